Source: an optimization exercise on an open RTL-to-GDS flow (aim: small area). Production flows keep margins and buffers that such runs may drop. At most, simulation tests tie the RTL to the original design; equivalence was not proved. Order is by start time. A run may have started before the one above it ended, and the first run may already hold edits. Not every run is shown, and edits may drop behaviour that the tests do not exercise. Function not checked in runs 4 and 10: the RTL went through the layout flow alone. Power is estimated from default activity; no workload was simulated.

## flow/design.v

```verilog
module cntwithen #(
    parameter BITWIDTH = 4  
) (
    input wire iClk,  
    input wire iRstN,  
    input wire iEn, 
    input wire iClr, 
    output reg [BITWIDTH - 1:0] oCnt
);
    always@(posedge iClk or negedge iRstN) begin
        if(~iRstN) begin
            oCnt <= 0;
        end else begin
            if(iClr) begin
                oCnt <= 0;
            end else begin
                oCnt <= oCnt + iEn;
            end
        end
    end
endmodule
module lsz # (
    parameter BITWIDTH = 4,
    parameter LOGBITWIDTH = $clog2(BITWIDTH)  
) (
    input wire [BITWIDTH - 1: 0] iGrey,  
    output wire [BITWIDTH - 1: 0] oOneHot,  
    output reg [LOGBITWIDTH - 1: 0] lszIdx  
);
    wire [BITWIDTH - 1: 0] tc;  
    genvar i;
    assign tc[0] = ~iGrey[0]; 
    generate 
        for (i = 1; i < BITWIDTH; i = i + 1) begin
            assign tc[i] = tc[i - 1] | ~iGrey[i];
        end
    endgenerate
    genvar j;
    assign oOneHot[0] = tc[0];
    generate 
        for(j = 1; j < BITWIDTH; j = j + 1) begin
            assign oOneHot[j] = tc[j - 1] ^ tc[j];
        end
    endgenerate
    always@(*) begin
        case(oOneHot)
            'd1 : lszIdx = 'd0;
            'd2 : lszIdx = 'd1;
            'd4 : lszIdx = 'd2;
            'd8 : lszIdx = 'd3;
            'd16 : lszIdx = 'd4;
            'd32 : lszIdx = 'd5;
            'd64 : lszIdx = 'd6;
            'd128 : lszIdx = 'd7;
            'd256 : lszIdx = 'd8;
            'd512 : lszIdx = 'd9;
            default : lszIdx = 'd0;
        endcase
    end
endmodule
module sobolrng_core #(
    parameter BITWIDTH = 8
) (
    input wire iClk,  
    input wire iRstN,  
    input wire iEn,
    input wire iClr,
    input wire [BITWIDTH - 1: 0] iOneHot,  
    input wire [BITWIDTH*BITWIDTH - 1: 0] dirVec,
    output reg [BITWIDTH - 1: 0] oRand  
);
    wire [BITWIDTH * BITWIDTH - 1: 0] orVec;
    wire [BITWIDTH - 1: 0] vec;
    assign orVec[BITWIDTH - 1: 0] = iOneHot[0] ? dirVec[BITWIDTH - 1: 0] : 0;
    genvar i;
    generate 
        for(i = 1; i < BITWIDTH; i = i + 1) begin
            assign orVec[(i+1)*BITWIDTH-1:i*BITWIDTH] = orVec[i*BITWIDTH-1:(i-1)*BITWIDTH] | (iOneHot[i] ? dirVec[(i+1)*BITWIDTH-1 : i*BITWIDTH] : 0);
        end
    endgenerate
    assign vec = orVec[BITWIDTH*BITWIDTH - 1: (BITWIDTH-1)*BITWIDTH];
    always@(posedge iClk or negedge iRstN) begin
        if(~iRstN) begin
            oRand <= 0;
        end else begin
            if(iClr) begin
                oRand <= 0;
            end else begin
                if(iEn) begin
                    oRand <= oRand ^ vec;
                end else begin 
                    oRand <= oRand;
                end 
            end 
        end
    end
endmodule
module sobolrng #(
    parameter BITWIDTH = 8
) (
    input wire iClk,  
    input wire iRstN,  
    input wire iEn, 
    input wire iClr, 
    output wire [BITWIDTH - 1: 0] sobolseq
);
    wire [BITWIDTH - 1: 0] cntNum;
    wire [BITWIDTH - 1: 0] oneHot;
    wire [BITWIDTH*BITWIDTH - 1: 0] dirVec;
    cntwithen #(
        .BITWIDTH(BITWIDTH)
    ) u_cntwithen (
        .iClk(iClk),
        .iRstN(iRstN),
        .iEn(iEn),
        .iClr(iClr),
        .oCnt(cntNum)
    );
    lsz #(
        .BITWIDTH(BITWIDTH)
    ) u_lsz (
        .iGrey(cntNum),
        .oOneHot(oneHot),
        .lszIdx()
    );
        assign dirVec[1*BITWIDTH-1 : 0*BITWIDTH] = 'd128;
        assign dirVec[2*BITWIDTH-1 : 1*BITWIDTH] = 'd64;
        assign dirVec[3*BITWIDTH-1 : 2*BITWIDTH] = 'd32;
        assign dirVec[4*BITWIDTH-1 : 3*BITWIDTH] = 'd16;
        assign dirVec[5*BITWIDTH-1 : 4*BITWIDTH] = 'd8;
        assign dirVec[6*BITWIDTH-1 : 5*BITWIDTH] = 'd4;
        assign dirVec[7*BITWIDTH-1 : 6*BITWIDTH] = 'd2;
        assign dirVec[8*BITWIDTH-1 : 7*BITWIDTH] = 'd1;
    sobolrng_core #(
        .BITWIDTH(BITWIDTH)
    ) u_sobolrng_core (
        .iClk(iClk),
        .iRstN(iRstN),
        .iEn(iEn),
        .iClr(iClr),
        .iOneHot(oneHot),
        .dirVec(dirVec),
        .oRand(sobolseq)
    );
endmodule
module parallelcnt (
    input wire iClk,
    input wire iRstN,
    input wire iA,
    input wire iB,
    output wire [1:0] oC
);
    assign oC = iA + iB;
endmodule
module uSADD #(
    parameter BINPUT = 2
) (
    input wire iClk,
    input wire iRstN, 
    input wire iA,
    input wire iB,
    output wire oC
);
    wire [BINPUT-1:0] PCout;
    reg [1:0] acc;
    parallelcnt u_parallelcnt (
        .iClk(iClk),
        .iRstN(iRstN),
        .iA(iA),
        .iB(iB),
        .oC(PCout)
    );
    always@(posedge iClk or negedge iRstN) begin
        if(~iRstN) begin
            acc <= 0;
        end else begin
            acc <= acc[0] + PCout;
        end
    end
    assign oC = acc[1];
endmodule
module uSSUB #(
    parameter BINPUT = 2
) (
    input wire iClk,
    input wire iRstN, 
    input wire iA,
    input wire iB,
    output wire oC
);
    wire [BINPUT-1:0] PCout;
    reg [1:0] acc;
    parallelcnt u_parallelcnt (
        .iClk(iClk),
        .iRstN(iRstN),
        .iA(iA),
        .iB(~iB),
        .oC(PCout)
    );
    always@(posedge iClk or negedge iRstN) begin
        if(~iRstN) begin
            acc <= 0;
        end else begin
            acc <= acc[0] + PCout;
        end
    end
    assign oC = acc[1];
endmodule
module uMUL_bi #(
    parameter BITWIDTH = 8
) (
    input wire iClk,
    input wire iRstN,
    input wire iA,
    input wire [BITWIDTH - 1: 0] iB,
    input wire loadB,
    input wire iClr,
    output reg oMult
);
    reg [BITWIDTH-1:0] iB_buff;  
    wire [BITWIDTH-1:0] sobolseqIn;
    wire [BITWIDTH-1:0] sobolseq;
    wire andTop;
    wire andBot;
    wire iA_inv = ~iA;
    always@(posedge iClk or negedge iRstN) begin
        if(~iRstN) begin
            iB_buff <= 0;
        end else begin
            if(loadB) begin
                iB_buff <= iB;
            end else begin
                iB_buff <= iB_buff;
            end
        end
    end
    sobolrng #(
        .BITWIDTH(BITWIDTH)
    ) u_sobolrngTop (
        .iClk(iClk),
        .iRstN(iRstN),
        .iEn(iA_inv), 
        .iClr(iClr),
        .sobolseq(sobolseqIn)
    );
    sobolrng #(
        .BITWIDTH(BITWIDTH)
    ) u_sobolrngBot (
        .iClk(iClk),
        .iRstN(iRstN),
        .iEn(iA), 
        .iClr(iClr),
        .sobolseq(sobolseq)
    );
    assign andTop = iA_inv & ~(iB_buff > sobolseqIn);
    assign andBot = iA & (iB_buff > sobolseq);
    always@(*) begin
        oMult <= andTop | andBot;
    end
endmodule
module uButterfly #(
    parameter BITWIDTH = 8,
              BINPUT = 2
) (
    input wire iClk,
    input wire iRstN,
    input wire loadW,
    input wire iClr,
    input wire iReal0,
    input wire iImg0,
    input wire iReal1,
    input wire iImg1,
    input wire [BITWIDTH-1:0] iwReal,
    input wire [BITWIDTH-1:0] iwImg,
    output wire oReal0,
    output wire oImg0,
    output wire oReal1,
    output wire oImg1
);
    wire eq_Real1_x_wReal;
    wire eq_Real1_x_wImg;
    wire eq_Img1_x_wReal;
    wire eq_Img1_x_wImg;
    wire scalerReal0;
    wire scalerImg0;
    wire real_eq;
    wire img_eq;
    reg biZero;
    always@(posedge iClk or negedge iRstN) begin
        if(~iRstN) begin 
            biZero <= 0;
        end else begin
            biZero <= ~biZero;
        end
    end
    uMUL_bi #(
        .BITWIDTH(BITWIDTH)
    )u_uMUL_bi_Real1_x_wReal (
        .iClk(iClk),
        .iRstN(iRstN),
        .iA(iReal1),
        .iB(iwReal),
        .loadB(loadW),
        .iClr(iClr),
        .oMult(eq_Real1_x_wReal)
    );
    uMUL_bi #(
        .BITWIDTH(BITWIDTH)
    ) u_uMUL_bi_Real1_x_wImg (
        .iClk(iClk),
        .iRstN(iRstN),
        .iA(iReal1),
        .iB(iwImg),
        .loadB(loadW),
        .iClr(iClr),
        .oMult(eq_Real1_x_wImg)
    );
    uMUL_bi #(
        .BITWIDTH(BITWIDTH)
    ) u_uMUL_bi_Img1_x_wReal (
        .iClk(iClk),
        .iRstN(iRstN),
        .iA(iImg1),
        .iB(iwReal),
        .loadB(loadW),
        .iClr(iClr),
        .oMult(eq_Img1_x_wReal)
    );
    uMUL_bi #(
        .BITWIDTH(BITWIDTH)
    ) u_uMUL_bi_Img1_x_wImg (
        .iClk(iClk),
        .iRstN(iRstN),
        .iA(iImg1),
        .iB(iwImg),
        .loadB(loadW),
        .iClr(iClr),
        .oMult(eq_Img1_x_wImg)
    );
    uSSUB #(
        .BINPUT(BINPUT)
    ) u_uSSUB_realeq (
        .iClk(iClk),
        .iRstN(iRstN),
        .iA(eq_Real1_x_wReal),
        .iB(eq_Img1_x_wImg),
        .oC(real_eq)
    );
    uSADD #(
        .BINPUT(BINPUT)
    ) u_uSADD_imgeq (
        .iClk(iClk),
        .iRstN(iRstN),
        .iA(eq_Real1_x_wImg),
        .iB(eq_Img1_x_wReal),
        .oC(img_eq) 
    );
    uSADD #(
        .BINPUT(BINPUT)
    ) u_uSADD_scalerReal (
        .iClk(iClk),
        .iRstN(iRstN),
        .iA(iReal0),
        .iB(biZero),
        .oC(scalerReal0)
    );
    uSADD #(
        .BINPUT(BINPUT)
    ) uSADD_scalerImg (
        .iClk(iClk),
        .iRstN(iRstN),
        .iA(iImg0),
        .iB(biZero),
        .oC(scalerImg0)
    );
    uSADD #(
        .BINPUT(BINPUT)
    ) u_uSADD_oReal0 (
        .iClk(iClk),
        .iRstN(iRstN),
        .iA(scalerReal0),
        .iB(real_eq),
        .oC(oReal0) 
    );
    uSADD #(
        .BINPUT(BINPUT)
    ) u_uSADD_oImg0 (
        .iClk(iClk),
        .iRstN(iRstN),
        .iA(scalerImg0),
        .iB(img_eq),
        .oC(oImg0) 
    );
    uSSUB #(
        .BINPUT(BINPUT)
    ) u_uSSUB_oReal1 (
        .iClk(iClk),
        .iRstN(iRstN),
        .iA(scalerReal0),
        .iB(real_eq),
        .oC(oReal1) 
    );
    uSSUB #(
        .BINPUT(BINPUT)
    ) u_uSSUB_oImg1 (
        .iClk(iClk),
        .iRstN(iRstN),
        .iA(scalerImg0),
        .iB(img_eq),
        .oC(oImg1) 
    );
endmodule
module uSFFT #(
    parameter BITWIDTH = 8,
    parameter BINPUT = 2
) (
    input wire iClk,
    input wire iRstN,
    input wire loadW,
    input wire iClr,
    input wire iAReal0,
    input wire iAImg0,
    input wire iAReal1,
    input wire iAImg1,
    input wire iBReal0,
    input wire iBImg0,
    input wire iBReal1,
    input wire iBImg1,
    input wire [BITWIDTH-1:0] iwReal,
    input wire [BITWIDTH-1:0] iwImg,
    output wire oCReal0,
    output wire oCImg0,
    output wire oCReal1,
    output wire oCImg1,
    output wire oDReal0,
    output wire oDImg0,
    output wire oDReal1,
    output wire oDImg1
);
    wire mid1_Real0;
    wire mid1_Img0;
    wire mid1_Real1;
    wire mid1_Img1;
    wire mid2_Real0;
    wire mid2_Img0;
    wire mid2_Real1;
    wire mid2_Img1;
    uButterfly #(
        .BITWIDTH(BITWIDTH),
        .BINPUT(BINPUT)
    ) u_uButterfly_in1 (
        .iClk(iClk),
        .iRstN(iRstN),
        .loadW(loadW),
        .iClr(iClr),
        .iReal0(iAReal0),
        .iImg0(iAImg0),
        .iReal1(iAReal1),
        .iImg1(iAImg1),
        .iwReal(iwReal),
        .iwImg(iwImg),
        .oReal0(mid1_Real0),
        .oImg0(mid1_Img0),
        .oReal1(mid1_Real1),
        .oImg1(mid1_Img1)
    );
    uButterfly #(
        .BITWIDTH(BITWIDTH),
        .BINPUT(BINPUT)
    ) u_uButterfly_in2 (
        .iClk(iClk),
        .iRstN(iRstN),
        .loadW(loadW),
        .iClr(iClr),
        .iReal0(iBReal0),
        .iImg0(iBImg0),
        .iReal1(iBReal1),
        .iImg1(iBImg1),
        .iwReal(iwReal),
        .iwImg(iwImg),
        .oReal0(mid2_Real0),
        .oImg0(mid2_Img0),
        .oReal1(mid2_Real1),
        .oImg1(mid2_Img1)
    );
    uButterfly #(
        .BITWIDTH(BITWIDTH),
        .BINPUT(BINPUT)
    ) u_uButterfly_out13 (
        .iClk(iClk),
        .iRstN(iRstN),
        .loadW(loadW),
        .iClr(iClr),
        .iReal0(mid1_Real0),
        .iImg0(mid1_Img0),
        .iReal1(mid2_Real0),
        .iImg1(mid2_Img0),
        .iwReal(iwReal),
        .iwImg(iwImg),
        .oReal0(oCReal0),
        .oImg0(oCImg0),
        .oReal1(oCReal1),
        .oImg1(oCImg1)
    );
    uButterfly #(
        .BITWIDTH(BITWIDTH),
        .BINPUT(BINPUT)
    ) u_uButterfly_out24 (
        .iClk(iClk),
        .iRstN(iRstN),
        .loadW(loadW),
        .iClr(iClr),
        .iReal0(mid1_Real1),
        .iImg0(mid1_Img1),
        .iReal1(mid2_Real1),
        .iImg1(mid2_Img1),
        .iwReal(iwReal),
        .iwImg(iwImg),
        .oReal0(oDReal0),
        .oImg0(oDImg0),
        .oReal1(oDReal1),
        .oImg1(oDImg1)
    );
endmodule
```

## flow/run.sh

```bash
#!/bin/bash
# synth_recipe.tcl (not shown) runs the flow's synth.tcl, then flattens the netlist and writes it again
# the make line also repeats each setting of config.mk as NAME=value (left out here)
make -C /OpenROAD-flow-scripts/flow DESIGN_CONFIG=/design/flow/config.mk WORK_HOME=/design/flow/orfs CLKGATE_MAP_FILE= SYNTH_SCRIPT=/design/flow/synth_recipe.tcl finish
```

## flow/config.mk

```make
export PLATFORM = sky130hd
export DESIGN_NAME = uSFFT
export DESIGN_NICKNAME = uSFFT
export VERILOG_FILES = /design/flow/design.v
export SDC_FILE = /design/flow/constraint.sdc
export NUM_CORES = 4
export LEC_CHECK = 0
export CAP_MARGIN = 20
export CORE_MARGIN = 2
export CORE_UTILIZATION = 40
export SLEW_MARGIN = 20
```

## flow/constraint.sdc

```tcl
create_clock -name core_clock -period 4.0 [get_ports {iClk}]
set_input_delay 0.8000 -clock core_clock [delete_from_list [all_inputs] [get_ports {iClk}]]
set_output_delay 0.8000 -clock core_clock [all_outputs]
set_load 0.01 [all_outputs]
```

==> results of run 1 <==
critical path: cells and delay by family (launching register included):
family / cells / cell delay, ns
buf+inv: 1 / 0.04
flops: 1 / 0.90
fa+ha+maj: 2 / 0.87
simple gates: 2 / 0.61
compound gates: 2 / 0.43
layout make-up:
type | instances | area, um2
fillers | 7623 | 43700
multi-input cells | 2259 | 16200
flip-flops and latches | 596 | 14900
clock buffers | 98 | 2060
well taps | 1060 | 1330
inverters | 288 | 1080
repair buffers | 81 | 868
clock inverters | 22 | 238
diodes | 1 | 2.50
cells in the mapped netlist, drive strengths merged:
cell type / number
xor2: 95
o211ai: 31
nor3b: 77
a21oi: 197
xnor2: 212
o221a: 7
nor3: 68
o31ai: 1
and4: 2
a211o: 3
dfrtp: 596
nand2: 101
fa: 32
mux2: 14
clkbuf: 61
and4bb: 3
or3: 148
ha: 320
and4b: 1
o21a: 8
nor4: 2
nand4b: 20
buf: 15
o41ai: 1
o311ai: 2
nor4b: 1
nand3: 102
clkinv: 1
nor2b: 102
a2111oi: 9
and3: 30
nor2: 336
o221ai: 8
inv: 287
or4: 6
o21ai: 169
o21bai: 2
nor4bb: 13
a21o: 23
nand4: 89
a211oi: 24
metrics by stage:
step / worst slack, ns / hold WS, ns / power (uW) / instance area [um2]
3_5_place_dp: 0.895 / 0.474 / 10800 / 34400
5_1_grt: 0.896 / 0.211 / 18200 / 36700
3_3_place_gp: 0.964 / 0.468 / 10700 / 34400
4_1_cts: 0.988 / 0.197 / 17400 / 36700
6_report: 1.02 / 0.188 / 17100 / 36700
2_1_floorplan: 1.41 / 0.453 / 9560 / 32500
metal layers:
metal	routed length, um	share of wire (%)	track usage, %	vias to the layer above
met1	33900	50	24.1	11000
met5	0	0	0	-
li1	-	-	-	11300
met3	1900	2.8	2.54	98
met2	30500	45	27.3	229
met4	1480	2.2	4.28	0
path summary, 6_finish.rpt:
path                                                                 endpoint  cells after the start                           startpoint
max                        u_uButterfly_out13.u_uSSUB_realeq.acc[0]$_DFF_PN0_                      7                                 flop
min                                                asynchronous set/reset pin                      1                                iRstN
max reg2reg                u_uButterfly_out13.u_uSSUB_realeq.acc[0]$_DFF_PN0_                      7                                 flop
min reg2reg                               u_uButterfly_out13.biZero$_DFF_PN0_                      1  u_uButterfly_out13.biZero$_DFF_PN0_
max in group asynchronous     u_uButterfly_in1.u_uSSUB_oImg1.acc[1]$_DFF_PN0_                      2                                iRstN
min in group core_clock                   u_uButterfly_out13.biZero$_DFF_PN0_                      1  u_uButterfly_out13.biZero$_DFF_PN0_
kinds of logic after synthesis:
kind of cell	after synthesis	share of synthesized area [%]
AO/OA/AOI/OAI	485	8.56
XOR/XNOR	307	8.28
adder cells (fa/ha/maj)	352	14.3
buffers and inverters	364	4.25
flip-flops	596	45.9
multiplexers	14	0.486
AND/OR/NAND/NOR	1101	18.2
report_power, final:
part           leakage, uW  switching, uW  internal [uW]
Combinational      0.00637           1650           1470
Clock              0.00115           2530           3890
Sequential         0.00804            784           6740
Total               0.0156           4960          12100
==> results.sh, run 1 <==
export IMPL_outcome="timing/DRC/antenna clean"
export IMPL_syn_avg_cell_area_um2=10.1
export IMPL_first_pass_iters=5
export IMPL_synth_cell_types=49
export IMPL_fin_crit_ns=2.98
export IMPL_setup_viol_count_final=0
export IMPL_synthCells=3219
export IMPL_critical_path_class="reg -> reg"
export IMPL_fin_crit_sh_pct=74.4
export IMPL_cp_end_kind="flop"
export IMPL_worst_slew_pin_slew_ns=1.00
export IMPL_cts_tree="yes"
export IMPL_max_slew_margin_pct=32.9
export IMPL_antenna_found_initial=0
export IMPL_vias=22600
export IMPL_post_cts_buffers=0
export IMPL_ios=36
export IMPL_arrival_ns=3.46
export IMPL_cp_max_fo=12
export IMPL_cts_sinks=596
export IMPL_dp_cells=4284
export IMPL_synth_top_cell_area_share_pct=45.9
export IMPL_coreArea_um2=80400
export IMPL_ctsHoldBuffers=0
export IMPL_nets=3674
export IMPL_grt_pass1_wl_um=116000
export IMPL_rows=104
export IMPL_clock_latency_ns=0.60
export IMPL_die_area_um2=83500
export IMPL_clkTransAtPathRegs_ns=0.06
export IMPL_synth_fp_nets=3599
export IMPL_synth_seq_area_share_pct=45.9
export IMPL_leakage_uw=0.0156
export IMPL_slowest_delay_ns=0.90
export IMPL_portBuffers=35
export IMPL_yosys_area_top_type="dfrtp_1"
export IMPL_die_w_um=289
export IMPL_area_delta_synth_final_pct=12.9
export IMPL_yosysWarningCount=7
export IMPL_hold_path_class="in -> async"
export IMPL_wl_per_cell_um=15.4
export IMPL_cp_slowest_cell="dfrtp_1"
export IMPL_layout_drive_gt1_share_pct=5.92
export IMPL_routed_wl_um=67800
export IMPL_cp_start_kind="flop"
export IMPL_gp_congestion=0.777
export IMPL_crit_chain="ha_1 > o21ai_0 > nor2_1 > o221a_2 > or4_1 > fa_1 > inv_1"
export IMPL_synthTopCellsByArea="dfrtp_1 (46%), ha_1 (12%), xnor2_1 (5.7%)"
export IMPL_root_buffer="clkbuf_16"
export IMPL_cts_buffers=68
export IMPL_cts_resized=0
export IMPL_r2r_slack_ns=1.02
export IMPL_final_common_cell="dfrtp_1"
export IMPL_fin_cells=4405
export IMPL_grt_pass1_vias=22500
export IMPL_hpwl_um=45500
export IMPL_cp_required_ns=4.48
export IMPL_ir_drop_uv=325
export IMPL_htreeDepth=3
export IMPL_finalMaxSlewViolations=0
export IMPL_setup_tns_ns=0
export IMPL_powerDensity_nw_per_um2=465
export IMPL_avgViaCountPerCell=5.13
export IMPL_final_setup_skew_ns=0.0149
export IMPL_final_hold_violation_count=0
export IMPL_fin_util_pct=45.6
export IMPL_drt_iter0_drc=1104
export IMPL_layout_common_cells="dfrtp_1 (596), nor2_1 (336), ha_1 (320)"
export IMPL_rsz0062_at_grt="false"
export IMPL_fmax_mhz=336
export IMPL_post_route_drc_count=0
export IMPL_initial_core_util_pct=40.4
export IMPL_overflow=0
export IMPL_die_h_um=289
export IMPL_drtAntennaViolNets=0
export IMPL_synth_area_um2=32500
export IMPL_grt_total_usage_pct=17.0
export IMPL_ys_ff_latch=596
export IMPL_clockBufferDepth=3
export IMPL_grt_max_degree=114
export IMPL_drv_cap=0
==> run 2: changes to the inputs <==
==> flow/design.v (replaced) <==
module uSADD (
    input wire iClk,
    input wire iRstN,
    input wire iA,
    input wire iB,
    output reg oC
);
    reg acc0;
    always@(posedge iClk or negedge iRstN) begin
        if(~iRstN) begin
            acc0 <= 1'b0;
            oC <= 1'b0;
        end else begin
            acc0 <= acc0 ^ iA ^ iB;
            oC <= (acc0 & iA) | (acc0 & iB) | (iA & iB);
        end
    end
endmodule
module uSSUB (
    input wire iClk,
    input wire iRstN,
    input wire iBiZero,
    input wire iA,
    input wire iB,
    output reg oAdd,
    output reg oSub
);
    reg acc0;
    wire sub0 = acc0 ^ iBiZero;
    wire iBn = ~iB;
    always@(posedge iClk or negedge iRstN) begin
        if(~iRstN) begin
            acc0 <= 1'b0;
            oAdd <= 1'b0;
            oSub <= 1'b0;
        end else begin
            acc0 <= acc0 ^ iA ^ iB;
            oAdd <= (acc0 & iA) | (acc0 & iB) | (iA & iB);
            oSub <= (sub0 & iA) | (sub0 & iBn) | (iA & iBn);
        end
    end
endmodule
module uMUL_bi (
    input wire iClk,
    input wire iRstN,
    input wire iClr,
    input wire iA,
    input wire [8:0] iT,
    input wire [7:0] iwReal,
    input wire [7:0] iwImg,
    output wire oMultReal,
    output wire oMultImg
);
    reg [8:0] nBot;
    wire [8:0] n = iA ? nBot : (iT - nBot);
    wire [7:0] g = n[7:0] ^ n[8:1];
    wire [7:0] seq = {g[0], g[1], g[2], g[3], g[4], g[5], g[6], g[7]};
    always@(posedge iClk or negedge iRstN) begin
        if(~iRstN) begin
            nBot <= 9'd0;
        end else begin
            if(iClr) begin
                nBot <= 9'd0;
            end else begin
                nBot <= nBot + {8'd0, iA};
            end
        end
    end
    assign oMultReal = ~(iA ^ (iwReal > seq));
    assign oMultImg = ~(iA ^ (iwImg > seq));
endmodule
module uButterfly (
    input wire iClk,
    input wire iRstN,
    input wire iClr,
    input wire iBiZero,
    input wire [8:0] iT,
    input wire iReal0,
    input wire iImg0,
    input wire iReal1,
    input wire iImg1,
    input wire [7:0] iwReal,
    input wire [7:0] iwImg,
    output wire oReal0,
    output wire oImg0,
    output wire oReal1,
    output wire oImg1
);
    wire eq_Real1_x_wReal;
    wire eq_Real1_x_wImg;
    wire eq_Img1_x_wReal;
    wire eq_Img1_x_wImg;
    wire scalerReal0;
    wire scalerImg0;
    wire real_eq;
    wire img_eq;
    uMUL_bi u_uMUL_bi_Real1 (
        .iClk(iClk),
        .iRstN(iRstN),
        .iClr(iClr),
        .iA(iReal1),
        .iT(iT),
        .iwReal(iwReal),
        .iwImg(iwImg),
        .oMultReal(eq_Real1_x_wReal),
        .oMultImg(eq_Real1_x_wImg)
    );
    uMUL_bi u_uMUL_bi_Img1 (
        .iClk(iClk),
        .iRstN(iRstN),
        .iClr(iClr),
        .iA(iImg1),
        .iT(iT),
        .iwReal(iwReal),
        .iwImg(iwImg),
        .oMultReal(eq_Img1_x_wReal),
        .oMultImg(eq_Img1_x_wImg)
    );
    uSSUB u_uSSUB_realeq (
        .iClk(iClk),
        .iRstN(iRstN),
        .iBiZero(iBiZero),
        .iA(eq_Real1_x_wReal),
        .iB(eq_Img1_x_wImg),
        .oAdd(),
        .oSub(real_eq)
    );
    uSADD u_uSADD_imgeq (
        .iClk(iClk),
        .iRstN(iRstN),
        .iA(eq_Real1_x_wImg),
        .iB(eq_Img1_x_wReal),
        .oC(img_eq)
    );
    uSADD u_uSADD_scalerReal (
        .iClk(iClk),
        .iRstN(iRstN),
        .iA(iReal0),
        .iB(iBiZero),
        .oC(scalerReal0)
    );
    uSADD u_uSADD_scalerImg (
        .iClk(iClk),
        .iRstN(iRstN),
        .iA(iImg0),
        .iB(iBiZero),
        .oC(scalerImg0)
    );
    uSSUB u_uSSUB_oReal (
        .iClk(iClk),
        .iRstN(iRstN),
        .iBiZero(iBiZero),
        .iA(scalerReal0),
        .iB(real_eq),
        .oAdd(oReal0),
        .oSub(oReal1)
    );
    uSSUB u_uSSUB_oImg (
        .iClk(iClk),
        .iRstN(iRstN),
        .iBiZero(iBiZero),
        .iA(scalerImg0),
        .iB(img_eq),
        .oAdd(oImg0),
        .oSub(oImg1)
    );
endmodule
module uSFFT #(
    parameter BITWIDTH = 8,
    parameter BINPUT = 2
) (
    input wire iClk,
    input wire iRstN,
    input wire loadW,
    input wire iClr,
    input wire iAReal0,
    input wire iAImg0,
    input wire iAReal1,
    input wire iAImg1,
    input wire iBReal0,
    input wire iBImg0,
    input wire iBReal1,
    input wire iBImg1,
    input wire [BITWIDTH-1:0] iwReal,
    input wire [BITWIDTH-1:0] iwImg,
    output wire oCReal0,
    output wire oCImg0,
    output wire oCReal1,
    output wire oCImg1,
    output wire oDReal0,
    output wire oDImg0,
    output wire oDReal1,
    output wire oDImg1
);
    reg [7:0] wReal;
    reg [7:0] wImg;
    reg biZero;
    reg [8:0] cycT;  
    always@(posedge iClk or negedge iRstN) begin
        if(~iRstN) begin
            wReal <= 8'd0;
            wImg <= 8'd0;
        end else begin
            if(loadW) begin
                wReal <= iwReal;
                wImg <= iwImg;
            end
        end
    end
    always@(posedge iClk or negedge iRstN) begin
        if(~iRstN) begin
            biZero <= 1'b0;
        end else begin
            biZero <= ~biZero;
        end
    end
    always@(posedge iClk or negedge iRstN) begin
        if(~iRstN) begin
            cycT <= 9'd0;
        end else begin
            if(iClr) begin
                cycT <= 9'd0;
            end else begin
                cycT <= cycT + 9'd1;
            end
        end
    end
    wire mid1_Real0;
    wire mid1_Img0;
    wire mid1_Real1;
    wire mid1_Img1;
    wire mid2_Real0;
    wire mid2_Img0;
    wire mid2_Real1;
    wire mid2_Img1;
    uButterfly u_uButterfly_in1 (
        .iClk(iClk), .iRstN(iRstN), .iClr(iClr), .iBiZero(biZero), .iT(cycT),
        .iReal0(iAReal0), .iImg0(iAImg0), .iReal1(iAReal1), .iImg1(iAImg1),
        .iwReal(wReal), .iwImg(wImg),
        .oReal0(mid1_Real0), .oImg0(mid1_Img0), .oReal1(mid1_Real1), .oImg1(mid1_Img1)
    );
    uButterfly u_uButterfly_in2 (
        .iClk(iClk), .iRstN(iRstN), .iClr(iClr), .iBiZero(biZero), .iT(cycT),
        .iReal0(iBReal0), .iImg0(iBImg0), .iReal1(iBReal1), .iImg1(iBImg1),
        .iwReal(wReal), .iwImg(wImg),
        .oReal0(mid2_Real0), .oImg0(mid2_Img0), .oReal1(mid2_Real1), .oImg1(mid2_Img1)
    );
    uButterfly u_uButterfly_out13 (
        .iClk(iClk), .iRstN(iRstN), .iClr(iClr), .iBiZero(biZero), .iT(cycT),
        .iReal0(mid1_Real0), .iImg0(mid1_Img0), .iReal1(mid2_Real0), .iImg1(mid2_Img0),
        .iwReal(wReal), .iwImg(wImg),
        .oReal0(oCReal0), .oImg0(oCImg0), .oReal1(oCReal1), .oImg1(oCImg1)
    );
    uButterfly u_uButterfly_out24 (
        .iClk(iClk), .iRstN(iRstN), .iClr(iClr), .iBiZero(biZero), .iT(cycT),
        .iReal0(mid1_Real1), .iImg0(mid1_Img1), .iReal1(mid2_Real1), .iImg1(mid2_Img1),
        .iwReal(wReal), .iwImg(wImg),
        .oReal0(oDReal0), .oImg0(oDImg0), .oReal1(oDReal1), .oImg1(oDImg1)
    );
endmodule
==> run 2 against run 1 <==
Against the previous run: routed wire length decreased by 45%; critical path depth increased by 14; largest power group is now combinational cells; sequential cell count decreased by 442; the layout now fails its checks (setup timing); combinational power up about 80%; synthesized cell count shrank 52%; core utilization rose by 4.2 points; area after synthesis fell by 57%.
==> results.sh, run 2 <==
export IMPL_outcome="complete, but fails checks"
export IMPL_failed_checks="setup timing"
export IMPL_drtAntennaViolNets=0
export IMPL_fin_ws_ns=-0.131
export IMPL_leakage_uw=0.00748
export IMPL_layout_common_cells="ha_1 (197), dfrtp_1 (151), buf_4 (132)"
export IMPL_avgViaCountPerCell=5.39
export IMPL_setup_viol_count_final=3
export IMPL_fmax_mhz=242
export IMPL_arrival_ns=4.48
export IMPL_cts_tree="yes"
export IMPL_cp_max_fo=4
export IMPL_grt_pass1_vias=11600
export IMPL_synth_top_cell_area_share_pct=27.4
export IMPL_grt_pass1_wl_um=59700
export IMPL_vias=11700
export IMPL_initial_core_util_pct=40.7
export IMPL_routed_wl_um=37500
export IMPL_rsz0062_at_grt="true"
export IMPL_synth_area_um2=14100
export IMPL_yosysWarningCount=4
export IMPL_ctsHoldBuffers=0
export IMPL_r2r_slack_ns=-0.13
export IMPL_dp_worst_setup_slack_ns=-0.256
export IMPL_cp_end_kind="flop"
export IMPL_synth_commonest_cells="ha_1 (209), dfrtp_1 (154), o21ai_0 (125), xnor2_1 (123), nor2_1 (105)"
export IMPL_critical_path_class="reg -> reg"
export IMPL_die_w_um=192
export IMPL_use_met3_pct=3.67
export IMPL_finalMaxSlewViolations=0
export IMPL_timing_rr_end="u_uButterfly_in2.u_uSADD_imgeq.acc0$_DFF_PN0_"
export IMPL_syn_avg_cell_area_um2=9.13
export IMPL_nets=1958
export IMPL_synth_edf_count=0
export IMPL_async_reset_ff_share_pct=100
export IMPL_p_int_uw=5850
export IMPL_setup_tns_ns=-0.187
export IMPL_synth_seq_area_share_pct=27.4
export IMPL_synthCells=1543
export IMPL_hpwl_um=27000
export IMPL_p_comb_share_pct=57.9
export IMPL_power_switching_uw=3850
export IMPL_fin_crit_sh_pct=103
export IMPL_drv_cap=0
export IMPL_synth_cell_types=53
export IMPL_overflow=0
export IMPL_final_setup_skew_ns=0.0118
export IMPL_clkTransAtPathRegs_ns=0.07
export IMPL_first_pass_iters=6
export IMPL_cts_buffers=17
export IMPL_layout_drive_gt1_share_pct=17.9
export IMPL_crit_chain="inv_2 > buf_6 > ha_4 > fa_2 > nor2b_4 > o2111ai_4 > a31oi_4 > or3_4 > o211a_1 > o31ai_2 > xor2_1 > ha_2 > nor2b_1 > o21a_1 > o21a_1 > o21a_1 > o21ai_1 > a21oi_1 > xor2_1 > fa_2 > inv_1"
export IMPL_cts_sinks=154
export IMPL_dp_cells=2110
export IMPL_die_h_um=192
export IMPL_cp_start_kind="flop"
export IMPL_worst_slew_pin_slew_ns=0.998
export IMPL_powerDensity_nw_per_um2=563
export IMPL_yosys_area_top_type="dfrtp_1"
export IMPL_antenna_found_initial=0
export IMPL_r2r_start="cycT[0]$_DFF_PN0_"
export IMPL_coreArea_um2=34600
export IMPL_ir_drop_uv=411
export IMPL_power_total_uw=9700
export IMPL_rows=68
export IMPL_met2_usage_pct=35.1
export IMPL_fin_hold_ws_ns=0.370
export IMPL_grt_max_degree=87
export IMPL_clockBufferDepth=2
export IMPL_num_antenna_cells=0
export IMPL_gp_congestion=0.869
export IMPL_reg2reg_depth=21
export IMPL_ios=36
export IMPL_final_common_cell="ha_1"
export IMPL_drt_iter0_drc=587
export IMPL_clock_latency_ns=0.45
export IMPL_grt_busiest_layer="met2"
export IMPL_cp_required_ns=4.35
export IMPL_portBuffers=35
export IMPL_synth_fp_nets=1808
export IMPL_root_buffer="clkbuf_16"
export IMPL_post_route_drc_count=0
export IMPL_p_clk_share_pct=18.5
export IMPL_max_slew_margin_pct=33.3
export IMPL_met1_usage_pct=26.9
export IMPL_wl_per_cell_um=17.4
export IMPL_htreeDepth=4
export IMPL_fin_crit_ns=4.13
export IMPL_final_hold_violation_count=0
export IMPL_crit_top_cell="o21a_1"
export IMPL_synth_most_common_cell="ha_1"
export IMPL_hold_path_class="in -> async"
export IMPL_seq_power_share_pct=23.7
export IMPL_switching_share_pct=39.7
export IMPL_fin_cells=2161
export IMPL_cp_slowest_cell="fa_2"
export IMPL_synthTopCellsByArea="dfrtp_1 (27%), ha_1 (19%), xnor2_1 (7.6%)"
export IMPL_die_area_um2=36700
export IMPL_area_delta_synth_final_pct=22.4
export IMPL_grt_total_usage_pct=21.1
export IMPL_slowest_delay_ns=0.53
export IMPL_synth_ff_type="dfrtp_1"
export IMPL_ys_ff_latch=154
[run 2: layer usage]
layer	vias to the layer above	routed length [um]
li1	5748	-
met1	5598	17000
met2	229	17400
met3	76	1610
met4	0	1460
met5	-	0
[run 2: worst max-delay path by stage]
| stage | start | cells past startpoint | to | slack, ns |
|---|---|---|---|---|
| floorplan | cycT[1]$_DFF_PN0_ | 19 | u_uButterfly_in2.u_uSADD_imgeq.acc0$_DFF_PN0_ | 0.006 |
| global placement | cycT[0]$_DFF_PN0_ | 21 | u_uButterfly_out24.u_uSADD_imgeq.acc0$_DFF_PN0_ | -0.18 |
| detailed placement | cycT[0]$_DFF_PN0_ | 21 | u_uButterfly_out24.u_uSADD_imgeq.acc0$_DFF_PN0_ | -0.26 |
| CTS | cycT[1]$_DFF_PN0_ | 20 | u_uButterfly_in2.u_uSADD_imgeq.acc0$_DFF_PN0_ | -0.12 |
| global route | cycT[0]$_DFF_PN0_ | 21 | u_uButterfly_in2.u_uSADD_imgeq.acc0$_DFF_PN0_ | -0.32 |
| finish | cycT[0]$_DFF_PN0_ | 21 | u_uButterfly_in2.u_uSADD_imgeq.acc0$_DFF_PN0_ | -0.13 |
[run 2: logic make-up (layout without fill, tap and decap cells)]
logic type | Yosys count | after routing | synth area share [%]
buffers and inverters | 138 | 301 | 3.68
AND/OR/NAND/NOR | 422 | 422 | 15.2
multiplexers | 20 | 20 | 1.55
adder cells (fa/ha/maj) | 249 | 249 | 23.4
AO/OA/AOI/OAI | 349 | 349 | 15.3
XOR/XNOR | 211 | 211 | 13.5
flip-flops | 154 | 154 | 27.4
[run 2: through the flow]
stage / utilization [%] / area, um2
3_3_place_gp: 45.7 / 15800
5_1_grt: 49.8 / 17200
2_1_floorplan: - / 14100
6_report: 49.8 / 17200
4_1_cts: 48.5 / 16800
3_5_place_dp: 45.7 / 15800
[run 2: cell type report]
class                           instances  area, um2
Clock buffer                           19        443
Clock inverter                         13        191
Fill cell                            3157      17400
Inverter                               92        349
Multi-Input combinational cell       1251      10300
Sequential cell                       154       3860
Tap cell                              455        569
Timing Repair Buffer                  177       1500
[run 2: power groups by stage]
| stage | clock network [uW] | logic (uW) | registers (uW) |
|---|---|---|---|
| 2_1_floorplan | 0 | 3730 | 2230 |
| 3_5_place_dp | 0 | 5070 | 2310 |
| 6_report | 1790 | 5610 | 2300 |
| 5_1_grt | 1900 | 6350 | 2340 |
| 4_1_cts | 1830 | 5300 | 2290 |
| 3_3_place_gp | 0 | 4880 | 2310 |
[run 2: what timing repair did]
item | in CTS | in global routing
setup buffers | 10 | 10
resized for setup | 69 | 83
pin swaps | 41 | 54
cloned | 0 | 0
endpoints found under the setup margin | 16 | 16
hold endpoints to repair | 0 | 0
[run 2: critical path, delay by kind of cell (launching register included)]
family                     cells  cell delay (ns)
AOI/OAI and AO/OA              9             1.37
xor gates and xnor gates       2             0.42
adders and majority gates      4             1.10
buffers and inverters          3             0.27
DFF                            1             0.39
and+or+nand+nor                3             0.46
==> run 3: changes to the inputs <==
--- a/flow/design.v
+++ b/flow/design.v
@@ -54,5 +54,17 @@
     reg [8:0] nBot;
-    wire [8:0] n = iA ? nBot : (iT - nBot);
+    reg [8:0] nTop;
+    wire [8:0] n = iA ? nBot : nTop;
+    wire [8:0] nInc = n + 9'd1;
     wire [7:0] g = n[7:0] ^ n[8:1];
-    wire [7:0] seq = {g[0], g[1], g[2], g[3], g[4], g[5], g[6], g[7]};
+    wire [8:0] cR;
+    wire [8:0] cI;
+    assign cR[8] = 1'b0;
+    assign cI[8] = 1'b0;
+    genvar i;
+    generate
+        for (i = 0; i < 8; i = i + 1) begin : g_cmp
+            assign cR[i] = (iwReal[7-i] & ~g[i]) | (cR[i+1] & (iwReal[7-i] | ~g[i]));
+            assign cI[i] = (iwImg[7-i] & ~g[i]) | (cI[i+1] & (iwImg[7-i] | ~g[i]));
+        end
+    endgenerate
     always@(posedge iClk or negedge iRstN) begin
@@ -60,2 +72,3 @@
             nBot <= 9'd0;
+            nTop <= 9'd0;
         end else begin
@@ -63,4 +76,9 @@
                 nBot <= 9'd0;
+                nTop <= 9'd0;
             end else begin
-                nBot <= nBot + {8'd0, iA};
+                if(iA) begin
+                    nBot <= nInc;
+                end else begin
+                    nTop <= nInc;
+                end
             end
@@ -68,4 +86,4 @@
     end
-    assign oMultReal = ~(iA ^ (iwReal > seq));
-    assign oMultImg = ~(iA ^ (iwImg > seq));
+    assign oMultReal = ~(iA ^ cR[0]);
+    assign oMultImg = ~(iA ^ cI[0]);
 endmodule
==> run 3 against run 2 <==
Against the previous run: highest routed layer unchanged; synthesized cell count is 18% lower; now clean on timing, DRC and antenna; register-to-register slack better by 0.60 ns; cell area is 17% lower; first-iteration DRC count is 5.5% lower; critical path type unchanged; critical path depth is 11 lower.
==> results.sh, run 3 <==
export IMPL_crit_top_cell="maj3_1"
export IMPL_yosys_area_top_type="dfrtp_1"
export IMPL_timing_rr_end="u_uButterfly_out13.u_uSADD_imgeq.acc0$_DFF_PN0_"
export IMPL_worst_slew_pin_slew_ns=1.03
export IMPL_cts_tree="yes"
export IMPL_dp_worst_setup_slack_ns=0.0221
export IMPL_powerDensity_nw_per_um2=513
export IMPL_drt_iter0_drc=555
export IMPL_fmax_mhz=284
export IMPL_critical_path_class="reg -> reg"
export IMPL_async_reset_ff_share_pct=100
export IMPL_layout_common_cells="dfrtp_1 (217), nor2_1 (171), xor2_1 (103)"
export IMPL_path_delay_family="adder cells"
export IMPL_r2r_start="u_uButterfly_in2.u_uSSUB_oReal.oAdd$_DFF_PN0_"
export IMPL_overflow=0
export IMPL_fin_ws_ns=0.473
export IMPL_synth_edf_count=0
export IMPL_coreArea_um2=31500
export IMPL_arrival_ns=3.95
export IMPL_drtAntennaViolNets=0
export IMPL_htreeDepth=1
export IMPL_syn_avg_cell_area_um2=10.1
export IMPL_rows=65
export IMPL_cts_resized=0
export IMPL_final_setup_skew_ns=0.00902
export IMPL_cp_start_kind="flop"
export IMPL_synth_ff_type="dfrtp_1"
export IMPL_setup_viol_count_final=0
export IMPL_final_hold_violation_count=0
export IMPL_cp_required_ns=4.42
export IMPL_yosysWarningCount=4
export IMPL_slowest_delay_ns=0.57
export IMPL_first_pass_iters=5
export IMPL_routed_wl_um=29200
export IMPL_cp_slowest_cell="dfrtp_1"
export IMPL_hold_path_class="in -> async"
export IMPL_cp_end_kind="flop"
export IMPL_fin_crit_sh_pct=88.2
export IMPL_avgViaCountPerCell=5.28
export IMPL_die_h_um=183
export IMPL_crit_chain="mux2_2 > ha_1 > nor2b_1 > maj3_1 > o311a_1 > o31ai_1 > maj3_1 > xnor2_1 > fa_1 > inv_1"
export IMPL_outcome="timing/DRC/antenna clean"
export IMPL_layout_drive_gt1_share_pct=10.6
export IMPL_ir_drop_uv=377
export IMPL_grt_total_usage_pct=18.1
export IMPL_synth_commonest_cells="dfrtp_1 (217), nor2_1 (171), xor2_1 (103), nand2_1 (76), inv_1 (68)"
export IMPL_reg2reg_depth=10
export IMPL_synth_cell_types=59
export IMPL_post_cts_buffers=0
export IMPL_finalMaxSlewViolations=0
export IMPL_synth_most_common_cell="dfrtp_1"
export IMPL_r2r_slack_ns=0.47
export IMPL_gp_congestion=0.906
export IMPL_grt_max_degree=97
export IMPL_ctsHoldBuffers=0
export IMPL_synth_fp_nets=1368
export IMPL_synthCells=1264
export IMPL_initial_core_util_pct=40.5
export IMPL_root_buffer="clkbuf_16"
export IMPL_area_delta_synth_final_pct=12.5
export IMPL_grt_pass1_vias=9364
export IMPL_cts_sinks=217
export IMPL_final_common_cell="dfrtp_1"
export IMPL_hpwl_um=20100
export IMPL_setup_tns_ns=0
export IMPL_ys_ff_latch=217
export IMPL_synth_seq_area_share_pct=42.6
export IMPL_worst_path_buf_inv=1
export IMPL_rsz0062_at_grt="false"
export IMPL_synthTopCellsByArea="dfrtp_1 (43%), xor2_1 (7.1%), mux2_2 (5.7%)"
export IMPL_die_w_um=183
export IMPL_synth_area_um2=12800
export IMPL_drv_cap=0
export IMPL_clkTransAtPathRegs_ns=0.06
export IMPL_clockBufferDepth=3
export IMPL_nets=1399
export IMPL_die_area_um2=33300
export IMPL_synth_top_cell_area_share_pct=42.6
export IMPL_max_slew_margin_pct=31.4
export IMPL_vias=9052
export IMPL_fin_crit_ns=3.53
export IMPL_num_antenna_cells=0
export IMPL_grt_pass1_wl_um=48800
export IMPL_clock_latency_ns=0.53
export IMPL_post_route_drc_count=0
export IMPL_wl_per_cell_um=17.0
export IMPL_cts_buffers=25
export IMPL_portBuffers=35
export IMPL_cp_max_fo=10
export IMPL_antenna_found_initial=0
export IMPL_leakage_uw=0.00650
export IMPL_ios=36
run 3: area by class of cell:
type	count	area [um2]
clock buffer	37	731
clock inverter	6	38.8
fill	2910	17100
inverter	75	282
multi-input combinational	913	6760
sequential	217	5430
tap	402	503
timing repair buffer	63	613
run 3: layer usage:
layer	routed length, um	track usage (%)
met5	0	0
met4	913	5.94
met1	13800	25.5
met2	13100	28.8
met3	1420	2.55
run 3: how the worst max path moves through the flow:
stage / startpoint / to / slack (ns) / cells after the start
after CTS: u_uButterfly_in2.u_uSSUB_oReal.oAdd$_DFF_PN0_ / u_uButterfly_out13.u_uSADD_imgeq.acc0$_DFF_PN0_ / 0.47 / 10
after global placement: iBImg1 / u_uButterfly_in2.u_uSSUB_realeq.oSub$_DFF_PN0_ / 0.06 / 10
after floorplan: iBImg1 / u_uButterfly_in2.u_uSADD_imgeq.acc0$_DFF_PN0_ / 0.28 / 11
after global routing: u_uButterfly_in2.u_uSSUB_oReal.oAdd$_DFF_PN0_ / u_uButterfly_out13.u_uSADD_imgeq.acc0$_DFF_PN0_ / 0.30 / 10
final: u_uButterfly_in2.u_uSSUB_oReal.oAdd$_DFF_PN0_ / u_uButterfly_out13.u_uSADD_imgeq.acc0$_DFF_PN0_ / 0.47 / 10
after detailed placement: iAImg1 / u_uButterfly_in1.u_uSADD_imgeq.acc0$_DFF_PN0_ / 0.02 / 12
run 3: power breakdown:
group	internal [uW]	switching (uW)	leakage [uW]
Combinational	1040	1160	0.00328
Clock	1260	914	0.000375
Sequential	2610	378	0.00285
Total	4910	2450	0.00650
run 3: cell families (layout without fill, tap and decap cells):
kind of cell | Yosys count | in the layout | synth area share (%)
compound gates | 160 | 160 | 8.23
xor+xnor | 170 | 170 | 11.8
fa+ha+maj | 116 | 116 | 11.8
buf+inv | 134 | 181 | 4.44
flops | 217 | 217 | 42.6
mux | 92 | 92 | 7.85
simple gates | 375 | 375 | 13.4
run 3: metrics by stage:
step / utilization (%) / cell area, um2 / total power (uW) / cells / hold slack (ns)
after detailed placement: 43.2 / 13600 / 5250 / 1670 / 0.505
after global routing: 45.6 / 14400 / 7860 / 1713 / 0.367
after CTS: 45.6 / 14400 / 7450 / 1713 / 0.336
after floorplan: - / 12800 / 4540 / 1264 / 0.480
final: 45.6 / 14400 / 7360 / 1713 / 0.307
after global placement: 43.2 / 13600 / 5180 / 1670 / 0.498
==> run 4: changes to the inputs <==
--- a/flow/design.v
+++ b/flow/design.v
@@ -54,6 +54,20 @@
     reg [8:0] nBot;
-    reg [8:0] nTop;
+    wire [8:0] nTop;
+    wire [9:0] cSub;  
+    wire [9:0] cBot;  
+    assign cSub[0] = 1'b1;
+    assign cBot[0] = iA;
     wire [8:0] n = iA ? nBot : nTop;
-    wire [8:0] nInc = n + 9'd1;
     wire [7:0] g = n[7:0] ^ n[8:1];
+    always@(posedge iClk or negedge iRstN) begin
+        if(~iRstN) begin
+            nBot <= 9'd0;
+        end else begin
+            if(iClr) begin
+                nBot <= 9'd0;
+            end else begin
+                nBot <= nBot ^ cBot[8:0];
+            end
+        end
+    end
     wire [8:0] cR;
@@ -67,21 +81,9 @@
             assign cI[i] = (iwImg[7-i] & ~g[i]) | (cI[i+1] & (iwImg[7-i] | ~g[i]));
+            assign cBot[i+1] = cBot[i] & nBot[i];
+        end
+        for (i = 0; i < 9; i = i + 1) begin : g_sub
+            assign nTop[i] = iT[i] ^ ~nBot[i] ^ cSub[i];
+            assign cSub[i+1] = (iT[i] & ~nBot[i]) | (cSub[i] & (iT[i] | ~nBot[i]));
         end
     endgenerate
-    always@(posedge iClk or negedge iRstN) begin
-        if(~iRstN) begin
-            nBot <= 9'd0;
-            nTop <= 9'd0;
-        end else begin
-            if(iClr) begin
-                nBot <= 9'd0;
-                nTop <= 9'd0;
-            end else begin
-                if(iA) begin
-                    nBot <= nInc;
-                end else begin
-                    nTop <= nInc;
-                end
-            end
-        end
-    end
     assign oMultReal = ~(iA ^ cR[0]);
==> run 4 against run 3 <==
Against the previous run: now fails the layout checks on setup timing; power is 21% higher; die area is 8.2% lower; register-to-register slack worse by 2.4 ns; synthesized cell count is 11% lower; clock power is 23% lower; sequential power is 23% lower; cell area is 4.1% higher; global-route usage is 2.0 points higher; routed wire length is 0.28% higher; highest routed layer unchanged; critical path depth is 14 higher; sequential cell count is 63 lower.
==> results.sh, run 4 <==
export IMPL_wl_per_cell_um=17.1
export IMPL_synth_compound_area_share_pct=10.7
export IMPL_synthCells=1131
export IMPL_synth_top_family_by_area="adder cells"
export IMPL_cp_required_ns=4.35
export IMPL_synth_xor_area_share_pct=14.4
export IMPL_post_route_drc_count=0
export IMPL_final_setup_skew_ns=0.0101
export IMPL_final_hold_violation_count=0
export IMPL_clkTransAtPathRegs_ns=0.07
export IMPL_synth_commonest_cells="dfrtp_1 (154), inv_1 (93), xnor2_1 (85), nor2_1 (79)"
export IMPL_routed_wl_um=29200
export IMPL_hold_path_class="in -> async"
export IMPL_avgViaCountPerCell=5.07
export IMPL_finalMaxSlewViolations=0
export IMPL_yosys_area_share_adder_pct=23.8
export IMPL_fin_crit_ns=5.94
export IMPL_vias=8657
export IMPL_initial_core_util_pct=40.6
export IMPL_leakage_uw=0.00686
export IMPL_failed_checks="setup timing"
export IMPL_grt_pass1_vias=8938
export IMPL_hpwl_um=21200
export IMPL_slowest_delay_ns=0.55
export IMPL_rsz0062_at_grt="true"
export IMPL_fmax_mhz=168
export IMPL_drv_cap=0
export IMPL_max_slew_margin_pct=28.8
export IMPL_arrival_ns=6.29
export IMPL_reg2reg_depth=24
export IMPL_coreArea_um2=28800
export IMPL_nets=1488
export IMPL_yosysWarningCount=4
export IMPL_gp_congestion=0.840
export IMPL_overflow=0
export IMPL_synth_most_common_cell="dfrtp_1"
export IMPL_seq_power_share_pct=26.0
export IMPL_p_comb_share_pct=55.0
export IMPL_area_delta_synth_final_pct=27.9
export IMPL_syn_avg_cell_area_um2=10.3
export IMPL_powerDensity_nw_per_um2=594
export IMPL_yosys_area_top_type="dfrtp_1"
export IMPL_worst_slew_pin_slew_ns=1.07
export IMPL_fin_cells=1708
export IMPL_cp_end_kind="flop"
export IMPL_power_switching_uw=3460
export IMPL_root_buffer="clkbuf_16"
export IMPL_fin_crit_sh_pct=148
export IMPL_fin_ws_ns=-1.94
export IMPL_synth_ff_type="dfrtp_1"
export IMPL_synth_edf_count=0
export IMPL_path_delay_family="adder cells"
export IMPL_synth_area_um2=11700
export IMPL_layout_common_cells="buf_4 (165), dfrtp_1 (154), nor2_1 (79)"
export IMPL_crit_chain="inv_4 > buf_6 > ha_4 > fa_2 > inv_2 > fa_2 > fa_2 > fa_2 > fa_2 > fa_2 > inv_2 > fa_2 > xnor3_2 > o211ai_2 > and3_4 > o211ai_1 > a31oi_1 > maj3_2 > maj3_2 > maj3_2 > a2bb2oi_4 > xnor2_2 > fa_2 > inv_2"
export IMPL_cts_tree="yes"
export IMPL_first_pass_iters=9
export IMPL_synth_seq_area_share_pct=32.9
export IMPL_die_w_um=175
export IMPL_clock_latency_ns=0.44
export IMPL_cp_max_fo=5
export IMPL_ios=36
export IMPL_synth_mux_area_share_pct=2.44
export IMPL_async_reset_ff_share_pct=100
export IMPL_drtAntennaViolNets=0
export IMPL_grt_max_degree=71
export IMPL_outcome="complete, but fails checks"
export IMPL_crit_top_cell="fa_2"
export IMPL_dp_worst_setup_slack_ns=-2.12
export IMPL_portBuffers=35
export IMPL_clockBufferDepth=2
export IMPL_drt_iter0_drc=543
export IMPL_p_clk_share_pct=19.0
export IMPL_antenna_found_initial=0
export IMPL_ys_ff_latch=154
export IMPL_switching_share_pct=38.9
export IMPL_cts_sinks=154
export IMPL_synthTopCellsByArea="dfrtp_1 (33%), fa_1 (13%), ha_1 (7.8%)"
export IMPL_die_area_um2=30600
export IMPL_grt_pass1_wl_um=47300
export IMPL_dp_cells=1653
export IMPL_layout_drive_gt1_share_pct=28.9
export IMPL_cp_start_kind="flop"
export IMPL_final_common_cell="buf_4"
export IMPL_htreeDepth=4
export IMPL_die_h_um=175
export IMPL_synth_fp_nets=1308
export IMPL_p_int_uw=5420
export IMPL_setup_tns_ns=-27.47
export IMPL_grt_total_usage_pct=20.1
export IMPL_cp_slowest_cell="fa_2"
export IMPL_cts_buffers=17
export IMPL_num_antenna_cells=0
export IMPL_critical_path_class="reg -> reg"
export IMPL_setup_viol_count_final=16
export IMPL_rows=62
export IMPL_synthSimpleGateAreaFrac_pct=11.1
export IMPL_synth_top_cell_area_share_pct=32.9
export IMPL_worst_path_buf_inv=5
export IMPL_ir_drop_uv=378
export IMPL_synth_cell_types=65
export IMPL_cp_depth=24
==> run 4: cell count changes after synthesis, moves of 17 or more <==
cell / previous run / this run
a21oi_1: 32 / 50
dfrtp_1: 217 / 154
fa_1: 20 / 76
ha_1: 56 / 73
inv_1: 68 / 93
mux2_2: 65 / 9
nand2_1: 76 / 53
nand3_1: 35 / 8
nor2_1: 171 / 79
nor2b_1: 26 / 65
xnor2_1: 66 / 85
xor2_1: 103 / 76
==> run 4: final cells by class <==
class                      instances  area, um2
clock inverter                    15        175
fill                            2578      13800
clock buffer                      17        425
timing repair buffer             215       1830
multi-input combinational        830       7830
tap                              384        480
inverter                          93        355
sequential                       154       3850
==> run 4: path summary, 6_finish.rpt <==
path / from / to / slack [ns]
setup / recovery: cycT[0]$_DFF_PN0_ / u_uButterfly_out24.u_uSADD_imgeq.acc0$_DFF_PN0_ / -1.94
hold / removal: iRstN / u_uButterfly_out24.u_uMUL_bi_Real1.nBot[5]$_DFF_PN0_ / 0.36
setup reg to reg: cycT[0]$_DFF_PN0_ / u_uButterfly_out24.u_uSADD_imgeq.acc0$_DFF_PN0_ / -1.94
hold reg to reg: u_uButterfly_in1.u_uSADD_scalerReal.acc0$_DFF_PN0_ / u_uButterfly_in1.u_uSADD_scalerReal.oC$_DFF_PN0_ / 0.52
max in group asynchronous: iRstN / u_uButterfly_out13.u_uMUL_bi_Img1.nBot[0]$_DFF_PN0_ / 2.72
min in group core_clock: u_uButterfly_in1.u_uSADD_scalerReal.acc0$_DFF_PN0_ / u_uButterfly_in1.u_uSADD_scalerReal.oC$_DFF_PN0_ / 0.52
==> run 4: worst register-to-register path, cell delays in order, from the launching register on <==
cell and delay [ns]:
dfrtp_1 0.41, inv_4 0.12, buf_6 0.11, ha_4 0.12, fa_2 0.20, inv_2 0.04, fa_2 0.33, fa_2 0.35
fa_2 0.35, fa_2 0.34, fa_2 0.34, inv_2 0.06, fa_2 0.47, xnor3_2 0.29, o211ai_2 0.10, and3_4 0.17
o211ai_1 0.10, a31oi_1 0.14, maj3_2 0.31, maj3_2 0.32, maj3_2 0.34, a2bb2oi_4 0.16, xnor2_2 0.12, fa_2 0.55
inv_2 0.03
==> run 4: cell families (layout without fill, tap and decap cells) <==
| kind of cell | count (synthesis) | count (layout) |
|---|---|---|
| AO/OA/AOI/OAI | 184 | 184 |
| XOR/XNOR | 173 | 173 |
| adder cells (fa/ha/maj) | 183 | 183 |
| buffers and inverters | 147 | 340 |
| flip-flops | 154 | 154 |
| multiplexers | 27 | 27 |
| AND/OR/NAND/NOR | 263 | 263 |
==> run 4: per-layer routing <==
metal / routed length [um] / GRT usage (%) / share of wire [%]
met5: 0 / 0 / 0
met4: 831 / 6.88 / 2.8
met3: 1250 / 3.33 / 4.3
met2: 14300 / 33.5 / 49
met1: 12800 / 26.6 / 44
==> run 4: power groups by stage <==
stage / registers (uW) / clock network, uW / logic, uW
final: 2310 / 1680 / 4890
after global routing: 2360 / 1790 / 5440
after CTS: 2310 / 1720 / 4730
after detailed placement: 2330 / 0 / 4400
after global placement: 2320 / 0 / 4270
after floorplan: 2190 / 0 / 3160
==> run 4: repair_timing <==
item,4_1_cts,5_1_grt
hold endpoints to repair,0,0
pin swaps,79,47
endpoints found under the setup margin,16,16
hold buffers,0,0
setup buffers,19,8
resized for setup,91,31
==> run 4: metrics by stage <==
| stage | instance area [um2] | hold slack, ns | power, uW | utilization [%] |
|---|---|---|---|---|
| floorplan | 11800 | 0.496 | 5350 | - |
| global placement | 13700 | 0.505 | 6590 | 47.7 |
| detailed placement | 13700 | 0.508 | 6730 | 47.7 |
| CTS | 14800 | 0.380 | 8760 | 51.4 |
| global route | 15000 | 0.415 | 9590 | 52.0 |
| finish | 15000 | 0.359 | 8880 | 52.0 |
==> run 5: changes to the inputs <==
--- a/flow/design.v
+++ b/flow/design.v
@@ -54,20 +54,6 @@
     reg [8:0] nBot;
-    wire [8:0] nTop;
-    wire [9:0] cSub;  
-    wire [9:0] cBot;  
-    assign cSub[0] = 1'b1;
-    assign cBot[0] = iA;
+    reg [8:0] nTop;
     wire [8:0] n = iA ? nBot : nTop;
+    wire [8:0] nInc = n + 9'd1;
     wire [7:0] g = n[7:0] ^ n[8:1];
-    always@(posedge iClk or negedge iRstN) begin
-        if(~iRstN) begin
-            nBot <= 9'd0;
-        end else begin
-            if(iClr) begin
-                nBot <= 9'd0;
-            end else begin
-                nBot <= nBot ^ cBot[8:0];
-            end
-        end
-    end
     wire [8:0] cR;
@@ -81,9 +67,21 @@
             assign cI[i] = (iwImg[7-i] & ~g[i]) | (cI[i+1] & (iwImg[7-i] | ~g[i]));
-            assign cBot[i+1] = cBot[i] & nBot[i];
-        end
-        for (i = 0; i < 9; i = i + 1) begin : g_sub
-            assign nTop[i] = iT[i] ^ ~nBot[i] ^ cSub[i];
-            assign cSub[i+1] = (iT[i] & ~nBot[i]) | (cSub[i] & (iT[i] | ~nBot[i]));
         end
     endgenerate
+    always@(posedge iClk or negedge iRstN) begin
+        if(~iRstN) begin
+            nBot <= 9'd0;
+            nTop <= 9'd0;
+        end else begin
+            if(iClr) begin
+                nBot <= 9'd0;
+                nTop <= 9'd0;
+            end else begin
+                if(iA) begin
+                    nBot <= nInc;
+                end else begin
+                    nTop <= nInc;
+                end
+            end
+        end
+    end
     assign oMultReal = ~(iA ^ cR[0]);
--- a/flow/config.mk
+++ b/flow/config.mk
@@ -10,2 +10,5 @@
 export CORE_UTILIZATION = 40
+export CTS_BUF_LIST = sky130_fd_sc_hd__clkbuf_8
+export CTS_CLUSTER_DIAMETER = 60
+export CTS_CLUSTER_SIZE = 20
 export SLEW_MARGIN = 20
==> run 5 against run 4 <==
Against the previous run: the run now finishes clean; sequential power grew 29%; critical path depth is 14 lower; core utilization decreased by 7.0 points; area after synthesis up 9.1%; sequential cell count increased by 63; register-to-register slack better by 2.4 ns; non-clock buffer count fell by 152; cell area down 5.3%; first-iteration DRC count grew 3.5%; largest cell class unchanged.
==> results.sh, run 5 <==
export IMPL_rsz0062_at_grt="false"
export IMPL_die_w_um=183
export IMPL_hold_path_class="in -> async"
export IMPL_hpwl_um=20100
export IMPL_die_area_um2=33300
export IMPL_worst_path_buf_inv=1
export IMPL_cts_resized=0
export IMPL_final_hold_violation_count=0
export IMPL_yosys_area_top_type="dfrtp_1"
export IMPL_yosysWarningCount=4
export IMPL_gp_congestion=0.906
export IMPL_stdcell_area_um2=14200
export IMPL_synth_commonest_cells="dfrtp_1 (217), nor2_1 (171), xor2_1 (103), nand2_1 (76), inv_1 (68)"
export IMPL_coreArea_um2=31500
export IMPL_clock_latency_ns=0.57
export IMPL_fin_crit_sh_pct=87.4
export IMPL_critical_path_class="reg -> reg"
export IMPL_crit_top_cell="maj3_1"
export IMPL_synth_xor_area_share_pct=11.8
export IMPL_layout_common_cells="dfrtp_1 (217), nor2_1 (171), xor2_1 (103)"
export IMPL_slowest_delay_ns=0.58
export IMPL_cts_buffers=24
export IMPL_outcome="timing/DRC/antenna clean"
export IMPL_htreeDepth=1
export IMPL_layout_drive_gt1_share_pct=11.1
export IMPL_clkTransAtPathRegs_ns=0.11
export IMPL_antenna_found_initial=0
export IMPL_grt_total_usage_pct=18.1
export IMPL_vias=9042
export IMPL_post_cts_buffers=0
export IMPL_syn_avg_cell_area_um2=10.1
export IMPL_routed_wl_um=29100
export IMPL_drv_cap=0
export IMPL_setup_viol_count_final=0
export IMPL_nets=1398
export IMPL_ys_ff_latch=217
export IMPL_synth_top_cell_area_share_pct=42.6
export IMPL_first_pass_iters=5
export IMPL_final_setup_skew_ns=0.0230
export IMPL_avgViaCountPerCell=5.28
export IMPL_synth_fp_nets=1368
export IMPL_cp_max_fo=10
export IMPL_power_total_uw=6890
export IMPL_grt_max_degree=97
export IMPL_grt_pass1_wl_um=48900
export IMPL_cp_end_kind="flop"
export IMPL_async_reset_ff_share_pct=100
export IMPL_worst_slew_pin_slew_ns=1.07
export IMPL_synthSimpleGateAreaFrac_pct=13.4
export IMPL_drt_iter0_drc=562
export IMPL_setup_tns_ns=0
export IMPL_fin_util_pct=45.0
export IMPL_synth_area_um2=12800
export IMPL_rows=65
export IMPL_root_buffer="clkbuf_8"
export IMPL_ios=36
export IMPL_synthCells=1264
export IMPL_drtAntennaViolNets=0
export IMPL_final_common_cell="dfrtp_1"
export IMPL_clockBufferDepth=3
export IMPL_die_h_um=183
export IMPL_wl_per_cell_um=17.0
export IMPL_synth_mux_area_share_pct=7.85
export IMPL_max_slew_margin_pct=28.7
export IMPL_crit_chain="mux2_2 > ha_1 > nor2b_1 > maj3_1 > o311a_1 > o31ai_1 > maj3_1 > xnor2_1 > fa_1 > inv_1"
export IMPL_grt_pass1_vias=9381
export IMPL_cts_sinks=217
export IMPL_synthTopCellsByArea="dfrtp_1 (43%), xor2_1 (7.1%), mux2_2 (5.7%)"
export IMPL_path_delay_family="adder cells"
export IMPL_area_delta_synth_final_pct=11.0
export IMPL_initial_core_util_pct=40.5
export IMPL_leakage_uw=0.00640
export IMPL_cp_start_kind="flop"
export IMPL_fin_crit_ns=3.49
export IMPL_post_dp_cell_area_um2=13600
export IMPL_num_antenna_cells=0
export IMPL_overflow=0
export IMPL_powerDensity_nw_per_um2=486
export IMPL_synth_seq_area_share_pct=42.6
export IMPL_finalMaxSlewViolations=0
export IMPL_cp_required_ns=4.47
export IMPL_fin_hold_ws_ns=0.256
export IMPL_synth_cell_types=59
export IMPL_portBuffers=35
export IMPL_ir_drop_uv=278
export IMPL_synth_edf_count=0
export IMPL_yosys_area_share_adder_pct=11.8
export IMPL_fmax_mhz=286
export IMPL_synth_ff_type="dfrtp_1"
export IMPL_synth_top_family_by_area="simple AND/OR/NAND/NOR gates"
export IMPL_post_route_drc_count=0
export IMPL_synth_compound_area_share_pct=8.23
export IMPL_cts_tree="yes"
export IMPL_synth_most_common_cell="dfrtp_1"
export IMPL_ctsHoldBuffers=0
export IMPL_cp_slowest_cell="dfrtp_1"
export IMPL_arrival_ns=3.97
run 5: cell families (layout without fill, tap and decap cells):
kind of cell / Yosys count / after routing
and+or+nand+nor: 375 / 375
DFF: 217 / 217
xor gates and xnor gates: 170 / 170
AOI/OAI and AO/OA: 160 / 160
buffers and inverters: 134 / 181
adders and majority gates: 116 / 116
muxes: 92 / 92
run 5: cell type report:
class                      count  area [um2]
clock buffer                  27         372
clock inverter                16         198
fill                        2948       17300
inverter                      75         282
multi-input combinational    913        6760
sequential                   217        5430
tap                          402         503
timing repair buffer          63         613
run 5: routing by layer:
| metal | share of wire [%] | track usage [%] |
|---|---|---|
| met1 | 47 | 25.6 |
| met2 | 45 | 28.9 |
| met3 | 5.5 | 2.65 |
| met4 | 3.1 | 5.61 |
| met5 | 0 | 0 |
run 5: power breakdown:
group	leakage [uW]	switching (uW)	internal, uW	total, uW
clock network	0.000277	946	750	1700
registers	0.00285	380	2600	2980
logic	0.00328	1160	1040	2210
total	0.00640	2490	4400	6890
run 5: stage by stage:
stage / instances / worst slack (ns)
floorplan: 1264 / 0.285
global placement: 1670 / 0.0594
detailed placement: 1670 / 0.0221
CTS: 1713 / 0.488
global route: 1713 / 0.324
finish: 1713 / 0.505
run 5: path summary, 6_finish.rpt:
path | startpoint | end | slack [ns] | cells past startpoint
max | u_uButterfly_in2.u_uSSUB_oReal.oAdd$_DFF_PN0_ | u_uButterfly_out13.u_uSADD_imgeq.acc0$_DFF_PN0_ | 0.51 | 10
min | iRstN | u_uButterfly_in2.u_uSSUB_oReal.acc0$_DFF_PN0_ | 0.26 | 1
max reg2reg | u_uButterfly_in2.u_uSSUB_oReal.oAdd$_DFF_PN0_ | u_uButterfly_out13.u_uSADD_imgeq.acc0$_DFF_PN0_ | 0.51 | 10
min reg2reg | u_uButterfly_in2.u_uMUL_bi_Img1.nBot[1]$_DFFE_PN0P_ | u_uButterfly_in2.u_uMUL_bi_Img1.nBot[1]$_DFFE_PN0P_ | 0.52 | 2
max in group asynchronous | iRstN | u_uButterfly_in2.u_uMUL_bi_Img1.nTop[3]$_DFFE_PN0P_ | 2.95 | 2
min in group core_clock | u_uButterfly_in2.u_uMUL_bi_Img1.nBot[1]$_DFFE_PN0P_ | u_uButterfly_in2.u_uMUL_bi_Img1.nBot[1]$_DFFE_PN0P_ | 0.52 | 2
run 5: worst reg2reg max path: cells and delay by family, from the launching register on:
kind	cells	cell delay (ns)
flops	1	0.58
xor+xnor	1	0.11
simple gates	1	0.15
mux	1	0.41
compound gates	2	0.64
fa+ha+maj	4	1.50
buf+inv	1	0.04
==> run 6: changes to the inputs <==
--- a/flow/config.mk
+++ b/flow/config.mk
@@ -10,5 +10,5 @@
 export CORE_UTILIZATION = 40
-export CTS_BUF_LIST = sky130_fd_sc_hd__clkbuf_8
-export CTS_CLUSTER_DIAMETER = 60
-export CTS_CLUSTER_SIZE = 20
+export CTS_BUF_LIST = sky130_fd_sc_hd__clkbuf_16
+export CTS_CLUSTER_DIAMETER = 100
+export CTS_CLUSTER_SIZE = 30
 export SLEW_MARGIN = 20
==> run 6 against run 5 <==
Against the previous run: still clean on timing, DRC and antenna; non-clock buffer count unchanged; largest cell class unchanged; largest power group unchanged; routed wire length shrank 1.0%; setup slack got worse by 0.065 ns; global-route usage decreased by 0.20 points.
==> results.sh, run 6 <==
export IMPL_outcome="timing/DRC/antenna clean"
export IMPL_rsz0062_at_grt="false"
export IMPL_yosys_area_top_type="dfrtp_1"
export IMPL_powerDensity_nw_per_um2=473
export IMPL_drv_cap=0
export IMPL_synth_cell_types=59
export IMPL_synthTopCellsByArea="dfrtp_1 (43%), xor2_1 (7.1%), mux2_2 (5.7%)"
export IMPL_synth_area_um2=12800
export IMPL_cts_sinks=217
export IMPL_yosysWarningCount=4
export IMPL_grt_max_degree=97
export IMPL_synth_commonest_cells="dfrtp_1 (217), nor2_1 (171), xor2_1 (103), nand2_1 (76), inv_1 (68)"
export IMPL_hpwl_um=20100
export IMPL_fin_crit_ns=3.56
export IMPL_vias=8919
export IMPL_syn_avg_cell_area_um2=10.1
export IMPL_fin_ws_ns=0.441
export IMPL_ctsHoldBuffers=0
export IMPL_htreeDepth=1
export IMPL_leakage_uw=0.00632
export IMPL_clkTransAtPathRegs_ns=0.11
export IMPL_ys_ff_latch=217
export IMPL_num_antenna_cells=0
export IMPL_setup_tns_ns=0
export IMPL_final_hold_violation_count=0
export IMPL_drtAntennaViolNets=0
export IMPL_area_delta_synth_final_pct=9.54
export IMPL_timing_rr_end="u_uButterfly_out13.u_uSADD_imgeq.acc0$_DFF_PN0_"
export IMPL_dp_worst_setup_slack_ns=0.0221
export IMPL_final_setup_skew_ns=0.0282
export IMPL_r2r_start="u_uButterfly_in2.u_uSSUB_oReal.oAdd$_DFF_PN0_"
export IMPL_ios=36
export IMPL_grt_pass1_vias=9270
export IMPL_final_common_cell="dfrtp_1"
export IMPL_overflow=0
export IMPL_cts_buffers=12
export IMPL_layout_common_cells="dfrtp_1 (217), nor2_1 (171), xor2_1 (103)"
export IMPL_grt_total_usage_pct=17.9
export IMPL_die_h_um=183
export IMPL_hold_path_class="in -> async"
export IMPL_cp_required_ns=4.38
export IMPL_ir_drop_uv=260
export IMPL_r2r_slack_ns=0.47
export IMPL_gp_congestion=0.906
export IMPL_finalMaxSlewViolations=0
export IMPL_reg2reg_depth=10
export IMPL_synthCells=1264
export IMPL_synth_most_common_cell="dfrtp_1"
export IMPL_async_reset_ff_share_pct=100
export IMPL_synth_edf_count=0
export IMPL_nets=1386
export IMPL_fin_cells=1688
export IMPL_max_slew_margin_pct=31.4
export IMPL_crit_chain="clkdlybuf4s50_1 > buf_12 > mux2_2 > ha_1 > nor2b_1 > o21ai_0 > a21oi_1 > a2111oi_0 > nand3b_1 > maj3_1"
export IMPL_rows=65
export IMPL_post_cts_buffers=0
export IMPL_wl_per_cell_um=17.0
export IMPL_post_route_drc_count=0
export IMPL_slowest_delay_ns=0.50
export IMPL_cp_max_fo=28
export IMPL_cp_end_kind="flop"
export IMPL_layout_drive_gt1_share_pct=9.25
export IMPL_cts_resized=0
export IMPL_synth_top_cell_area_share_pct=42.6
export IMPL_synth_ff_type="dfrtp_1"
export IMPL_critical_path_class="in -> reg"
export IMPL_fin_crit_sh_pct=89.0
export IMPL_clockBufferDepth=3
export IMPL_setup_viol_count_final=0
export IMPL_avgViaCountPerCell=5.28
export IMPL_cts_tree="yes"
export IMPL_initial_core_util_pct=40.5
export IMPL_cp_slowest_cell="clkdlybuf4s50_1"
export IMPL_coreArea_um2=31500
export IMPL_root_buffer="clkbuf_16"
export IMPL_portBuffers=35
export IMPL_fmax_mhz=281
export IMPL_antenna_found_initial=0
export IMPL_clock_latency_ns=0.50
export IMPL_die_area_um2=33300
export IMPL_die_w_um=183
export IMPL_dp_cells=1670
export IMPL_grt_pass1_wl_um=48400
export IMPL_synth_fp_nets=1368
export IMPL_drt_iter0_drc=535
export IMPL_first_pass_iters=5
export IMPL_arrival_ns=3.94
export IMPL_worst_slew_pin_slew_ns=1.03
export IMPL_power_total_uw=6610
export IMPL_cp_start_kind="input pin"
export IMPL_fill_cells=2948
export IMPL_synth_seq_area_share_pct=42.6
export IMPL_routed_wl_um=28800
[run 6: changes by cell type in the layout (fill, tap and decap cells not counted)]
cell,delta
clkbuf_8,-27
clkbuf_16,+13
clkinv_8,-4
clkinv_4,-3
clkinvlp_4,-3
clkinv_2,-2
bufinv_16,-1
clkinv_1,+1
inv_12,+1
inv_6,+1
inv_8,-1
[run 6: final cells by class]
type	count	area [um2]	area share (%)
inverters	75	282	2.01
repair buffers	63	613	4.39
flip-flops and latches	217	5430	38.8
clock buffers	13	325	2.33
multi-input cells	913	6760	48.4
well taps	402	503	3.60
clock inverters	5	61.3	0.439
[run 6: cells by family (layout without fill, tap and decap cells)]
family          after synthesis  after routing  share of synthesized area, %
flops                       217            217                          42.6
compound gates              160            160                          8.23
simple gates                375            375                          13.4
xor+xnor                    170            170                          11.8
fa+ha+maj                   116            116                          11.8
buf+inv                     134            156                          4.44
mux                          92             92                          7.85
[run 6: worst max-delay path by stage]
stage / start / endpoint
after floorplan: iBImg1 / u_uButterfly_in2.u_uSADD_imgeq.acc0$_DFF_PN0_
after global placement: iBImg1 / u_uButterfly_in2.u_uSSUB_realeq.oSub$_DFF_PN0_
after detailed placement: iAImg1 / u_uButterfly_in1.u_uSADD_imgeq.acc0$_DFF_PN0_
after CTS: u_uButterfly_in2.u_uSSUB_oReal.oAdd$_DFF_PN0_ / u_uButterfly_out13.u_uSADD_imgeq.acc0$_DFF_PN0_
after global routing: iBImg1 / u_uButterfly_in2.u_uSSUB_realeq.oSub$_DFF_PN0_
final: iBImg1 / u_uButterfly_in2.u_uSSUB_realeq.oSub$_DFF_PN0_
[run 6: where the power goes]
group	total (uW)	switching (uW)	leakage (uW)	internal, uW
clock network	1430	802	0.000188	624
logic	2200	1160	0.00328	1040
registers	2980	376	0.00285	2600
[run 6: per-layer routing]
metal,routed length (um),GRT usage (%),share of wire [%],vias to the layer above
met3,1390,2.18,4.8,61
met5,0,0,0,-
met4,797,5.39,2.8,0
met1,13600,25.5,47,4353
li1,-,-,-,4292
met2,13000,28.7,45,213
[run 6: metrics by stage]
| step | util, % | hold slack (ns) | cell area, um2 |
|---|---|---|---|
| 6_report | 44.4 | 0.336 | 14000 |
| 5_1_grt | 44.4 | 0.383 | 14000 |
| 4_1_cts | 44.4 | 0.367 | 14000 |
| 3_5_place_dp | 43.2 | 0.505 | 13600 |
| 3_3_place_gp | 43.2 | 0.498 | 13600 |
| 2_1_floorplan | - | 0.480 | 12800 |
[run 6: critical path, delay by kind of cell]
family / cells / cell delay (ns)
simple gates: 2 / 0.39
compound gates: 3 / 0.87
buf+inv: 2 / 0.69
mux: 1 / 0.37
fa+ha+maj: 2 / 0.83
==> run 7: changes to the inputs <==
==> flow/flow/run.sh (new file) <==
#!/bin/bash
# Own layout flow: the standard flow (standard.sh) with two changes.
#  - Synthesis maps the logic with an area-oriented ABC script (area.abc)
#    instead of ORFS's delay-oriented one, and without ORFS's pre-mapping
#    of full/half adders, so ABC sees all of the logic.
#  - The ports are buffered with the smallest buffer, buf_1.
# Everything else (the synthesis passes, register names, floorplan, power
# grid, placement, CTS, routing) is the standard flow.
set -euo pipefail
W=$(pwd)
F=$W/flow

# The standard flow's synthesis script, with its abc call given our script
{
  head -n 1 synth_recipe.tcl
  cat <<TCL
proc abc {args} {
  set i [lsearch \$args -script]
  if {\$i >= 0} {
    set args [lreplace \$args \$i [expr {\$i + 1}] -script $F/area.abc]
  }
  yosys abc {*}\$args
}
TCL
  tail -n +2 synth_recipe.tcl
} > own_synth.tcl

sed -e "s#SYNTH_SCRIPT=[^ ]*#SYNTH_SCRIPT=$W/own_synth.tcl ADDER_MAP_FILE= 'BUFFER_PORTS_ARGS=-buffer_cell sky130_fd_sc_hd__buf_1'#" \
  standard.sh > own_standard.sh

bash own_standard.sh > own_flow.log 2>&1
==> flow/flow/area.abc (new file) <==
&get -n
&st
&dch
&nf -a
&put
==> flow/standard.sh (new file) <==
#!/bin/bash
# synth_recipe.tcl (not shown) runs the flow's synth.tcl, then flattens the netlist and writes it again
# the make line also repeats each setting of config.mk as NAME=value (left out here)
make -C /OpenROAD-flow-scripts/flow DESIGN_CONFIG=/design/flow/config.mk WORK_HOME=/design/flow/orfs CLKGATE_MAP_FILE= SYNTH_SCRIPT=/design/flow/synth_recipe.tcl "${@:-finish}"
--- a/flow/config.mk
+++ b/flow/config.mk
@@ -10,5 +10,5 @@
 export CORE_UTILIZATION = 40
-export CTS_BUF_LIST = sky130_fd_sc_hd__clkbuf_16
-export CTS_CLUSTER_DIAMETER = 100
-export CTS_CLUSTER_SIZE = 30
+export CTS_BUF_LIST = sky130_fd_sc_hd__clkbuf_8
+export CTS_CLUSTER_DIAMETER = 60
+export CTS_CLUSTER_SIZE = 20
 export SLEW_MARGIN = 20
removed: flow/run.sh
==> run 7 against run 6 <==
Against the previous run: clock-buffer cell count up 11; combinational power fell by 6%; sequential cell count is the same; cell area down 6.8%; synthesized cell count down 5.4%; non-clock buffer count is 4 lower; setup slack better by 0.18 ns; first-iteration DRC count rose by 20%; via count grew 0.22%; core utilization rose by 0.99 points; critical path type is now reg -> reg.
==> results.sh, run 7 <==
export IMPL_outcome="timing/DRC/antenna clean"
export IMPL_slowest_delay_ns=0.76
export IMPL_clock_latency_ns=0.57
export IMPL_yosysWarningCount=4
export IMPL_synth_top_cell_area_share_pct=46.5
export IMPL_leakage_uw=0.00549
export IMPL_cts_resized=0
export IMPL_final_common_cell="dfrtp_1"
export IMPL_dp_cells=1639
export IMPL_powerDensity_nw_per_um2=516
export IMPL_wl_per_cell_um=15.7
export IMPL_cp_required_ns=4.44
export IMPL_post_route_drc_count=0
export IMPL_cp_start_kind="flop"
export IMPL_vias=8939
export IMPL_fin_crit_ns=3.38
export IMPL_synth_fp_nets=1224
export IMPL_drtAntennaViolNets=0
export IMPL_drt_met1_wl_um=12800
export IMPL_startpoint="u_uButterfly_in2.u_uSSUB_oImg.oAdd$_DFF_PN0_"
export IMPL_die_h_um=175
export IMPL_setup_viol_count_final=0
export IMPL_overflow=0
export IMPL_syn_avg_cell_area_um2=9.75
export IMPL_synth_seq_area_share_pct=46.5
export IMPL_cts_buffers=23
export IMPL_r2r_start="u_uButterfly_in2.u_uSSUB_oImg.oAdd$_DFF_PN0_"
export IMPL_timing_rr_end="u_uButterfly_out13.u_uSSUB_realeq.acc0$_DFF_PN0_"
export IMPL_first_pass_iters=5
export IMPL_critical_path_class="reg -> reg"
export IMPL_synth_commonest_cells="dfrtp_1 (217), nand2_1 (208), o21ai_0 (160), xnor2_1 (98), nor2_1 (88)"
export IMPL_final_hold_violation_count=0
export IMPL_synth_ff_type="dfrtp_1"
export IMPL_fin_hold_ws_ns=0.361
export IMPL_cts_tree="yes"
export IMPL_synth_edf_count=0
export IMPL_rows=62
export IMPL_r2r_slack_ns=0.62
export IMPL_grt_pass1_wl_um=44300
export IMPL_clkTransAtPathRegs_ns=0.10
export IMPL_final_setup_skew_ns=0.0294
export IMPL_coreArea_um2=28700
export IMPL_cp_max_fo=15
export IMPL_worst_slew_pin_slew_ns=1.05
export IMPL_ys_ff_latch=217
export IMPL_post_cts_buffers=0
export IMPL_htreeDepth=1
export IMPL_fin_crit_sh_pct=84.5
export IMPL_fmax_mhz=296
export IMPL_die_w_um=175
export IMPL_wl_met2_um=11700
export IMPL_ios=36
export IMPL_synth_cell_types=40
export IMPL_fin_cells=1681
export IMPL_fill_cells=2773
export IMPL_rsz0062_at_grt="false"
export IMPL_grt_max_degree=63
export IMPL_initial_core_util_pct=40.6
export IMPL_crit_chain="mux2i_1 > xnor2_1 > a22oi_1 > o21ai_0 > o221ai_1 > a311o_1 > a31oi_1 > xor2_1 > xnor3_1"
export IMPL_drv_cap=0
export IMPL_grt_total_usage_pct=17.6
export IMPL_max_slew_margin_pct=30.0
export IMPL_hold_path_class="in -> async"
export IMPL_async_reset_ff_share_pct=100
export IMPL_root_buffer="clkbuf_8"
export IMPL_ir_drop_uv=333
export IMPL_dr_wl_met3_um=1300
export IMPL_drt_iter0_drc=643
export IMPL_arrival_ns=3.82
export IMPL_reg2reg_depth=9
export IMPL_grt_pass1_vias=8602
export IMPL_clockBufferDepth=3
export IMPL_highest_layer="met5"
export IMPL_gp_congestion=0.794
export IMPL_die_area_um2=30500
export IMPL_cp_slowest_cell="dfrtp_1"
export IMPL_portBuffers=35
export IMPL_ctsHoldBuffers=0
export IMPL_layout_common_cells="dfrtp_1 (217), nand2_1 (208), o21ai_0 (160)"
export IMPL_layout_drive_gt1_share_pct=5.17
export IMPL_num_antenna_cells=0
export IMPL_antenna_found_initial=1
export IMPL_synthCells=1196
export IMPL_fin_util_pct=45.4
export IMPL_setup_tns_ns=0
export IMPL_synth_most_common_cell="dfrtp_1"
export IMPL_synthTopCellsByArea="dfrtp_1 (47%), xnor2_1 (7.4%), o21ai_0 (6.9%)"
export IMPL_cp_end_kind="flop"
export IMPL_synth_area_um2=11700
export IMPL_cts_sinks=217
export IMPL_routed_wl_um=26400
export IMPL_hpwl_um=17300
export IMPL_yosys_area_top_type="dfrtp_1"
export IMPL_area_delta_synth_final_pct=11.7
export IMPL_avgViaCountPerCell=5.32
export IMPL_finalMaxSlewViolations=0
export IMPL_nets=1308
==> run 7: cell count changes after synthesis, moves of 20 or more <==
cell	previous run	this run
inv_1	68	0
clkbuf_1	31	0
xor2_1	103	30
nand3_1	35	9
nand2_1	76	208
mux2i_1	27	70
mux2_2	65	0
o21ai_0	44	160
xnor2_1	66	98
fa_1	20	0
nor2_1	171	88
ha_1	56	0
a22oi_1	9	34
==> run 7: stage by stage <==
stage                     area, um2  setup WS [ns]  power [uW]
after floorplan               11700          0.906        4570
after global placement        12500          0.424        5110
after detailed placement      12500          0.349        5170
after CTS                     13000          0.620        6810
after global routing          13000          0.311        7140
final                         13000          0.621        6730
==> run 7: cell type report <==
| type | count | area [um2] | share of cell area (%) |
|---|---|---|---|
| well taps | 384 | 480 | 3.69 |
| clock buffers | 24 | 330 | 2.53 |
| inverters | 9 | 33.8 | 0.259 |
| repair buffers | 59 | 367 | 2.81 |
| multi-input cells | 970 | 6200 | 47.6 |
| flip-flops and latches | 217 | 5430 | 41.7 |
| clock inverters | 18 | 188 | 1.44 |
==> run 7: how the worst max path moves through the flow <==
stage / slack, ns / to
global placement: 0.42 / u_uButterfly_in1.u_uSADD_imgeq.acc0$_DFF_PN0_
CTS: 0.62 / u_uButterfly_out13.u_uSSUB_realeq.acc0$_DFF_PN0_
detailed placement: 0.35 / u_uButterfly_in2.u_uSSUB_realeq.acc0$_DFF_PN0_
floorplan: 0.91 / u_uButterfly_out24.u_uSADD_imgeq.oC$_DFF_PN0_
finish: 0.62 / u_uButterfly_out13.u_uSSUB_realeq.acc0$_DFF_PN0_
global route: 0.31 / u_uButterfly_out13.u_uSSUB_realeq.acc0$_DFF_PN0_
==> run 7: cells by family after synthesis <==
logic type / after synthesis / synth area share, %
adders and majority gates: 33 / 2.83
buffers and inverters: 9 / 0.290
AOI/OAI and AO/OA: 282 / 14.8
and+or+nand+nor: 430 / 16.5
muxes: 89 / 7.84
xor gates and xnor gates: 136 / 11.2
DFF: 217 / 46.5
==> run 7: power by group <==
group	total (uW)	internal [uW]	switching, uW	leakage (uW)
logic	2070	1050	1020	0.00239
registers	3040	2590	451	0.00283
clock network	1610	689	925	0.000262
==> run 7: per-layer routing <==
metal  global-route usage, %  up-vias
met5                       0        -
met4                    4.79        2
met3                    2.42       45
met2                    27.8      188
met1                    25.5     4281
li1                        -     4423
==> run 7: worst max-delay path: cells and delay by family (launching register included) <==
| family | cells | cell delay, ns |
|---|---|---|
| compound gates | 5 | 1.07 |
| xor+xnor | 3 | 0.89 |
| flops | 1 | 0.76 |
| mux | 1 | 0.52 |
==> run 8: changes to the inputs <==
--- a/flow/flow/run.sh
+++ b/flow/flow/run.sh
@@ -6,2 +6,3 @@
 #  - The ports are buffered with the smallest buffer, buf_1.
+#  - CTS builds the clock tree from clkbuf_8 without dummy loads.
 # Everything else (the synthesis passes, register names, floorplan, power
@@ -27,3 +28,7 @@
 
-sed -e "s#SYNTH_SCRIPT=[^ ]*#SYNTH_SCRIPT=$W/own_synth.tcl ADDER_MAP_FILE= 'BUFFER_PORTS_ARGS=-buffer_cell sky130_fd_sc_hd__buf_1'#" \
+CTS="-sink_clustering_enable -repair_clock_nets -dont_use_dummy_load"
+CTS="$CTS -sink_clustering_size 20 -sink_clustering_max_diameter 60"
+CTS="$CTS -buf_list sky130_fd_sc_hd__clkbuf_8"
+
+sed -e "s#SYNTH_SCRIPT=[^ ]*#SYNTH_SCRIPT=$W/own_synth.tcl ADDER_MAP_FILE= 'BUFFER_PORTS_ARGS=-buffer_cell sky130_fd_sc_hd__buf_1' 'CTS_ARGS=$CTS'#" \
   standard.sh > own_standard.sh
==> run 8 against run 7 <==
Against the previous run: largest power group unchanged; clock power fell by 23%; core utilization is 0.70 points lower; first-iteration DRC count shrank 0.78%; clock-buffer cell count shrank 1; routed wire length fell by 0.39%; power decreased by 5.6%; synthesized cell count unchanged; global-route usage about the same; cell area down 1.5%.
==> results.sh, run 8 <==
export IMPL_cts_tree="yes"
export IMPL_cts_resized=0
export IMPL_grt_total_usage_pct=17.6
export IMPL_cp_depth=9
export IMPL_rsz0062_at_grt="false"
export IMPL_die_area_um2=30500
export IMPL_first_pass_iters=5
export IMPL_dp_worst_setup_slack_ns=0.349
export IMPL_r2r_start="u_uButterfly_in2.u_uSSUB_oImg.oAdd$_DFF_PN0_"
export IMPL_die_w_um=175
export IMPL_fin_crit_sh_pct=84.4
export IMPL_area_delta_synth_final_pct=9.97
export IMPL_switching_share_pct=34.6
export IMPL_drt_iter0_drc=638
export IMPL_nets=1308
export IMPL_p_comb_share_pct=32.6
export IMPL_worst_slew_pin_slew_ns=1.03
export IMPL_portBuffers=35
export IMPL_max_slew_margin_pct=31.5
export IMPL_startpoint="u_uButterfly_in2.u_uSSUB_oImg.oAdd$_DFF_PN0_"
export IMPL_ios=36
export IMPL_clockBufferDepth=3
export IMPL_synth_cell_types=40
export IMPL_fin_ws_ns=0.626
export IMPL_final_setup_skew_ns=0.0770
export IMPL_cp_start_kind="flop"
export IMPL_die_h_um=175
export IMPL_synth_edf_count=0
export IMPL_timing_rr_end="u_uButterfly_out13.u_uSSUB_realeq.acc0$_DFF_PN0_"
export IMPL_clkTransAtPathRegs_ns=0.10
export IMPL_fin_crit_ns=3.37
export IMPL_reg2reg_depth=9
export IMPL_setup_tns_ns=0
export IMPL_crit_chain="mux2i_1 > xnor2_1 > a22oi_1 > o21ai_0 > o221ai_1 > a311o_1 > a31oi_1 > xor2_1 > xnor3_1"
export IMPL_num_antenna_cells=0
export IMPL_critical_path_class="reg -> reg"
export IMPL_p_int_uw=4150
export IMPL_cts_sinks=217
export IMPL_synth_ff_type="dfrtp_1"
export IMPL_leakage_uw=0.00539
export IMPL_cp_max_fo=15
export IMPL_synthTopCellsByArea="dfrtp_1 (47%), xnor2_1 (7.4%), o21ai_0 (6.9%)"
export IMPL_post_dp_cell_area_um2=12500
export IMPL_synth_top_cell_area_share_pct=46.5
export IMPL_overflow=0
export IMPL_cts_buffers=23
export IMPL_synth_fp_nets=1224
export IMPL_stdcell_area_um2=12800
export IMPL_coreArea_um2=28700
export IMPL_synth_area_um2=11700
export IMPL_rows=62
export IMPL_async_reset_ff_share_pct=100
export IMPL_ir_drop_uv=304
export IMPL_ctsHoldBuffers=0
export IMPL_post_cts_buffers=0
export IMPL_power_total_uw=6350
export IMPL_wl_per_cell_um=15.8
export IMPL_syn_avg_cell_area_um2=9.75
export IMPL_arrival_ns=3.78
export IMPL_yosysWarningCount=4
export IMPL_hold_path_class="in -> async"
export IMPL_slowest_delay_ns=0.75
export IMPL_synthCells=1196
export IMPL_powerDensity_nw_per_um2=495
export IMPL_finalMaxSlewViolations=0
export IMPL_clock_latency_ns=0.58
export IMPL_fmax_mhz=296
export IMPL_crit_path_end="u_uButterfly_out13.u_uSSUB_realeq.acc0$_DFF_PN0_"
export IMPL_seq_power_share_pct=47.9
export IMPL_r2r_slack_ns=0.63
export IMPL_yosys_area_top_type="dfrtp_1"
export IMPL_initial_core_util_pct=40.6
export IMPL_root_buffer="clkbuf_8"
export IMPL_power_switching_uw=2200
export IMPL_worst_path_buf_inv=0
export IMPL_final_hold_violation_count=0
export IMPL_post_route_drc_count=0
export IMPL_cp_slowest_cell="dfrtp_1"
export IMPL_final_common_cell="dfrtp_1"
export IMPL_cp_end_kind="flop"
export IMPL_synth_commonest_cells="dfrtp_1 (217), nand2_1 (208), o21ai_0 (160), xnor2_1 (98), nor2_1 (88)"
export IMPL_gp_congestion=0.794
export IMPL_dp_cells=1639
export IMPL_vias=8889
export IMPL_setup_viol_count_final=0
export IMPL_path_delay_family="compound AO/OA/AOI/OAI gates"
export IMPL_layout_common_cells="dfrtp_1 (217), nand2_1 (208), o21ai_0 (160)"
export IMPL_antenna_found_initial=1
export IMPL_avgViaCountPerCell=5.35
export IMPL_grt_pass1_wl_um=44200
export IMPL_hpwl_um=17300
export IMPL_htreeDepth=1
export IMPL_synth_most_common_cell="dfrtp_1"
export IMPL_routed_wl_um=26300
export IMPL_fin_cells=1662
export IMPL_cp_required_ns=4.40
export IMPL_grt_pass1_vias=8573
export IMPL_grt_max_degree=63
export IMPL_p_clk_share_pct=19.5
export IMPL_synth_seq_area_share_pct=46.5
export IMPL_outcome="timing/DRC/antenna clean"
export IMPL_layout_drive_gt1_share_pct=3.83
export IMPL_drv_cap=0
export IMPL_drtAntennaViolNets=0
export IMPL_ys_ff_latch=217
-- run 8: worst reg2reg max path, cell delays in order, from the launching register on --
cell and delay (ns):
dfrtp_1 0.75, mux2i_1 0.52, xnor2_1 0.25, a22oi_1 0.14, o21ai_0 0.21, o221ai_1 0.13, a311o_1 0.40, a31oi_1 0.20
xor2_1 0.35, xnor3_1 0.27
-- run 8: power by group through the flow --
stage / combinational (uW) / clock (uW) / sequential [uW]
finish: 2070 / 1240 / 3040
floorplan: 1550 / 0 / 3020
detailed placement: 2090 / 0 / 3080
global route: 2300 / 1360 / 3090
CTS: 2100 / 1310 / 3030
global placement: 2050 / 0 / 3060
-- run 8: how the worst min path moves through the flow --
stage / end / slack (ns) / depth (start not counted)
2_1_floorplan: u_uButterfly_out24.u_uMUL_bi_Img1.nBot[8]$_DFFE_PN0P_ / 0.44 / 2
3_5_place_dp: u_uButterfly_in2.u_uMUL_bi_Real1.nTop[0]$_DFFE_PN0P_ / 0.46 / 2
3_3_place_gp: u_uButterfly_out24.u_uMUL_bi_Img1.nBot[8]$_DFFE_PN0P_ / 0.45 / 2
6_report: u_uButterfly_in2.u_uMUL_bi_Real1.nBot[8]$_DFFE_PN0P_ / 0.36 / 1
4_1_cts: u_uButterfly_in2.u_uMUL_bi_Real1.nBot[8]$_DFFE_PN0P_ / 0.37 / 1
5_1_grt: u_uButterfly_in2.u_uMUL_bi_Real1.nBot[8]$_DFFE_PN0P_ / 0.42 / 1
-- run 8: cell type report --
| class | count | area, um2 |
|---|---|---|
| Clock buffer | 23 | 317 |
| Fill cell | 2791 | 15900 |
| Inverter | 9 | 33.8 |
| Multi-Input combinational cell | 970 | 6200 |
| Sequential cell | 217 | 5430 |
| Tap cell | 384 | 480 |
| Timing Repair Buffer | 59 | 367 |
-- run 8: logic make-up after synthesis --
logic type | count (synthesis) | share of synthesized area, %
flip-flops | 217 | 46.5
XOR/XNOR | 136 | 11.2
adder cells (fa/ha/maj) | 33 | 2.83
AO/OA/AOI/OAI | 282 | 14.8
buffers and inverters | 9 | 0.290
multiplexers | 89 | 7.84
AND/OR/NAND/NOR | 430 | 16.5
-- run 8: through the flow --
stage	util, %	hold WS (ns)
final	44.7	0.364
after global routing	44.7	0.419
after CTS	44.7	0.366
after detailed placement	43.6	0.460
after global placement	43.6	0.454
after floorplan	-	0.438
-- run 8: routing by layer --
layer / GRT usage [%] / vias to the layer above / share of wire [%]
met2: 27.8 / 185 / 45
li1: - / 4394 / -
met5: 0 / - / 0.050
met1: 25.5 / 4264 / 48
met4: 4.79 / 2 / 2.3
met3: 2.39 / 44 / 4.9
==> run 9: changes to the inputs <==
--- a/flow/design.v
+++ b/flow/design.v
@@ -47,3 +47,3 @@
     input wire iA,
-    input wire [8:0] iT,
+    input wire [2:0] iT,
     input wire [7:0] iwReal,
@@ -54,3 +54,5 @@
     reg [8:0] nBot;
-    reg [8:0] nTop;
+    reg [8:3] nTopHi;
+    wire [2:0] nTopLo = iT[2:0] - nBot[2:0];
+    wire [8:0] nTop = {nTopHi, nTopLo};
     wire [8:0] n = iA ? nBot : nTop;
@@ -58,2 +60,19 @@
     wire [7:0] g = n[7:0] ^ n[8:1];
+    always@(posedge iClk or negedge iRstN) begin
+        if(~iRstN) begin
+            nBot <= 9'd0;
+            nTopHi <= 6'd0;
+        end else begin
+            if(iClr) begin
+                nBot <= 9'd0;
+                nTopHi <= 6'd0;
+            end else begin
+                if(iA) begin
+                    nBot <= nInc;
+                end else begin
+                    nTopHi <= nInc[8:3];
+                end
+            end
+        end
+    end
     wire [8:0] cR;
@@ -69,19 +88,2 @@
     endgenerate
-    always@(posedge iClk or negedge iRstN) begin
-        if(~iRstN) begin
-            nBot <= 9'd0;
-            nTop <= 9'd0;
-        end else begin
-            if(iClr) begin
-                nBot <= 9'd0;
-                nTop <= 9'd0;
-            end else begin
-                if(iA) begin
-                    nBot <= nInc;
-                end else begin
-                    nTop <= nInc;
-                end
-            end
-        end
-    end
     assign oMultReal = ~(iA ^ cR[0]);
@@ -94,3 +96,3 @@
     input wire iBiZero,
-    input wire [8:0] iT,
+    input wire [2:0] iT,
     input wire iReal0,
@@ -215,3 +217,3 @@
     reg biZero;
-    reg [8:0] cycT;  
+    reg [2:0] cycT;  
     always@(posedge iClk or negedge iRstN) begin
@@ -236,8 +238,8 @@
         if(~iRstN) begin
-            cycT <= 9'd0;
+            cycT <= 3'd0;
         end else begin
             if(iClr) begin
-                cycT <= 9'd0;
+                cycT <= 3'd0;
             end else begin
-                cycT <= cycT + 9'd1;
+                cycT <= cycT + 3'd1;
             end
==> run 9 against run 8 <==
Against the previous run: worst hold slack improved by 0.076 ns; first-iteration DRC count down 14%; sequential cell count down 21; core utilization is 0.69 points higher; synthesized cell count fell by 4.8%; critical path type unchanged; largest power group is now combinational cells.
==> results.sh, run 9 <==
export IMPL_die_w_um=171
export IMPL_yosys_area_top_type="dfrtp_1"
export IMPL_max_slew_margin_pct=37.4
export IMPL_clockBufferDepth=2
export IMPL_layout_common_cells="dfrtp_1 (195), nand2_1 (175), o21ai_0 (122)"
export IMPL_path_delay_family="adder cells"
export IMPL_drv_cap=0
export IMPL_first_pass_iters=5
export IMPL_ys_ff_latch=196
export IMPL_synth_edf_count=0
export IMPL_cp_slowest_cell="dfrtp_1"
export IMPL_outcome="timing/DRC/antenna clean"
export IMPL_die_h_um=171
export IMPL_synth_commonest_cells="dfrtp_1 (196), nand2_1 (175), o21ai_0 (122), xnor2_1 (118), maj3_1 (76)"
export IMPL_fin_crit_sh_pct=94.1
export IMPL_htreeDepth=4
export IMPL_setup_viol_count_final=0
export IMPL_grt_pass1_vias=8492
export IMPL_gp_congestion=0.809
export IMPL_cp_max_fo=10
export IMPL_area_delta_synth_final_pct=12.2
export IMPL_crit_top_cell="maj3_1"
export IMPL_cp_required_ns=4.33
export IMPL_arrival_ns=4.10
export IMPL_synthTopCellsByArea="dfrtp_1 (44%), xnor2_1 (9.2%), maj3_1 (6.8%)"
export IMPL_portBuffers=35
export IMPL_clkTransAtPathRegs_ns=0.10
export IMPL_powerDensity_nw_per_um2=528
export IMPL_hpwl_um=18300
export IMPL_fmax_mhz=266
export IMPL_critical_path_class="reg -> reg"
export IMPL_routed_wl_um=26600
export IMPL_cts_tree="yes"
export IMPL_wl_per_cell_um=16.3
export IMPL_synth_mux_area_share_pct=6.41
export IMPL_fill_cells=2638
export IMPL_r2r_slack_ns=0.23
export IMPL_drtAntennaViolNets=0
export IMPL_grt_pass1_wl_um=44300
export IMPL_r2r_start="u_uButterfly_in2.u_uSSUB_oImg.oSub$_DFF_PN0_"
export IMPL_rsz0062_at_grt="false"
export IMPL_clock_latency_ns=0.48
export IMPL_synth_top_cell_area_share_pct=43.7
export IMPL_initial_core_util_pct=40.5
export IMPL_final_hold_violation_count=0
export IMPL_overflow=0
export IMPL_cts_buffers=17
export IMPL_fin_crit_ns=3.77
export IMPL_cp_start_kind="flop"
export IMPL_post_route_drc_count=0
export IMPL_vias=8593
export IMPL_root_buffer="clkbuf_8"
export IMPL_ir_drop_uv=263
export IMPL_grt_total_usage_pct=19.2
export IMPL_synth_area_um2=11200
export IMPL_coreArea_um2=27700
export IMPL_drt_iter0_drc=546
export IMPL_final_common_cell="dfrtp_1"
export IMPL_antenna_found_initial=1
export IMPL_async_reset_ff_share_pct=100
export IMPL_cp_end_kind="flop"
export IMPL_synth_compound_area_share_pct=14.5
export IMPL_synthSimpleGateAreaFrac_pct=13.8
export IMPL_worst_slew_pin_slew_ns=0.936
export IMPL_timing_rr_end="u_uButterfly_out24.u_uSSUB_realeq.oSub$_DFF_PN0_"
export IMPL_ios=36
export IMPL_synthCells=1139
export IMPL_worst_path_buf_inv=0
export IMPL_post_dp_cell_area_um2=12300
export IMPL_die_area_um2=29400
export IMPL_syn_avg_cell_area_um2=9.84
export IMPL_nets=1285
export IMPL_leakage_uw=0.00501
export IMPL_synth_top_family_by_area="compound AO/OA/AOI/OAI gates"
export IMPL_synth_fp_nets=1167
export IMPL_fin_util_pct=45.4
export IMPL_cts_sinks=196
export IMPL_rows=61
export IMPL_synth_most_common_cell="dfrtp_1"
export IMPL_avgViaCountPerCell=5.26
export IMPL_synth_cell_types=38
export IMPL_synth_seq_area_share_pct=43.7
export IMPL_synth_xor_area_share_pct=14.2
export IMPL_finalMaxSlewViolations=0
export IMPL_yosys_area_share_adder_pct=6.78
export IMPL_layout_drive_gt1_share_pct=6.77
export IMPL_grt_max_degree=70
export IMPL_slowest_delay_ns=0.67
export IMPL_crit_chain="mux2i_1 > xor2_1 > a22oi_1 > a21oi_1 > o21ai_0 > maj3_1 > maj3_1 > maj3_1 > xor2_1 > maj3_1"
export IMPL_reg2reg_depth=10
export IMPL_hold_path_class="in -> async"
export IMPL_num_antenna_cells=0
export IMPL_final_setup_skew_ns=0.0443
export IMPL_yosysWarningCount=4
export IMPL_stdcell_area_um2=12600
export IMPL_synth_ff_type="dfrtp_1"
-- run 9: changes by cell type in the layout (fill, tap and decap cells not counted), sizes merged, moves of 23 or more --
cell / previous run / this run
a21oi: 13 / 36
nand2: 208 / 175
nor2: 88 / 52
o31ai: 3 / 31
maj3: 33 / 76
o21ai: 160 / 122
buf: 58 / 97
-- run 9: logic make-up after synthesis --
kind of cell             Yosys count
AO/OA/AOI/OAI                    269
XOR/XNOR                         168
AND/OR/NAND/NOR                  341
adder cells (fa/ha/maj)           76
buffers and inverters             19
multiplexers                      70
flip-flops                       196
-- run 9: metrics by stage --
stage	power, uW	hold slack (ns)	setup TNS, ns	cells	setup WS [ns]
after CTS	6710	0.440	0	1633	0.175
after global placement	5610	0.454	0	1616	0.0773
after floorplan	4930	0.438	0	1139	0.294
after global routing	7140	0.481	0	1633	0.0508
final	6640	0.440	0	1633	0.235
after detailed placement	5680	0.465	-0.0124	1616	-0.0124
-- run 9: per-layer routing --
layer	wire, um	vias up	GRT usage, %
li1	-	4263	-
met2	12100	191	30.8
met4	528	2	5.56
met5	13	-	0
met1	12500	4099	26.3
met3	1370	38	3.82
-- run 9: how the worst max path moves through the flow --
stage	from	endpoint	cells past startpoint
finish	u_uButterfly_in2.u_uSSUB_oImg.oSub$_DFF_PN0_	u_uButterfly_out24.u_uSSUB_realeq.oSub$_DFF_PN0_	10
global route	u_uButterfly_in2.u_uSSUB_oImg.oSub$_DFF_PN0_	u_uButterfly_out24.u_uSADD_imgeq.oC$_DFF_PN0_	10
CTS	u_uButterfly_in2.u_uSSUB_oReal.oSub$_DFF_PN0_	u_uButterfly_out24.u_uSSUB_realeq.acc0$_DFF_PN0_	10
detailed placement	iBReal1	u_uButterfly_in2.u_uSSUB_realeq.acc0$_DFF_PN0_	12
global placement	iBReal1	u_uButterfly_in2.u_uSSUB_realeq.acc0$_DFF_PN0_	12
floorplan	cycT[1]$_DFF_PN0_	u_uButterfly_out24.u_uSADD_imgeq.acc0$_DFF_PN0_	10
-- run 9: final cells by class --
| class | count | area, um2 | share of cell area, % |
|---|---|---|---|
| clock buffers | 17 | 234 | 1.86 |
| inverters | 19 | 71.3 | 0.567 |
| well taps | 378 | 473 | 3.76 |
| multi-input cells | 924 | 6240 | 49.6 |
| repair buffers | 99 | 656 | 5.21 |
| flip-flops and latches | 196 | 4910 | 39.0 |
-- run 9: repair_timing --
action | 4_1_cts | 5_1_grt
setup buffers | 0 | 0
hold buffers | 0 | 0
resized for setup | 0 | 1
endpoints found under the setup margin | 0 | 2
-- run 9: power breakdown --
group	internal (uW)	switching [uW]	total [uW]
Combinational	1490	1370	2860
Sequential	2360	421	2780
Clock	377	618	995
==> run 10: changes to the inputs <==
--- a/flow/design.v
+++ b/flow/design.v
@@ -47,3 +47,3 @@
     input wire iA,
-    input wire [2:0] iT,
+    input wire [3:0] iT,
     input wire [7:0] iwReal,
@@ -54,4 +54,4 @@
     reg [8:0] nBot;
-    reg [8:3] nTopHi;
-    wire [2:0] nTopLo = iT[2:0] - nBot[2:0];
+    reg [8:4] nTopHi;
+    wire [3:0] nTopLo = iT[3:0] - nBot[3:0];
     wire [8:0] nTop = {nTopHi, nTopLo};
@@ -63,3 +63,3 @@
             nBot <= 9'd0;
-            nTopHi <= 6'd0;
+            nTopHi <= 5'd0;
         end else begin
@@ -67,3 +67,3 @@
                 nBot <= 9'd0;
-                nTopHi <= 6'd0;
+                nTopHi <= 5'd0;
             end else begin
@@ -72,3 +72,3 @@
                 end else begin
-                    nTopHi <= nInc[8:3];
+                    nTopHi <= nInc[8:4];
                 end
@@ -96,3 +96,3 @@
     input wire iBiZero,
-    input wire [2:0] iT,
+    input wire [3:0] iT,
     input wire iReal0,
@@ -217,3 +217,3 @@
     reg biZero;
-    reg [2:0] cycT;  
+    reg [3:0] cycT;  
     always@(posedge iClk or negedge iRstN) begin
@@ -238,8 +238,8 @@
         if(~iRstN) begin
-            cycT <= 3'd0;
+            cycT <= 4'd0;
         end else begin
             if(iClr) begin
-                cycT <= 3'd0;
+                cycT <= 4'd0;
             end else begin
-                cycT <= cycT + 3'd1;
+                cycT <= cycT + 4'd1;
             end
==> flow/flow/area.abc (replaced) <==
strash
dch -f
amap
topo
==> run 10 against run 9 <==
Against the previous run: clock-buffer cell count unchanged; register-to-register slack better by 0.05 ns; cell count up 15%; core utilization up 0.43 points; critical path depth up 12; combinational power up 56%; fmax up 1.5%; synthesized cell count up 27%.
==> results.sh, run 10 <==
export IMPL_avgViaCountPerCell=5.77
export IMPL_async_reset_ff_share_pct=100
export IMPL_synth_most_common_cell="nor2_1"
export IMPL_synthSimpleGateAreaFrac_pct=16.1
export IMPL_cts_buffers=17
export IMPL_leakage_uw=0.00478
export IMPL_cts_sinks=189
export IMPL_yosys_area_share_adder_pct=0
export IMPL_drv_cap=0
export IMPL_clock_latency_ns=0.49
export IMPL_htreeDepth=4
export IMPL_final_setup_skew_ns=0.0460
export IMPL_arrival_ns=4.13
export IMPL_cp_required_ns=4.42
export IMPL_hpwl_um=22000
export IMPL_cp_end_kind="flop"
export IMPL_fmax_mhz=269
export IMPL_reg2reg_depth=22
export IMPL_grt_pass1_vias=10000
export IMPL_slowest_delay_ns=0.42
export IMPL_synth_area_um2=11000
export IMPL_ir_drop_uv=234
export IMPL_synth_xor_area_share_pct=0
export IMPL_ios=36
export IMPL_nets=1575
export IMPL_drt_iter0_drc=892
export IMPL_timing_rr_end="u_uButterfly_out24.u_uSADD_imgeq.acc0$_DFF_PN0_"
export IMPL_initial_core_util_pct=40.6
export IMPL_die_h_um=169
export IMPL_grt_total_usage_pct=23.1
export IMPL_portBuffers=35
export IMPL_first_pass_iters=8
export IMPL_yosysWarningCount=4
export IMPL_setup_viol_count_final=0
export IMPL_gp_congestion=0.858
export IMPL_syn_avg_cell_area_um2=7.59
export IMPL_post_route_drc_count=0
export IMPL_hold_path_class="in -> async"
export IMPL_die_area_um2=28700
export IMPL_ys_ff_latch=189
export IMPL_crit_top_cell="a21oi_1"
export IMPL_grt_pass1_wl_um=52300
export IMPL_synthCells=1442
export IMPL_dp_worst_setup_slack_ns=-0.0709
export IMPL_synth_compound_area_share_pct=32.0
export IMPL_ctsHoldBuffers=0
export IMPL_num_antenna_cells=0
export IMPL_rsz0062_at_grt="true"
export IMPL_wl_per_cell_um=17.1
export IMPL_synthTopCellsByArea="dfrtp_1 (43%), o22ai_1 (12%), nor2_1 (9.4%)"
export IMPL_r2r_slack_ns=0.29
export IMPL_overflow=0
export IMPL_synth_cell_types=25
export IMPL_setup_tns_ns=0
export IMPL_routed_wl_um=32200
export IMPL_clockBufferDepth=2
export IMPL_synth_top_family_by_area="compound AO/OA/AOI/OAI gates"
export IMPL_synth_fp_nets=1470
export IMPL_critical_path_class="reg -> reg"
export IMPL_final_common_cell="nor2_1"
export IMPL_antenna_found_initial=0
export IMPL_die_w_um=169
export IMPL_fin_crit_sh_pct=92.8
export IMPL_worst_slew_pin_slew_ns=0.930
export IMPL_grt_max_degree=69
export IMPL_synth_seq_area_share_pct=43.2
export IMPL_finalMaxSlewViolations=0
export IMPL_cp_slowest_cell="dfrtp_1"
export IMPL_worst_path_buf_inv=3
export IMPL_max_slew_margin_pct=38.0
export IMPL_powerDensity_nw_per_um2=671
export IMPL_layout_drive_gt1_share_pct=6.93
export IMPL_cp_start_kind="flop"
export IMPL_outcome="timing/DRC/antenna clean"
export IMPL_vias=10900
export IMPL_cts_tree="yes"
export IMPL_drtAntennaViolNets=0
export IMPL_coreArea_um2=27000
export IMPL_area_delta_synth_final_pct=12.7
export IMPL_fin_util_pct=45.8
export IMPL_final_hold_violation_count=0
export IMPL_fin_crit_ns=3.71
export IMPL_rows=60
export IMPL_r2r_start="cycT[1]$_DFF_PN0_"
export IMPL_crit_chain="clkinv_1 > buf_4 > nor2_1 > a21oi_1 > nor2b_1 > o32ai_1 > a21oi_1 > o22ai_2 > clkinv_1 > o22ai_1 > o21ai_0 > nand3_1 > o221a_1 > a21oi_1 > a21oi_1 > a21oi_1 > nor2b_1 > nor2_1 > nand2_1 > o21ai_0 > nor2_1 > a21oi_1"
export IMPL_synth_commonest_cells="nor2_1 (274), clkinv_1 (254), o22ai_1 (215), dfrtp_1 (189), a21oi_1 (177)"
export IMPL_path_delay_family="compound AO/OA/AOI/OAI gates"
export IMPL_fin_ws_ns=0.289
export IMPL_synth_ff_type="dfrtp_1"
export IMPL_synth_mux_area_share_pct=0
export IMPL_clkTransAtPathRegs_ns=0.11
export IMPL_layout_common_cells="nor2_1 (269), clkinv_1 (249), o22ai_1 (197)"
export IMPL_synth_edf_count=0
export IMPL_synth_top_cell_area_share_pct=43.2
export IMPL_root_buffer="clkbuf_8"
export IMPL_yosys_area_top_type="dfrtp_1"
export IMPL_cp_max_fo=7
## run 10: how the worst max path moves through the flow
| stage | end | depth (start not counted) | start | slack (ns) |
|---|---|---|---|---|
| after CTS | u_uButterfly_out13.u_uSSUB_realeq.acc0$_DFF_PN0_ | 22 | cycT[1]$_DFF_PN0_ | 0.16 |
| after detailed placement | u_uButterfly_in1.u_uSADD_imgeq.acc0$_DFF_PN0_ | 21 | iAReal1 | -0.07 |
| after floorplan | u_uButterfly_in2.u_uSSUB_realeq.acc0$_DFF_PN0_ | 19 | iBReal1 | 0.43 |
| final | u_uButterfly_out24.u_uSADD_imgeq.acc0$_DFF_PN0_ | 22 | cycT[1]$_DFF_PN0_ | 0.29 |
| after global placement | u_uButterfly_in1.u_uSADD_imgeq.acc0$_DFF_PN0_ | 21 | iAReal1 | -0.004 |
| after global routing | u_uButterfly_out24.u_uSADD_imgeq.acc0$_DFF_PN0_ | 22 | cycT[1]$_DFF_PN0_ | -0.05 |
## run 10: cell type report
type	instances	area, um2
well taps	341	427
clock buffers	17	234
inverters	254	957
fillers	2692	14600
multi-input cells	999	5440
repair buffers	86	556
flip-flops and latches	189	4730
## run 10: cell families (layout without fill, tap and decap cells)
family          count (synthesis)  after routing
compound gates                557            557
buf+inv                       254            357
flops                         189            189
simple gates                  442            442
## run 10: metal layers
metal | share of wire [%] | GRT usage [%] | vias up
met4 | 1.8 | 6.13 | 0
li1 | - | - | 5418
met2 | 45 | 36.5 | 303
met3 | 5.9 | 3.36 | 40
met5 | 0 | 0 | -
met1 | 47 | 33.2 | 5127
## run 10: repair_timing
| item | 4_1_cts | 5_1_grt |
|---|---|---|
| gates resized for setup | 0 | 42 |
| hold endpoints to repair | 0 | 0 |
| endpoints found under the setup margin | 0 | 15 |
| buffers inserted | 0 | 0 |
## run 10: through the flow
step | cell area (um2) | hold WS [ns] | power (uW) | cells
after floorplan | 11000 | 0.468 | 6000 | 1442
after global placement | 11900 | 0.499 | 6990 | 1869
after detailed placement | 11900 | 0.495 | 7100 | 1869
after CTS | 12200 | 0.488 | 8110 | 1886
after global routing | 12300 | 0.518 | 9070 | 1886
final | 12300 | 0.432 | 8290 | 1886
## run 10: power by group
group,switching [uW],internal (uW)
Sequential,407,2420
Clock,631,377
Combinational,2790,1670
Total,3830,4460
==> run 11: changes to the inputs <==
--- a/flow/design.v
+++ b/flow/design.v
@@ -47,3 +47,3 @@
     input wire iA,
-    input wire [3:0] iT,
+    input wire [2:0] iT,
     input wire [7:0] iwReal,
@@ -54,4 +54,4 @@
     reg [8:0] nBot;
-    reg [8:4] nTopHi;
-    wire [3:0] nTopLo = iT[3:0] - nBot[3:0];
+    reg [8:3] nTopHi;
+    wire [2:0] nTopLo = iT[2:0] - nBot[2:0];
     wire [8:0] nTop = {nTopHi, nTopLo};
@@ -63,3 +63,3 @@
             nBot <= 9'd0;
-            nTopHi <= 5'd0;
+            nTopHi <= 6'd0;
         end else begin
@@ -67,3 +67,3 @@
                 nBot <= 9'd0;
-                nTopHi <= 5'd0;
+                nTopHi <= 6'd0;
             end else begin
@@ -72,3 +72,3 @@
                 end else begin
-                    nTopHi <= nInc[8:4];
+                    nTopHi <= nInc[8:3];
                 end
@@ -96,3 +96,3 @@
     input wire iBiZero,
-    input wire [3:0] iT,
+    input wire [2:0] iT,
     input wire iReal0,
@@ -217,3 +217,3 @@
     reg biZero;
-    reg [3:0] cycT;  
+    reg [2:0] cycT;  
     always@(posedge iClk or negedge iRstN) begin
@@ -238,8 +238,8 @@
         if(~iRstN) begin
-            cycT <= 4'd0;
+            cycT <= 3'd0;
         end else begin
             if(iClr) begin
-                cycT <= 4'd0;
+                cycT <= 3'd0;
             end else begin
-                cycT <= cycT + 4'd1;
+                cycT <= cycT + 3'd1;
             end
==> run 11 against run 10 <==
Against the previous run: worst hold slack lost 0.0032 ns; still clean on timing, DRC and antenna; cell count shrank 3.4%; sequential power grew 3%; largest power group unchanged.
==> results.sh, run 11 <==
export IMPL_setup_viol_count_final=0
export IMPL_synthCells=1391
export IMPL_yosysWarningCount=4
export IMPL_vias=10200
export IMPL_synth_ff_type="dfrtp_1"
export IMPL_coreArea_um2=27000
export IMPL_num_antenna_cells=0
export IMPL_portBuffers=35
export IMPL_clock_latency_ns=0.48
export IMPL_final_hold_violation_count=0
export IMPL_drt_iter0_drc=771
export IMPL_drtAntennaViolNets=0
export IMPL_gp_congestion=0.827
export IMPL_finalMaxSlewViolations=0
export IMPL_synth_fp_nets=1419
export IMPL_cp_required_ns=4.42
export IMPL_cp_max_fo=9
export IMPL_fmax_mhz=276
export IMPL_final_setup_skew_ns=0.0404
export IMPL_syn_avg_cell_area_um2=7.94
export IMPL_ys_ff_latch=196
export IMPL_cts_resized=0
export IMPL_seq_power_share_pct=36.1
export IMPL_powerDensity_nw_per_um2=660
export IMPL_arrival_ns=4.04
export IMPL_worst_slew_pin_slew_ns=0.827
export IMPL_avgViaCountPerCell=5.59
export IMPL_first_pass_iters=6
export IMPL_initial_core_util_pct=40.8
export IMPL_yosys_area_top_type="dfrtp_1"
export IMPL_dp_worst_setup_slack_ns=0.0323
export IMPL_max_slew_margin_pct=44.9
export IMPL_async_reset_ff_share_pct=100
export IMPL_ir_drop_uv=285
export IMPL_synth_top_cell_area_share_pct=44.4
export IMPL_nets=1510
export IMPL_final_common_cell="clkinv_1"
export IMPL_rsz0062_at_grt="true"
export IMPL_grt_pass1_vias=9418
export IMPL_grt_max_degree=77
export IMPL_ctsHoldBuffers=0
export IMPL_layout_drive_gt1_share_pct=4.93
export IMPL_synth_edf_count=0
export IMPL_power_switching_uw=3570
export IMPL_synth_cell_types=20
export IMPL_cp_start_kind="flop"
export IMPL_fin_hold_ws_ns=0.428
export IMPL_routed_wl_um=29100
export IMPL_post_route_drc_count=0
export IMPL_critical_path_class="reg -> reg"
export IMPL_leakage_uw=0.00470
export IMPL_synth_seq_area_share_pct=44.4
export IMPL_synthTopCellsByArea="dfrtp_1 (44%), o22ai_1 (15%), clkinv_1 (9.0%)"
export IMPL_switching_share_pct=44.2
export IMPL_p_comb_share_pct=51.4
export IMPL_clockBufferDepth=2
export IMPL_cts_tree="yes"
export IMPL_ios=36
export IMPL_die_area_um2=28900
export IMPL_drv_cap=0
export IMPL_fin_crit_sh_pct=90.5
export IMPL_r2r_start="u_uButterfly_in2.u_uSSUB_oReal.oAdd$_DFF_PN0_"
export IMPL_outcome="timing/DRC/antenna clean"
export IMPL_power_total_uw=8070
export IMPL_antenna_found_initial=0
export IMPL_die_h_um=170
export IMPL_layout_common_cells="clkinv_1 (263), o22ai_1 (258), nor2_1 (226)"
export IMPL_grt_pass1_wl_um=47900
export IMPL_overflow=0
export IMPL_startpoint="u_uButterfly_in2.u_uSSUB_oReal.oAdd$_DFF_PN0_"
export IMPL_post_cts_buffers=0
export IMPL_wl_per_cell_um=16.0
export IMPL_grt_total_usage_pct=20.7
export IMPL_reg2reg_depth=20
export IMPL_area_delta_synth_final_pct=10.8
export IMPL_root_buffer="clkbuf_8"
export IMPL_p_int_uw=4500
export IMPL_p_clk_share_pct=12.5
export IMPL_synth_area_um2=11000
export IMPL_cts_buffers=17
export IMPL_rows=60
export IMPL_crit_path_end="u_uButterfly_out13.u_uSADD_imgeq.acc0$_DFF_PN0_"
export IMPL_timing_rr_end="u_uButterfly_out13.u_uSADD_imgeq.acc0$_DFF_PN0_"
export IMPL_htreeDepth=4
export IMPL_fin_util_pct=45.3
export IMPL_die_w_um=170
export IMPL_synth_commonest_cells="clkinv_1 (264), o22ai_1 (264), nor2_1 (227), dfrtp_1 (196), a21oi_1 (125)"
export IMPL_r2r_slack_ns=0.38
export IMPL_fin_ws_ns=0.379
export IMPL_hold_path_class="in -> async"
export IMPL_clkTransAtPathRegs_ns=0.11
export IMPL_fin_crit_ns=3.62
export IMPL_cts_sinks=196
export IMPL_hpwl_um=19700
export IMPL_setup_tns_ns=0
export IMPL_cp_end_kind="flop"
==> run 11: cell count changes in the layout (fill, tap and decap cells not counted), sizes merged, moves of 12 or more <==
| cell | before | now |
|---|---|---|
| nand2 | 118 | 88 |
| o221a | 6 | 32 |
| nor3 | 12 | 0 |
| buf | 85 | 70 |
| o32ai | 43 | 6 |
| a222oi | 16 | 0 |
| a21oi | 177 | 125 |
| o22ai | 215 | 264 |
| nor2 | 274 | 227 |
| clkinv | 249 | 263 |
| a221o | 0 | 22 |
| o211ai | 16 | 0 |
| o21ai | 45 | 78 |
| or2 | 2 | 19 |
==> run 11: how the worst min path moves through the flow <==
| stage | from | endpoint | depth (start not counted) |
|---|---|---|---|
| global route | iRstN | u_uButterfly_out13.u_uSSUB_oImg.oSub$_DFF_PN0_ | 1 |
| finish | iRstN | u_uButterfly_out24.u_uMUL_bi_Real1.nTopHi[5]$_DFFE_PN0P_ | 1 |
| global placement | u_uButterfly_out24.u_uSADD_imgeq.oC$_DFF_PN0_ | u_uButterfly_out24.u_uSSUB_oImg.oSub$_DFF_PN0_ | 1 |
| floorplan | u_uButterfly_in1.u_uSADD_imgeq.oC$_DFF_PN0_ | u_uButterfly_in1.u_uSSUB_oImg.oSub$_DFF_PN0_ | 1 |
| CTS | iRstN | u_uButterfly_in1.u_uSADD_scalerImg.acc0$_DFF_PN0_ | 1 |
| detailed placement | u_uButterfly_out24.u_uSADD_imgeq.oC$_DFF_PN0_ | u_uButterfly_out24.u_uSSUB_oImg.oSub$_DFF_PN0_ | 1 |
==> run 11: kinds of logic after synthesis <==
group,count (synthesis),share of synthesized area [%]
compound gates,579,33.8
simple gates,352,12.8
buf+inv,264,8.98
flops,196,44.4
==> run 11: area by class of cell <==
cell class              instances  area [um2]
multi-input cells             931        5220
repair buffers                 72         452
fillers                      2688       14800
flip-flops and latches        196        4900
clock buffers                  17         234
well taps                     341         427
inverters                     264         991
==> run 11: power groups by stage <==
stage	combinational (uW)	clock [uW]	sequential, uW
after floorplan	3090	0	2890
after global placement	3990	0	2930
after detailed placement	4070	0	2940
after CTS	4080	1040	2910
after global routing	4720	1120	2980
final	4150	1010	2920
==> run 11: worst max-delay path, stage by stage, from the launching register on <==
cell and delay, ns:
dfrtp_1 0.37, clkinv_1 0.24, o22ai_1 0.37, clkinv_1 0.21, o22ai_2 0.26, clkinv_1 0.12
o21ai_0 0.16, nand2_1 0.07, o221a_1 0.11, a221o_1 0.26, o221a_1 0.12, a221o_1 0.26
o21ai_0 0.08, nor2_1 0.06, a21oi_1 0.17, nor2_1 0.06, a21oi_1 0.22, nand2_1 0.12
o21ai_0 0.13, nor2_1 0.07, a21oi_1 0.12
==> run 11: routing by layer <==
metal / GRT usage (%) / vias to the layer above / routed length [um]
li1: - / 5259 / -
met1: 27.1 / 4722 / 13600
met2: 35.5 / 169 / 13900
met3: 3.16 / 30 / 1060
met4: 6.35 / 0 / 612
met5: 0 / - / 0
==> run 11: stage by stage <==
step / instance area, um2 / std cells
after floorplan: 11000 / 1391
after global placement: 11900 / 1804
after CTS: 12200 / 1821
after global routing: 12200 / 1821
final: 12200 / 1821
after detailed placement: 11900 / 1804
==> run 12: changes to the inputs <==
==> flow/flow/area.abc (replaced) <==
&get -n
&st
&dch -f
&nf -a -R 100
&put
==> run 12 against run 11 <==
Against the previous run: largest power group is now sequential cells; clock skew rose by 0.00054 ns; sequential cell count did not move; critical path type unchanged; critical path depth fell by 9.
==> results.sh, run 12 <==
export IMPL_leakage_uw=0.00495
export IMPL_layout_drive_gt1_share_pct=5.88
export IMPL_initial_core_util_pct=40.8
export IMPL_grt_max_degree=81
export IMPL_yosys_area_top_type="dfrtp_1"
export IMPL_grt_total_usage_pct=18.5
export IMPL_synth_most_common_cell="dfrtp_1"
export IMPL_setup_tns_ns=0
export IMPL_synthCells=1154
export IMPL_max_slew_margin_pct=41.6
export IMPL_async_reset_ff_share_pct=100
export IMPL_htreeDepth=4
export IMPL_synth_mux_area_share_pct=6.00
export IMPL_finalMaxSlewViolations=0
export IMPL_fill_cells=2597
export IMPL_final_setup_skew_ns=0.0409
export IMPL_synth_xor_area_share_pct=13.4
export IMPL_r2r_start="cycT[1]$_DFF_PN0_"
export IMPL_synth_compound_area_share_pct=14.2
export IMPL_hold_path_class="in -> async"
export IMPL_met2_usage_pct=29.8
export IMPL_fin_crit_ns=3.79
export IMPL_root_buffer="clkbuf_8"
export IMPL_met1_usage_pct=26.2
export IMPL_first_pass_iters=5
export IMPL_fin_crit_sh_pct=94.8
export IMPL_nets=1289
export IMPL_final_common_cell="dfrtp_1"
export IMPL_use_met3_pct=3.09
export IMPL_wl_per_cell_um=15.6
export IMPL_grt_pass1_vias=8268
export IMPL_die_area_um2=28900
export IMPL_ys_ff_latch=196
export IMPL_vias=8406
export IMPL_area_delta_synth_final_pct=11.2
export IMPL_grt_pass1_wl_um=42500
export IMPL_syn_avg_cell_area_um2=9.55
export IMPL_cp_max_fo=8
export IMPL_synthSimpleGateAreaFrac_pct=13.7
export IMPL_final_hold_violation_count=0
export IMPL_critical_path_class="reg -> reg"
export IMPL_clock_latency_ns=0.47
export IMPL_synth_cell_types=25
export IMPL_antenna_found_initial=1
export IMPL_synth_edf_count=0
export IMPL_overflow=0
export IMPL_synth_ff_type="dfrtp_1"
export IMPL_synth_area_um2=11000
export IMPL_gp_congestion=0.808
export IMPL_cts_buffers=17
export IMPL_cp_end_kind="flop"
export IMPL_yosysWarningCount=4
export IMPL_die_h_um=170
export IMPL_ctsHoldBuffers=0
export IMPL_grt_busiest_layer="met2"
export IMPL_portBuffers=35
export IMPL_powerDensity_nw_per_um2=519
export IMPL_setup_viol_count_final=0
export IMPL_avgViaCountPerCell=5.25
export IMPL_reg2reg_depth=11
export IMPL_coreArea_um2=27000
export IMPL_synth_commonest_cells="dfrtp_1 (196), nand2_1 (182), o21ai_0 (167), xnor2_1 (126), maj3_1 (84)"
export IMPL_synth_seq_area_share_pct=44.5
export IMPL_outcome="timing/DRC/antenna clean"
export IMPL_ir_drop_uv=241
export IMPL_num_antenna_cells=0
export IMPL_clkTransAtPathRegs_ns=0.09
export IMPL_cp_required_ns=4.32
export IMPL_cts_tree="yes"
export IMPL_fmax_mhz=264
export IMPL_routed_wl_um=25000
export IMPL_cp_start_kind="flop"
export IMPL_startpoint="cycT[1]$_DFF_PN0_"
export IMPL_fin_hold_ws_ns=0.468
export IMPL_worst_slew_pin_slew_ns=0.872
export IMPL_drt_iter0_drc=445
export IMPL_rsz0062_at_grt="false"
export IMPL_synth_fp_nets=1182
export IMPL_arrival_ns=4.12
export IMPL_hpwl_um=16900
export IMPL_drv_cap=0
export IMPL_synth_top_cell_area_share_pct=44.5
export IMPL_yosys_area_share_adder_pct=7.63
export IMPL_synthTopCellsByArea="dfrtp_1 (45%), xnor2_1 (10%), maj3_1 (7.6%)"
export IMPL_synth_top_family_by_area="compound AO/OA/AOI/OAI gates"
export IMPL_layout_common_cells="dfrtp_1 (196), nand2_1 (182), o21ai_0 (167)"
export IMPL_cts_sinks=196
export IMPL_ios=36
export IMPL_die_w_um=170
export IMPL_rows=60
export IMPL_drtAntennaViolNets=0
export IMPL_clockBufferDepth=2
export IMPL_post_route_drc_count=0
## run 12: worst max-delay path, stage by stage, from the launching register on
cell and delay [ns]:
dfrtp_1 0.34, clkinv_1 0.34, maj3_1 0.49, a21oi_1 0.14, o21ai_0 0.12, xor2_1 0.40, xnor2_1 0.17, maj3_1 0.36
maj3_1 0.36, maj3_1 0.38, xor2_1 0.18, maj3_1 0.39
## run 12: timing repair
action	4_1_cts	5_1_grt
gates resized for setup	0	1
endpoints found under the hold margin	0	0
setup endpoints to repair	0	1
setup buffers	0	0
## run 12: final cells by class
cell class,count,area (um2),share of cell area [%]
Tap cell,341,427,3.48
Clock buffer,17,234,1.91
Timing Repair Buffer,88,573,4.68
Sequential cell,196,4900,40.0
Inverter,13,48.8,0.398
Multi-Input combinational cell,945,6070,49.5
## run 12: logic make-up after synthesis
| group | count (synthesis) |
|---|---|
| muxes | 64 |
| and+or+nand+nor | 345 |
| xor gates and xnor gates | 169 |
| buffers and inverters | 13 |
| AOI/OAI and AO/OA | 283 |
| adders and majority gates | 84 |
| DFF | 196 |
## run 12: power breakdown
| part | switching (uW) | total [uW] | internal [uW] | leakage, uW |
|---|---|---|---|---|
| Sequential | 425 | 2790 | 2370 | 0.00255 |
| Combinational | 1310 | 2570 | 1260 | 0.00228 |
| Clock | 618 | 996 | 378 | 0.000122 |
| Total | 2350 | 6360 | 4010 | 0.00495 |
## run 12: per-layer routing
layer  vias up  wire (um)
met2       138      11300
met1      3996      12300
met4         2        281
li1       4249          -
met5         -         13
met3        21        987
## run 12: stage by stage
step / utilization (%) / instances / instance area (um2) / power (uW) / setup slack, ns
floorplan: - / 1154 / 11000 / 4740 / 0.327
global placement: 44.5 / 1583 / 12000 / 5340 / 0.0824
detailed placement: 44.5 / 1583 / 12000 / 5410 / -0.0295
CTS: 45.3 / 1600 / 12200 / 6430 / 0.219
global route: 45.3 / 1600 / 12300 / 6860 / 0.0159
finish: 45.3 / 1600 / 12300 / 6360 / 0.210
## run 12: path summary, 6_finish.rpt
path                                                                      endpoint  slack [ns]
setup / recovery                  u_uButterfly_out13.u_uSSUB_realeq.oSub$_DFF_PN0_        0.21
hold / removal                     u_uButterfly_out13.u_uSSUB_oReal.oAdd$_DFF_PN0_        0.47
setup reg to reg                  u_uButterfly_out13.u_uSSUB_realeq.oSub$_DFF_PN0_        0.21
hold reg to reg            u_uButterfly_out13.u_uMUL_bi_Img1.nTopHi[4]$_DFFE_PN0P_        0.49
max in group asynchronous      u_uButterfly_in1.u_uMUL_bi_Img1.nBot[0]$_DFFE_PN0P_        2.60
min in group core_clock    u_uButterfly_out13.u_uMUL_bi_Img1.nTopHi[4]$_DFFE_PN0P_        0.49
==> run 13: changes to the inputs <==
==> flow/flow/area.abc (replaced) <==
strash
dch -f
amap
topo
--- a/flow/config.mk
+++ b/flow/config.mk
@@ -10,5 +10,3 @@
 export CORE_UTILIZATION = 40
-export CTS_BUF_LIST = sky130_fd_sc_hd__clkbuf_8
-export CTS_CLUSTER_DIAMETER = 60
-export CTS_CLUSTER_SIZE = 20
+export GPL_TIMING_DRIVEN = 0
 export SLEW_MARGIN = 20
==> run 13 against run 12 <==
Against the previous run: core utilization shrank 0.12 points; non-clock buffer count shrank 42; clock power is essentially flat; via count grew 21%; register-to-register slack gained 0.08 ns; sequential cell count is the same; combinational power grew 57%; clock skew shrank 0.0048 ns; sequential share of layout area grew 0.25 points; worst hold slack lost 0.21 ns; largest cell class unchanged.
==> results.sh, run 13 <==
export IMPL_yosysWarningCount=4
export IMPL_ios=36
export IMPL_synth_seq_area_share_pct=44.4
export IMPL_finalMaxSlewViolations=0
export IMPL_wl_per_cell_um=15.7
export IMPL_hpwl_um=18800
export IMPL_synthCells=1391
export IMPL_synth_edf_count=0
export IMPL_met1_usage_pct=25.8
export IMPL_grt_busiest_layer="met2"
export IMPL_drtAntennaViolNets=0
export IMPL_final_hold_violation_count=0
export IMPL_critical_path_class="reg -> reg"
export IMPL_synth_xor_area_share_pct=0
export IMPL_yosys_area_share_adder_pct=0
export IMPL_final_common_cell="clkinv_1"
export IMPL_die_area_um2=28900
export IMPL_post_route_drc_count=0
export IMPL_async_reset_ff_share_pct=100
export IMPL_max_slew_margin_pct=37.0
export IMPL_seq_power_share_pct=37.4
export IMPL_root_buffer="clkbuf_8"
export IMPL_synth_cell_types=20
export IMPL_synth_commonest_cells="clkinv_1 (264), o22ai_1 (264), nor2_1 (227), dfrtp_1 (196), a21oi_1 (125)"
export IMPL_clock_latency_ns=0.49
export IMPL_cts_buffers=17
export IMPL_power_total_uw=8070
export IMPL_portBuffers=35
export IMPL_synth_mux_area_share_pct=0
export IMPL_grt_pass1_vias=9402
export IMPL_power_switching_uw=3590
export IMPL_yosys_area_top_type="dfrtp_1"
export IMPL_fin_crit_sh_pct=92.7
export IMPL_powerDensity_nw_per_um2=660
export IMPL_setup_viol_count_final=0
export IMPL_ctsHoldBuffers=0
export IMPL_synthSimpleGateAreaFrac_pct=12.8
export IMPL_clkTransAtPathRegs_ns=0.11
export IMPL_syn_avg_cell_area_um2=7.94
export IMPL_grt_pass1_wl_um=46400
export IMPL_area_delta_synth_final_pct=10.7
export IMPL_fin_util_pct=45.2
export IMPL_first_pass_iters=7
export IMPL_drv_cap=0
export IMPL_p_clk_share_pct=12.6
export IMPL_p_comb_share_pct=50.0
export IMPL_cp_end_kind="flop"
export IMPL_routed_wl_um=28200
export IMPL_synth_ff_type="dfrtp_1"
export IMPL_p_int_uw=4480
export IMPL_die_h_um=170
export IMPL_fmax_mhz=270
export IMPL_switching_share_pct=44.4
export IMPL_grt_total_usage_pct=20.0
export IMPL_cp_start_kind="flop"
export IMPL_htreeDepth=4
export IMPL_ys_ff_latch=196
export IMPL_cp_required_ns=4.34
export IMPL_overflow=0
export IMPL_synth_area_um2=11000
export IMPL_gp_congestion=0.798
export IMPL_cts_tree="yes"
export IMPL_synth_top_family_by_area="compound AO/OA/AOI/OAI gates"
export IMPL_synth_compound_area_share_pct=33.8
export IMPL_nets=1484
export IMPL_clockBufferDepth=2
export IMPL_cp_max_fo=8
export IMPL_avgViaCountPerCell=5.65
export IMPL_met2_usage_pct=34.8
export IMPL_num_antenna_cells=0
export IMPL_worst_slew_pin_slew_ns=0.945
export IMPL_fin_crit_ns=3.71
export IMPL_cts_sinks=196
export IMPL_layout_common_cells="clkinv_1 (254), o22ai_1 (247), nor2_1 (227)"
export IMPL_hold_path_class="in -> async"
export IMPL_synth_top_cell_area_share_pct=44.4
export IMPL_fin_hold_ws_ns=0.257
export IMPL_leakage_uw=0.00467
export IMPL_coreArea_um2=27000
export IMPL_initial_core_util_pct=40.8
export IMPL_synthTopCellsByArea="dfrtp_1 (44%), o22ai_1 (15%), clkinv_1 (9.0%)"
export IMPL_arrival_ns=4.04
export IMPL_vias=10100
export IMPL_use_met3_pct=3.42
export IMPL_grt_max_degree=41
export IMPL_drt_iter0_drc=622
export IMPL_outcome="timing/DRC/antenna clean"
export IMPL_dp_worst_setup_slack_ns=-1.38
export IMPL_fin_ws_ns=0.293
export IMPL_antenna_found_initial=0
export IMPL_final_setup_skew_ns=0.0361
export IMPL_synth_fp_nets=1419
export IMPL_layout_drive_gt1_share_pct=5.50
export IMPL_die_w_um=170
export IMPL_rows=60
export IMPL_ir_drop_uv=207
==> run 13: final cells by class <==
cell class                 count  area (um2)
fill                        2729       14800
clock buffer                  17         234
timing repair buffer          46         314
inverter                     264        1020
tap                          341         427
multi-input combinational    931        5310
sequential                   196        4920
==> run 13: metal layers <==
metal  part of all wire [%]  vias up
met5                      0        -
met2                     48      183
met4                    1.6        0
met3                    4.0       34
met1                     46     4747
li1                       -     5174
==> run 13: final timing paths <==
check | from | cells after the start | slack [ns] | end
max in group asynchronous | iRstN | 3 | 2.91 | u_uButterfly_in1.u_uMUL_bi_Img1.nBot[0]$_DFFE_PN0P_
min in group core_clock | u_uButterfly_in1.u_uSSUB_realeq.oSub$_DFF_PN0_ | 1 | 0.48 | u_uButterfly_in1.u_uSSUB_oReal.oSub$_DFF_PN0_
setup / recovery | cycT[1]$_DFF_PN0_ | 18 | 0.29 | u_uButterfly_in1.u_uSSUB_realeq.oSub$_DFF_PN0_
hold / removal | iRstN | 1 | 0.26 | u_uButterfly_out24.u_uMUL_bi_Img1.nTopHi[8]$_DFFE_PN0P_
hold reg to reg | u_uButterfly_in1.u_uSSUB_realeq.oSub$_DFF_PN0_ | 1 | 0.48 | u_uButterfly_in1.u_uSSUB_oReal.oSub$_DFF_PN0_
setup reg to reg | cycT[1]$_DFF_PN0_ | 18 | 0.29 | u_uButterfly_in1.u_uSSUB_realeq.oSub$_DFF_PN0_
==> run 13: per-stage QoR <==
step,instances,TNS [ns],instance area [um2]
5_1_grt,1795,-0.0401,12200
2_1_floorplan,1391,0,11000
3_3_place_gp,1767,-1533.37,11600
4_1_cts,1791,0,12000
6_report,1795,0,12200
3_5_place_dp,1774,-16.26,11700
==> run 13: what timing repair did <==
| action | 4_1_cts | 5_1_grt |
|---|---|---|
| gates resized for setup | 27 | 46 |
| pin swaps | 0 | 2 |
| endpoints found under the setup margin | 44 | 16 |
| setup buffers | 0 | 4 |
==> run 13: cells by family (layout without fill, tap and decap cells) <==
group,count (synthesis),count (layout)
buffers and inverters,264,327
DFF,196,196
AOI/OAI and AO/OA,579,579
and+or+nand+nor,352,352
==> run 13: power groups by stage <==
stage	Combinational, uW	Sequential [uW]	Clock, uW
after floorplan	3090	2890	0
after global placement	3780	3010	0
after detailed placement	3870	3020	0
after CTS	3900	2990	1050
after global routing	4600	3100	1110
final	4040	3020	1020
==> run 13: worst max-delay path, stage by stage, from the launching register on <==
cell	delay (ns)
dfrtp_4	0.52
buf_4	0.20
o22ai_1	0.18
nor2_1	0.08
a21oi_1	0.16
nor2_1	0.06
a211oi_1	0.33
nor2_1	0.09
a21oi_2	0.22
clkinv_1	0.14
o22ai_2	0.21
o221a_1	0.21
a21oi_1	0.05
a221oi_1	0.34
a21oi_1	0.09
nand2_1	0.09
nor2b_1	0.24
nor2_1	0.07
o21ai_1	0.30
==> run 14: changes to the inputs <==
--- a/flow/design.v
+++ b/flow/design.v
@@ -58,3 +58,2 @@
     wire [8:0] n = iA ? nBot : nTop;
-    wire [8:0] nInc = n + 9'd1;
     wire [7:0] g = n[7:0] ^ n[8:1];
@@ -69,7 +68,4 @@
             end else begin
-                if(iA) begin
-                    nBot <= nInc;
-                end else begin
-                    nTopHi <= nInc[8:3];
-                end
+                nBot <= nBot + {8'd0, iA};
+                nTopHi <= nTopHi + {5'd0, ~iA & (&nTopLo)};
             end
--- a/flow/flow/run.sh
+++ b/flow/flow/run.sh
@@ -6,3 +6,3 @@
 #  - The ports are buffered with the smallest buffer, buf_1.
-#  - CTS builds the clock tree from clkbuf_8 without dummy loads.
+#  - CTS builds the clock tree from clkbuf_16 without dummy loads.
 # Everything else (the synthesis passes, register names, floorplan, power
@@ -30,3 +30,3 @@
 CTS="$CTS -sink_clustering_size 20 -sink_clustering_max_diameter 60"
-CTS="$CTS -buf_list sky130_fd_sc_hd__clkbuf_8"
+CTS="$CTS -buf_list sky130_fd_sc_hd__clkbuf_16"
 
--- a/flow/config.mk
+++ b/flow/config.mk
@@ -10,3 +10,2 @@
 export CORE_UTILIZATION = 40
-export GPL_TIMING_DRIVEN = 0
 export SLEW_MARGIN = 20
==> run 14 against run 13 <==
Against the previous run: sequential power is 15% lower; cell area is 2.2% lower; core utilization grew 0.54 points; largest cell class unchanged; power fell by 16%; clock power rose by about 40%; clock skew is 0.0053 ns lower; first-iteration DRC count grew 6.8%; register-to-register slack improved by 0.15 ns; area after synthesis down 3.1%; sequential cell count did not move.
==> results.sh, run 14 <==
export IMPL_outcome="timing/DRC/antenna clean"
export IMPL_arrival_ns=3.92
export IMPL_setup_viol_count_final=0
export IMPL_layout_common_cells="nor2_1 (275), dfrtp_1 (196), a21oi_1 (134), o22ai_1 (134), clkinv_1 (110)"
export IMPL_gp_congestion=0.843
export IMPL_initial_core_util_pct=40.9
export IMPL_htreeDepth=4
export IMPL_die_w_um=168
export IMPL_yosys_area_top_type="dfrtp_1"
export IMPL_synth_top_cell_area_share_pct=45.8
export IMPL_area_delta_synth_final_pct=11.8
export IMPL_path_delay_family="compound AO/OA/AOI/OAI gates"
export IMPL_synth_seq_area_share_pct=45.8
export IMPL_grt_pass1_vias=8771
export IMPL_wl_per_cell_um=15.7
export IMPL_clockBufferDepth=2
export IMPL_grt_max_degree=74
export IMPL_root_buffer="clkbuf_16"
export IMPL_die_area_um2=28100
export IMPL_worst_path_buf_inv=2
export IMPL_routed_wl_um=27200
export IMPL_yosysWarningCount=4
export IMPL_rsz0062_at_grt="false"
export IMPL_synthCells=1311
export IMPL_hold_path_class="in -> async"
export IMPL_final_common_cell="nor2_1"
export IMPL_powerDensity_nw_per_um2=565
export IMPL_synth_fp_nets=1339
export IMPL_clock_latency_ns=0.45
export IMPL_cts_buffers=17
export IMPL_cp_end_kind="flop"
export IMPL_slowest_delay_ns=0.51
export IMPL_synth_commonest_cells="nor2_1 (275), dfrtp_1 (196), a21oi_1 (134), o22ai_1 (134), clkinv_1 (111)"
export IMPL_crit_top_cell="o21ai_0"
export IMPL_async_reset_ff_share_pct=100
export IMPL_leakage_uw=0.00482
export IMPL_avgViaCountPerCell=5.61
export IMPL_rows=59
export IMPL_post_dp_cell_area_um2=11500
export IMPL_cp_max_fo=9
export IMPL_hpwl_um=18900
export IMPL_fin_crit_ns=3.56
export IMPL_drtAntennaViolNets=0
export IMPL_fin_crit_sh_pct=88.9
export IMPL_cts_tree="yes"
export IMPL_drt_iter0_drc=664
export IMPL_post_route_drc_count=0
export IMPL_ir_drop_uv=316
export IMPL_cp_slowest_cell="dfrtp_1"
export IMPL_coreArea_um2=26100
export IMPL_grt_pass1_wl_um=45000
export IMPL_drv_cap=0
export IMPL_cp_start_kind="flop"
export IMPL_final_setup_skew_ns=0.0307
export IMPL_first_pass_iters=5
export IMPL_stdcell_area_um2=12000
export IMPL_layout_drive_gt1_share_pct=3.66
export IMPL_nets=1424
export IMPL_r2r_slack_ns=0.44
export IMPL_ios=36
export IMPL_synth_cell_types=16
export IMPL_die_h_um=168
export IMPL_portBuffers=35
export IMPL_post_cts_buffers=0
export IMPL_critical_path_class="reg -> reg"
export IMPL_syn_avg_cell_area_um2=8.16
export IMPL_setup_tns_ns=0
export IMPL_num_antenna_cells=0
export IMPL_worst_slew_pin_slew_ns=0.781
export IMPL_synth_ff_type="dfrtp_1"
export IMPL_overflow=0
export IMPL_cts_sinks=196
export IMPL_cp_required_ns=4.37
export IMPL_final_hold_violation_count=0
export IMPL_ys_ff_latch=196
export IMPL_antenna_found_initial=0
export IMPL_fmax_mhz=281
export IMPL_clkTransAtPathRegs_ns=0.07
export IMPL_max_slew_margin_pct=48.0
export IMPL_grt_total_usage_pct=20.1
export IMPL_synth_most_common_cell="nor2_1"
export IMPL_finalMaxSlewViolations=0
export IMPL_synth_edf_count=0
export IMPL_crit_chain="clkinv_1 > o22ai_1 > nand2_1 > o21ai_0 > clkinv_1 > o22ai_1 > o21ai_0 > nand2_1 > o221a_1 > a221o_1 > o221a_1 > a221o_1 > o21ai_0 > nor2_1 > a21oi_1 > o21ai_0 > nor2_1 > a21oi_1 > nor2_1 > a21oi_1"
export IMPL_synthTopCellsByArea="dfrtp_1 (46%), nor2_1 (9.6%), o22ai_1 (7.8%)"
export IMPL_synth_area_um2=10700
export IMPL_vias=9695
## run 14: changes by cell type after synthesis, moves of 10 or more
cell,change
a211oi_1,+22
a21o_1,-11
a221o_1,+10
and2_0,+31
and3_1,+49
clkinv_1,-153
nor2_1,+48
nor3_1,+91
o22ai_1,-130
or2_0,-19
## run 14: area by class of cell
| type | instances | area, um2 |
|---|---|---|
| fillers | 2602 | 14200 |
| multi-input cells | 1004 | 5380 |
| flip-flops and latches | 196 | 4900 |
| clock buffers | 17 | 425 |
| inverters | 111 | 420 |
| well taps | 335 | 419 |
| repair buffers | 66 | 409 |
## run 14: layer usage
metal  routed length, um  GRT usage, %
met2               12900          34.0
met4                 550          6.39
met3                 946          2.88
met1               12800          26.7
met5                   0             0
## run 14: what timing repair did
item,4_1_cts,5_1_grt
hold buffers,0,0
resized for setup,0,1
setup endpoints to repair,0,4
## run 14: power by group
group          switching, uW  leakage (uW)  internal, uW  total [uW]
Sequential               274       0.00253          2300        2570
Clock                    689      0.000209           740        1430
Combinational           1690       0.00208          1070        2760
Total                   2650       0.00482          4110        6760
## run 14: worst reg2reg max path, stage by stage, from the launching register on
cell      delay (ns)
dfrtp_1         0.51
clkinv_1        0.26
o22ai_1         0.30
nand2_1         0.09
o21ai_0         0.21
clkinv_1        0.17
o22ai_1         0.16
o21ai_0         0.11
nand2_1         0.09
o221a_1         0.16
a221o_1         0.10
o221a_1         0.16
a221o_1         0.10
o21ai_0         0.07
nor2_1          0.12
a21oi_1         0.07
o21ai_0         0.41
nor2_1          0.07
a21oi_1         0.16
nor2_1          0.06
a21oi_1         0.12
## run 14: worst paths after layout
check,startpoint,cells past startpoint,endpoint
worst max-delay path,u_uButterfly_in2.u_uSSUB_oReal.oAdd$_DFF_PN0_,20,u_uButterfly_out13.u_uSSUB_realeq.acc0$_DFF_PN0_
worst min-delay path,iRstN,1,u_uButterfly_out24.u_uMUL_bi_Real1.nBot[8]$_DFF_PN0_
worst max register to register,u_uButterfly_in2.u_uSSUB_oReal.oAdd$_DFF_PN0_,20,u_uButterfly_out13.u_uSSUB_realeq.acc0$_DFF_PN0_
worst min register to register,u_uButterfly_in2.u_uMUL_bi_Real1.nBot[8]$_DFF_PN0_,1,u_uButterfly_in2.u_uMUL_bi_Real1.nBot[8]$_DFF_PN0_
max in group asynchronous,iRstN,2,u_uButterfly_in1.u_uMUL_bi_Real1.nBot[7]$_DFF_PN0_
min in group core_clock,u_uButterfly_in2.u_uMUL_bi_Real1.nBot[8]$_DFF_PN0_,1,u_uButterfly_in2.u_uMUL_bi_Real1.nBot[8]$_DFF_PN0_
## run 14: kinds of logic after synthesis
family,share of synthesized area [%]
AO/OA/AOI/OAI,28.4
buffers and inverters,3.89
AND/OR/NAND/NOR,21.9
flip-flops,45.8
## run 14: through the flow
| stage | util, % | power [uW] | instances | hold WS (ns) | setup slack (ns) |
|---|---|---|---|---|---|
| 3_5_place_dp | 44.1 | 5340 | 1712 | 0.469 | 0.312 |
| 2_1_floorplan | - | 4630 | 1311 | 0.446 | 0.648 |
| 4_1_cts | 45.7 | 6790 | 1729 | 0.480 | 0.450 |
| 3_3_place_gp | 44.1 | 5280 | 1712 | 0.465 | 0.375 |
| 5_1_grt | 45.8 | 7340 | 1729 | 0.502 | 0.0181 |
| 6_report | 45.8 | 6760 | 1729 | 0.461 | 0.443 |
==> run 15: changes to the inputs <==
--- a/flow/flow/run.sh
+++ b/flow/flow/run.sh
@@ -6,3 +6,3 @@
 #  - The ports are buffered with the smallest buffer, buf_1.
-#  - CTS builds the clock tree from clkbuf_16 without dummy loads.
+#  - CTS builds the clock tree from clkbuf_8 without dummy loads.
 # Everything else (the synthesis passes, register names, floorplan, power
@@ -30,3 +30,3 @@
 CTS="$CTS -sink_clustering_size 20 -sink_clustering_max_diameter 60"
-CTS="$CTS -buf_list sky130_fd_sc_hd__clkbuf_16"
+CTS="$CTS -buf_list \"sky130_fd_sc_hd__clkbuf_8 sky130_fd_sc_hd__clkbuf_16\""
 
==> run 15 against run 14 <==
Against the previous run: the flow now stops in 4_1_cts; area after synthesis did not move; synthesized cell count stayed put.
==> results.sh, run 15 <==
export IMPL_outcome="aborted with a tool error"
export IMPL_stop_stage="4_1_cts"
export IMPL_error_line="[ERROR STA-0564] clock_tree_synthesis positional arguments not supported."
export IMPL_synthTopCellsByArea="dfrtp_1 (46%), nor2_1 (9.6%), o22ai_1 (7.8%)"
export IMPL_yosys_area_top_type="dfrtp_1"
export IMPL_yosys_area_share_adder_pct=0
export IMPL_synth_cell_types=16
export IMPL_syn_avg_cell_area_um2=8.16
export IMPL_synth_xor_area_share_pct=0
export IMPL_synth_area_um2=10700
export IMPL_portBuffers=35
export IMPL_initial_core_util_pct=40.9
export IMPL_synth_compound_area_share_pct=28.4
export IMPL_synth_fp_nets=1339
export IMPL_die_w_um=168
export IMPL_gp_congestion=0.843
export IMPL_hpwl_um=18900
export IMPL_synthCells=1311
export IMPL_ios=36
export IMPL_synth_most_common_cell="nor2_1"
export IMPL_rows=59
export IMPL_synthSimpleGateAreaFrac_pct=21.9
export IMPL_synth_seq_area_share_pct=45.8
export IMPL_synth_edf_count=0
export IMPL_synth_top_cell_area_share_pct=45.8
export IMPL_post_dp_cell_area_um2=11500
export IMPL_synth_top_family_by_area="compound AO/OA/AOI/OAI gates"
export IMPL_yosysWarningCount=4
export IMPL_synth_commonest_cells="nor2_1 (275), dfrtp_1 (196), a21oi_1 (134), o22ai_1 (134), clkinv_1 (111)"
export IMPL_async_reset_ff_share_pct=100
export IMPL_ys_ff_latch=196
export IMPL_die_h_um=168
export IMPL_synth_mux_area_share_pct=0
export IMPL_synth_ff_type="dfrtp_1"
[run 15: kinds of logic after synthesis]
logic type | after synthesis
and+or+nand+nor | 535
AOI/OAI and AO/OA | 469
buffers and inverters | 111
DFF | 196
[run 15: through the flow]
| stage | worst slack, ns | hold WS (ns) | util, % | total power (uW) | cells |
|---|---|---|---|---|---|
| 3_5_place_dp | 0.312 | 0.469 | 44.1 | 5340 | 1712 |
| 3_3_place_gp | 0.375 | 0.465 | 44.1 | 5280 | 1712 |
| 2_1_floorplan | 0.648 | 0.446 | - | 4630 | 1311 |
[run 15: power by group through the flow]
| stage | clock network, uW | registers, uW | logic (uW) |
|---|---|---|---|
| after floorplan | 0 | 2560 | 2070 |
| after global placement | 0 | 2600 | 2680 |
| after detailed placement | 0 | 2600 | 2740 |
[run 15: worst max path at each step]
stage,to,slack (ns),cells after the start
after floorplan,u_uButterfly_in1.u_uSSUB_realeq.acc0$_DFF_PN0_,0.65,20
after detailed placement,u_uButterfly_in2.u_uSSUB_realeq.acc0$_DFF_PN0_,0.31,21
after global placement,u_uButterfly_in2.u_uSSUB_realeq.acc0$_DFF_PN0_,0.38,21
==> run 16: changes to the inputs <==
--- a/flow/flow/run.sh
+++ b/flow/flow/run.sh
@@ -1,3 +1,3 @@
 #!/bin/bash
-# Own layout flow: the standard flow (standard.sh) with two changes.
+# Own layout flow: the standard flow (standard.sh) with these changes.
 #  - Synthesis maps the logic with an area-oriented ABC script (area.abc)
@@ -6,3 +6,3 @@
 #  - The ports are buffered with the smallest buffer, buf_1.
-#  - CTS builds the clock tree from clkbuf_8 without dummy loads.
+#  - CTS builds the clock tree from clkbuf_16 without dummy loads.
 # Everything else (the synthesis passes, register names, floorplan, power
@@ -30,3 +30,3 @@
 CTS="$CTS -sink_clustering_size 20 -sink_clustering_max_diameter 60"
-CTS="$CTS -buf_list \"sky130_fd_sc_hd__clkbuf_8 sky130_fd_sc_hd__clkbuf_16\""
+CTS="$CTS -buf_list sky130_fd_sc_hd__clkbuf_16"
 
==> run 16 against run 15 <==
Against the previous run: now clean on timing, DRC and antenna; synthesized cell count stayed put; area after synthesis stayed put.
==> results.sh, run 16 <==
export IMPL_area_delta_synth_final_pct=11.8
export IMPL_powerDensity_nw_per_um2=565
export IMPL_clock_latency_ns=0.45
export IMPL_hold_path_class="in -> async"
export IMPL_ios=36
export IMPL_synth_cell_types=16
export IMPL_final_common_cell="nor2_1"
export IMPL_portBuffers=35
export IMPL_synth_edf_count=0
export IMPL_root_buffer="clkbuf_16"
export IMPL_ir_drop_uv=316
export IMPL_critical_path_class="reg -> reg"
export IMPL_synth_seq_area_share_pct=45.8
export IMPL_p_comb_share_pct=40.8
export IMPL_cts_resized=0
export IMPL_synth_top_cell_area_share_pct=45.8
export IMPL_die_h_um=168
export IMPL_antenna_found_initial=0
export IMPL_cp_required_ns=4.37
export IMPL_htreeDepth=4
export IMPL_first_pass_iters=5
export IMPL_routed_wl_um=27200
export IMPL_max_slew_margin_pct=48.0
export IMPL_outcome="timing/DRC/antenna clean"
export IMPL_yosys_area_top_type="dfrtp_1"
export IMPL_cts_buffers=17
export IMPL_grt_max_degree=74
export IMPL_fin_hold_ws_ns=0.461
export IMPL_post_cts_buffers=0
export IMPL_ys_ff_latch=196
export IMPL_synthTopCellsByArea="dfrtp_1 (46%), nor2_1 (9.6%), o22ai_1 (7.8%)"
export IMPL_die_area_um2=28100
export IMPL_met1_usage_pct=26.7
export IMPL_use_met3_pct=2.88
export IMPL_cp_start_kind="flop"
export IMPL_gp_congestion=0.843
export IMPL_grt_busiest_layer="met2"
export IMPL_clkTransAtPathRegs_ns=0.07
export IMPL_drt_iter0_drc=664
export IMPL_post_route_drc_count=0
export IMPL_final_hold_violation_count=0
export IMPL_seq_power_share_pct=38.1
export IMPL_grt_pass1_vias=8771
export IMPL_synth_ff_type="dfrtp_1"
export IMPL_setup_tns_ns=0
export IMPL_coreArea_um2=26100
export IMPL_nets=1424
export IMPL_hpwl_um=18900
export IMPL_power_total_uw=6760
export IMPL_power_switching_uw=2650
export IMPL_num_antenna_cells=0
export IMPL_rows=59
export IMPL_drv_cap=0
export IMPL_vias=9695
export IMPL_rsz0062_at_grt="false"
export IMPL_fin_util_pct=45.8
export IMPL_arrival_ns=3.92
export IMPL_cp_end_kind="flop"
export IMPL_grt_total_usage_pct=20.1
export IMPL_yosysWarningCount=4
export IMPL_overflow=0
export IMPL_layout_drive_gt1_share_pct=3.66
export IMPL_met2_usage_pct=34.0
export IMPL_cp_max_fo=9
export IMPL_p_clk_share_pct=21.2
export IMPL_synth_area_um2=10700
export IMPL_fin_crit_sh_pct=88.9
export IMPL_clockBufferDepth=2
export IMPL_worst_slew_pin_slew_ns=0.781
export IMPL_layout_common_cells="nor2_1 (275), dfrtp_1 (196), a21oi_1 (134), o22ai_1 (134), clkinv_1 (110)"
export IMPL_final_setup_skew_ns=0.0307
export IMPL_syn_avg_cell_area_um2=8.16
export IMPL_p_int_uw=4110
export IMPL_grt_pass1_wl_um=45000
export IMPL_synthCells=1311
export IMPL_ctsHoldBuffers=0
export IMPL_drtAntennaViolNets=0
export IMPL_wl_per_cell_um=15.7
export IMPL_synth_most_common_cell="nor2_1"
export IMPL_avgViaCountPerCell=5.61
export IMPL_fmax_mhz=281
export IMPL_finalMaxSlewViolations=0
export IMPL_synth_commonest_cells="nor2_1 (275), dfrtp_1 (196), a21oi_1 (134), o22ai_1 (134), clkinv_1 (111)"
export IMPL_synth_fp_nets=1339
export IMPL_die_w_um=168
export IMPL_cts_tree="yes"
export IMPL_async_reset_ff_share_pct=100
export IMPL_initial_core_util_pct=40.9
export IMPL_fin_crit_ns=3.56
export IMPL_leakage_uw=0.00482
export IMPL_cts_sinks=196
export IMPL_setup_viol_count_final=0
export IMPL_switching_share_pct=39.2
==> run 16: cell counts after synthesis <==
Identical to the previous run, type by type.
==> run 16: power by group through the flow <==
stage / Clock (uW) / Sequential (uW) / Combinational (uW)
after floorplan: 0 / 2560 / 2070
after global placement: 0 / 2600 / 2680
after detailed placement: 0 / 2600 / 2740
after CTS: 1470 / 2570 / 2750
after global routing: 1550 / 2600 / 3180
final: 1430 / 2570 / 2760
==> run 16: cell families after synthesis <==
family / Yosys count / synth area share, %
buffers and inverters: 111 / 3.89
DFF: 196 / 45.8
AOI/OAI and AO/OA: 469 / 28.4
and+or+nand+nor: 535 / 21.9
==> run 16: worst paths after layout <==
check	start	endpoint	slack, ns	depth (start not counted)
max	u_uButterfly_in2.u_uSSUB_oReal.oAdd$_DFF_PN0_	u_uButterfly_out13.u_uSSUB_realeq.acc0$_DFF_PN0_	0.44	20
min in group core_clock	u_uButterfly_in2.u_uMUL_bi_Real1.nBot[8]$_DFF_PN0_	u_uButterfly_in2.u_uMUL_bi_Real1.nBot[8]$_DFF_PN0_	0.48	1
max in group asynchronous	iRstN	u_uButterfly_in1.u_uMUL_bi_Real1.nBot[7]$_DFF_PN0_	2.66	2
min	iRstN	u_uButterfly_out24.u_uMUL_bi_Real1.nBot[8]$_DFF_PN0_	0.46	1
max reg2reg	u_uButterfly_in2.u_uSSUB_oReal.oAdd$_DFF_PN0_	u_uButterfly_out13.u_uSSUB_realeq.acc0$_DFF_PN0_	0.44	20
min reg2reg	u_uButterfly_in2.u_uMUL_bi_Real1.nBot[8]$_DFF_PN0_	u_uButterfly_in2.u_uMUL_bi_Real1.nBot[8]$_DFF_PN0_	0.48	1
==> run 16: metal layers <==
metal / routed length, um / part of all wire (%)
met2: 12900 / 47
met3: 946 / 3.5
met4: 550 / 2.0
met5: 0 / 0
met1: 12800 / 47
==> run 16: area by class of cell <==
class | instances | area, um2
Sequential cell | 196 | 4900
Inverter | 111 | 420
Timing Repair Buffer | 66 | 409
Multi-Input combinational cell | 1004 | 5380
Fill cell | 2602 | 14200
Tap cell | 335 | 419
Clock buffer | 17 | 425
==> run 16: worst max-delay path: stages (launching register included) <==
cell	delay, ns
dfrtp_1	0.51
clkinv_1	0.26
o22ai_1	0.30
nand2_1	0.09
o21ai_0	0.21
clkinv_1	0.17
o22ai_1	0.16
o21ai_0	0.11
nand2_1	0.09
o221a_1	0.16
a221o_1	0.10
o221a_1	0.16
a221o_1	0.10
o21ai_0	0.07
nor2_1	0.12
a21oi_1	0.07
o21ai_0	0.41
nor2_1	0.07
a21oi_1	0.16
nor2_1	0.06
a21oi_1	0.12
==> run 16: metrics by stage <==
stage          setup slack, ns  area (um2)  instances
3_5_place_dp             0.312       11500       1712
2_1_floorplan            0.648       10700       1311
5_1_grt                 0.0181       12000       1729
6_report                 0.443       12000       1729
4_1_cts                  0.450       12000       1729
3_3_place_gp             0.375       11500       1712
==> run 17: changes to the inputs <==
--- a/flow/flow/run.sh
+++ b/flow/flow/run.sh
@@ -29,3 +29,3 @@
 CTS="-sink_clustering_enable -repair_clock_nets -dont_use_dummy_load"
-CTS="$CTS -sink_clustering_size 20 -sink_clustering_max_diameter 60"
+CTS="$CTS -sink_clustering_size 30 -sink_clustering_max_diameter 80"
 CTS="$CTS -buf_list sky130_fd_sc_hd__clkbuf_16"
==> run 17 against run 16 <==
Against the previous run: sequential share of layout area did not move; setup slack did not move; largest cell class unchanged; clock skew did not move; cell area did not move; worst hold slack did not move; global-route usage did not move; register-to-register slack barely moved; non-clock buffer count did not move; combinational power barely moved; via count did not move; die area did not move; power did not move.
==> results.sh, run 17 <==
export IMPL_power_switching_uw=2650
export IMPL_coreArea_um2=26100
export IMPL_grt_pass1_wl_um=45000
export IMPL_drv_cap=0
export IMPL_first_pass_iters=5
export IMPL_cp_max_fo=9
export IMPL_ios=36
export IMPL_synth_fp_nets=1339
export IMPL_arrival_ns=3.92
export IMPL_worst_path_buf_inv=2
export IMPL_synth_commonest_cells="nor2_1 (275), dfrtp_1 (196), a21oi_1 (134), o22ai_1 (134), clkinv_1 (111)"
export IMPL_die_h_um=168
export IMPL_antenna_found_initial=0
export IMPL_fin_crit_ns=3.56
export IMPL_die_w_um=168
export IMPL_worst_slew_pin_slew_ns=0.781
export IMPL_path_delay_family="compound AO/OA/AOI/OAI gates"
export IMPL_p_clk_share_pct=21.2
export IMPL_synth_cell_types=16
export IMPL_hpwl_um=18900
export IMPL_rsz0062_at_grt="false"
export IMPL_synth_top_cell_area_share_pct=45.8
export IMPL_post_dp_cell_area_um2=11500
export IMPL_portBuffers=35
export IMPL_fmax_mhz=281
export IMPL_layout_common_cells="nor2_1 (275), dfrtp_1 (196), a21oi_1 (134), o22ai_1 (134), clkinv_1 (110)"
export IMPL_syn_avg_cell_area_um2=8.16
export IMPL_synth_edf_count=0
export IMPL_routed_wl_um=27200
export IMPL_fill_cells=2602
export IMPL_seq_power_share_pct=38.1
export IMPL_max_slew_margin_pct=48.0
export IMPL_hold_path_class="in -> async"
export IMPL_powerDensity_nw_per_um2=565
export IMPL_cp_slowest_cell="dfrtp_1"
export IMPL_htreeDepth=4
export IMPL_final_setup_skew_ns=0.0307
export IMPL_initial_core_util_pct=40.9
export IMPL_cts_tree="yes"
export IMPL_stdcell_area_um2=12000
export IMPL_drtAntennaViolNets=0
export IMPL_grt_max_degree=74
export IMPL_root_buffer="clkbuf_16"
export IMPL_wl_per_cell_um=15.7
export IMPL_finalMaxSlewViolations=0
export IMPL_rows=59
export IMPL_post_cts_buffers=0
export IMPL_synth_most_common_cell="nor2_1"
export IMPL_outcome="timing/DRC/antenna clean"
export IMPL_layout_drive_gt1_share_pct=3.66
export IMPL_leakage_uw=0.00482
export IMPL_die_area_um2=28100
export IMPL_p_int_uw=4110
export IMPL_p_comb_share_pct=40.8
export IMPL_synthTopCellsByArea="dfrtp_1 (46%), nor2_1 (9.6%), o22ai_1 (7.8%)"
export IMPL_yosysWarningCount=4
export IMPL_ys_ff_latch=196
export IMPL_synth_area_um2=10700
export IMPL_ir_drop_uv=316
export IMPL_grt_pass1_vias=8771
export IMPL_synth_ff_type="dfrtp_1"
export IMPL_post_route_drc_count=0
export IMPL_slowest_delay_ns=0.51
export IMPL_switching_share_pct=39.2
export IMPL_fin_crit_sh_pct=88.9
export IMPL_drt_iter0_drc=664
export IMPL_overflow=0
export IMPL_yosys_area_top_type="dfrtp_1"
export IMPL_vias=9695
export IMPL_final_hold_violation_count=0
export IMPL_nets=1424
export IMPL_final_common_cell="nor2_1"
export IMPL_clkTransAtPathRegs_ns=0.07
export IMPL_setup_tns_ns=0
export IMPL_async_reset_ff_share_pct=100
export IMPL_clockBufferDepth=2
export IMPL_cp_start_kind="flop"
export IMPL_gp_congestion=0.843
export IMPL_setup_viol_count_final=0
export IMPL_synthCells=1311
export IMPL_clock_latency_ns=0.45
export IMPL_crit_chain="clkinv_1 > o22ai_1 > nand2_1 > o21ai_0 > clkinv_1 > o22ai_1 > o21ai_0 > nand2_1 > o221a_1 > a221o_1 > o221a_1 > a221o_1 > o21ai_0 > nor2_1 > a21oi_1 > o21ai_0 > nor2_1 > a21oi_1 > nor2_1 > a21oi_1"
export IMPL_synth_seq_area_share_pct=45.8
export IMPL_crit_top_cell="o21ai_0"
export IMPL_avgViaCountPerCell=5.61
export IMPL_cp_end_kind="flop"
export IMPL_cts_buffers=17
export IMPL_cp_required_ns=4.37
export IMPL_critical_path_class="reg -> reg"
export IMPL_area_delta_synth_final_pct=11.8
export IMPL_grt_total_usage_pct=20.1
export IMPL_num_antenna_cells=0
export IMPL_r2r_slack_ns=0.44
export IMPL_cts_sinks=196
## run 17: cell counts after synthesis
Identical to the previous run, type by type.
## run 17: routing by layer
metal  track usage, %  up-vias  share of wire [%]
li1                 -     5020                  -
met1             26.7     4467                 47
met2             34.0      179                 47
met3             2.88       29                3.5
met4             6.39        0                2.0
met5                0        -                  0
## run 17: kinds of logic after synthesis
logic type	synth area share, %
AND/OR/NAND/NOR	21.9
AO/OA/AOI/OAI	28.4
flip-flops	45.8
buffers and inverters	3.89
## run 17: worst reg2reg max path: stages, from the launching register on
cell	delay, ns
dfrtp_1	0.51
clkinv_1	0.26
o22ai_1	0.30
nand2_1	0.09
o21ai_0	0.21
clkinv_1	0.17
o22ai_1	0.16
o21ai_0	0.11
nand2_1	0.09
o221a_1	0.16
a221o_1	0.10
o221a_1	0.16
a221o_1	0.10
o21ai_0	0.07
nor2_1	0.12
a21oi_1	0.07
o21ai_0	0.41
nor2_1	0.07
a21oi_1	0.16
nor2_1	0.06
a21oi_1	0.12
## run 17: final timing paths
kind,start,to,cells past startpoint
setup / recovery,u_uButterfly_in2.u_uSSUB_oReal.oAdd$_DFF_PN0_,u_uButterfly_out13.u_uSSUB_realeq.acc0$_DFF_PN0_,20
hold / removal,iRstN,u_uButterfly_out24.u_uMUL_bi_Real1.nBot[8]$_DFF_PN0_,1
setup reg to reg,u_uButterfly_in2.u_uSSUB_oReal.oAdd$_DFF_PN0_,u_uButterfly_out13.u_uSSUB_realeq.acc0$_DFF_PN0_,20
hold reg to reg,u_uButterfly_in2.u_uMUL_bi_Real1.nBot[8]$_DFF_PN0_,u_uButterfly_in2.u_uMUL_bi_Real1.nBot[8]$_DFF_PN0_,1
max in group asynchronous,iRstN,u_uButterfly_in1.u_uMUL_bi_Real1.nBot[7]$_DFF_PN0_,2
min in group core_clock,u_uButterfly_in2.u_uMUL_bi_Real1.nBot[8]$_DFF_PN0_,u_uButterfly_in2.u_uMUL_bi_Real1.nBot[8]$_DFF_PN0_,1
## run 17: final cells by class
| class | count | area [um2] | share of cell area, % |
|---|---|---|---|
| multi-input cells | 1004 | 5380 | 45.0 |
| flip-flops and latches | 196 | 4900 | 41.0 |
| clock buffers | 17 | 425 | 3.56 |
| inverters | 111 | 420 | 3.52 |
| well taps | 335 | 419 | 3.51 |
| repair buffers | 66 | 409 | 3.42 |
## run 17: metrics by stage
| step | util [%] | worst slack (ns) | instances | hold WS (ns) | total power (uW) |
|---|---|---|---|---|---|
| 5_1_grt | 45.8 | 0.0181 | 1729 | 0.502 | 7340 |
| 2_1_floorplan | - | 0.648 | 1311 | 0.446 | 4630 |
| 4_1_cts | 45.7 | 0.450 | 1729 | 0.480 | 6790 |
| 6_report | 45.8 | 0.443 | 1729 | 0.461 | 6760 |
| 3_3_place_gp | 44.1 | 0.375 | 1712 | 0.465 | 5280 |
| 3_5_place_dp | 44.1 | 0.312 | 1712 | 0.469 | 5340 |
## run 17: power by group through the flow
stage               clock network [uW]  logic [uW]  registers (uW)
floorplan                            0        2070            2560
global placement                     0        2680            2600
detailed placement                   0        2740            2600
CTS                               1470        2750            2570
global route                      1550        3180            2600
finish                            1430        2760            2570
## run 17: repair_timing
action | CTS | global route
setup endpoints to repair | 0 | 4
hold buffers | 0 | 0
resized for setup | 0 | 1
==> run 18: changes to the inputs <==
--- a/flow/flow/run.sh
+++ b/flow/flow/run.sh
@@ -6,3 +6,3 @@
 #  - The ports are buffered with the smallest buffer, buf_1.
-#  - CTS builds the clock tree from clkbuf_16 without dummy loads.
+#  - CTS builds the clock tree from clkbuf_8 without dummy loads.
 # Everything else (the synthesis passes, register names, floorplan, power
@@ -29,4 +29,4 @@
 CTS="-sink_clustering_enable -repair_clock_nets -dont_use_dummy_load"
-CTS="$CTS -sink_clustering_size 30 -sink_clustering_max_diameter 80"
-CTS="$CTS -buf_list sky130_fd_sc_hd__clkbuf_16"
+CTS="$CTS -sink_clustering_size 10 -sink_clustering_max_diameter 40"
+CTS="$CTS -buf_list sky130_fd_sc_hd__clkbuf_8"
 
==> run 18 against run 17 <==
Against the previous run: cell count did not move; fmax grew 0.14%; setup slack improved by 0.0051 ns; largest power group unchanged; cell area down 1.6%; combinational power is essentially flat; register-to-register slack hardly changed; power is 6.3% lower.
==> results.sh, run 18 <==
export IMPL_rsz0062_at_grt="false"
export IMPL_drv_cap=0
export IMPL_cp_slowest_cell="dfrtp_1"
export IMPL_max_slew_margin_pct=46.9
export IMPL_htreeDepth=4
export IMPL_yosys_area_top_type="dfrtp_1"
export IMPL_portBuffers=35
export IMPL_multi_input_area_um2=5380
export IMPL_finalMaxSlewViolations=0
export IMPL_die_h_um=168
export IMPL_rows=59
export IMPL_cts_tree="yes"
export IMPL_routed_wl_um=27100
export IMPL_synth_seq_area_share_pct=45.8
export IMPL_layout_common_cells="nor2_1 (275), dfrtp_1 (196), a21oi_1 (134), o22ai_1 (134), clkinv_1 (110)"
export IMPL_hold_path_class="in -> async"
export IMPL_synth_ff_type="dfrtp_1"
export IMPL_ctsHoldBuffers=0
export IMPL_die_area_um2=28100
export IMPL_coreArea_um2=26100
export IMPL_crit_top_cell="o21ai_0"
export IMPL_worst_path_buf_inv=2
export IMPL_final_common_cell="nor2_1"
export IMPL_vias=9653
export IMPL_arrival_ns=3.95
export IMPL_cp_max_fo=9
export IMPL_synthTopCellsByArea="dfrtp_1 (46%), nor2_1 (9.6%), o22ai_1 (7.8%)"
export IMPL_synth_edf_count=0
export IMPL_layout_drive_gt1_share_pct=3.66
export IMPL_post_dp_cell_area_um2=11500
export IMPL_fin_crit_ns=3.55
export IMPL_clock_latency_ns=0.48
export IMPL_grt_pass1_vias=8757
export IMPL_hpwl_um=18900
export IMPL_synth_area_um2=10700
export IMPL_setup_viol_count_final=0
export IMPL_num_antenna_cells=0
export IMPL_drt_iter0_drc=654
export IMPL_fmax_mhz=282
export IMPL_cts_buffers=17
export IMPL_outcome="timing/DRC/antenna clean"
export IMPL_clockBufferDepth=2
export IMPL_die_w_um=168
export IMPL_yosysWarningCount=4
export IMPL_ir_drop_uv=194
export IMPL_synth_commonest_cells="nor2_1 (275), dfrtp_1 (196), a21oi_1 (134), o22ai_1 (134), clkinv_1 (111)"
export IMPL_ys_ff_latch=196
export IMPL_first_pass_iters=5
export IMPL_drtAntennaViolNets=0
export IMPL_nets=1424
export IMPL_syn_avg_cell_area_um2=8.16
export IMPL_leakage_uw=0.00474
export IMPL_cts_sinks=196
export IMPL_avgViaCountPerCell=5.58
export IMPL_overflow=0
export IMPL_slowest_delay_ns=0.52
export IMPL_setup_tns_ns=0
export IMPL_fin_crit_sh_pct=88.8
export IMPL_powerDensity_nw_per_um2=538
export IMPL_grt_pass1_wl_um=44800
export IMPL_root_buffer="clkbuf_8"
export IMPL_area_delta_synth_final_pct=9.96
export IMPL_synth_most_common_cell="nor2_1"
export IMPL_path_delay_family="compound AO/OA/AOI/OAI gates"
export IMPL_cp_required_ns=4.39
export IMPL_grt_max_degree=74
export IMPL_final_hold_violation_count=0
export IMPL_gp_congestion=0.843
export IMPL_initial_core_util_pct=40.9
export IMPL_ios=36
export IMPL_crit_chain="clkinv_1 > o22ai_1 > nand2_1 > o21ai_0 > clkinv_1 > o22ai_1 > o21ai_0 > nand2_1 > o221a_1 > a221o_1 > o221a_1 > a221o_1 > o21ai_0 > nor2_1 > a21oi_1 > o21ai_0 > nor2_1 > a21oi_1 > nor2_1 > a21oi_1"
export IMPL_worst_slew_pin_slew_ns=0.796
export IMPL_critical_path_class="reg -> reg"
export IMPL_wl_per_cell_um=15.7
export IMPL_clkTransAtPathRegs_ns=0.10
export IMPL_antenna_found_initial=0
export IMPL_stdcell_area_um2=11800
export IMPL_seqCellArea_um2=4900
export IMPL_synth_fp_nets=1339
export IMPL_synth_top_cell_area_share_pct=45.8
export IMPL_synth_cell_types=16
export IMPL_cp_start_kind="flop"
export IMPL_grt_total_usage_pct=20.0
export IMPL_final_setup_skew_ns=0.0383
export IMPL_async_reset_ff_share_pct=100
export IMPL_cp_end_kind="flop"
export IMPL_fill_cells=2635
export IMPL_post_route_drc_count=0
export IMPL_synthCells=1311
## run 18: final cells by class
cell class / instances / area share [%]
clock buffers: 17 / 1.99
flip-flops and latches: 196 / 41.7
repair buffers: 66 / 3.48
inverters: 111 / 3.57
multi-input cells: 1004 / 45.7
well taps: 335 / 3.56
## run 18: path summary, 6_finish.rpt
kind                                                                          from                                                     end  slack, ns  cells past startpoint
worst max register to register       u_uButterfly_in2.u_uSSUB_oReal.oAdd$_DFF_PN0_        u_uButterfly_out13.u_uSSUB_realeq.acc0$_DFF_PN0_       0.45                     20
worst min-delay path                                                         iRstN  u_uButterfly_out24.u_uMUL_bi_Real1.nTopHi[7]$_DFF_PN0_       0.43                      1
worst max-delay path                 u_uButterfly_in2.u_uSSUB_oReal.oAdd$_DFF_PN0_        u_uButterfly_out13.u_uSSUB_realeq.acc0$_DFF_PN0_       0.45                     20
min in group core_clock         u_uButterfly_in2.u_uMUL_bi_Real1.nBot[8]$_DFF_PN0_      u_uButterfly_in2.u_uMUL_bi_Real1.nBot[8]$_DFF_PN0_       0.48                      1
worst min register to register  u_uButterfly_in2.u_uMUL_bi_Real1.nBot[8]$_DFF_PN0_      u_uButterfly_in2.u_uMUL_bi_Real1.nBot[8]$_DFF_PN0_       0.48                      1
max in group asynchronous                                                    iRstN      u_uButterfly_in1.u_uMUL_bi_Real1.nBot[7]$_DFF_PN0_       2.68                      2
## run 18: through the flow
step	utilization [%]	worst slack, ns	hold WS, ns	total power, uW	std cells
floorplan	-	0.648	0.446	4630	1311
global placement	44.1	0.375	0.465	5280	1712
detailed placement	44.1	0.312	0.469	5340	1712
CTS	45.0	0.448	0.432	6360	1729
global route	45.0	0.0264	0.455	6910	1729
finish	45.0	0.448	0.427	6330	1729
## run 18: report_power, final
part | leakage (uW) | internal, uW | switching (uW) | total (uW)
sequential | 0.00253 | 2290 | 272 | 2570
combinational | 0.00208 | 1070 | 1680 | 2750
clock | 0.000122 | 378 | 634 | 1010
total | 0.00474 | 3740 | 2590 | 6330
## run 18: what timing repair did
item	CTS	global route
endpoints found under the setup margin	0	4
setup buffers	0	0
gates resized for setup	0	1
## run 18: cells by family (layout without fill, tap and decap cells)
logic type	after synthesis	after routing	synth area share [%]
simple gates	535	535	21.9
flops	196	196	45.8
buf+inv	111	194	3.89
compound gates	469	469	28.4
## run 18: metal layers
metal	GRT usage, %	up-vias	wire length, um
li1	-	5011	-
met1	26.6	4445	12800
met2	33.6	169	12700
met3	3.00	28	951
met4	6.28	0	569
met5	0	-	0
==> run 19: changes to the inputs <==
--- a/flow/config.mk
+++ b/flow/config.mk
@@ -9,3 +9,4 @@
 export CORE_MARGIN = 2
-export CORE_UTILIZATION = 40
+export CORE_UTILIZATION = 60
+export GPL_TIMING_DRIVEN = 0
 export SLEW_MARGIN = 20
==> run 19 against run 18 <==
Against the previous run: still clean on timing, DRC and antenna; die area is 33% lower; non-clock buffer count down 8; critical path depth fell by 2; critical path type unchanged; critical endpoint is now u_uButterfly_in1.u_uSSUB_realeq.oSub$_DFF_PN0_; highest routed layer unchanged.
==> results.sh, run 19 <==
export IMPL_fill_cells=1478
export IMPL_final_hold_violation_count=0
export IMPL_stdcell_area_um2=11700
export IMPL_synth_edf_count=0
export IMPL_hold_path_class="in -> async"
export IMPL_ys_ff_latch=196
export IMPL_rows=48
export IMPL_crit_top_cell="nor2_1"
export IMPL_root_buffer="clkbuf_8"
export IMPL_clock_latency_ns=0.49
export IMPL_drt_iter0_drc=749
export IMPL_cp_slowest_cell="dfrtp_4"
export IMPL_synth_ff_type="dfrtp_1"
export IMPL_area_delta_synth_final_pct=9.38
export IMPL_r2r_start="cycT[1]$_DFF_PN0_"
export IMPL_grt_pass1_wl_um=42400
export IMPL_cts_tree="yes"
export IMPL_syn_avg_cell_area_um2=8.16
export IMPL_antenna_found_initial=0
export IMPL_die_w_um=138
export IMPL_synth_cell_types=16
export IMPL_clkTransAtPathRegs_ns=0.11
export IMPL_post_dp_cell_area_um2=11300
export IMPL_finalMaxSlewViolations=0
export IMPL_overflow=0
export IMPL_fin_crit_ns=3.67
export IMPL_cp_start_kind="flop"
export IMPL_synth_area_um2=10700
export IMPL_powerDensity_nw_per_um2=542
export IMPL_worst_path_buf_inv=2
export IMPL_vias=9892
export IMPL_cts_buffers=17
export IMPL_synthCells=1311
export IMPL_clockBufferDepth=2
export IMPL_reg2reg_depth=18
export IMPL_num_antenna_cells=0
export IMPL_critical_path_class="reg -> reg"
export IMPL_synth_top_cell_area_share_pct=45.8
export IMPL_grt_pass1_vias=8645
export IMPL_die_area_um2=18900
export IMPL_gp_congestion=0.829
export IMPL_final_setup_skew_ns=0.0403
export IMPL_cts_sinks=196
export IMPL_first_pass_iters=5
export IMPL_yosysWarningCount=4
export IMPL_cp_required_ns=4.35
export IMPL_cp_end_kind="flop"
export IMPL_worst_slew_pin_slew_ns=0.832
export IMPL_synthTopCellsByArea="dfrtp_1 (46%), nor2_1 (9.6%), o22ai_1 (7.8%)"
export IMPL_ctsHoldBuffers=0
export IMPL_fin_crit_sh_pct=91.8
export IMPL_avgViaCountPerCell=6.14
export IMPL_drv_cap=0
export IMPL_outcome="timing/DRC/antenna clean"
export IMPL_initial_core_util_pct=61.6
export IMPL_slowest_delay_ns=0.61
export IMPL_synth_seq_area_share_pct=45.8
export IMPL_ir_drop_uv=315
export IMPL_ios=36
export IMPL_path_delay_family="compound AO/OA/AOI/OAI gates"
export IMPL_portBuffers=35
export IMPL_yosys_area_top_type="dfrtp_1"
export IMPL_final_common_cell="nor2_1"
export IMPL_setup_viol_count_final=0
export IMPL_wl_per_cell_um=16.2
export IMPL_drtAntennaViolNets=0
export IMPL_fin_cells=1611
export IMPL_leakage_uw=0.00474
export IMPL_arrival_ns=4.02
export IMPL_startpoint="cycT[1]$_DFF_PN0_"
export IMPL_die_h_um=138
export IMPL_dp_cells=1580
export IMPL_async_reset_ff_share_pct=100
export IMPL_crit_chain="clkinv_2 > o22ai_1 > nor2_1 > a21oi_1 > nor2_1 > a21oi_1 > o22ai_1 > clkinv_1 > o22ai_1 > o221a_1 > a221o_1 > o21ai_0 > nor2_1 > a21oi_1 > nor2_1 > a21oi_1 > nor2_1 > o21ai_0"
export IMPL_fin_hold_ws_ns=0.243
export IMPL_layout_common_cells="nor2_1 (275), dfrtp_1 (192), a21oi_1 (134)"
export IMPL_synth_commonest_cells="nor2_1 (275), dfrtp_1 (196), a21oi_1 (134), o22ai_1 (134), clkinv_1 (111)"
export IMPL_grt_max_degree=40
export IMPL_htreeDepth=4
export IMPL_fmax_mhz=272
export IMPL_coreArea_um2=17400
export IMPL_synth_most_common_cell="nor2_1"
export IMPL_grt_total_usage_pct=28.8
export IMPL_hpwl_um=17700
export IMPL_setup_tns_ns=0
export IMPL_max_slew_margin_pct=44.5
export IMPL_routed_wl_um=26100
export IMPL_cp_depth=18
export IMPL_cp_max_fo=18
export IMPL_layout_drive_gt1_share_pct=4.55
export IMPL_synth_fp_nets=1339
export IMPL_nets=1416
export IMPL_post_route_drc_count=0
[run 19: cell counts after synthesis]
No cell type changed its count.
[run 19: report_power, final]
part	switching [uW]	internal (uW)	total (uW)
sequential	326	2300	2620
combinational	1640	1090	2730
clock	614	377	991
total	2580	3770	6340
[run 19: cells by family (layout without fill, tap and decap cells)]
family / after synthesis / count (layout) / share of synthesized area (%)
simple gates: 535 / 535 / 21.9
compound gates: 469 / 469 / 28.4
flops: 196 / 196 / 45.8
buf+inv: 111 / 186 / 3.89
[run 19: worst paths after layout]
kind | endpoint | slack, ns
min in group core_clock | u_uButterfly_in2.u_uMUL_bi_Img1.nBot[8]$_DFF_PN0_ | 0.48
hold reg to reg | u_uButterfly_in2.u_uMUL_bi_Img1.nBot[8]$_DFF_PN0_ | 0.48
setup reg to reg | u_uButterfly_in1.u_uSSUB_realeq.oSub$_DFF_PN0_ | 0.33
setup / recovery | u_uButterfly_in1.u_uSSUB_realeq.oSub$_DFF_PN0_ | 0.33
max in group asynchronous | u_uButterfly_out13.u_uMUL_bi_Img1.nBot[5]$_DFF_PN0_ | 2.72
hold / removal | u_uButterfly_out24.u_uMUL_bi_Real1.nTopHi[7]$_DFF_PN0_ | 0.24
[run 19: repair_timing]
action | CTS | global route
buffers inserted | 0 | 14
setup endpoints to repair | 16 | 16
resized for setup | 4 | 23
endpoints found under the hold margin | 0 | 0
[run 19: area by class of cell]
cell class,instances,area (um2),share of cell area (%)
multi-input combinational,1004,5410,46.2
sequential,196,4910,42.0
inverter,111,443,3.78
timing repair buffer,58,423,3.61
tap,225,282,2.41
clock buffer,17,234,2.00
[run 19: worst reg2reg max path, stage by stage, from the launching register on]
cell and delay, ns:
dfrtp_4 0.61, clkinv_2 0.32, o22ai_1 0.29, nor2_1 0.08, a21oi_1 0.16, nor2_1 0.07
a21oi_1 0.17, o22ai_1 0.12, clkinv_1 0.09, o22ai_1 0.13, o221a_1 0.24, a221o_1 0.25
o21ai_0 0.08, nor2_1 0.06, a21oi_1 0.16, nor2_1 0.06, a21oi_1 0.32, nor2_1 0.07
o21ai_0 0.30
[run 19: through the flow]
stage	setup slack (ns)	power, uW	util, %
floorplan	0.648	4630	-
global placement	-7.25	5150	64.0
detailed placement	-0.593	5260	65.1
CTS	0.0689	6240	66.5
global route	-0.0185	6870	67.4
finish	0.329	6340	67.4
[run 19: metal layers]
metal,wire length (um),track usage (%),up-vias
met5,0,0,-
met4,621,9.22,0
met3,1550,6.03,50
met2,11800,44.9,251
met1,12200,40.4,4580
li1,-,-,5011
==> run 20: changes to the inputs <==
--- a/flow/config.mk
+++ b/flow/config.mk
@@ -10,3 +10,2 @@
 export CORE_UTILIZATION = 60
-export GPL_TIMING_DRIVEN = 0
 export SLEW_MARGIN = 20
==> run 20 against run 19 <==
Against the previous run: first-iteration DRC count is 21% higher; sequential cell count is the same; register-to-register slack better by 0.098 ns; via count decreased by 0.54%; sequential share of layout area increased by 0.33 points; global-route usage about the same; die area did not move; largest power group unchanged.
==> results.sh, run 20 <==
export IMPL_outcome="timing/DRC/antenna clean"
export IMPL_nets=1420
export IMPL_synthTopCellsByArea="dfrtp_1 (46%), nor2_1 (9.6%), o22ai_1 (7.8%)"
export IMPL_cp_start_kind="flop"
export IMPL_syn_avg_cell_area_um2=8.16
export IMPL_wl_per_cell_um=16.0
export IMPL_num_antenna_cells=0
export IMPL_dr_wl_met3_um=1370
export IMPL_synth_fp_nets=1339
export IMPL_grt_pass1_vias=8626
export IMPL_worst_slew_pin_slew_ns=0.896
export IMPL_drv_cap=0
export IMPL_ctsHoldBuffers=0
export IMPL_cts_tree="yes"
export IMPL_multi_input_area_um2=5380
export IMPL_synth_cell_types=16
export IMPL_portBuffers=35
export IMPL_fin_crit_ns=3.57
export IMPL_cp_slowest_cell="clkinv_1"
export IMPL_synth_seq_area_share_pct=45.8
export IMPL_setup_tns_ns=0
export IMPL_htreeDepth=4
export IMPL_seqCellArea_um2=4900
export IMPL_slowest_delay_ns=0.42
export IMPL_layout_drive_gt1_share_pct=3.31
export IMPL_finalMaxSlewViolations=0
export IMPL_fin_crit_sh_pct=89.3
export IMPL_synth_ff_type="dfrtp_1"
export IMPL_hold_path_class="in -> async"
export IMPL_antenna_found_initial=0
export IMPL_die_h_um=138
export IMPL_final_hold_violation_count=0
export IMPL_synth_most_common_cell="nor2_1"
export IMPL_area_delta_synth_final_pct=8.36
export IMPL_drtAntennaViolNets=0
export IMPL_crit_chain="clkinv_1 > o22ai_1 > nor2_1 > a21oi_1 > nor2_1 > a21oi_1 > o22ai_1 > clkinv_1 > o22ai_1 > buf_4 > o221a_1 > a221o_1 > o21ai_0 > nor2_1 > a21oi_1 > nor2_1 > a21oi_1 > nand2_1 > o21ai_0 > nor2_1 > a21oi_1"
export IMPL_cp_max_fo=9
export IMPL_ir_drop_uv=420
export IMPL_initial_core_util_pct=61.6
export IMPL_final_setup_skew_ns=0.0349
export IMPL_layout_common_cells="nor2_1 (275), dfrtp_1 (196), a21oi_1 (134), o22ai_1 (134), clkinv_1 (111)"
export IMPL_post_route_drc_count=0
export IMPL_drt_met1_wl_um=12400
export IMPL_fin_util_pct=66.8
export IMPL_ys_ff_latch=196
export IMPL_synth_area_um2=10700
export IMPL_grt_pass1_wl_um=42700
export IMPL_clock_latency_ns=0.48
export IMPL_fmax_mhz=280
export IMPL_critical_path_class="reg -> reg"
export IMPL_async_reset_ff_share_pct=100
export IMPL_setup_viol_count_final=0
export IMPL_wl_met2_um=11700
export IMPL_die_area_um2=18900
export IMPL_clockBufferDepth=2
export IMPL_grt_total_usage_pct=28.8
export IMPL_synth_commonest_cells="nor2_1 (275), dfrtp_1 (196), a21oi_1 (134), o22ai_1 (134), clkinv_1 (111)"
export IMPL_die_w_um=138
export IMPL_gp_congestion=0.869
export IMPL_hpwl_um=17700
export IMPL_cts_sinks=196
export IMPL_drt_iter0_drc=906
export IMPL_cp_required_ns=4.39
export IMPL_yosysWarningCount=4
export IMPL_arrival_ns=3.96
export IMPL_coreArea_um2=17400
export IMPL_vias=9839
export IMPL_synth_edf_count=0
export IMPL_clkTransAtPathRegs_ns=0.10
export IMPL_ios=36
export IMPL_root_buffer="clkbuf_8"
export IMPL_powerDensity_nw_per_um2=544
export IMPL_overflow=0
export IMPL_fill_cells=1475
export IMPL_rows=48
export IMPL_final_common_cell="nor2_1"
export IMPL_synth_top_cell_area_share_pct=45.8
export IMPL_yosys_area_top_type="dfrtp_1"
export IMPL_routed_wl_um=25800
export IMPL_cts_buffers=17
export IMPL_avgViaCountPerCell=6.09
export IMPL_rsz0062_at_grt="false"
export IMPL_leakage_uw=0.00472
export IMPL_grt_max_degree=83
export IMPL_synthCells=1311
export IMPL_max_slew_margin_pct=40.3
export IMPL_cp_end_kind="flop"
export IMPL_highest_layer="met4"
export IMPL_first_pass_iters=5
## run 20: changes by cell type in the layout (fill, tap and decap cells not counted), moves of 3 or more
cell	change
clkinvlp_4	-6
dfrtp_1	+4
clkinv_2	-3
buf_4	+10
clkinv_1	+9
buf_1	+3
o21ai_1	-4
o22ai_1	+5
clkbuf_2	-3
o21ai_0	+4
dfrtp_2	-3
buf_12	-6
o22ai_2	-5
## run 20: logic make-up after synthesis
logic type,synth area share (%)
simple gates,21.9
compound gates,28.4
flops,45.8
buf+inv,3.89
## run 20: where the power goes
group | switching (uW) | internal (uW)
Combinational | 1650 | 1080
Sequential | 291 | 2300
Clock | 618 | 377
## run 20: routing by layer
metal  vias to the layer above  track usage (%)
li1                       5022                -
met1                      4541             41.6
met2                       247             45.7
met3                        29             5.00
met4                         0             6.59
met5                         -                0
## run 20: cell type report
| cell class | count | share of cell area (%) |
|---|---|---|
| Multi-Input combinational cell | 1004 | 46.4 |
| Inverter | 111 | 3.59 |
| Clock buffer | 17 | 2.02 |
| Sequential cell | 196 | 42.3 |
| Timing Repair Buffer | 62 | 3.27 |
| Tap cell | 225 | 2.43 |
## run 20: what timing repair did
action / 4_1_cts / 5_1_grt
endpoints found under the setup margin: 0 / 1
gates resized for setup: 0 / 1
buffers inserted: 0 / 0
## run 20: stage by stage
step / setup WS (ns) / instances / power [uW] / hold WS [ns] / area (um2)
floorplan: 0.648 / 1311 / 4630 / 0.446 / 10700
global placement: 0.277 / 1598 / 5240 / 0.465 / 11400
detailed placement: 0.0896 / 1598 / 5320 / 0.470 / 11400
CTS: 0.505 / 1615 / 6310 / 0.443 / 11600
global route: 0.0581 / 1615 / 6850 / 0.466 / 11600
finish: 0.428 / 1615 / 6310 / 0.423 / 11600
## run 20: critical path: cells and delay by family (launching register included)
| family | cells | cell delay (ns) |
|---|---|---|
| flip-flops | 1 | 0.35 |
| buffers and inverters | 3 | 0.68 |
| AO/OA/AOI/OAI | 12 | 2.05 |
| AND/OR/NAND/NOR | 6 | 0.43 |
## run 20: path summary, 6_finish.rpt
check	start	to	slack, ns	depth (start not counted)
setup reg to reg	cycT[1]$_DFF_PN0_	u_uButterfly_out24.u_uSADD_imgeq.acc0$_DFF_PN0_	0.43	21
setup / recovery	cycT[1]$_DFF_PN0_	u_uButterfly_out24.u_uSADD_imgeq.acc0$_DFF_PN0_	0.43	21
min in group core_clock	u_uButterfly_out13.u_uMUL_bi_Img1.nTopHi[8]$_DFF_PN0_	u_uButterfly_out13.u_uMUL_bi_Img1.nTopHi[8]$_DFF_PN0_	0.48	1
max in group asynchronous	iRstN	u_uButterfly_out13.u_uMUL_bi_Img1.nBot[2]$_DFF_PN0_	2.67	2
hold / removal	iRstN	u_uButterfly_out24.u_uMUL_bi_Real1.nBot[1]$_DFF_PN0_	0.42	1
hold reg to reg	u_uButterfly_out13.u_uMUL_bi_Img1.nTopHi[8]$_DFF_PN0_	u_uButterfly_out13.u_uMUL_bi_Img1.nTopHi[8]$_DFF_PN0_	0.48	1
==> run 21: changes to the inputs <==
--- a/flow/config.mk
+++ b/flow/config.mk
@@ -9,3 +9,3 @@
 export CORE_MARGIN = 2
-export CORE_UTILIZATION = 60
+export CORE_UTILIZATION = 70
 export SLEW_MARGIN = 20
==> run 21 against run 20 <==
Against the previous run: synthesized cell count unchanged; sequential power about the same; critical endpoint is now u_uButterfly_out13.u_uSSUB_realeq.acc0$_DFF_PN0_; non-clock buffer count fell by 2; combinational power is essentially flat; highest routed layer unchanged; fmax decreased by 0.51%; area after synthesis did not move; sequential share of layout area grew 0.32 points.
==> results.sh, run 21 <==
export IMPL_hold_depth=1
export IMPL_die_h_um=128
export IMPL_synth_fp_nets=1339
export IMPL_cts_buffers=17
export IMPL_grt_max_degree=71
export IMPL_num_antenna_cells=0
export IMPL_power_total_uw=6290
export IMPL_clockBufferDepth=2
export IMPL_rows=45
export IMPL_ir_drop_uv=367
export IMPL_dp_cells=1559
export IMPL_overflow=0
export IMPL_finalMaxSlewViolations=0
export IMPL_hold_end="u_uButterfly_in2.u_uMUL_bi_Img1.nBot[8]$_DFF_PN0_"
export IMPL_setup_viol_count_final=0
export IMPL_fin_cells=1576
export IMPL_fmax_mhz=279
export IMPL_worst_slew_pin_slew_ns=0.979
export IMPL_synth_top_cell_area_share_pct=45.8
export IMPL_hold_path_class="reg -> reg"
export IMPL_vias=10000
export IMPL_arrival_ns=4.01
export IMPL_ios=36
export IMPL_syn_avg_cell_area_um2=8.16
export IMPL_outcome="timing/DRC/antenna clean"
export IMPL_rsz0062_at_grt="false"
export IMPL_synth_top_family_by_area="compound AO/OA/AOI/OAI gates"
export IMPL_grt_pass1_wl_um=42300
export IMPL_yosysWarningCount=4
export IMPL_fin_util_pct=76.3
export IMPL_die_area_um2=16300
export IMPL_fill_cells=1156
export IMPL_hpwl_um=17500
export IMPL_coreArea_um2=15100
export IMPL_final_setup_skew_ns=0.0356
export IMPL_synth_area_um2=10700
export IMPL_powerDensity_nw_per_um2=547
export IMPL_hp_start="u_uButterfly_in2.u_uMUL_bi_Img1.nBot[8]$_DFF_PN0_"
export IMPL_initial_core_util_pct=70.9
export IMPL_synth_xor_area_share_pct=0
export IMPL_wl_per_cell_um=16.5
export IMPL_ys_ff_latch=196
export IMPL_antenna_found_initial=0
export IMPL_grt_pass1_vias=8988
export IMPL_portBuffers=35
export IMPL_first_pass_iters=6
export IMPL_grt_total_usage_pct=32.7
export IMPL_cts_tree="yes"
export IMPL_layout_drive_gt1_share_pct=3.17
export IMPL_r2r_start="cycT[1]$_DFF_PN0_"
export IMPL_synthSimpleGateAreaFrac_pct=21.9
export IMPL_seqCellArea_um2=4900
export IMPL_root_buffer="clkbuf_8"
export IMPL_leakage_uw=0.00470
export IMPL_synthCells=1311
export IMPL_multi_input_area_um2=5380
export IMPL_synth_seq_area_share_pct=45.8
export IMPL_max_slew_margin_pct=34.7
export IMPL_cp_max_fo=9
export IMPL_cp_end_kind="flop"
export IMPL_nets=1418
export IMPL_cp_slowest_cell="o21ai_0"
export IMPL_gp_congestion=0.895
export IMPL_area_delta_synth_final_pct=7.55
export IMPL_setup_tns_ns=0
export IMPL_synth_commonest_cells="nor2_1 (275), dfrtp_1 (196), a21oi_1 (134), o22ai_1 (134), clkinv_1 (111)"
export IMPL_layout_common_cells="nor2_1 (275), dfrtp_1 (196), a21oi_1 (134), o22ai_1 (134), clkinv_1 (111)"
export IMPL_yosys_area_top_type="dfrtp_1"
export IMPL_cp_start_kind="flop"
export IMPL_cp_required_ns=4.42
export IMPL_synth_ff_type="dfrtp_1"
export IMPL_critical_path_class="reg -> reg"
export IMPL_clkTransAtPathRegs_ns=0.11
export IMPL_final_common_cell="nor2_1"
export IMPL_post_route_drc_count=0
export IMPL_reg2reg_depth=18
export IMPL_async_reset_ff_share_pct=100
export IMPL_fin_crit_sh_pct=89.8
export IMPL_final_hold_violation_count=0
export IMPL_synth_cell_types=16
export IMPL_fin_hold_ws_ns=0.489
export IMPL_drv_cap=0
export IMPL_yosys_area_share_adder_pct=0
export IMPL_die_w_um=128
export IMPL_drtAntennaViolNets=0
export IMPL_synth_most_common_cell="nor2_1"
export IMPL_synthTopCellsByArea="dfrtp_1 (46%), nor2_1 (9.6%), o22ai_1 (7.8%)"
export IMPL_fin_crit_ns=3.59
export IMPL_slowest_delay_ns=0.41
export IMPL_synth_edf_count=0
export IMPL_r2r_slack_ns=0.41
export IMPL_timing_rr_end="u_uButterfly_out13.u_uSSUB_realeq.acc0$_DFF_PN0_"
export IMPL_htreeDepth=4
export IMPL_clock_latency_ns=0.48
export IMPL_crit_chain="clkinv_1 > o22ai_1 > nor2_1 > a21oi_1 > a21oi_1 > o22ai_1 > clkinv_1 > o22ai_1 > o221a_1 > a221o_1 > o21ai_0 > nor2_1 > a21oi_1 > o21ai_0 > nor2_1 > a21oi_1 > nor2_1 > a21oi_1"
export IMPL_crit_top_cell="a21oi_1"
export IMPL_avgViaCountPerCell=6.36
export IMPL_routed_wl_um=26000
export IMPL_drt_iter0_drc=698
export IMPL_synth_mux_area_share_pct=0
export IMPL_cts_sinks=196
export IMPL_synth_compound_area_share_pct=28.4
run 21: cell counts after synthesis:
Identical to the previous run, type by type.
run 21: cell type report:
| type | count | area share, % |
|---|---|---|
| multi-input combinational | 1004 | 46.7 |
| sequential | 196 | 42.6 |
| inverter | 111 | 3.62 |
| timing repair buffer | 60 | 2.95 |
| tap | 188 | 2.04 |
| clock buffer | 17 | 2.03 |
run 21: through the flow:
step	area, um2	setup WS, ns
3_3_place_gp	11300	0.231
2_1_floorplan	10700	0.648
5_1_grt	11500	0.00275
4_1_cts	11500	0.416
6_report	11500	0.409
3_5_place_dp	11300	0.0819
run 21: cell families after synthesis:
| logic type | count (synthesis) |
|---|---|
| AOI/OAI and AO/OA | 469 |
| buffers and inverters | 111 |
| and+or+nand+nor | 535 |
| DFF | 196 |
run 21: worst max path at each step:
stage / start / end / slack [ns] / cells past startpoint
floorplan: iAReal1 / u_uButterfly_in1.u_uSSUB_realeq.acc0$_DFF_PN0_ / 0.65 / 20
global route: cycT[1]$_DFF_PN0_ / u_uButterfly_out24.u_uSSUB_realeq.acc0$_DFF_PN0_ / 0.003 / 18
global placement: iAReal1 / u_uButterfly_in1.u_uSSUB_realeq.acc0$_DFF_PN0_ / 0.23 / 21
finish: cycT[1]$_DFF_PN0_ / u_uButterfly_out13.u_uSSUB_realeq.acc0$_DFF_PN0_ / 0.41 / 18
CTS: iAReal1 / u_uButterfly_in1.u_uSSUB_realeq.acc0$_DFF_PN0_ / 0.42 / 21
detailed placement: iAReal1 / u_uButterfly_in1.u_uSSUB_realeq.acc0$_DFF_PN0_ / 0.08 / 21
run 21: report_power, final:
group | switching (uW) | internal (uW) | total, uW
clock | 604 | 377 | 981
sequential | 305 | 2290 | 2600
combinational | 1660 | 1050 | 2710
total | 2570 | 3720 | 6290
run 21: layer usage:
layer	part of all wire (%)	track usage, %	vias up
li1	-	-	5024
met1	44	44.4	4592
met2	46	52.3	351
met3	8.3	7.91	53
met4	2.1	10.8	0
met5	0	0	-
run 21: critical path, delay by kind of cell (launching register included):
family                 cells  cell delay (ns)
and+or+nand+nor            4             0.34
AOI/OAI and AO/OA         12             2.33
buffers and inverters      2             0.53
DFF                        1             0.35
run 21: timing repair:
action | 4_1_cts | 5_1_grt
endpoints found under the setup margin | 0 | 1
setup buffers | 0 | 0
hold buffers | 0 | 0
gates resized for setup | 0 | 1
==> run 22: changes to the inputs <==
--- a/flow/config.mk
+++ b/flow/config.mk
@@ -9,3 +9,3 @@
 export CORE_MARGIN = 2
-export CORE_UTILIZATION = 70
+export CORE_UTILIZATION = 80
 export SLEW_MARGIN = 20
==> run 22 against run 21 <==
Against the previous run: power increased by 1.4%; area after synthesis unchanged; synthesized cell count is the same; fmax down 2.0%; highest routed layer unchanged; global-route usage rose by 8.2 points; clock power hardly changed; critical endpoint is now u_uButterfly_out13.u_uSADD_imgeq.acc0$_DFF_PN0_; die area shrank 12%; first-iteration DRC count is 85% higher; clock-buffer cell count unchanged; cell count is 0.95% lower; largest power group unchanged; setup slack lost 0.072 ns.
==> results.sh, run 22 <==
export IMPL_outcome="timing/DRC/antenna clean"
export IMPL_clkTransAtPathRegs_ns=0.10
export IMPL_dp_worst_setup_slack_ns=0.272
export IMPL_layout_drive_gt1_share_pct=3.25
export IMPL_synthTopCellsByArea="dfrtp_1 (46%), nor2_1 (9.6%), o22ai_1 (7.8%)"
export IMPL_cp_slowest_cell="dfrtp_1"
export IMPL_cp_max_fo=11
export IMPL_hold_path_class="in -> async"
export IMPL_power_switching_uw=2670
export IMPL_initial_core_util_pct=81.4
export IMPL_synth_seq_area_share_pct=45.8
export IMPL_drt_iter0_drc=1289
export IMPL_p_comb_share_pct=43.3
export IMPL_fin_crit_ns=3.66
export IMPL_root_buffer="clkbuf_8"
export IMPL_drv_cap=0
export IMPL_cts_buffers=17
export IMPL_clock_latency_ns=0.48
export IMPL_area_delta_synth_final_pct=7.34
export IMPL_use_met3_pct=6.89
export IMPL_p_int_uw=3720
export IMPL_synth_area_um2=10700
export IMPL_setup_viol_count_final=0
export IMPL_slowest_delay_ns=0.59
export IMPL_post_cts_buffers=0
export IMPL_cp_required_ns=4.41
export IMPL_hpwl_um=18800
export IMPL_yosys_area_top_type="dfrtp_1"
export IMPL_num_antenna_cells=0
export IMPL_first_pass_iters=7
export IMPL_worst_slew_pin_slew_ns=0.825
export IMPL_die_h_um=120
export IMPL_grt_busiest_layer="met2"
export IMPL_vias=10700
export IMPL_final_setup_skew_ns=0.0276
export IMPL_antenna_found_initial=0
export IMPL_wl_per_cell_um=18.2
export IMPL_synthSimpleGateAreaFrac_pct=21.9
export IMPL_cp_end_kind="flop"
export IMPL_leakage_uw=0.00469
export IMPL_ios=36
export IMPL_synth_commonest_cells="nor2_1 (275), dfrtp_1 (196), a21oi_1 (134), o22ai_1 (134), clkinv_1 (111)"
export IMPL_dp_cells=1544
export IMPL_cp_start_kind="flop"
export IMPL_nets=1415
export IMPL_syn_avg_cell_area_um2=8.16
export IMPL_synth_fp_nets=1339
export IMPL_drtAntennaViolNets=0
export IMPL_synth_xor_area_share_pct=0
export IMPL_arrival_ns=4.07
export IMPL_fmax_mhz=273
export IMPL_gp_congestion=0.920
export IMPL_portBuffers=35
export IMPL_overflow=0
export IMPL_grt_max_degree=96
export IMPL_fin_util_pct=87.4
export IMPL_critical_path_class="reg -> reg"
export IMPL_synth_compound_area_share_pct=28.4
export IMPL_synth_mux_area_share_pct=0
export IMPL_fin_cells=1561
export IMPL_yosys_area_share_adder_pct=0
export IMPL_die_area_um2=14300
export IMPL_ys_ff_latch=196
export IMPL_setup_tns_ns=0
export IMPL_powerDensity_nw_per_um2=556
export IMPL_fin_crit_sh_pct=91.6
export IMPL_crit_chain="clkinvlp_4 > o22ai_1 > nor2_1 > a21oi_1 > o22ai_1 > o21ai_0 > nand2_1 > o221a_1 > a221o_1 > o221a_1 > a221o_1 > o21ai_0 > nor2_1 > a21oi_1 > nor2_1 > a21oi_1 > nand2_1 > o21ai_0 > nor2_1 > a21oi_1"
export IMPL_ir_drop_uv=357
export IMPL_rsz0062_at_grt="false"
export IMPL_synthCells=1311
export IMPL_layout_common_cells="nor2_1 (275), dfrtp_1 (195), a21oi_1 (134)"
export IMPL_path_delay_family="compound AO/OA/AOI/OAI gates"
export IMPL_grt_pass1_vias=9914
export IMPL_die_w_um=120
export IMPL_seq_power_share_pct=41.3
export IMPL_yosysWarningCount=4
export IMPL_synth_top_cell_area_share_pct=45.8
export IMPL_met2_usage_pct=67.3
export IMPL_final_common_cell="nor2_1"
export IMPL_p_clk_share_pct=15.4
export IMPL_fill_cells=733
export IMPL_synth_edf_count=0
export IMPL_routed_wl_um=28300
export IMPL_cts_tree="yes"
export IMPL_coreArea_um2=13100
export IMPL_met1_usage_pct=54.0
export IMPL_post_route_drc_count=0
export IMPL_clockBufferDepth=2
export IMPL_finalMaxSlewViolations=0
export IMPL_grt_pass1_wl_um=46500
export IMPL_avgViaCountPerCell=6.88
export IMPL_synth_ff_type="dfrtp_1"
export IMPL_final_hold_violation_count=0
export IMPL_grt_total_usage_pct=40.9
export IMPL_worst_path_buf_inv=1
export IMPL_cts_sinks=196
export IMPL_synth_most_common_cell="nor2_1"
export IMPL_async_reset_ff_share_pct=100
export IMPL_htreeDepth=4
export IMPL_switching_share_pct=41.8
export IMPL_rows=42
export IMPL_synth_cell_types=16
export IMPL_synth_top_family_by_area="compound AO/OA/AOI/OAI gates"
export IMPL_max_slew_margin_pct=45.0
export IMPL_fin_ws_ns=0.337
[run 22: cell counts after synthesis]
No cell type changed its count.
[run 22: path summary, 6_finish.rpt]
check,from,endpoint,slack (ns),depth (start not counted)
worst max-delay path,u_uButterfly_in2.u_uSSUB_oReal.oAdd$_DFF_PN0_,u_uButterfly_out13.u_uSADD_imgeq.acc0$_DFF_PN0_,0.34,20
worst min-delay path,iRstN,u_uButterfly_out24.u_uMUL_bi_Real1.nTopHi[8]$_DFF_PN0_,0.35,1
worst max register to register,u_uButterfly_in2.u_uSSUB_oReal.oAdd$_DFF_PN0_,u_uButterfly_out13.u_uSADD_imgeq.acc0$_DFF_PN0_,0.34,20
worst min register to register,u_uButterfly_in2.u_uMUL_bi_Img1.nBot[8]$_DFF_PN0_,u_uButterfly_in2.u_uMUL_bi_Img1.nBot[8]$_DFF_PN0_,0.49,1
max in group asynchronous,iRstN,wReal[3]$_DFFE_PN0P_,2.62,2
min in group core_clock,u_uButterfly_in2.u_uMUL_bi_Img1.nBot[8]$_DFF_PN0_,u_uButterfly_in2.u_uMUL_bi_Img1.nBot[8]$_DFF_PN0_,0.49,1
[run 22: what timing repair did]
action | 4_1_cts | 5_1_grt
resized for setup | 0 | 7
setup endpoints to repair | 0 | 6
hold buffers | 0 | 0
[run 22: cell type report]
type	instances	area (um2)	share of cell area, %
Multi-Input combinational cell	1004	5390	46.9
Inverter	111	424	3.69
Timing Repair Buffer	57	317	2.76
Sequential cell	196	4910	42.7
Clock buffer	17	234	2.04
Tap cell	176	220	1.92
[run 22: stage by stage]
stage	hold WS (ns)	instance area [um2]	total power, uW
final	0.352	11500	6380
after global routing	0.401	11500	6820
after CTS	0.371	11500	6290
after detailed placement	0.476	11200	5320
after global placement	0.466	11200	5120
after floorplan	0.446	10700	4630
[run 22: cells by family after synthesis]
logic type | after synthesis
simple gates | 535
compound gates | 469
flops | 196
buf+inv | 111
[run 22: worst reg2reg max path, cell delays in order, from the launching register on]
cell and delay [ns]:
dfrtp_1 0.59, clkinvlp_4 0.34, o22ai_1 0.34, nor2_1 0.09, a21oi_1 0.22, o22ai_1 0.11, o21ai_0 0.09, nand2_1 0.07
o221a_1 0.11, a221o_1 0.25, o221a_1 0.11, a221o_1 0.25, o21ai_0 0.07, nor2_1 0.06, a21oi_1 0.16, nor2_1 0.06
a21oi_1 0.23, nand2_1 0.12, o21ai_0 0.13, nor2_1 0.08, a21oi_1 0.15
[run 22: per-layer routing]
layer / share of wire (%) / vias up / wire [um]
li1: - / 4999 / -
met1: 38 / 4982 / 10700
met2: 48 / 614 / 13700
met3: 9.7 / 141 / 2740
met4: 4.6 / 0 / 1290
met5: 0 / - / 0
[run 22: power groups by stage]
stage          Clock, uW  Combinational, uW  Sequential (uW)
2_1_floorplan          0               2070             2560
6_report             980               2770             2640
5_1_grt             1050               3100             2670
4_1_cts              980               2700             2610
3_3_place_gp           0               2500             2620
3_5_place_dp           0               2670             2640
==> run 23: changes to the inputs <==
--- a/flow/flow/run.sh
+++ b/flow/flow/run.sh
@@ -3,4 +3,4 @@
 #  - Synthesis maps the logic with an area-oriented ABC script (area.abc)
-#    instead of ORFS's delay-oriented one, and without ORFS's pre-mapping
-#    of full/half adders, so ABC sees all of the logic.
+#    instead of ORFS's delay-oriented one, and pre-maps only full adders
+#    (not half adders) before ABC.
 #  - The ports are buffered with the smallest buffer, buf_1.
@@ -24,2 +24,5 @@
 }
+proc extract_fa {args} {
+  yosys extract_fa -fa {*}\$args
+}
 TCL
@@ -32,3 +35,3 @@
 
-sed -e "s#SYNTH_SCRIPT=[^ ]*#SYNTH_SCRIPT=$W/own_synth.tcl ADDER_MAP_FILE= 'BUFFER_PORTS_ARGS=-buffer_cell sky130_fd_sc_hd__buf_1' 'CTS_ARGS=$CTS'#" \
+sed -e "s#SYNTH_SCRIPT=[^ ]*#SYNTH_SCRIPT=$W/own_synth.tcl 'BUFFER_PORTS_ARGS=-buffer_cell sky130_fd_sc_hd__buf_1' 'CTS_ARGS=$CTS'#" \
   standard.sh > own_standard.sh
--- a/flow/config.mk
+++ b/flow/config.mk
@@ -9,3 +9,3 @@
 export CORE_MARGIN = 2
-export CORE_UTILIZATION = 80
+export CORE_UTILIZATION = 70
 export SLEW_MARGIN = 20
==> run 23 against run 22 <==
Against the previous run: non-clock buffer count rose by 14; die area rose by 13%; cell area rose by 0.37%; clock skew rose by 0.013 ns; core utilization fell by 11 points; critical path type unchanged; highest routed layer unchanged.
==> results.sh, run 23 <==
export IMPL_num_antenna_cells=0
export IMPL_drv_cap=0
export IMPL_fin_hold_ws_ns=0.351
export IMPL_grt_pass1_wl_um=40300
export IMPL_initial_core_util_pct=70.8
export IMPL_die_area_um2=16200
export IMPL_synth_top_cell_area_share_pct=46.1
export IMPL_rows=45
export IMPL_grt_total_usage_pct=31.5
export IMPL_synth_ff_type="dfrtp_1"
export IMPL_synth_cell_types=19
export IMPL_final_setup_skew_ns=0.0402
export IMPL_cts_resized=0
export IMPL_root_buffer="clkbuf_8"
export IMPL_area_delta_synth_final_pct=8.37
export IMPL_power_total_uw=6410
export IMPL_first_pass_iters=5
export IMPL_cp_start_kind="flop"
export IMPL_yosys_area_top_type="dfrtp_1"
export IMPL_cp_max_fo=10
export IMPL_syn_avg_cell_area_um2=8.84
export IMPL_rsz0062_at_grt="false"
export IMPL_max_slew_margin_pct=51.9
export IMPL_hold_path_class="in -> async"
export IMPL_cp_required_ns=4.36
export IMPL_critical_path_class="reg -> reg"
export IMPL_antenna_found_initial=0
export IMPL_drtAntennaViolNets=0
export IMPL_clockBufferDepth=2
export IMPL_post_cts_buffers=0
export IMPL_synthCells=1204
export IMPL_r2r_slack_ns=0.31
export IMPL_synth_edf_count=0
export IMPL_ios=36
export IMPL_post_route_drc_count=0
export IMPL_finalMaxSlewViolations=0
export IMPL_final_hold_violation_count=0
export IMPL_vias=9223
export IMPL_yosysWarningCount=4
export IMPL_die_w_um=127
export IMPL_htreeDepth=4
export IMPL_grt_max_degree=103
export IMPL_coreArea_um2=15000
export IMPL_drt_iter0_drc=766
export IMPL_arrival_ns=4.04
export IMPL_gp_congestion=0.872
export IMPL_clkTransAtPathRegs_ns=0.08
export IMPL_leakage_uw=0.00477
export IMPL_synth_area_um2=10600
export IMPL_fin_crit_sh_pct=92.1
export IMPL_outcome="timing/DRC/antenna clean"
export IMPL_ir_drop_uv=318
export IMPL_synth_seq_area_share_pct=46.1
export IMPL_setup_viol_count_final=0
export IMPL_overflow=0
export IMPL_synth_fp_nets=1260
export IMPL_hpwl_um=17300
export IMPL_nets=1350
export IMPL_ctsHoldBuffers=0
export IMPL_powerDensity_nw_per_um2=556
export IMPL_cts_tree="yes"
export IMPL_async_reset_ff_share_pct=100
export IMPL_wl_per_cell_um=16.8
export IMPL_fmax_mhz=271
export IMPL_clock_latency_ns=0.47
export IMPL_fill_cells=1141
export IMPL_layout_common_cells="nor2_1 (239), dfrtp_1 (196), o22ai_1 (114)"
export IMPL_cp_end_kind="flop"
export IMPL_grt_pass1_vias=8358
export IMPL_worst_slew_pin_slew_ns=0.721
export IMPL_cts_buffers=17
export IMPL_layout_drive_gt1_share_pct=4.26
export IMPL_portBuffers=35
export IMPL_final_common_cell="nor2_1"
export IMPL_synthTopCellsByArea="dfrtp_1 (46%), nor2_1 (8.4%), o22ai_1 (6.7%)"
export IMPL_ys_ff_latch=196
export IMPL_cts_sinks=196
export IMPL_routed_wl_um=24800
export IMPL_die_h_um=127
export IMPL_fin_crit_ns=3.69
export IMPL_synth_commonest_cells="nor2_1 (239), dfrtp_1 (196), o22ai_1 (114), clkinv_1 (107), nor3_1 (85)"
export IMPL_setup_tns_ns=0
export IMPL_avgViaCountPerCell=6.23
export IMPL_synth_most_common_cell="nor2_1"
[run 23: cell count changes after synthesis]
cell / change
or2_0: +4
clkinv_1: -4
and3_1: +2
nor3_1: -6
a21oi_1: -70
and2_0: -7
fa_1: +28
o22ai_1: -20
nor2_1: -36
o21ai_0: -8
a22oi_1: +7
xnor2_1: +3
[run 23: kinds of logic after synthesis]
kind of cell	Yosys count	synth area share (%)
buffers and inverters	107	3.78
XOR/XNOR	3	0.247
flip-flops	196	46.1
AND/OR/NAND/NOR	492	20.4
adder cells (fa/ha/maj)	28	5.27
AO/OA/AOI/OAI	378	24.2
[run 23: path summary, 6_finish.rpt]
path,from,endpoint,cells after the start
worst min register to register,u_uButterfly_out24.u_uMUL_bi_Img1.nBot[8]$_DFF_PN0_,u_uButterfly_out24.u_uMUL_bi_Img1.nBot[8]$_DFF_PN0_,1
min in group core_clock,u_uButterfly_out24.u_uMUL_bi_Img1.nBot[8]$_DFF_PN0_,u_uButterfly_out24.u_uMUL_bi_Img1.nBot[8]$_DFF_PN0_,1
max in group asynchronous,iRstN,u_uButterfly_in1.u_uMUL_bi_Img1.nBot[2]$_DFF_PN0_,2
worst max-delay path,u_uButterfly_in2.u_uSSUB_oReal.oSub$_DFF_PN0_,u_uButterfly_out24.u_uSSUB_realeq.acc0$_DFF_PN0_,20
worst max register to register,u_uButterfly_in2.u_uSSUB_oReal.oSub$_DFF_PN0_,u_uButterfly_out24.u_uSSUB_realeq.acc0$_DFF_PN0_,20
worst min-delay path,iRstN,u_uButterfly_out24.u_uMUL_bi_Real1.nTopHi[4]$_DFF_PN0_,1
[run 23: routing by layer]
metal	part of all wire, %	global-route usage [%]	vias up	wire (um)
met3	5.3	6.37	56	1330
met4	2.4	10.8	0	590
met1	43	40.5	4314	10600
met5	0	0	-	0
li1	-	-	4579	-
met2	49	53.8	274	12300
[run 23: power by group]
group / total [uW] / internal, uW / switching [uW]
Clock: 959 / 377 / 582
Sequential: 2670 / 2330 / 335
Combinational: 2780 / 1130 / 1660
[run 23: cell type report]
type	instances	area [um2]	share of cell area, %
Tap cell	188	235	2.04
Inverter	107	402	3.48
Sequential cell	196	4900	42.5
Timing Repair Buffer	71	422	3.66
Multi-Input combinational cell	901	5330	46.2
Clock buffer	17	234	2.03
[run 23: stage by stage]
stage / instance area, um2 / utilization, % / setup slack (ns) / instances
final: 11500 / 76.7 / 0.314 / 1480
after global routing: 11500 / 76.7 / 0.0249 / 1480
after CTS: 11500 / 76.7 / 0.405 / 1480
after detailed placement: 11300 / 75.1 / 0.204 / 1463
after global placement: 11300 / 75.1 / 0.314 / 1463
after floorplan: 10600 / - / 0.532 / 1204
[run 23: critical path: stages (launching register included)]
cell and delay (ns):
dfrtp_1 0.53, clkinv_1 0.20, o22ai_1 0.30, nand2_1 0.07, o21ai_0 0.25, clkinv_1 0.18
o22ai_1 0.17, o21ai_0 0.11, nand2_1 0.09, o221a_1 0.16, a221o_1 0.10, o221a_1 0.16
a221o_1 0.11, o21ai_0 0.09, nor2_1 0.12, a21oi_1 0.07, o21ai_0 0.41, nor2_1 0.07
a21oi_1 0.18, nor2_1 0.07, a21oi_1 0.15
==> run 24: changes to the inputs <==
--- a/flow/flow/run.sh
+++ b/flow/flow/run.sh
@@ -3,6 +3,8 @@
 #  - Synthesis maps the logic with an area-oriented ABC script (area.abc)
-#    instead of ORFS's delay-oriented one, and pre-maps only full adders
-#    (not half adders) before ABC.
+#    instead of ORFS's delay-oriented one, and without ORFS's pre-mapping
+#    of full/half adders, so ABC sees all of the logic.
 #  - The ports are buffered with the smallest buffer, buf_1.
 #  - CTS builds the clock tree from clkbuf_8 without dummy loads.
+#  - After global routing, cells on paths with positive slack are
+#    downsized (ORFS's RECOVER_POWER).
 # Everything else (the synthesis passes, register names, floorplan, power
@@ -24,5 +26,2 @@
 }
-proc extract_fa {args} {
-  yosys extract_fa -fa {*}\$args
-}
 TCL
@@ -35,3 +34,3 @@
 
-sed -e "s#SYNTH_SCRIPT=[^ ]*#SYNTH_SCRIPT=$W/own_synth.tcl 'BUFFER_PORTS_ARGS=-buffer_cell sky130_fd_sc_hd__buf_1' 'CTS_ARGS=$CTS'#" \
+sed -e "s#SYNTH_SCRIPT=[^ ]*#SYNTH_SCRIPT=$W/own_synth.tcl ADDER_MAP_FILE= 'BUFFER_PORTS_ARGS=-buffer_cell sky130_fd_sc_hd__buf_1' 'CTS_ARGS=$CTS' RECOVER_POWER=100#" \
   standard.sh > own_standard.sh
==> run 24 against run 23 <==
Against the previous run: now fails the layout checks on capacitance limit, slew limit; via count rose by 8.8%; sequential power decreased by 3%; power down 2.0%; non-clock buffer count down 11; clock skew fell by 0.0054 ns; core utilization down 0.80 points; routed wire length is 4.6% higher; global-route usage rose by 1.2 points; largest cell class unchanged.
==> results.sh, run 24 <==
export IMPL_gp_congestion=0.895
export IMPL_overflow=0
export IMPL_synth_edf_count=0
export IMPL_fin_crit_ns=3.64
export IMPL_timing_rr_end="u_uButterfly_out13.u_uSSUB_realeq.acc0$_DFF_PN0_"
export IMPL_synth_seq_area_share_pct=45.8
export IMPL_critical_path_class="reg -> reg"
export IMPL_portBuffers=35
export IMPL_synth_most_common_cell="nor2_1"
export IMPL_cts_buffers=17
export IMPL_area_delta_synth_final_pct=7.02
export IMPL_final_hold_violation_count=0
export IMPL_post_dp_cell_area_um2=11300
export IMPL_nets=1418
export IMPL_synth_cell_types=16
export IMPL_leakage_uw=0.00466
export IMPL_cts_resized=0
export IMPL_clockBufferDepth=2
export IMPL_ys_ff_latch=196
export IMPL_grt_pass1_wl_um=42300
export IMPL_htreeDepth=4
export IMPL_hpwl_um=17500
export IMPL_grt_total_usage_pct=32.7
export IMPL_synth_top_cell_area_share_pct=45.8
export IMPL_routed_wl_um=26000
export IMPL_r2r_start="cycT[1]$_DFF_PN0_"
export IMPL_multi_input_area_um2=5380
export IMPL_yosys_area_top_type="dfrtp_1"
export IMPL_reg2reg_depth=18
export IMPL_die_h_um=128
export IMPL_synthSimpleGateAreaFrac_pct=21.9
export IMPL_synthTopCellsByArea="dfrtp_1 (46%), nor2_1 (9.6%), o22ai_1 (7.8%)"
export IMPL_power_switching_uw=2570
export IMPL_finalMaxSlewViolations=159
export IMPL_hold_path_class="reg -> reg"
export IMPL_arrival_ns=4.05
export IMPL_worst_slew_pin_slew_ns=2.09
export IMPL_switching_share_pct=40.9
export IMPL_synth_top_family_by_area="compound AO/OA/AOI/OAI gates"
export IMPL_synth_xor_area_share_pct=0
export IMPL_rsz0062_at_grt="false"
export IMPL_crit_chain="clkinv_1 > o22ai_1 > nor2_1 > a21oi_1 > a21oi_1 > o22ai_1 > clkinv_1 > o22ai_1 > o221a_1 > a221o_1 > o21ai_0 > nor2_1 > a21oi_1 > o21ai_0 > nor2_1 > a21oi_1 > nor2_1 > a21oi_1"
export IMPL_yosys_area_share_adder_pct=0
export IMPL_powerDensity_nw_per_um2=549
export IMPL_vias=10000
export IMPL_slowest_delay_ns=0.41
export IMPL_wl_per_cell_um=16.5
export IMPL_drt_iter0_drc=706
export IMPL_stdcell_area_um2=11500
export IMPL_fmax_mhz=275
export IMPL_synth_fp_nets=1339
export IMPL_drtAntennaViolNets=0
export IMPL_cp_end_kind="flop"
export IMPL_yosysWarningCount=4
export IMPL_avgViaCountPerCell=6.37
export IMPL_layout_drive_gt1_share_pct=2.45
export IMPL_first_pass_iters=5
export IMPL_r2r_slack_ns=0.36
export IMPL_cts_tree="yes"
export IMPL_setup_viol_count_final=0
export IMPL_clock_latency_ns=0.48
export IMPL_ios=36
export IMPL_die_w_um=128
export IMPL_num_antenna_cells=0
export IMPL_post_cts_buffers=0
export IMPL_cp_slowest_cell="o21ai_0"
export IMPL_setup_tns_ns=0
export IMPL_crit_top_cell="a21oi_1"
export IMPL_outcome="complete, but fails checks"
export IMPL_fin_util_pct=75.9
export IMPL_layout_common_cells="nor2_1 (275), dfrtp_1 (196), a21oi_1 (134), o22ai_1 (134), clkinv_1 (111)"
export IMPL_ir_drop_uv=367
export IMPL_coreArea_um2=15100
export IMPL_hp_start="u_uButterfly_out13.u_uMUL_bi_Img1.nTopHi[8]$_DFF_PN0_"
export IMPL_hold_depth=1
export IMPL_seqCellArea_um2=4900
export IMPL_syn_avg_cell_area_um2=8.16
export IMPL_cp_max_fo=9
export IMPL_synth_ff_type="dfrtp_1"
export IMPL_synth_compound_area_share_pct=28.4
export IMPL_root_buffer="clkbuf_8"
export IMPL_die_area_um2=16300
export IMPL_max_slew_margin_pct=-39.4
export IMPL_antenna_found_initial=0
export IMPL_seq_power_share_pct=41.4
export IMPL_synthCells=1311
export IMPL_cp_required_ns=4.42
export IMPL_fin_crit_sh_pct=90.9
export IMPL_synth_commonest_cells="nor2_1 (275), dfrtp_1 (196), a21oi_1 (134), o22ai_1 (134), clkinv_1 (111)"
export IMPL_grt_pass1_vias=8988
export IMPL_p_comb_share_pct=43.1
export IMPL_ctsHoldBuffers=0
export IMPL_p_clk_share_pct=15.5
export IMPL_clkTransAtPathRegs_ns=0.11
export IMPL_rows=45
export IMPL_cts_sinks=196
export IMPL_hold_end="u_uButterfly_out13.u_uMUL_bi_Img1.nTopHi[8]$_DFF_PN0_"
export IMPL_grt_max_degree=71
export IMPL_post_route_drc_count=0
export IMPL_synth_area_um2=10700
export IMPL_final_setup_skew_ns=0.0348
export IMPL_initial_core_util_pct=70.9
export IMPL_failed_checks="capacitance limit, slew limit"
export IMPL_async_reset_ff_share_pct=100
export IMPL_cp_start_kind="flop"
export IMPL_p_int_uw=3720
export IMPL_synth_mux_area_share_pct=0
export IMPL_drv_cap=3
export IMPL_fill_cells=1165
export IMPL_final_common_cell="nor2_1"
[run 24: changes by cell type after synthesis]
| cell | before | now |
|---|---|---|
| nor3_1 | 85 | 91 |
| xnor2_1 | 3 | 0 |
| and2_0 | 32 | 39 |
| nor2_1 | 239 | 275 |
| or2_0 | 4 | 0 |
| a22oi_1 | 8 | 1 |
| o21ai_0 | 75 | 83 |
| a21oi_1 | 64 | 134 |
| o22ai_1 | 114 | 134 |
| and3_1 | 51 | 49 |
| clkinv_1 | 107 | 111 |
| fa_1 | 28 | 0 |
[run 24: cell type report]
cell class                      instances  area share [%]
Clock buffer                           17            2.04
Inverter                              111            3.64
Multi-Input combinational cell       1004            47.0
Sequential cell                       196            42.8
Tap cell                              188            2.05
Timing Repair Buffer                   60            2.46
[run 24: layer usage]
metal	vias to the layer above	part of all wire, %	GRT usage (%)
li1	5019	-	-
met1	4586	44	44.4
met2	363	45	52.3
met3	66	8.3	7.91
met4	0	2.7	10.8
met5	-	0	0
[run 24: worst max-delay path by stage]
| stage | from | end | slack, ns | depth (start not counted) |
|---|---|---|---|---|
| floorplan | iAReal1 | u_uButterfly_in1.u_uSSUB_realeq.acc0$_DFF_PN0_ | 0.65 | 20 |
| global placement | iAReal1 | u_uButterfly_in1.u_uSSUB_realeq.acc0$_DFF_PN0_ | 0.23 | 21 |
| detailed placement | iAReal1 | u_uButterfly_in1.u_uSSUB_realeq.acc0$_DFF_PN0_ | 0.08 | 21 |
| CTS | iAReal1 | u_uButterfly_in1.u_uSSUB_realeq.acc0$_DFF_PN0_ | 0.42 | 21 |
| global route | cycT[1]$_DFF_PN0_ | u_uButterfly_out24.u_uSSUB_realeq.acc0$_DFF_PN0_ | 0.003 | 18 |
| finish | cycT[1]$_DFF_PN0_ | u_uButterfly_out13.u_uSSUB_realeq.acc0$_DFF_PN0_ | 0.36 | 18 |
[run 24: power by group through the flow]
stage / combinational, uW / sequential, uW / clock (uW)
detailed placement: 2670 / 2630 / 0
finish: 2710 / 2600 / 977
CTS: 2690 / 2590 / 997
global route: 3090 / 2630 / 1060
floorplan: 2070 / 2560 / 0
global placement: 2570 / 2610 / 0
[run 24: cells by family (layout without fill, tap and decap cells)]
family / Yosys count / in the layout
buffers and inverters: 111 / 188
AO/OA/AOI/OAI: 469 / 469
flip-flops: 196 / 196
AND/OR/NAND/NOR: 535 / 535
[run 24: through the flow]
step           hold slack, ns  worst slack (ns)  total power [uW]  cells
3_5_place_dp            0.471            0.0819              5300   1559
4_1_cts                 0.486             0.416              6270   1576
5_1_grt                 0.498           0.00275              6790   1576
3_3_place_gp            0.468             0.231              5180   1559
2_1_floorplan           0.446             0.648              4630   1311
6_report                0.491             0.364              6290   1576
[run 24: critical path: cells and delay by family, from the launching register on]
kind | cells | cell delay (ns)
AOI/OAI and AO/OA | 12 | 2.35
buffers and inverters | 2 | 0.55
and+or+nand+nor | 4 | 0.35
DFF | 1 | 0.35
==> run 25: changes to the inputs <==
--- a/flow/flow/run.sh
+++ b/flow/flow/run.sh
@@ -3,4 +3,4 @@
 #  - Synthesis maps the logic with an area-oriented ABC script (area.abc)
-#    instead of ORFS's delay-oriented one, and without ORFS's pre-mapping
-#    of full/half adders, so ABC sees all of the logic.
+#    instead of ORFS's delay-oriented one, and pre-maps only full adders
+#    (not half adders) before ABC.
 #  - The ports are buffered with the smallest buffer, buf_1.
@@ -26,2 +26,5 @@
 }
+proc extract_fa {args} {
+  yosys extract_fa -fa {*}\$args
+}
 TCL
@@ -34,3 +37,3 @@
 
-sed -e "s#SYNTH_SCRIPT=[^ ]*#SYNTH_SCRIPT=$W/own_synth.tcl ADDER_MAP_FILE= 'BUFFER_PORTS_ARGS=-buffer_cell sky130_fd_sc_hd__buf_1' 'CTS_ARGS=$CTS' RECOVER_POWER=100#" \
+sed -e "s#SYNTH_SCRIPT=[^ ]*#SYNTH_SCRIPT=$W/own_synth.tcl 'BUFFER_PORTS_ARGS=-buffer_cell sky130_fd_sc_hd__buf_1' 'CTS_ARGS=$CTS' RECOVER_POWER=100#" \
   standard.sh > own_standard.sh
==> run 25 against run 24 <==
Against the previous run: fmax shrank 0.99%; combinational power up 2%; routed wire length down 4.5%; die area fell by 0.56%; cell area is 0.23% higher; highest routed layer unchanged; sequential power up 3%; non-clock buffer count is 11 higher; clock skew increased by 0.0061 ns; still fails the layout checks on capacitance limit, slew limit; first-iteration DRC count increased by 10%; clock-buffer cell count is the same; cell count fell by 6.1%.
==> results.sh, run 25 <==
export IMPL_grt_pass1_vias=8358
export IMPL_failed_checks="capacitance limit, slew limit"
export IMPL_async_reset_ff_share_pct=100
export IMPL_layout_drive_gt1_share_pct=3.72
export IMPL_synth_fp_nets=1260
export IMPL_grt_max_degree=103
export IMPL_worst_slew_pin_slew_ns=2.09
export IMPL_cp_start_kind="flop"
export IMPL_ir_drop_uv=316
export IMPL_die_w_um=127
export IMPL_stdcell_area_um2=11500
export IMPL_cp_end_kind="flop"
export IMPL_post_dp_cell_area_um2=11300
export IMPL_cp_slowest_cell="dfrtp_1"
export IMPL_gp_congestion=0.872
export IMPL_nets=1350
export IMPL_max_slew_margin_pct=-39.5
export IMPL_area_delta_synth_final_pct=7.89
export IMPL_setup_tns_ns=0
export IMPL_finalMaxSlewViolations=76
export IMPL_root_buffer="clkbuf_8"
export IMPL_die_h_um=127
export IMPL_fin_hold_ws_ns=0.478
export IMPL_yosysWarningCount=4
export IMPL_synth_top_cell_area_share_pct=46.1
export IMPL_layout_common_cells="nor2_1 (239), dfrtp_1 (196), o22ai_1 (114)"
export IMPL_hold_path_class="reg -> reg"
export IMPL_num_antenna_cells=0
export IMPL_synth_seq_area_share_pct=46.1
export IMPL_drtAntennaViolNets=0
export IMPL_ios=36
export IMPL_synth_ff_type="dfrtp_1"
export IMPL_drt_iter0_drc=780
export IMPL_synth_commonest_cells="nor2_1 (239), dfrtp_1 (196), o22ai_1 (114), clkinv_1 (107), nor3_1 (85)"
export IMPL_coreArea_um2=15000
export IMPL_final_hold_violation_count=0
export IMPL_cts_tree="yes"
export IMPL_grt_total_usage_pct=31.5
export IMPL_setup_viol_count_final=0
export IMPL_initial_core_util_pct=70.8
export IMPL_synth_area_um2=10600
export IMPL_slowest_delay_ns=0.53
export IMPL_critical_path_class="reg -> reg"
export IMPL_crit_top_cell="o21ai_0"
export IMPL_grt_pass1_wl_um=40300
export IMPL_antenna_found_initial=0
export IMPL_ctsHoldBuffers=0
export IMPL_rows=45
export IMPL_fmax_mhz=272
export IMPL_crit_chain="clkinv_1 > o22ai_1 > nand2_1 > o21ai_0 > clkinv_1 > o22ai_1 > o21ai_0 > nand2_1 > o221a_1 > a221o_1 > o221a_1 > a221o_1 > o21ai_0 > nor2_1 > a21oi_1 > o21ai_0 > nor2_1 > a21oi_1 > nor2_1 > a21oi_1"
export IMPL_powerDensity_nw_per_um2=558
export IMPL_fin_crit_sh_pct=91.8
export IMPL_die_area_um2=16200
export IMPL_clockBufferDepth=2
export IMPL_post_cts_buffers=0
export IMPL_synthTopCellsByArea="dfrtp_1 (46%), nor2_1 (8.4%), o22ai_1 (6.7%)"
export IMPL_yosys_area_top_type="dfrtp_1"
export IMPL_arrival_ns=4.03
export IMPL_vias=9246
export IMPL_avgViaCountPerCell=6.25
export IMPL_synth_most_common_cell="nor2_1"
export IMPL_final_setup_skew_ns=0.0410
export IMPL_clock_latency_ns=0.48
export IMPL_outcome="complete, but fails checks"
export IMPL_first_pass_iters=5
export IMPL_cts_buffers=17
export IMPL_clkTransAtPathRegs_ns=0.09
export IMPL_fill_cells=1153
export IMPL_drv_cap=2
export IMPL_synthCells=1204
export IMPL_overflow=0
export IMPL_cts_sinks=196
export IMPL_post_route_drc_count=0
export IMPL_ys_ff_latch=196
export IMPL_final_common_cell="nor2_1"
export IMPL_syn_avg_cell_area_um2=8.84
export IMPL_synth_edf_count=0
export IMPL_cts_resized=0
export IMPL_leakage_uw=0.00474
export IMPL_htreeDepth=4
export IMPL_wl_per_cell_um=16.8
export IMPL_routed_wl_um=24800
export IMPL_rsz0062_at_grt="false"
export IMPL_portBuffers=35
export IMPL_fin_crit_ns=3.67
export IMPL_hpwl_um=17300
export IMPL_cp_required_ns=4.36
export IMPL_cp_max_fo=10
export IMPL_synth_cell_types=19
run 25: logic make-up (layout without fill, tap and decap cells):
family	Yosys count	in the layout	synth area share, %
AND/OR/NAND/NOR	492	492	20.4
adder cells (fa/ha/maj)	28	28	5.27
buffers and inverters	107	195	3.78
XOR/XNOR	3	3	0.247
AO/OA/AOI/OAI	378	378	24.2
flip-flops	196	196	46.1
run 25: worst max-delay path, delay by kind of cell (launching register included):
kind	cells	cell delay [ns]
AO/OA/AOI/OAI	13	2.23
flip-flops	1	0.53
AND/OR/NAND/NOR	5	0.42
buffers and inverters	2	0.38
run 25: metal layers:
metal	vias to the layer above	track usage, %	wire [um]
met1	4317	40.5	10600
li1	4575	-	-
met2	295	53.8	12200
met3	59	6.37	1430
met5	-	0	0
met4	0	10.8	571
run 25: cell type report:
class	count	area (um2)	share of cell area [%]
Timing Repair Buffer	71	370	3.23
Sequential cell	196	4900	42.7
Inverter	107	402	3.50
Tap cell	188	235	2.05
Clock buffer	17	234	2.04
Multi-Input combinational cell	901	5330	46.5
run 25: through the flow:
stage,setup WS (ns),utilization (%),std cells,power [uW]
floorplan,0.532,-,1204,4690
detailed placement,0.204,75.1,1463,5440
global route,0.0166,76.3,1480,6930
CTS,0.405,76.7,1480,6420
finish,0.328,76.3,1480,6400
global placement,0.314,75.1,1463,5300
run 25: power by group:
part	leakage [uW]	switching, uW	internal, uW
sequential	0.00254	336	2330
combinational	0.00208	1650	1120
clock	0.000122	585	377
run 25: final timing paths:
kind	slack (ns)	from	to	cells past startpoint
worst max-delay path	0.33	u_uButterfly_in2.u_uSSUB_oReal.oSub$_DFF_PN0_	u_uButterfly_out24.u_uSSUB_realeq.acc0$_DFF_PN0_	20
worst min-delay path	0.48	u_uButterfly_out24.u_uMUL_bi_Img1.nBot[8]$_DFF_PN0_	u_uButterfly_out24.u_uMUL_bi_Img1.nBot[8]$_DFF_PN0_	1
worst max register to register	0.33	u_uButterfly_in2.u_uSSUB_oReal.oSub$_DFF_PN0_	u_uButterfly_out24.u_uSSUB_realeq.acc0$_DFF_PN0_	20
worst min register to register	0.48	u_uButterfly_out24.u_uMUL_bi_Img1.nBot[8]$_DFF_PN0_	u_uButterfly_out24.u_uMUL_bi_Img1.nBot[8]$_DFF_PN0_	1
max in group asynchronous	0.63	iRstN	u_uButterfly_in1.u_uMUL_bi_Img1.nBot[2]$_DFF_PN0_	2
min in group asynchronous	0.94	iRstN	u_uButterfly_out24.u_uMUL_bi_Real1.nTopHi[4]$_DFF_PN0_	1

## static timing again, ports no longer ideal
The results above use ideal ports. As a check the final layouts listed here were re-extracted and re-timed, cells and wires unchanged.
Step 1 sets driving cells, clkbuf_16 on the clock port and buf_2 on the other inputs (assumed; they add their load-dependent delay and slew).
Step 2 adds t to the input delays and takes it off the output delays; t is the mean of the earliest and latest rising clock arrival at the registers after step 1. Input paths then give back, and output paths get back, about the clock's delay inside the block.
Three values: no drivers, after step 1, after step 2; two values: the first two.
run	shift t [ns]	setup WS [ns]	latest minus earliest clock arrival (ns)
run 1	0.652	1.025 / 1.025 / 0.888	0.016 / 0.016
run 2	0.489	-0.131 / -0.131 / -0.131	0.013 / 0.013
run 3	0.579	0.473 / 0.473 / -0.029	0.012 / 0.011
run 4	0.488	-1.939 / -1.939 / -1.939	0.011 / 0.012
run 5	0.605	0.505 / 0.505 / -0.015	0.023 / 0.023
run 6	0.540	0.441 / 0.468 / -0.070	0.037 / 0.038
run 7	0.605	0.621 / 0.621 / 0.320	0.031 / 0.031
run 8	0.580	0.626 / 0.626 / 0.359	0.084 / 0.084
run 9	0.504	0.235 / 0.235 / -0.101	0.045 / 0.045
run 10	0.515	0.289 / 0.289 / -0.056	0.048 / 0.048
run 11	0.506	0.379 / 0.379 / 0.042	0.042 / 0.042
run 12	0.490	0.210 / 0.210 / 0.017	0.042 / 0.041
run 13	0.512	0.293 / 0.293 / -0.163	0.037 / 0.037
run 14	0.486	0.443 / 0.443 / 0.290	0.031 / 0.031
run 16	0.486	0.443 / 0.443 / 0.290	0.031 / 0.031
run 17	0.486	0.443 / 0.443 / 0.290	0.031 / 0.031
run 18	0.507	0.448 / 0.448 / 0.292	0.039 / 0.038
run 19	0.511	0.329 / 0.329 / -0.049	0.040 / 0.040
run 20	0.504	0.428 / 0.428 / -0.005	0.035 / 0.035
run 21	0.501	0.409 / 0.409 / -0.066	0.035 / 0.036
run 22	0.504	0.337 / 0.337 / 0.046	0.032 / 0.032
run 23	0.493	0.314 / 0.314 / 0.074	0.043 / 0.043
run 24	0.502	0.364 / 0.364 / -0.101	0.035 / 0.035
run 25	0.495	0.328 / 0.328 / 0.134	0.043 / 0.043
The setup slack of run 5, which loses most, moves by 0.000 ns with the drivers and by -0.520 ns with both steps.
